What follows belongs to an exercise in optimizing a design on an open flow for small area; a production flow would make more cautious choices. At most, simulation tests tie the RTL to the original design; equivalence was not proved. Runs are listed by start time; runs that overlapped did not see each other's results, and the first one shown may already differ from the original design. The series may have gaps, and a smaller design here may also do less where the tests do not look. Only the layout flow was run in run 3; the RTL was not checked for function there. The flow treats the clock pin as an ideal source, which a real chip does not have. No activity file was given, so power comes from the tool's default toggle rates.

==> flow/design.v <==
module ALU (
    input wire                 reset,
    input wire signed [7:0]    a,
    input wire signed [7:0]    b,
    input wire [5:0]           alu_fun, 
    output reg signed [7:0]    alu_out,
    output wire [3:0]           flags
);
    reg zero, neg, cout, overflow;
    assign flags = { overflow, cout, neg, zero };
    always @(*) begin
        alu_out   = b;
        zero      = 'd0;
        neg       = 'd0;
        cout      = 'd0;
        overflow  = 'd0;
        if (~reset) begin
            alu_out   = 'd0;
            zero      = 'd0;
            neg       = 'd0;
            cout      = 'd0;
            overflow  = 'd0;
        end else begin
            case (alu_fun)
                'd2: begin  
                    { cout, alu_out } = a + b;
                    zero              = ~|alu_out;
                    neg               = alu_out[7];
                    overflow          = (a[7] == b[7]) && (alu_out[7] != a[7]);
                end
                'd3: begin  
                    { cout, alu_out } = a - b;
                    zero              = ~|alu_out;
                    neg               = alu_out[7];
                    overflow          = (a[7] != b[7]) && (alu_out[7] != a[7]);
                end
                'd5: begin  
                    alu_out           = a | b;
                    zero              = ~|alu_out;
                    neg               = alu_out[7];
                end
                'd6: begin  
                    alu_out           = { b[6:0], cout };
                    cout              = b[7];
                end
                'd7: begin  
                    alu_out           = { cout, b[7:1] };
                    cout              = b[0];
                end
                'd8: begin  
                    cout              = 'd1;
                end
                'd9: begin  
                    cout              = 'd0;
                end
                'd14: begin  
                    alu_out           = ~b;
                    zero              = ~|alu_out;
                    neg               = alu_out[7];
                end
                'd15: begin  
                    alu_out           = ~b + 1;
                    zero              = ~|alu_out;
                    neg               = alu_out[7];
                end
                'd16: begin  
                    alu_out           = b + 1;
                    zero              = ~|alu_out;
                    neg               = alu_out[7];
                end
                'd17: begin  
                    alu_out           = b - 1;
                    zero              = ~|alu_out;
                    neg               = alu_out[7];
                end
                default: begin
                    alu_out           = b;
                end
            endcase
        end
    end
endmodule
module CCR
(
    input wire CLK,
    input wire RST,
    input wire [ 3 :0 ] IN,
    input wire F_Save,
    input wire F_Restore,
output wire [ 3 : 0 ] OUT
);
reg [ 3 : 0 ] Current_Flags;
reg [ 3 : 0 ] Stacked_flags;
always@( posedge CLK or negedge RST )
    begin
        if( !RST )
            begin
                Current_Flags <= 4'b0;
                Stacked_flags <= 4'b0;
            end
        else
            begin
                if ( F_Save )
                    begin
                        Stacked_flags <= Current_Flags;  
                    end
                Current_Flags <= IN;  
            end
    end
assign OUT = F_Restore ? Stacked_flags : Current_Flags;  
endmodule 
module CU (
    input clk,
    input rst,  
    input wire [7:0] opcode,       
    input wire [3:0] flags,               
    input wire INTR_in,                 
	output reg [1:0] old_rb,  
	output reg [1:0] MUX_RDATA_Sel,
	output reg [1:0] MUX_DMEM_WD_Sel,
	output reg [1:0] MUX_DMEM_A_Sel,
	output reg MUX_OUT_Sel,
	output reg [1:0] PC_Sel,
	output reg [1:0] ADDR_Sel,
	output reg branch_taken_E,
	output reg is_2byte_D,
	output reg F_Save,
	output reg F_Restore,
	output reg SP_Sel,
	output reg RD2_Sel,
	output reg OUT_PORT_sel,
	output reg wr_en_dmem,  
	output reg rd_en,
	output reg wr_en_regf,  
	output reg is_ret,
	output reg [5:0] alu_control
);
	localparam  IDLE = 2'b00, SECOND_BYTE = 2'b01;
	reg [1:0] current_state, next_state;
	reg [7:0] storage;
	reg [3:0] instr_opcode ;
	reg [1:0] instr_ra  ;
	reg [1:0] instr_rb ;
	reg [1:0] instr_brx ;
	always @ (posedge clk or negedge rst)
		begin
			if(~rst)
			begin
				current_state <= IDLE ;
			end
			else
			begin
				current_state <= next_state ;
			end
		end
	always @ (posedge clk or negedge rst)
		begin
			if(~rst)
				storage <= 8'b00000000;
			else if ((current_state == IDLE) && ~INTR_in && (opcode[7:4] == 4'd12))
				storage <= opcode;
		end
	always @ (*)
		begin
			old_rb = 2'b00;
			MUX_RDATA_Sel = 2'b00;
			MUX_DMEM_WD_Sel = 2'b00;
			MUX_DMEM_A_Sel = 2'b00;
			MUX_OUT_Sel = 1'b0;
			PC_Sel = 2'b00;
			ADDR_Sel = 2'b00;
			branch_taken_E = 1'b0;
			is_2byte_D = 1'b0;
			F_Save = 1'b0;
			F_Restore = 1'b0;
			SP_Sel = 1'b0;
			RD2_Sel = 1'b0;
			OUT_PORT_sel = 1'b0;
			wr_en_dmem = 1'b0;
			rd_en = 1'b0;
			wr_en_regf = 1'b0;
			is_ret = 1'b0;
			alu_control = 6'b000000;
			next_state = IDLE;
			instr_opcode = opcode[7:4];
			instr_ra = opcode[3:2];
			instr_rb = opcode[1:0];
			instr_brx = opcode[3:2];
			case (current_state)
				IDLE   :  begin
								if (~rst)
									begin
										old_rb = 2'b00;
										MUX_RDATA_Sel =  2'b00; 
										MUX_DMEM_WD_Sel =  2'b00; 
										MUX_DMEM_A_Sel =  2'b00; 
										MUX_OUT_Sel = 0; 
										PC_Sel = 2'b01;  
										ADDR_Sel = 2'b00;
										wr_en_dmem = 0; 
										rd_en  = 0;
										wr_en_regf  = 0; 
										is_ret  = 0; 
										alu_control = 6'b000000;  
										branch_taken_E = 0;
										F_Save = 0;
										F_Restore = 0;
										SP_Sel = 0;
										RD2_Sel = 0;
										OUT_PORT_sel=1'b0;
									end
								else if (INTR_in)
									begin
										old_rb = 2'b00;
										MUX_RDATA_Sel =  2'b00;  
										MUX_DMEM_WD_Sel =  2'b11;  
										MUX_DMEM_A_Sel =  2'b01;   
										PC_Sel = 2'b10;  
										ADDR_Sel = 2'b10;  
										wr_en_dmem = 1; 
										rd_en  = 0;
										wr_en_regf  = 1; 
										is_ret  = 0; 
										alu_control = 6'b100000;  
										branch_taken_E = 0;
										F_Save = 1;
										SP_Sel = 0;  
									end
								else if (instr_opcode == 'd12)
									begin
									next_state = SECOND_BYTE; 
									is_2byte_D = 1'b1 ;  
										MUX_RDATA_Sel =  2'b00; 
										MUX_DMEM_WD_Sel =  2'b00; 
										MUX_DMEM_A_Sel =  2'b00; 
										MUX_OUT_Sel = 0; 
										PC_Sel = 2'b00;
										ADDR_Sel = 2'b00;
										wr_en_dmem = 0; 
										rd_en  = 0;
										wr_en_regf  = 0; 
										is_ret  = 0; 
										alu_control = 6'b000000; 
										branch_taken_E = 0;
										F_Save = 0;
										F_Restore = 0;
										SP_Sel = 0;
										RD2_Sel = 0;
										OUT_PORT_sel=1'b0;
									end
								else 
									begin
											case (instr_opcode)
												4'b0000: begin
													alu_control = 6'b000000;  
						                            PC_Sel = 2'b00;  
						                        end
												4'b0001: begin
													alu_control = 6'b000001;  
						                            ADDR_Sel = 2'b00;  
						                            MUX_RDATA_Sel = 2'b01;  
						                            wr_en_regf = 1'b1;
						                            PC_Sel = 2'b00;  
						                        end
												4'b0010: begin
						                            alu_control = 6'b000010;     
						                            MUX_OUT_Sel = 1'b1;          
						                            ADDR_Sel = 2'b00;            
						                            MUX_RDATA_Sel = 2'b10;  	 
						                            wr_en_regf = 1'b1;
						                            PC_Sel = 2'b00;	             
						                        end
												4'b0011: begin
						                            alu_control = 6'b000011;  
						                            MUX_OUT_Sel = 1'b1;		  
						                            ADDR_Sel = 2'b00;         
						                            MUX_RDATA_Sel = 2'b10;    
						                            wr_en_regf = 1'b1;
						                            PC_Sel = 2'b00;           
						                        end
												4'b0100: begin
						                            alu_control = 6'b000100;  
						                            MUX_OUT_Sel = 1'b1;       
						                            ADDR_Sel = 2'b00;		  
						                            MUX_RDATA_Sel = 2'b10;    
						                            wr_en_regf = 1'b1;
						                            PC_Sel = 2'b00;           
						                        end
												4'b0101: begin
						                            alu_control = 6'b000101;  
						                            MUX_OUT_Sel = 1'b1;       
						                            ADDR_Sel = 2'b00;		  
						                            MUX_RDATA_Sel = 2'b10;    
						                            wr_en_regf = 1'b1;
						                            PC_Sel = 2'b00;           
						                        end
												4'b0110: begin
						                            case (instr_ra)
						                                2'b00: begin  
						                                    alu_control = 6'b001010;  
						                                    MUX_OUT_Sel = 1'b1;       
						                                    ADDR_Sel = 2'b01;         
						                                    MUX_RDATA_Sel = 2'b10;    
						                                    wr_en_regf = 1'b1;
						                                end
						                                2'b01: begin  
						                                    alu_control = 6'b001011;   
						                                    MUX_OUT_Sel = 1'b1;        
						                                    ADDR_Sel = 2'b01;          
						                                    MUX_RDATA_Sel = 2'b10;     
						                                    wr_en_regf = 1'b1;
						                                end
						                                2'b10: begin  
						                                    alu_control = 6'b001000;   
						                                end
						                                2'b11: begin  
						                                    alu_control = 6'b001001;    
						                                end
						                            endcase
						                            PC_Sel = 2'b00;     
						                        end
												4'b0111: begin
						                            case (instr_ra)
						                                2'b00: begin  
						                                	alu_control = 6'b001010;  
						                                    MUX_DMEM_WD_Sel = 2'b01;  
						                                    MUX_DMEM_A_Sel = 2'b01;   
						                                    wr_en_dmem = 1'b1;
						                                    PC_Sel = 2'b00;
						                                end
						                                2'b01: begin  
						                                	alu_control = 6'b001011;  
						                                	SP_Sel = 1'b1;  
						                                    MUX_DMEM_A_Sel = 2'b10;  
						                                    MUX_OUT_Sel = 1'b0;  
						                                    rd_en = 1'b1;
						                                    wr_en_regf = 1'b1;
						                                    ADDR_Sel = 2'b01;  
						                                    PC_Sel = 2'b00;
						                                end
						                                2'b10: begin  
						                                    alu_control = 6'b001100;  
														    PC_Sel = 2'b00;       
														    OUT_PORT_sel=1'b1;
						                                end
						                                2'b11: begin  
						                                	alu_control = 6'b001101;  
						                                    wr_en_regf = 1'b1;
						                                    MUX_RDATA_Sel=2'b01;   
						                                    ADDR_Sel = 2'b01;      
						                                    PC_Sel = 2'b00;
						                                end
						                            endcase
						                        end
												4'b1000: begin
													case (instr_ra)
														2'b00: begin   
															alu_control = 6'b001110;
															wr_en_regf = 1'b1;
															ADDR_Sel = 2'b01;  
															MUX_OUT_Sel = 1;  
															MUX_RDATA_Sel = 2'b10;  
															wr_en_dmem = 0; 
															rd_en  = 0;
															RD2_Sel = 0;
														end
														2'b01: begin   
															alu_control = 6'b001111;
															wr_en_regf = 1'b1;
															ADDR_Sel = 2'b01;  
															MUX_OUT_Sel = 1;  
															MUX_RDATA_Sel = 2'b10;  
															wr_en_dmem = 0; 
															rd_en  = 0;	
															is_ret  = 0;
															RD2_Sel = 0; 							
														end
														2'b10: begin   
															alu_control = 6'b010000;
															wr_en_regf = 1'b1;
															ADDR_Sel = 2'b01;  
															MUX_OUT_Sel = 1;  
															MUX_RDATA_Sel = 2'b10;  
															wr_en_dmem = 0; 
															rd_en  = 0;		
															is_ret  = 0; 
															RD2_Sel = 0;		
														end
														2'b11: begin   
															alu_control = 6'b010001;
															wr_en_regf = 1'b1;
															ADDR_Sel = 2'b01;  
															MUX_OUT_Sel = 1;  
															MUX_RDATA_Sel = 2'b10;  
															wr_en_dmem = 0; 
															rd_en  = 0;		
															is_ret  = 0; 	
															RD2_Sel = 0;					
														end
													endcase
													PC_Sel = 2'b00;  
												end
												4'b1001: begin
						                            branch_taken_E = 1'b0;
						                            case (instr_brx)
						                                2'b00: begin  
						                                	alu_control = 6'b010010;  
						                                    if (flags[3] == 1'b1) begin    
						                                        alu_control = 6'b010111;  
						                                        MUX_OUT_Sel = 1'b1;  
						                                        PC_Sel = 2'b11;  
						                                        is_ret  = 1'b0; 
						                                        branch_taken_E = 1'b1;
						                                    end else PC_Sel = 2'b00;
						                                end
						                                2'b01: begin  
						                                	alu_control = 6'b010011;  
						                                    if (flags[2] == 1'b1) begin     
						                                        alu_control = 6'b010111;  
						                                        MUX_OUT_Sel = 1'b1;  
						                                        PC_Sel = 2'b11;  
						                                        is_ret  = 1'b0; 
						                                        branch_taken_E = 1'b1;
						                                    end else PC_Sel = 2'b00;
						                                end
						                                2'b10: begin  
						                                	alu_control = 6'b010100;  
						                                    if (flags[1] == 1'b1) begin     
						                                        alu_control = 6'b010111;  
						                                        MUX_OUT_Sel = 1'b1;  
						                                        PC_Sel = 2'b11;  
						                                        is_ret  = 1'b0; 
						                                        branch_taken_E = 1'b1;
						                                    end else PC_Sel = 2'b00;
						                                end
						                                2'b11: begin  
						                                	alu_control = 6'b010101;  
						                                    if (flags[0] == 1'b1) begin     
						                                        alu_control = 6'b010111;  
						                                        MUX_OUT_Sel = 1'b1;  
						                                        PC_Sel = 2'b11;  
						                                        is_ret  = 1'b0; 
						                                        branch_taken_E = 1'b1;
						                                    end else PC_Sel = 2'b00;
						                                end
						                            endcase
						                        end
												4'b1010: begin
						                            alu_control = 6'b010110;  
						                            if (flags[3] != 1'b0) begin
						                                PC_Sel = 2'b11;  
						                                branch_taken_E = 1'b1;
						                            end else begin
						                                PC_Sel = 2'b00;
						                            end
						                            MUX_RDATA_Sel=2'b10;
						                            MUX_OUT_Sel=1'b1;
						                            wr_en_regf = 1'b1;  
						                            ADDR_Sel = 2'b00;  
						                        end
												4'b1011: begin
													case (instr_brx)
														2'b00: begin   
															alu_control = 6'b010111;  
															MUX_OUT_Sel = 1;  
															PC_Sel = 2'b11;  
															is_ret  = 0; 
															branch_taken_E = 1;  
															wr_en_dmem = 0; 
															rd_en  = 0;
															wr_en_regf  = 0; 
															F_Save = 0;
															F_Restore = 0;
															RD2_Sel = 0;
														end
														2'b01: begin   
															alu_control = 6'b011000;  
															MUX_OUT_Sel = 1;   
															PC_Sel = 2'b11;  
															is_ret  = 0; 
															branch_taken_E = 1;  
															MUX_RDATA_Sel =  2'b00; 
															MUX_DMEM_A_Sel =  2'b01;   
															MUX_DMEM_WD_Sel =  2'b10;  
															ADDR_Sel = 2'b10;  
															wr_en_dmem = 1; 
															rd_en  = 0;
															wr_en_regf  = 1;
															SP_Sel = 0;  
															F_Save = 0;
															F_Restore = 0;
															RD2_Sel = 0;
														end
														2'b10: begin   
															MUX_RDATA_Sel =  2'b00;  
															MUX_DMEM_A_Sel =  2'b10;  
															MUX_OUT_Sel = 0;  
															PC_Sel = 2'b11;  
															ADDR_Sel = 2'b10;  
															wr_en_dmem = 0; 
															rd_en  = 1; 
															wr_en_regf  = 1; 
															is_ret  = 1;  
															alu_control = 6'b011001;  
															branch_taken_E = 0;
															F_Save = 0;
															F_Restore = 0;
															SP_Sel = 1;  
															RD2_Sel = 0; 
														end
														2'b11: begin   
															MUX_RDATA_Sel =  2'b00;  
															MUX_DMEM_A_Sel =  2'b10;  
															MUX_OUT_Sel = 0;  
															PC_Sel = 2'b11;  
															ADDR_Sel = 2'b10;  
															wr_en_dmem = 0; 
															rd_en  = 1; 
															wr_en_regf  = 1; 
															is_ret  = 1;  
															alu_control = 6'b011010;  
															branch_taken_E = 0;
															F_Save = 0;
															F_Restore = 1;  
															SP_Sel = 1;  
															RD2_Sel = 0;
														end
													endcase
												end
												4'b1101: begin
													MUX_RDATA_Sel =  2'b10;  
													MUX_DMEM_A_Sel =  2'b00;  
													MUX_OUT_Sel = 0;   
													PC_Sel = 2'b00;  
													ADDR_Sel = 2'b01;  
													wr_en_dmem = 0; 
													rd_en  = 1;
													wr_en_regf  = 1; 
													is_ret  = 0; 
													alu_control = 6'b011110;  
													branch_taken_E = 0;
													RD2_Sel = 0;
												end
												4'b1110: begin
													MUX_DMEM_WD_Sel =  2'b01;  
													MUX_DMEM_A_Sel =  2'b00;  
													PC_Sel = 2'b00;  
													wr_en_dmem = 1; 
													rd_en  = 0;
													wr_en_regf  = 0; 
													is_ret  = 0; 
													alu_control = 6'b011111;  
													branch_taken_E = 0;
													RD2_Sel = 0;
												end
												default: begin
													PC_Sel = 2'b00;
													wr_en_dmem = 0; 
													rd_en  = 0;
													wr_en_regf  = 0; 
													is_ret  = 0; 
													alu_control = 6'b000000;  
													RD2_Sel = 0;
												end
											endcase
									end
				end	
				SECOND_BYTE  :  begin
								instr_opcode = storage[7:4];
								instr_ra = storage[3:2];
								instr_rb = storage[1:0];
								next_state = IDLE;
								old_rb = storage[1:0];
								PC_Sel = 2'b00;  
								if (instr_ra == 2'b00) begin   
									MUX_RDATA_Sel =  2'b11;  
									MUX_OUT_Sel = 1;  
									ADDR_Sel = 2'b11;  
									wr_en_dmem = 0; 
									rd_en  = 0;
									wr_en_regf  = 1; 
									is_ret  = 0; 
									alu_control = 6'b011011;  
									branch_taken_E = 0;
									F_Save = 0;
									F_Restore = 0;
									RD2_Sel = 0;
								end else if (instr_ra == 2'b01) begin   
									MUX_RDATA_Sel =  2'b10;  
									MUX_DMEM_A_Sel =  2'b11;  
									MUX_OUT_Sel = 0;  
									ADDR_Sel = 2'b11;  
									wr_en_dmem = 0; 
									rd_en  = 1;
									wr_en_regf  = 1; 
									is_ret  = 0; 
									alu_control = 6'b011100;  
									branch_taken_E = 0;
									F_Save = 0;
									F_Restore = 0;
									RD2_Sel = 0;
								end else if (instr_ra == 2'b10) begin   
									MUX_DMEM_WD_Sel =  2'b01;  
									MUX_DMEM_A_Sel =  2'b11;  
									wr_en_dmem = 1; 
									rd_en  = 0;
									wr_en_regf  = 0; 
									is_ret  = 0; 
									alu_control = 6'b011101;  
									branch_taken_E = 0;
									F_Save = 0;
									F_Restore = 0;
									RD2_Sel = 1;  
								end
				end
				default : begin
							next_state = IDLE;
				end  
			endcase 
		end
endmodule
module EX_MEM_Reg (
    input wire clk, reset,
    input wire wr_en_regf,     
    input wire wr_en_dmem,     
    input wire rd_en,          
    input wire out_port_sel,   
    input wire is_ret,         
    input wire branch_taken_E, 
    input wire mux_out_sel,     
    input wire [1:0] mux_rdata_sel,   
    input wire [7:0] alu_out,    
    input wire [7:0] RD2,      
    input wire [1:0]  ADDER,      
    input wire [7:0]  IN_PORT,    
    input wire [1:0]  RA,         
    input wire [1:0]  RB,         
    input wire [7:0] instr_in,   
    input wire [7:0] MUX_DMEM_1, 
    input wire [7:0] MUX_DMEM_2, 
    output reg        wr_en_regf_M, wr_en_dmem_M, rd_en_M,
    output reg        out_port_sel_M, is_ret_M, branch_taken_M,
    output reg        mux_out_sel_M, 
    output reg [1:0]  mux_rdata_sel_M,
    output reg [7:0] alu_out_M,
    output reg [7:0] RD2_M,
    output reg [1:0]  rd_M,       
    output reg [7:0]  IN_PORT_M,
    output reg [1:0]  RA_M, RB_M,
    output reg [7:0] instr_M,
    output reg [7:0] mem_addr_M,  
    output reg [7:0] mem_wd_M     
);
    always @(posedge clk or negedge reset) begin
        if (~reset) begin
            wr_en_regf_M     <= 1'b0;
            wr_en_dmem_M     <= 1'b0;
            rd_en_M          <= 1'b0;
            out_port_sel_M   <= 1'b0;
            is_ret_M         <= 1'b0;
            branch_taken_M   <= 1'b0;
            mux_out_sel_M    <= 1'b0;
            mux_rdata_sel_M  <= 2'b0;
            alu_out_M        <= 8'b0;
            RD2_M            <= 8'b0;
            rd_M             <= 2'b0;
            IN_PORT_M        <= 8'b0;
            RA_M             <= 2'b0;
            RB_M             <= 2'b0;
            instr_M          <= 8'b0;
            mem_addr_M       <= 8'b0;
            mem_wd_M         <= 8'b0;
        end 
        else begin
            wr_en_regf_M     <= wr_en_regf;
            wr_en_dmem_M     <= wr_en_dmem;
            rd_en_M          <= rd_en;
            out_port_sel_M   <= out_port_sel;
            is_ret_M         <= is_ret;
            branch_taken_M   <= branch_taken_E;
            mux_out_sel_M    <= mux_out_sel;
            mux_rdata_sel_M  <= mux_rdata_sel;
            alu_out_M        <= alu_out;
            RD2_M            <= RD2;
            rd_M             <= ADDER;
            IN_PORT_M        <= IN_PORT;
            RA_M             <= RA;
            RB_M             <= RB;
            instr_M          <= instr_in;
            mem_addr_M       <= MUX_DMEM_1;
            mem_wd_M         <= MUX_DMEM_2;
        end
    end
endmodule
module Hazard_Unit (
    input wire [1:0] rs_E,       
    input wire [1:0] rt_E,       
    input wire [1:0] rd_M,       
    input wire reg_write_M,     
    input wire [1:0] rd_W,       
    input wire reg_write_W,      
    input wire [1:0] rs_D,       
    input wire [1:0] rt_D,       
    input wire is_2byte_D,
    input wire [1:0] rd_E,       
    input wire mem_read_E,       
    input wire branch_taken_E,    
    input wire is_ret_D,     
    input wire is_ret_E,      
    input wire is_ret_M,       
    output reg [1:0] forward_a_E, 
    output reg [1:0] forward_b_E,
    output reg stall_F,       
    output reg stall_D,       
    output reg flush_E,       
    output reg flush_D        
);
    always @(*) begin
        forward_a_E = 2'b00;  
        if (reg_write_M && (rd_M == rs_E)) begin
            forward_a_E = 2'b10;  
        end else if (reg_write_W && (rd_W == rs_E)) begin
            forward_a_E = 2'b01;  
        end
        forward_b_E = 2'b00;  
        if (reg_write_M && (rd_M == rt_E)) begin
            forward_b_E = 2'b10;
        end else if (reg_write_W && (rd_W == rt_E)) begin
            forward_b_E = 2'b01;
        end
        stall_F = 1'b1;      
        stall_D = 1'b1;      
        flush_E = 1'b0;      
        flush_D = 1'b0;      
        if (is_ret_D || is_ret_E || is_ret_M) begin
            stall_F = 1'b0;     
            flush_D = 1'b1;        
        end
        else if (branch_taken_E) begin
            flush_E = 1'b1;      
            flush_D = 1'b1;      
        end
        else if (is_2byte_D) begin 
        flush_E = 1'b1; 
         end
        else if (mem_read_E && ((rd_E == rs_D) || (rd_E == rt_D))) begin
            stall_F = 1'b0;      
            stall_D = 1'b0;      
            flush_E = 1'b1;      
        end
    end
endmodule
module ID_EX_Reg (
    input wire clk, reset,
    input wire flush_E,           
    input wire [5:0] alu_control, 
    input wire wr_en_regf,     
    input wire wr_en_dmem,     
    input wire rd_en,          
    input wire rd2_sel,    
    input wire mux_out_sel,      
    input wire [1:0] mux_dmem_a_sel,  
    input wire [1:0] mux_dmem_wd_sel,  
    input wire [1:0] mux_rdata_sel,   
    input wire f_save,         
    input wire f_restore,      
    input wire is_ret,         
    input wire branch_taken_E,  
    input wire out_port_sel, 
    input wire [7:0] RD1, 
    input wire [7:0] RD2, 
    input wire [7:0] imm,       
    input wire [7:0] pc_reg,    
    input wire [7:0] pc_plus_1, 
    input wire [1:0]  RA,        
    input wire [1:0]  RB,        
    input wire [1:0]  ADDER,        
    input wire [1:0]  old_rb,
    input wire [7:0] instr_in,  
    input wire [7:0]  sp,       
    input wire [7:0]  sp_plus_1_or_2,
    input wire [7:0]  IN_PORT,
    output reg [5:0]  alu_control_E,
    output reg        wr_en_regf_E, wr_en_dmem_E, rd_en_E,
    output reg        rd2_sel_E,mux_out_sel_E,
    output reg [1:0]  mux_dmem_a_sel_E,mux_dmem_wd_sel_E, mux_rdata_sel_E,
    output reg        f_save_E, f_restore_E, is_ret_E,
    output reg        branch_taken_E_out, out_port_sel_E,
    output reg [7:0] RD1_E, RD2_E, imm_E,
    output reg [7:0] pc_reg_E, pc_plus_1_E,
    output reg [1:0]  RA_E, RB_E, ADDER_E,
    output reg [1:0]  old_rb_E,
    output reg [7:0] instr_out,
    output reg [7:0] sp_E, sp_plus_1_or_2_E,
    output reg [7:0]  IN_PORT_E
);
    always @(posedge clk or negedge reset) begin
        if (~reset) begin
            alu_control_E      <= 6'b0;
            wr_en_regf_E       <= 1'b0;
            wr_en_dmem_E       <= 1'b0;
            rd_en_E            <= 1'b0;
            rd2_sel_E          <= 1'b0;
            mux_out_sel_E      <= 1'b0;
            mux_dmem_a_sel_E   <= 2'b0;
            mux_dmem_wd_sel_E  <= 2'b0;
            mux_rdata_sel_E    <= 2'b0;
            f_save_E           <= 1'b0;
            f_restore_E        <= 1'b0;
            is_ret_E           <= 1'b0;
            branch_taken_E_out <= 1'b0;
            out_port_sel_E     <= 1'b0;
            RD1_E              <= 8'b0;
            RD2_E              <= 8'b0;
            imm_E              <= 8'b0;
            pc_reg_E           <= 8'b0;
            pc_plus_1_E        <= 8'b0;
            RA_E               <= 2'b0;
            RB_E               <= 2'b0;
            ADDER_E            <= 2'b0;
            old_rb_E           <= 2'b0;
            instr_out       <= 8'b0;
            sp_E               <= 8'b0;
            sp_plus_1_or_2_E   <= 8'b0;
            IN_PORT_E          <= 8'b0;
        end
        else if (flush_E) begin
            alu_control_E      <= 6'b0;
            wr_en_regf_E       <= 1'b0;
            wr_en_dmem_E       <= 1'b0;
            rd_en_E            <= 1'b0;
            rd2_sel_E          <= 1'b0;
            mux_out_sel_E      <= 1'b0;
            mux_dmem_a_sel_E   <= 2'b0;
            mux_dmem_wd_sel_E  <= 2'b0;
            mux_rdata_sel_E    <= 2'b0;
            f_save_E           <= 1'b0;
            f_restore_E        <= 1'b0;
            is_ret_E           <= 1'b0;
            branch_taken_E_out <= 1'b0;
            out_port_sel_E     <= 1'b0;
            RD1_E              <= 8'b0;
            RD2_E              <= 8'b0;
            imm_E              <= 8'b0;
            pc_reg_E           <= 8'b0;
            pc_plus_1_E        <= 8'b0;
            RA_E               <= 2'b0;
            RB_E               <= 2'b0;
            ADDER_E            <= 2'b0;
            old_rb_E           <= 2'b0;
            instr_out       <= 8'b0;
            sp_E               <= 8'b0;
            sp_plus_1_or_2_E   <= 8'b0;
            IN_PORT_E          <= 8'b0;
        end 
        else begin
            alu_control_E      <= alu_control;
            wr_en_regf_E       <= wr_en_regf;
            wr_en_dmem_E       <= wr_en_dmem;
            rd_en_E            <= rd_en;
            rd2_sel_E          <= rd2_sel;
            mux_out_sel_E      <= mux_out_sel;
            mux_dmem_a_sel_E   <= mux_dmem_a_sel;
            mux_dmem_wd_sel_E  <= mux_dmem_wd_sel;
            mux_rdata_sel_E    <= mux_rdata_sel;
            f_save_E           <= f_save;
            f_restore_E        <= f_restore;
            is_ret_E           <= is_ret;
            branch_taken_E_out <= branch_taken_E;
            out_port_sel_E     <= out_port_sel;
            RD1_E              <= RD1;
            RD2_E              <= RD2;
            imm_E              <= imm;
            pc_reg_E           <= pc_reg;
            pc_plus_1_E        <= pc_plus_1;
            RA_E               <= RA;
            RB_E               <= RB;
            ADDER_E            <= ADDER;
            old_rb_E           <= old_rb;
            instr_out        <= instr_in;
            sp_E               <= sp;
            sp_plus_1_or_2_E   <= sp_plus_1_or_2;
            IN_PORT_E          <= IN_PORT;
        end
    end
endmodule
module IF_ID_Reg (
    input wire clk,
    input wire reset,
    input wire stall_D,    
    input wire flush_D,    
    input wire [7:0] instr_in,       
    input wire [7:0] pc_reg_in,      
    input wire [7:0] pc_plus_1_in,   
    output reg [7:0] instr_out,
    output reg [7:0] pc_reg_out,
    output reg [7:0] pc_plus_1_out
);
    always @(posedge clk or negedge reset) begin
        if (~reset) begin
            instr_out      <= 8'h00;
            pc_reg_out     <= 8'h00;
            pc_plus_1_out  <= 8'h00;
        end 
        else if (flush_D) begin
            instr_out      <= 8'h00; 
            pc_reg_out     <= 8'h00;
            pc_plus_1_out  <= 8'h00;
        end 
        else if (stall_D) begin
            instr_out      <= instr_in;
            pc_reg_out     <= pc_reg_in;
            pc_plus_1_out  <= pc_plus_1_in;
        end
    end
endmodule
module MEM_WB_Reg (
    input wire clk, reset,
    input wire wr_en_regf_M,     
    input wire mux_out_sel_M,    
    input wire [1:0] mux_rdata_sel_M,  
    input wire out_port_sel_M,   
    input wire branch_taken_E,   
    input wire rd_en_M,          
    input wire [1:0] ADDER,      
    input wire [7:0] read_data_M,  
    input wire [7:0] alu_out_M,    
    input wire [7:0]  IN_PORT_M,    
    input wire [7:0] instr_M,      
    input wire [7:0] RD2_M,        
    output reg        wr_en_regf_W, mux_out_sel_W,
    output reg [1:0]  mux_rdata_sel_W,
    output reg        out_port_sel_W, branch_taken_W, rd_en_W,
    output reg [1:0]  ADDER_W,
    output reg [7:0] read_data_W, alu_out_W, instr_W, RD2_W,
    output reg [7:0]  IN_PORT_W
);
    always @(posedge clk or negedge reset) begin
        if (~reset) begin
            wr_en_regf_W    <= 1'b0;
            mux_out_sel_W   <= 1'b0;
            mux_rdata_sel_W <= 2'b0;
            out_port_sel_W  <= 1'b0;
            branch_taken_W  <= 1'b0;
            rd_en_W         <= 1'b0;
            ADDER_W         <= 2'b0;
            read_data_W     <= 8'b0;
            alu_out_W       <= 8'b0;
            IN_PORT_W       <= 8'b0;
            instr_W         <= 8'b0;
            RD2_W           <= 8'b0;
        end 
        else begin
            wr_en_regf_W    <= wr_en_regf_M;
            mux_out_sel_W   <= mux_out_sel_M;
            mux_rdata_sel_W <= mux_rdata_sel_M;
            out_port_sel_W  <= out_port_sel_M;
            branch_taken_W  <= branch_taken_E;
            rd_en_W         <= rd_en_M;
            ADDER_W         <= ADDER;
            read_data_W     <= read_data_M;
            alu_out_W       <= alu_out_M;
            IN_PORT_W       <= IN_PORT_M;
            instr_W         <= instr_M;
            RD2_W           <= RD2_M;
        end
    end
endmodule
module Register_file( 
    input clk,
    input rst,
    input [1:0] RA,        
    input [1:0] RB,        
    input [1:0] ADDER,        
    input [7:0] RDATA,
    input wr_en,
    output [7:0] RD1,
    output [7:0] RD2,
    output [7:0] SP
    );
    reg [7:0] R [0:3];
    always @(posedge clk or negedge rst) begin
        if (~rst) begin
            R[0] <= 8'd0;
            R[1] <= 8'd0;
            R[2] <= 8'd0;
            R[3] <= 8'd255;     
        end else if (wr_en) begin
            R[ADDER] <= RDATA;
        end
    end
    assign RD1 = R[RA];
    assign RD2 = R[RB];
    assign SP = R[3];
endmodule
module Register_en
(
 input wire CLK,
 input wire RST,
 input wire [ 7 : 0 ] in,
 input wire en,
output reg [ 7 : 0 ] out
);
always@( posedge CLK or negedge RST )
    begin
        if( !RST )
            begin
                out <= 0;
            end
        else if ( en )
            begin
                out <= in;
            end
    end
endmodule
module adder (
    input wire [7:0] a,       
    input wire [7:0] b,       
    output wire [7:0] sum    
);
    assign sum = a + b;
endmodule
module mux_2x1 (
    input wire [ 7 : 0 ] i0,     
    input wire [ 7 : 0 ] i1,     
    input wire s,      
    output wire [ 7 : 0 ] out     
);
    assign out = s ? i1 : i0;
endmodule
module mux_4x1 (
    input wire [ 7 : 0 ] i0,     
    input wire [ 7 : 0 ] i1,     
    input wire [ 7 : 0 ] i2,     
    input wire [ 7 : 0 ] i3,     
    input wire s0,     
    input wire s1,     
    output reg [ 7 : 0 ] out     
);
    always @(*) begin
        case ({s1, s0})
            2'b00: out = i0;  
            2'b01: out = i1;  
            2'b10: out = i2;  
            2'b11: out = i3;  
            default: out = 1'b0;
        endcase
    end
endmodule
module mux_4x1_2bits (
    input wire [ 1 : 0 ] i0,     
    input wire [ 1 : 0 ] i1,     
    input wire [ 1 : 0 ] i2,     
    input wire [ 1 : 0 ] i3,     
    input wire s0,     
    input wire s1,     
    output reg [ 1 : 0 ] out     
);
    always @(*) begin
        case ({s1, s0})
            2'b00: out = i0;  
            2'b01: out = i1;  
            2'b10: out = i2;  
            2'b11: out = i3;  
            default: out = 1'b0;
        endcase
    end
endmodule
module pc ( 
    input clk,
	input enable , 
    input [7:0] pc_in,
    output reg [7:0] pc_out
);
	always @(posedge clk ) 
		begin
            if(enable)
				pc_out <= pc_in;
        end
endmodule
module CPU 
(
    input wire CLK,
    input wire RST,
    input wire [ 7 : 0 ] INPUT,
    input wire INTR_in,
    output wire [ 7 : 0 ] imem_addr,
    input wire [ 7 : 0 ] imem_data,
    input wire [ 7 : 0 ] imem_m0,
    input wire [ 7 : 0 ] imem_m1,
    output wire [ 7 : 0 ] dmem_addr,
    output wire [ 7 : 0 ] dmem_wdata,
    output wire dmem_we,
    output wire dmem_re,
    input wire [ 7 : 0 ] dmem_rdata,
    output wire [ 7 : 0 ] OUTPUT
);
wire [ 7 : 0 ] PC_P_one_internal;  
wire [ 7 : 0 ] M0_internal ;  
wire [ 7 : 0 ] M1_internal;  
wire [ 7 : 0 ] MUX_OUT_OUTPUT_internal;  
wire [ 1 : 0 ] PC_Sel_internal;  
wire [ 7 : 0 ] pc_in_internal;  
wire stall_F_internal;  
wire [ 7 : 0 ] pc_out_internal;  
wire [ 7 : 0 ] RD_IM_internal;  
wire [ 7 : 0 ] pc_out_internal_FD_Stage_output;  
wire [ 7 : 0 ] PC_P_one_internal_FD_Stage_output;  
wire stall_D_internal;  
wire flush_D_internal;  
wire [ 7 : 0 ] RD_IM_internal_FD_Stage_output;
wire [ 3 : 0 ] CCR_OUT_internal;  
wire [ 1 : 0 ] old_rb_internal;  
wire [ 1 : 0 ] MUX_RDATA_Sel_internal;  
wire [ 1 : 0 ] MUX_DMEM_WD_Sel_internal;  
wire [ 1 : 0 ] MUX_DMEM_A_Sel_internal;  
wire MUX_OUT_Sel_internal;  
wire [ 1 : 0 ] ADDR_Sel_internal;  
wire branch_taken_E_internal;  
wire is_2byte_D_internal;  
wire F_Save_internal;  
wire F_Restore_internal;  
wire SP_Sel_internal;  
wire RD2_Sel_internal;  
wire OUT_PORT_sel_internal;  
wire wr_en_dmem_internal;  
wire rd_en_internal;  
wire wr_en_regf_internal;  
wire is_ret_internal;  
wire [ 5 : 0 ] alu_control_internal;  
wire [ 1 : 0 ] ADDER_internal_Regf_Addr_MUX;  
wire [ 7 : 0 ] SP_INC_DEC_internal;  
wire [ 7 : 0 ] RD_IM_internal_MWB_Stage_output;  
wire [ 7 : 0 ] RDATA_internal;  
wire [ 1 : 0 ] MUX_RDATA_Sel_internal_MWB_Stage_output;  
wire [ 7 : 0 ] MUX_SP_OUTPUT_internal;  
wire [ 7 : 0 ] SP_internal;  
wire [ 1 : 0 ] ADDER_internal_MWB_Stage_output;  
wire wr_en_regf_internal_WMB_Stage_output;  
wire [ 7 : 0 ] RD1_internal;  
wire [ 7 : 0 ] RD2_internal;  
wire flush_E_internal;  
wire [ 5 : 0 ] alu_control_internal_DEX_Stage_output;  
wire wr_en_regf_internal_DEX_Stage_output;
wire wr_en_dmem_internal_DEX_Stage_output;
wire rd_en_internal_DEX_Stage_output;
wire RD2_Sel_internal_DEX_Stage_output;
wire [ 7 : 0 ] INPUT_DEX_Stage_output;
wire MUX_OUT_Sel_internal_DEX_Stage_output;
wire [ 1 : 0 ] MUX_DMEM_A_Sel_internal_DEX_Stage_output;
wire [ 1 : 0 ] MUX_DMEM_WD_Sel_internal_DEX_Stage_output;
wire [ 1 : 0 ] MUX_RDATA_Sel_internal_DEX_Stage_output;
wire F_Save_internal_DEX_Stage_output;
wire F_Restore_internal_DEX_Stage_output;
wire branch_taken_E_internal_DEX_Stage_output;
wire OUT_PORT_sel_internal_DEX_Stage_output;
wire [ 7 : 0 ] RD1_internal_DEX_Stage_output;
wire [ 7 : 0 ] RD2_internal_DEX_Stage_output;
wire [ 7 : 0 ] IMM_internal_DEX_Stage_output;
wire [ 7 : 0 ] pc_out_internal_DEX_Stage_output;
wire [ 7 : 0 ] PC_P_one_internal_DEX_Stage_output;
wire [ 1 : 0 ] RA_internal_DEX_Stage_output;
wire [ 1 : 0 ] RB_internal_DEX_Stage_output;
wire [ 1 : 0 ] ADDER_internal_Regf_Addr_MUX_DEX_Stage_output;
wire [ 1 : 0 ] old_rb_internal_DEX_Stage_output;
wire [ 7 : 0 ] INSTR_internal_DEX_Stage_output;
wire [ 7 : 0 ] SP_internal_DEX_Stage_output;
wire [ 7 : 0 ] SP_INC_DEC_internal_DEX_Stage_output;
wire [ 7 : 0 ] MUX_RD2_output;
wire [ 7 : 0 ] ALU_OUT_internal;
wire [ 7 : 0 ] MUX1_ALU_output;
wire [ 7 : 0 ] MUX2_ALU_output;
wire [ 3 : 0 ] Flag_internal; 
wire [ 7 : 0 ] MUX_DMEM_A_out;
wire [ 7 : 0 ] MUX_DMEM_WD_out;
wire wr_en_regf_internal_EXM_Stage_output;
wire rd_en_internal_EXM_Stage_output;
wire OUT_PORT_sel_internal_EXM_Stage_output;
wire is_ret_internal_EXM_Stage_output;
wire branch_taken_E_internal_EXM_Stage_output;
wire MUX_OUT_Sel_internal_EXM_Stage_output;
wire [ 1 : 0 ] MUX_RDATA_Sel_internal_EXM_Stage_output;
wire [ 7 : 0 ] ALU_OUT_internal_EXM_Stage_output;
wire [ 7 : 0 ] RD2_internal_EXM_Stage_output;
wire [ 7 : 0 ] INPUT_EXM_Stage_output;
wire [ 1 : 0 ] RA_internal_EXM_Stage_output;
wire [ 1 : 0 ] RB_internal_EXM_Stage_output;
wire [ 7 : 0 ] INSTR_internal_EXM_Stage_output;
wire [ 7 : 0 ] MUX_DMEM_A_out_EXM_Stage_output;
wire [ 7 : 0 ] MUX_DMEM_WD_out_EXM_Stage_output;
wire [ 1 : 0 ] ADDER_internal_Regf_Addr_MUX_EXM_Stage_output;
wire [ 7 : 0 ] RD_DM_internal;
wire MUX_OUT_Sel_internal_MWB_Stage_output;
wire OUT_PORT_sel_internal_MWB_Stage_output;
wire rd_en_internal_MWB_Stage_output;
wire [ 1 : 0 ] ADDER_internal_Regf_Addr_MUX_MWB_Stage_output;
wire [ 7 : 0 ] RD_DM_internal_MWB_Stage_output;
wire [ 7 : 0 ] ALU_OUT_internal_MWB_Stage_output;
wire [ 7 : 0 ] INSTR_internal_MWB_Stage_output;
wire [ 7 : 0 ] RD2_internal_MWB_Stage_output;
wire [ 7 : 0 ] INPUT_MWB_Stage_output;
assign ADDER_internal_MWB_Stage_output = ADDER_internal_Regf_Addr_MUX_MWB_Stage_output;
assign RD_IM_internal_MWB_Stage_output = INSTR_internal_MWB_Stage_output;
wire [ 1 : 0 ] forward_a_E_internal;
wire [ 1 : 0 ] forward_b_E_internal;
mux_4x1 MUX_PC 
(
.i0( PC_P_one_internal ),    
.i1( M0_internal ),   
.i2( M1_internal ),   
.i3( MUX_OUT_OUTPUT_internal ),    
.s0( PC_Sel_internal[0] ),
.s1( PC_Sel_internal[1] ),
.out( pc_in_internal )
);
pc PC
(
.clk( CLK ),
.enable( stall_F_internal ), 
.pc_in( pc_in_internal ),
.pc_out( pc_out_internal )
);
adder PC_adder
(
.a( pc_out_internal ),
.b( 8'b00000001 ),     
.sum( PC_P_one_internal ) 
);
assign imem_addr = pc_out_internal;
assign RD_IM_internal = imem_data;
assign M0_internal = imem_m0;
assign M1_internal = imem_m1;
IF_ID_Reg Fetch_Decode_Register
(
.clk( CLK ),
.reset( RST ),
.stall_D( stall_D_internal ),   
.flush_D( flush_D_internal ),  
.instr_in( RD_IM_internal ),     
.pc_reg_in( pc_out_internal ),     
.pc_plus_1_in( PC_P_one_internal ), 
.instr_out( RD_IM_internal_FD_Stage_output ),
.pc_reg_out( pc_out_internal_FD_Stage_output ),
.pc_plus_1_out( PC_P_one_internal_FD_Stage_output )
);
CU Control_unit 
(
.clk( CLK ),
.rst( RST ), 
.opcode( RD_IM_internal_FD_Stage_output ),      
.flags( CCR_OUT_internal ),             
.INTR_in( INTR_in ), 
.old_rb( old_rb_internal ),
.MUX_RDATA_Sel( MUX_RDATA_Sel_internal ),
.MUX_DMEM_WD_Sel( MUX_DMEM_WD_Sel_internal ),
.MUX_DMEM_A_Sel( MUX_DMEM_A_Sel_internal ),
.MUX_OUT_Sel( MUX_OUT_Sel_internal ),
.PC_Sel( PC_Sel_internal ),
.ADDR_Sel( ADDR_Sel_internal ),
.branch_taken_E( branch_taken_E_internal ),
.is_2byte_D( is_2byte_D_internal ),
.F_Save( F_Save_internal ),
.F_Restore( F_Restore_internal ),
.SP_Sel( SP_Sel_internal ),
.RD2_Sel(RD2_Sel_internal),
.OUT_PORT_sel( OUT_PORT_sel_internal ),
.wr_en_dmem( wr_en_dmem_internal ),
.rd_en( rd_en_internal ),
.wr_en_regf( wr_en_regf_internal ),
.is_ret( is_ret_internal ),
.alu_control( alu_control_internal )
);
mux_4x1_2bits Regf_Addr_MUX
(
.i0( RD_IM_internal_FD_Stage_output [ 1 : 0 ] ),    
.i1( RD_IM_internal_FD_Stage_output [ 2 : 1 ] ),   
.i2( 2'd3 ),   
.i3( old_rb_internal ),    
.s0( ADDR_Sel_internal[ 0 ] ),
.s1( ADDR_Sel_internal[ 1 ] ),
.out( ADDER_internal_Regf_Addr_MUX )
);
mux_4x1 MUX_RDATA
(
.i0( SP_INC_DEC_internal ),    
.i1( INPUT ),   
.i2( MUX_OUT_OUTPUT_internal ),   
.i3( RD_IM_internal_MWB_Stage_output ),    
.s0( MUX_RDATA_Sel_internal_MWB_Stage_output [ 0 ] ),
.s1( MUX_RDATA_Sel_internal_MWB_Stage_output[ 1 ] ),
.out( RDATA_internal )
);
 mux_2x1 MUS_SP
 (
.i0( 8'hff ),    
.i1( 8'h01 ),   
.s( SP_Sel_internal ),    
.out( MUX_SP_OUTPUT_internal )    
);
adder SP_ADD_SUB 
(
.a( SP_internal ),
.b( MUX_SP_OUTPUT_internal ),     
.sum( SP_INC_DEC_internal ) 
);
Register_file Reg_file 
(
.clk( CLK ),
.rst( RST ),
.RA( RD_IM_internal_FD_Stage_output [ 3 : 2 ] ),      
.RB( RD_IM_internal_FD_Stage_output [ 1 : 0 ] ),      
.ADDER( ADDER_internal_MWB_Stage_output ),      
.RDATA( RDATA_internal ),
.wr_en( wr_en_regf_internal_WMB_Stage_output ),
.RD1( RD1_internal ),
.RD2( RD2_internal ),
.SP( SP_internal )
);
ID_EX_Reg Decode_Execute_Register 
(
.clk( CLK ),
.reset( RST ),
.flush_E( flush_E_internal ),          
.alu_control( alu_control_internal ), 
.wr_en_regf( wr_en_regf_internal ),     
.wr_en_dmem( wr_en_dmem_internal ),     
.rd_en( rd_en_internal ),          
.rd2_sel( RD2_Sel_internal ),        
.mux_out_sel( MUX_OUT_Sel_internal ),    
.mux_dmem_a_sel( MUX_DMEM_A_Sel_internal ), 
.mux_dmem_wd_sel( MUX_DMEM_WD_Sel_internal ),
.mux_rdata_sel( MUX_RDATA_Sel_internal ),  
.f_save( F_Save_internal ),         
.f_restore( F_Restore_internal ),      
.is_ret( is_ret_internal ),         
.branch_taken_E( branch_taken_E_internal ),  
.out_port_sel( OUT_PORT_sel_internal ), 
.RD1( RD1_internal ), 
.RD2( RD2_internal ), 
.imm( RD_IM_internal_FD_Stage_output ),       
.pc_reg( pc_out_internal_FD_Stage_output ),    
.pc_plus_1( PC_P_one_internal_FD_Stage_output ), 
.RA( RD_IM_internal_FD_Stage_output [ 3 : 2 ] ),        
.RB( RD_IM_internal_FD_Stage_output [ 1 : 0 ] ),        
.ADDER( ADDER_internal_Regf_Addr_MUX ),        
.old_rb( old_rb_internal ),
.instr_in( RD_IM_internal_FD_Stage_output ),  
.sp( SP_internal ),       
.sp_plus_1_or_2( SP_INC_DEC_internal ),
.IN_PORT( INPUT ),
.alu_control_E( alu_control_internal_DEX_Stage_output ),
.wr_en_regf_E( wr_en_regf_internal_DEX_Stage_output ),
.wr_en_dmem_E( wr_en_dmem_internal_DEX_Stage_output ), 
.rd_en_E( rd_en_internal_DEX_Stage_output ),
.rd2_sel_E( RD2_Sel_internal_DEX_Stage_output ),
.mux_out_sel_E( MUX_OUT_Sel_internal_DEX_Stage_output ),
.mux_dmem_a_sel_E( MUX_DMEM_A_Sel_internal_DEX_Stage_output ),
.mux_dmem_wd_sel_E( MUX_DMEM_WD_Sel_internal_DEX_Stage_output ),
.mux_rdata_sel_E( MUX_RDATA_Sel_internal_DEX_Stage_output ),
.f_save_E( F_Save_internal_DEX_Stage_output ),
.f_restore_E( F_Restore_internal_DEX_Stage_output ), 
.is_ret_E( is_ret_internal_DEX_Stage_output ),
.branch_taken_E_out( branch_taken_E_internal_DEX_Stage_output ), 
.out_port_sel_E( OUT_PORT_sel_internal_DEX_Stage_output ),
.RD1_E( RD1_internal_DEX_Stage_output ), 
.RD2_E( RD2_internal_DEX_Stage_output ), 
.imm_E( IMM_internal_DEX_Stage_output ),
.pc_reg_E( pc_out_internal_DEX_Stage_output ),
.pc_plus_1_E( PC_P_one_internal_DEX_Stage_output ),
.RA_E( RA_internal_DEX_Stage_output ), 
.RB_E( RB_internal_DEX_Stage_output ), 
.ADDER_E( ADDER_internal_Regf_Addr_MUX_DEX_Stage_output ),
.old_rb_E( old_rb_internal_DEX_Stage_output ),
.instr_out( INSTR_internal_DEX_Stage_output ),
.sp_E( SP_internal_DEX_Stage_output ), 
.sp_plus_1_or_2_E( SP_INC_DEC_internal_DEX_Stage_output ),
.IN_PORT_E( INPUT_DEX_Stage_output )
);
mux_2x1 MUX_RD2
(
.i0( RD2_internal_DEX_Stage_output ),    
.i1( { 6'b0 , old_rb_internal_DEX_Stage_output } ),   
.s( RD2_Sel_internal_DEX_Stage_output ),    
.out( MUX_RD2_output )    
);
mux_4x1 MUX1_ALU 
(
.i0( RD1_internal_DEX_Stage_output ),    
.i1( MUX_OUT_OUTPUT_internal ),   
.i2( ALU_OUT_internal_EXM_Stage_output ),   
.i3( 8'b0 ),    
.s0( forward_a_E_internal [ 0 ] ),
.s1( forward_a_E_internal [ 1 ] ),
.out( MUX1_ALU_output )
);
mux_4x1 MUX2_ALU
(
.i0( MUX_RD2_output ),    
.i1(  MUX_OUT_OUTPUT_internal  ),   
.i2( ALU_OUT_internal_EXM_Stage_output  ),   
.i3( 8'b0 ),    
.s0( forward_b_E_internal [ 0 ] ),
.s1( forward_b_E_internal [ 1 ] ),
.out( MUX2_ALU_output )
);
ALU ALU1
(
.reset( RST ),
.a( MUX1_ALU_output ),
.b( MUX2_ALU_output ),
.alu_fun( alu_control_internal_DEX_Stage_output ), 
.alu_out( ALU_OUT_internal ),
.flags( Flag_internal )
);
CCR CCR1
(
.CLK( CLK ),
.RST( RST ),
.IN( Flag_internal ),
.F_Save( F_Save_internal_DEX_Stage_output ),
.F_Restore( F_Restore_internal_DEX_Stage_output ),
.OUT( CCR_OUT_internal )
);
mux_4x1 MUX_DMEM_A
(
.i0( ALU_OUT_internal ),    
.i1( SP_internal_DEX_Stage_output ),   
.i2( SP_INC_DEC_internal_DEX_Stage_output ),   
.i3( IMM_internal_DEX_Stage_output ),    
.s0( MUX_DMEM_A_Sel_internal_DEX_Stage_output [ 0 ] ),
.s1( MUX_DMEM_A_Sel_internal_DEX_Stage_output [ 1 ] ),
.out( MUX_DMEM_A_out )
);
mux_4x1 MUX_DMEM_WD
(
.i0( IMM_internal_DEX_Stage_output ),    
.i1( RD2_internal_DEX_Stage_output ),   
.i2( PC_P_one_internal_DEX_Stage_output ),   
.i3( pc_out_internal_DEX_Stage_output ),    
.s0( MUX_DMEM_WD_Sel_internal_DEX_Stage_output[ 0 ] ),
.s1( MUX_DMEM_WD_Sel_internal_DEX_Stage_output[ 1 ] ),
.out( MUX_DMEM_WD_out )
);
EX_MEM_Reg EXecute_Memory_Register
 (
.clk( CLK ), 
.reset( RST ),
.wr_en_regf( wr_en_regf_internal_DEX_Stage_output ),     
.wr_en_dmem( wr_en_dmem_internal_DEX_Stage_output ),     
.rd_en( rd_en_internal_DEX_Stage_output ),          
.out_port_sel( OUT_PORT_sel_internal_DEX_Stage_output ),   
.is_ret( is_ret_internal_DEX_Stage_output ),         
.branch_taken_E( branch_taken_E_internal_DEX_Stage_output ), 
.mux_out_sel( MUX_OUT_Sel_internal_DEX_Stage_output ),   
.mux_rdata_sel( MUX_RDATA_Sel_internal_DEX_Stage_output ),  
.alu_out( ALU_OUT_internal ),    
.RD2( RD2_internal_DEX_Stage_output ),      
.ADDER( ADDER_internal_Regf_Addr_MUX_DEX_Stage_output ),      
.IN_PORT( INPUT_DEX_Stage_output ),    
.RA( RA_internal_DEX_Stage_output ),         
.RB( RB_internal_DEX_Stage_output ),         
.instr_in( INSTR_internal_DEX_Stage_output ),   
.MUX_DMEM_1(MUX_DMEM_A_out ),
.MUX_DMEM_2(MUX_DMEM_WD_out ), 
.wr_en_regf_M( wr_en_regf_internal_EXM_Stage_output ), 
.wr_en_dmem_M( wr_en_dmem_internal_EXM_Stage_output ) , 
.rd_en_M( rd_en_internal_EXM_Stage_output ),
.out_port_sel_M( OUT_PORT_sel_internal_EXM_Stage_output ), 
.is_ret_M( is_ret_internal_EXM_Stage_output ), 
.branch_taken_M( branch_taken_E_internal_EXM_Stage_output ),
.mux_out_sel_M( MUX_OUT_Sel_internal_EXM_Stage_output ), 
.mux_rdata_sel_M( MUX_RDATA_Sel_internal_EXM_Stage_output ),
.alu_out_M( ALU_OUT_internal_EXM_Stage_output ),
.RD2_M( RD2_internal_EXM_Stage_output ),
.rd_M( ADDER_internal_Regf_Addr_MUX_EXM_Stage_output ),       
.IN_PORT_M( INPUT_EXM_Stage_output ),
.RA_M( RA_internal_EXM_Stage_output ), 
.RB_M( RB_internal_EXM_Stage_output ),
.instr_M( INSTR_internal_EXM_Stage_output ),
.mem_addr_M( MUX_DMEM_A_out_EXM_Stage_output ), 
.mem_wd_M( MUX_DMEM_WD_out_EXM_Stage_output )    
);
assign dmem_addr = MUX_DMEM_A_out_EXM_Stage_output;
assign dmem_wdata = MUX_DMEM_WD_out_EXM_Stage_output;
assign dmem_we = wr_en_dmem_internal_EXM_Stage_output;
assign dmem_re = rd_en_internal_EXM_Stage_output;
assign RD_DM_internal = dmem_rdata;
 MEM_WB_Reg Memory_WriteBack_Register
 (
.clk( CLK ), 
.reset( RST ),
.wr_en_regf_M( wr_en_regf_internal_EXM_Stage_output ),    
.mux_out_sel_M( MUX_OUT_Sel_internal_EXM_Stage_output ),   
.mux_rdata_sel_M( MUX_RDATA_Sel_internal_EXM_Stage_output ), 
.out_port_sel_M( OUT_PORT_sel_internal_EXM_Stage_output ),  
.branch_taken_E( branch_taken_E_internal_EXM_Stage_output ),  
.rd_en_M( rd_en_internal_EXM_Stage_output ),         
.ADDER( ADDER_internal_Regf_Addr_MUX_EXM_Stage_output ),    
.read_data_M( RD_DM_internal ), 
.alu_out_M( ALU_OUT_internal_EXM_Stage_output ),   
.IN_PORT_M( INPUT_EXM_Stage_output ),   
.instr_M( INSTR_internal_EXM_Stage_output ),     
.RD2_M( RD2_internal_EXM_Stage_output ),      
.wr_en_regf_W( wr_en_regf_internal_WMB_Stage_output ), 
.mux_out_sel_W( MUX_OUT_Sel_internal_MWB_Stage_output ),
.mux_rdata_sel_W(MUX_RDATA_Sel_internal_MWB_Stage_output),
.out_port_sel_W(OUT_PORT_sel_internal_MWB_Stage_output),
.branch_taken_W(branch_taken_E_internal_MWB_Stage_output), 
.rd_en_W( rd_en_internal_MWB_Stage_output ),
.ADDER_W( ADDER_internal_Regf_Addr_MUX_MWB_Stage_output ),
.read_data_W( RD_DM_internal_MWB_Stage_output ), 
.alu_out_W( ALU_OUT_internal_MWB_Stage_output ), 
.instr_W( INSTR_internal_MWB_Stage_output ), 
.RD2_W( RD2_internal_MWB_Stage_output ),
.IN_PORT_W( INPUT_MWB_Stage_output )
);
Register_en output_Registered
(
.CLK( CLK ),
.RST( RST ),
.in( RD2_internal_MWB_Stage_output ),
.en( OUT_PORT_sel_internal_MWB_Stage_output ),
.out( OUTPUT )
);
mux_2x1 MUX_RD_IM
 (
.i0( RD_DM_internal_MWB_Stage_output ),    
.i1( ALU_OUT_internal_MWB_Stage_output ),   
.s( MUX_OUT_Sel_internal_MWB_Stage_output ),    
.out( MUX_OUT_OUTPUT_internal )    
);
Hazard_Unit HU
(
.rs_E( RA_internal_DEX_Stage_output ),       
.rt_E( RB_internal_DEX_Stage_output ),       
.rd_M(ADDER_internal_Regf_Addr_MUX_EXM_Stage_output),       
.reg_write_M( wr_en_regf_internal_EXM_Stage_output ),     
.rd_W( ADDER_internal_Regf_Addr_MUX_MWB_Stage_output ),       
.reg_write_W( wr_en_regf_internal_WMB_Stage_output ),      
.rs_D( RD_IM_internal_FD_Stage_output[ 3 : 2 ] ),       
.rt_D( RD_IM_internal_FD_Stage_output[ 1 : 0 ] ),       
.is_2byte_D( is_2byte_D_internal ),
.rd_E( ADDER_internal_Regf_Addr_MUX_DEX_Stage_output ),       
.mem_read_E( rd_en_internal_MWB_Stage_output ),       
.branch_taken_E( branch_taken_E_internal_MWB_Stage_output ),   
.is_ret_D( is_ret_internal ),     
.is_ret_E( is_ret_internal_DEX_Stage_output ),      
.is_ret_M( is_ret_internal_EXM_Stage_output ),       
.forward_a_E( forward_a_E_internal ), 
.forward_b_E( forward_b_E_internal ),
.stall_F( stall_F_internal ),     
.stall_D( stall_D_internal ),      
.flush_E( flush_E_internal ),      
.flush_D( flush_D_internal )    
);
endmodule 
==> flow/run.sh <==
#!/bin/bash
# synth_recipe.tcl (not shown) runs the flow's synth.tcl, then flattens the netlist and writes it again
# the make line also repeats each setting of config.mk as NAME=value (left out here)
make -C /OpenROAD-flow-scripts/flow DESIGN_CONFIG=/design/flow/config.mk WORK_HOME=/design/flow/orfs CLKGATE_MAP_FILE= SYNTH_SCRIPT=/design/flow/synth_recipe.tcl finish
==> flow/config.mk <==
export PLATFORM = sky130hd
export DESIGN_NAME = CPU
export DESIGN_NICKNAME = CPU
export VERILOG_FILES = /design/flow/design.v
export SDC_FILE = /design/flow/constraint.sdc
export NUM_CORES = 4
export LEC_CHECK = 0
export CAP_MARGIN = 20
export CORE_MARGIN = 2
export CORE_UTILIZATION = 40
export SLEW_MARGIN = 20
==> flow/constraint.sdc <==
create_clock -name core_clock -period 8.0 [get_ports {CLK}]
set_input_delay 1.6000 -clock core_clock [delete_from_list [all_inputs] [get_ports {CLK}]]
set_output_delay 1.6000 -clock core_clock [all_outputs]
set_load 0.01 [all_outputs]
==> results.yml, run 1 <==
setup_path:
  r2r_slack_ns: 3.14
  cpMaxStageDelayCell: "or3_1"
  reg2regPathDepth: 14
  required_ns: 8.47
  crit_top_cell: "a21oi_1"
  reg2reg_to: "EXecute_Memory_Register.mem_addr_M[7]"
  critPathMaxFanout: 74
  cpPeakStageDelay_ns: 0.55
  crit_arrival_ns: 5.80
  cp_top_family: "compound AO/OA/AOI/OAI gates"
  crit_start: "RST"
  path_cells: "buf_8 -> inv_1 -> or3_1 -> nor2_1 -> nand2_1 -> ha_1 -> a21o_1 -> a21oi_1 -> o21bai_1 -> a21oi_1 -> o21bai_1 -> a21oi_1 -> xnor2_1 -> mux4_2 -> o21ai_0"
  cp.depth: 15
  cp.buffers_inverters: 2
  crit_end: "Reg_file.R[3][7]"
  path_class: "in -> reg"
  worstSetupEndpointType: "register"
  r2r-start: "Memory_WriteBack_Register.wr_en_regf_W"
  start_kind: "primary input"
routing:
  wl_per_cell_um: 21.77
  drtPass1Iterations: 7
  drt_wl_total_mm: 37.35
  drcViolationCount: 0
  routed_via_density: 5.693
  vias: 9769
  ant_nets: 0
  drtIter0Drc: 1055
sta:
  fmax_mhz: 187.5
  finalHoldViolations: 0
  finalCriticalPeriod_ns: 5.333
  fin_skew_ns: 0.01404
  slew_violations: 0
  finalSetupTns_ns: 0
  max_slew_margin_pct: 32.50
  tightest_slew_ns: 1.012
  rsz0062_at_grt: "false"
  period_share_pct: 66.67
  setup_viol: 0
power:
  p_total_w: 0.005208
  peakVddDrop_uv: 210.1
  p_switching_w: 0.001908
  p_leak_nw: 6.376
  p_seq_share_pct: 37.3
  clkPwrFrac_pct: 25.6
  power_density_nw_per_um2: 338.2
  intPower_w: 0.003300
  comb_power_share_pct: 37.1
  swShare_pct: 36.64
run:
  cap_violations: 0
hold_path:
  hold_class: "reg -> reg"
floorplanning:
  start_util_pct: 40.76
  die_w_um: 186.5
  dieArea_um2: 34800
  die_height_um: 186.5
  ios: 77
  core-area_um2: 32700
  fp-row-count: 66
global_routing:
  grt_pass1_vias: 9648
  grt_max_degree: 78
  grt_pass1_wl_mm: 58.73
  antenna_found_initial: 3
  grt-ovfl-total: 0
  grt_util_all_layers_pct: 21.52
clocking:
  cts_buffers: 29
  clock-sinks: 258
  clk_latency_ns: 0.56
  cts_max_level: 1
  clockBufferDepth: 3
  tritoncts: "yes"
  cts_resized: 0
  post_cts_buffers: 0
  clock-root-buffer: "clkbuf_16"
  clkTransAtPathRegs_ns: 0.06
  cts_hold_buffers: 0
logic_synthesis:
  yosysWarnings: 17
  synth_fp_nets: 1298
  synth_cells: 1208
  async_flop_share_pct: 96.90
  synth_edf_count: 8
  synth-seq-cells: 258
  synth_cell_type_count: 86
  ys.flop_type: "dfrtp_1"
  yosysSeqAreaShare_pct: 48.81
  syn_area_per_cell_um2: 11.03
  syn-cell-area_um2: 13330
final_layout:
  fin_nets: 1340
  largest_reg_flops: 32
  layout-drive-gt1-share_pct: 15.79
  syn2layout_area_growth_pct: 15.54
  largest-register: "Reg_file.R"
place:
  hpwl_mm: 27.07
  port_buffers: 76
  place_congestion: 0.9104
run_status:
  status: "no timing/DRC/antenna violations"
==> how the worst min path moves through the flow <==
stage	from	endpoint	slack [ns]	cells past startpoint
final	EXecute_Memory_Register.mux_rdata_sel_M[0]	Memory_WriteBack_Register.mux_rdata_sel_W[0]	0.35	0
after global routing	EXecute_Memory_Register.mux_rdata_sel_M[0]	Memory_WriteBack_Register.mux_rdata_sel_W[0]	0.35	0
after CTS	EXecute_Memory_Register.RD2_M[1]	Memory_WriteBack_Register.RD2_W[1]	0.35	0
after detailed placement	EXecute_Memory_Register.RD2_M[1]	Memory_WriteBack_Register.RD2_W[1]	0.33	0
after global placement	Decode_Execute_Register.branch_taken_E_out	EXecute_Memory_Register.branch_taken_M	0.33	0
after floorplan	Decode_Execute_Register.branch_taken_E_out	EXecute_Memory_Register.branch_taken_M	0.33	0
==> area by class of cell <==
type	count	area, µm²
Multi-Input combinational cell	829	6342
Clock buffer	31	743.2
Sequential cell	258	6506
Clock inverter	23	230.2
Inverter	45	173.9
Fill cell	3069	17300
Timing Repair Buffer	87	848.3
Antenna cell	1	2.502
Tap cell	442	553.0
==> routing by layer <==
layer,GRT usage [%],part of all wire (%),wire (µm)
met1,32.14,47,17450
met2,33.04,45,16810
met3,2.990,5.8,2172
met4,5.495,2.5,928
met5,0,0,0
==> layout by cell type (no fill, tap or decap), drive strengths merged, types with 7 or more instances in the layout <==
| cell type | count |
|---|---|
| dfrtp | 242 |
| buf | 12 |
| a22oi | 14 |
| mux4 | 30 |
| inv | 48 |
| nor3 | 30 |
| nor4 | 16 |
| o21ai | 59 |
| nand4 | 15 |
| mux2i | 16 |
| nor2 | 83 |
| nor2b | 55 |
| nand2b | 10 |
| o311ai | 7 |
| a31oi | 13 |
| a22o | 19 |
| edfxtp | 8 |
| clkinv | 14 |
| xor2 | 17 |
| clkbuf | 31 |
| xnor2 | 35 |
| nand2 | 86 |
| nand3 | 24 |
| ha | 44 |
| dfstp | 8 |
| a222oi | 8 |
| clkdlybuf4s50 | 75 |
| a21oi | 71 |
| mux2 | 60 |
| or3 | 11 |
==> stage by stage <==
step | util (%) | instance area [µm²] | hold slack (ns) | instances | worst slack, ns
floorplan | - | 13330 | 0.3312 | 1208 | 3.589
CTS | 47.08 | 15390 | 0.3484 | 1715 | 2.731
global placement | 44.10 | 14420 | 0.3322 | 1661 | 2.299
detailed placement | 44.10 | 14420 | 0.3347 | 1661 | 2.135
global route | 47.08 | 15400 | 0.3463 | 1715 | 2.262
finish | 47.09 | 15400 | 0.3451 | 1716 | 2.667
==> cell usage after synthesis, drive strengths merged, types with 10 or more instances <==
| cell | number | share of area (%) |
|---|---|---|
| mux2 | 60 | 5.1 |
| nand4 | 15 | 0.70 |
| nor3 | 30 | 1.2 |
| a22o | 19 | 1.2 |
| nand3 | 24 | 0.98 |
| nor2b | 55 | 2.6 |
| clkbuf | 59 | 1.7 |
| nand2b | 10 | 0.47 |
| inv | 45 | 1.3 |
| a22oi | 14 | 0.79 |
| xor2 | 17 | 1.5 |
| buf | 17 | 0.73 |
| mux4 | 30 | 5.1 |
| ha | 44 | 4.1 |
| a21oi | 71 | 2.7 |
| nand2 | 86 | 2.4 |
| dfrtp | 242 | 45 |
| a31oi | 13 | 0.93 |
| mux2i | 16 | 1.2 |
| nor4 | 16 | 0.94 |
| or3 | 11 | 0.52 |
| o21ai | 59 | 2.2 |
| nor2 | 83 | 2.3 |
| xnor2 | 35 | 2.5 |
==> cell families after synthesis <==
logic type      count (synthesis)  synth area share [%]
xor+xnor                       52                 3.980
fa+ha+maj                      47                 4.581
buf+inv                       121                 3.708
compound gates                265                 13.84
flops                         258                 48.81
simple gates                  359                 13.74
mux                           106                 11.34
==> power by group through the flow <==
stage	sequential (W)	combinational [W]	clock, W
floorplan	0.00183	0.00141	0
global placement	0.00196	0.00190	0
detailed placement	0.00197	0.00190	0
CTS	0.00194	0.00192	0.00136
global route	0.00198	0.00212	0.00142
finish	0.00194	0.00193	0.00133
==> worst register-to-register path, delay by kind of cell, from the launching register on <==
family	cells	cell delay, ns
DFF	1	0.62
AOI/OAI and AO/OA	6	1.37
adders and majority gates	1	0.45
buffers and inverters	1	0.22
muxes	2	0.91
and+or+nand+nor	4	1.16
==> run 2, diff against run 1 <==
==> flow/design.v (replaced) <==
module CPU
(
    input wire CLK,
    input wire RST,
    input wire [ 7 : 0 ] INPUT,
    input wire INTR_in,
    output wire [ 7 : 0 ] imem_addr,
    input wire [ 7 : 0 ] imem_data,
    input wire [ 7 : 0 ] imem_m0,
    input wire [ 7 : 0 ] imem_m1,
    output wire [ 7 : 0 ] dmem_addr,
    output wire [ 7 : 0 ] dmem_wdata,
    output wire dmem_we,
    output wire dmem_re,
    input wire [ 7 : 0 ] dmem_rdata,
    output wire [ 7 : 0 ] OUTPUT
);
localparam OP_PASS = 4'd0, OP_ADD = 4'd1, OP_SUB = 4'd2, OP_OR  = 4'd3,
           OP_NOT  = 4'd4, OP_NEG = 4'd5, OP_INC = 4'd6, OP_DEC = 4'd7,
           OP_SETC = 4'd8;
localparam AS_INSTR = 2'd0, AS_SP = 2'd1, AS_SP1 = 2'd2;
reg [7:0] pc;                  
reg [7:0] ir_d, pc_d;          
reg       sb;                  
reg [7:0] r0, r1, r2, r3;      
reg [7:0] ea, eb, ec;          
reg [1:0] ra_e, rb_e;
reg       wr_e, we_e, re_e, mo_e, ret_e, br_e, out_e;
reg [3:0] op_e;
reg [1:0] rd_e;
reg [1:0] rs_e;                
reg       apre_e;              
reg       wsel_e;              
reg [7:0] alu_m, addr_m, wd_m;
reg       wr_m, we_m, re_m, mo_m, ret_m, br_m, out_m;
reg [1:0] rs_m, rd_m;
reg [7:0] mo_w, aux_w;
reg       wr_w, out_w, br_w, re_w;
reg [1:0] rs_w, rd_w;
reg [3:0] flg;                 
reg [7:0] outr;
wire [3:0] opc = ir_d[7:4];
wire [1:0] fa  = ir_d[3:2];
wire [1:0] fb  = ir_d[1:0];
reg       d_wr, d_we, d_re, d_mo, d_ret, d_br, d_out, d_apre, d_wsel, d_call;
reg       d_2b, d_intr, d_jmp, d_spinc;
reg [1:0] d_rs, d_rd, d_as;
reg [3:0] d_op;
always @(*) begin
    d_wr = 1'b0; d_we = 1'b0; d_re = 1'b0; d_mo = 1'b0; d_ret = 1'b0;
    d_br = 1'b0; d_out = 1'b0; d_apre = 1'b0; d_wsel = 1'b0; d_call = 1'b0;
    d_2b = 1'b0; d_intr = 1'b0; d_jmp = 1'b0; d_spinc = 1'b0;
    d_rs = 2'b00; d_rd = fb; d_as = AS_INSTR; d_op = OP_PASS;
    if (!sb) begin
        if (INTR_in) begin
            d_intr = 1'b1; d_wr = 1'b1; d_we = 1'b1; d_wsel = 1'b1;
            d_apre = 1'b1; d_as = AS_SP; d_rd = 2'd3;
        end else begin
            case (opc)
                4'd1: begin d_rs = 2'b01; d_wr = 1'b1; end
                4'd2: begin d_op = OP_ADD; d_mo = 1'b1; d_rs = 2'b10; d_wr = 1'b1; end
                4'd3: begin d_op = OP_SUB; d_mo = 1'b1; d_rs = 2'b10; d_wr = 1'b1; end
                4'd4: begin d_mo = 1'b1; d_rs = 2'b10; d_wr = 1'b1; end
                4'd5: begin d_op = OP_OR; d_mo = 1'b1; d_rs = 2'b10; d_wr = 1'b1; end
                4'd6: begin
                    case (fa)
                        2'd0, 2'd1: begin d_mo = 1'b1; d_rd = ir_d[2:1]; d_rs = 2'b10; d_wr = 1'b1; end
                        2'd2: d_op = OP_SETC;
                        default: ;
                    endcase
                end
                4'd7: begin
                    case (fa)
                        2'd0: begin d_apre = 1'b1; d_as = AS_SP; d_we = 1'b1; end
                        2'd1: begin d_spinc = 1'b1; d_apre = 1'b1; d_as = AS_SP1; d_re = 1'b1;
                                    d_wr = 1'b1; d_rd = ir_d[2:1]; end
                        2'd2: d_out = 1'b1;
                        default: begin d_wr = 1'b1; d_rs = 2'b01; d_rd = ir_d[2:1]; end
                    endcase
                end
                4'd8: begin
                    case (fa)
                        2'd0: d_op = OP_NOT;
                        2'd1: d_op = OP_NEG;
                        2'd2: d_op = OP_INC;
                        default: d_op = OP_DEC;
                    endcase
                    d_wr = 1'b1; d_rd = ir_d[2:1]; d_mo = 1'b1; d_rs = 2'b10;
                end
                4'd9: begin
                    if (flg[~fa]) begin d_mo = 1'b1; d_jmp = 1'b1; d_br = 1'b1; end
                end
                4'd10: begin
                    d_rs = 2'b10; d_mo = 1'b1; d_wr = 1'b1;
                    if (flg[3]) begin d_jmp = 1'b1; d_br = 1'b1; end
                end
                4'd11: begin
                    case (fa)
                        2'd0: begin d_mo = 1'b1; d_jmp = 1'b1; d_br = 1'b1; end
                        2'd1: begin d_mo = 1'b1; d_jmp = 1'b1; d_br = 1'b1; d_apre = 1'b1;
                                    d_as = AS_SP; d_wsel = 1'b1; d_call = 1'b1; d_rd = 2'd3;
                                    d_we = 1'b1; d_wr = 1'b1; end
                        default: begin d_apre = 1'b1; d_as = AS_SP1; d_rd = 2'd3; d_re = 1'b1;
                                    d_wr = 1'b1; d_ret = 1'b1; d_spinc = 1'b1; end
                    endcase
                end
                4'd12: d_2b = 1'b1;
                4'd13: begin d_rs = 2'b10; d_rd = ir_d[2:1]; d_re = 1'b1; d_wr = 1'b1; end
                4'd14: d_we = 1'b1;
                default: ;
            endcase
        end
    end else begin
        case (ec[3:2])
            2'd0: begin d_rs = 2'b11; d_mo = 1'b1; d_rd = ec[1:0]; d_wr = 1'b1; end
            2'd1: begin d_rs = 2'b10; d_apre = 1'b1; d_rd = ec[1:0]; d_re = 1'b1; d_wr = 1'b1; end
            2'd2: begin d_apre = 1'b1; d_we = 1'b1; end
            default: ;
        endcase
    end
end
wire ret_h   = d_ret | ret_e | ret_m;
wire lu      = re_w & ((rd_e == fa) | (rd_e == fb));
wire lu_stall = ~br_w & ~d_2b & lu;
wire pc_hold = ret_h | lu_stall;
wire flush_d = ret_h | br_w;
wire hold_d  = ~ret_h & lu_stall;
wire flush_e = ~ret_h & (br_w | d_2b | lu);
reg [7:0] rd1, rd2;
always @(*) begin
    case (fa) 2'd0: rd1 = r0; 2'd1: rd1 = r1; 2'd2: rd1 = r2; default: rd1 = r3; endcase
    case (fb) 2'd0: rd2 = r0; 2'd1: rd2 = r1; 2'd2: rd2 = r2; default: rd2 = r3; endcase
end
wire [7:0] spid = d_spinc ? r3 + 8'd1 : r3 - 8'd1;
wire [7:0] pc_inc = pc + 8'd1;
always @(posedge CLK) begin
    if (!RST)
        pc <= imem_m0;
    else if (!pc_hold)
        pc <= d_intr ? imem_m1 : d_jmp ? mo_w : pc_inc;
end
assign imem_addr = pc;
always @(posedge CLK or negedge RST) begin
    if (!RST) begin
        ir_d <= 8'h00; pc_d <= 8'h00; sb <= 1'b0;
    end else begin
        sb <= d_2b;
        if (flush_d) begin
            ir_d <= 8'h00; pc_d <= 8'h00;
        end else if (!hold_d) begin
            ir_d <= imem_data; pc_d <= pc;
        end
    end
end
always @(posedge CLK or negedge RST) begin
    if (!RST) begin
        wr_e <= 1'b0; we_e <= 1'b0; re_e <= 1'b0; mo_e <= 1'b0; ret_e <= 1'b0;
        br_e <= 1'b0; out_e <= 1'b0; op_e <= OP_PASS; rd_e <= 2'd0;
    end else if (flush_e) begin
        wr_e <= 1'b0; we_e <= 1'b0; re_e <= 1'b0; mo_e <= 1'b0; ret_e <= 1'b0;
        br_e <= 1'b0; out_e <= 1'b0; op_e <= OP_PASS; rd_e <= 2'd0;
    end else begin
        wr_e <= d_wr; we_e <= d_we; re_e <= d_re; mo_e <= d_mo; ret_e <= d_ret;
        br_e <= d_br; out_e <= d_out; op_e <= d_op; rd_e <= d_rd;
    end
end
always @(posedge CLK) begin
    ea <= d_wsel ? pc_d + {7'd0, d_call} : rd1;
    eb <= rd2;
    ec <= (d_as == AS_SP) ? r3 : (d_as == AS_SP1) ? spid : ir_d;
    ra_e <= fa; rb_e <= fb;
    rs_e <= d_rs; apre_e <= d_apre; wsel_e <= d_wsel;
end
wire fa_m = wr_m & (rd_m == ra_e);
wire fa_w = wr_w & (rd_w == ra_e);
wire fb_m = wr_m & (rd_m == rb_e);
wire fb_w = wr_w & (rd_w == rb_e);
wire [7:0] A = fa_m ? alu_m : fa_w ? mo_w : ea;
wire [7:0] B = fb_m ? alu_m : fb_w ? mo_w : eb;
reg        use_a, inv_b, cin, dec, is_or, zn, cv, setc;
always @(*) begin
    use_a = 1'b0; inv_b = 1'b0; cin = 1'b0; dec = 1'b0; is_or = 1'b0;
    zn = 1'b1; cv = 1'b0; setc = 1'b0;
    case (op_e)
        OP_ADD:  begin use_a = 1'b1; cv = 1'b1; end
        OP_SUB:  begin use_a = 1'b1; inv_b = 1'b1; cin = 1'b1; cv = 1'b1; end
        OP_OR:   is_or = 1'b1;
        OP_NOT:  inv_b = 1'b1;
        OP_NEG:  begin inv_b = 1'b1; cin = 1'b1; end
        OP_INC:  cin = 1'b1;
        OP_DEC:  dec = 1'b1;
        OP_SETC: begin zn = 1'b0; setc = 1'b1; end
        default: zn = 1'b0;
    endcase
end
wire [7:0] P = use_a ? A : {8{dec}};
wire [7:0] Q = inv_b ? ~B : B;
wire [8:0] S = {P[7], P} + {Q[7], Q} + {8'd0, cin};
wire [7:0] alu = is_or ? (A | B) : S[7:0];
wire       f_z = zn & ~|alu;
wire       f_n = zn & alu[7];
wire       f_v = cv & (P[7] == Q[7]) & (S[7] != P[7]);
wire       f_c = (cv & S[8]) | setc;
wire [7:0] addr_e = apre_e ? ec : alu;
wire [7:0] wd_e   = wsel_e ? ea : (rs_e == 2'b11) ? ec : eb;
always @(posedge CLK) flg <= {f_v, f_c, f_n, f_z};
always @(posedge CLK or negedge RST) begin
    if (!RST) begin
        wr_m <= 1'b0; we_m <= 1'b0; re_m <= 1'b0; mo_m <= 1'b0; ret_m <= 1'b0;
        br_m <= 1'b0; out_m <= 1'b0;
    end else begin
        wr_m <= wr_e; we_m <= we_e; re_m <= re_e; mo_m <= mo_e; ret_m <= ret_e;
        br_m <= br_e; out_m <= out_e;
    end
end
always @(posedge CLK) begin
    alu_m <= alu; addr_m <= addr_e; wd_m <= wd_e; rs_m <= rs_e; rd_m <= rd_e;
end
assign dmem_addr  = addr_m;
assign dmem_wdata = wd_m;
assign dmem_we    = we_m;
assign dmem_re    = re_m;
always @(posedge CLK or negedge RST) begin
    if (!RST) begin
        wr_w <= 1'b0; out_w <= 1'b0; br_w <= 1'b0; re_w <= 1'b0;
    end else begin
        wr_w <= wr_m; out_w <= out_m; br_w <= br_m; re_w <= re_m;
    end
end
always @(posedge CLK) begin
    mo_w <= mo_m ? alu_m : dmem_rdata;
    aux_w <= wd_m; rs_w <= rs_m; rd_w <= rd_m;
end
reg [7:0] wdata;
always @(*) begin
    case (rs_w)
        2'b00: wdata = spid;
        2'b01: wdata = INPUT;
        2'b10: wdata = mo_w;
        default: wdata = aux_w;
    endcase
end
always @(posedge CLK or negedge RST) begin
    if (!RST) begin
        r0 <= 8'd0; r1 <= 8'd0; r2 <= 8'd0; r3 <= 8'd255;
    end else if (wr_w) begin
        case (rd_w)
            2'd0: r0 <= wdata;
            2'd1: r1 <= wdata;
            2'd2: r2 <= wdata;
            default: r3 <= wdata;
        endcase
    end
end
always @(posedge CLK or negedge RST) begin
    if (!RST) outr <= 8'd0;
    else if (out_w) outr <= aux_w;
end
assign OUTPUT = outr;
endmodule
==> run 2 against run 1 <==
  * Routed wire length fell by 33%
  * Combinational power decreased by 28%
  * Setup slack improved by 0.49 ns
  * Power decreased by 30%
  * Sequential share of layout area shrank 3.3 points
  * First-iteration DRC count fell by 44%
  * Register-to-register slack improved by 0.29 ns
  * Still clean on timing, DRC and antenna
  * Final area decreased by 34%
  * Clock-buffer cell count decreased by 14
  * Synthesized cell count shrank 27%
  * Sequential power is 25% lower
==> results.yml, run 2 <==
run_status:
  status: "no timing/DRC/antenna violations"
final_layout:
  fill_cells: 1967
  fin_nets: 1000
  layout_commonest_cell: "nand2_1"
  layout-drive-gt1-share_pct: 10.79
  syn2layout_area_growth_pct: 17.27
  mostFrequentLayoutCells: "nand2_1, dfxtp_1, o21ai_0, clkdlybuf4s50_1, dfrtp_1"
  final_cells: 1220
  num_antenna_cells: 0
sta:
  hold_slack_ns: 0.3291
  finalCriticalPeriod_ns: 4.845
  period_share_pct: 60.56
  setup_viol: 0
  max_slew_margin_pct: 31.39
  finalHoldViolations: 0
  slew_violations: 0
  fmax_mhz: 206.4
  tightest_slew_ns: 1.025
  fin_skew_ns: 0.01412
  rsz0062_at_grt: "false"
  finalSetupTns_ns: 0
logic_synthesis:
  synth_top_area_share_pct: 21.10
  synthTopCellsByArea: "dfrtp_1, dfxtp_1, mux4_2, nand2_1, o21ai_0"
  synth_edf_count: 8
  ys.flop_type: "dfxtp_1"
  synth_cell_type_count: 70
  synth_most_common_cell: "nand2_1"
  ys_top_cells_by_count: "nand2_1, dfxtp_1, o21ai_0"
  async_flop_share_pct: 46.82
  synth-seq-cells: 173
  syn-cell-area_um2: 8657
  syn_area_per_cell_um2: 9.804
  yosysWarnings: 1
  yosysTopAreaCell: "dfrtp_1"
  yosysSeqAreaShare_pct: 45.73
  synth_cells: 883
  synth_fp_nets: 951
global_routing:
  grt_pass1_vias: 6464
  grt_pass1_wl_mm: 38.16
  grt-ovfl-total: 0
  grt_max_degree: 76
  grt_util_all_layers_pct: 22.55
  antenna_found_initial: 1
power:
  clkPwrFrac_pct: 21.8
  swShare_pct: 38.48
  p_seq_share_pct: 40.0
  peakVddDrop_uv: 176.3
  p_switching_w: 0.001404
  p_leak_nw: 4.282
  intPower_w: 0.002244
  p_total_w: 0.003647
  comb_power_share_pct: 38.1
  power_density_nw_per_um2: 359.3
setup_path:
  r2r-start: "rd_w[0]"
  start_kind: "primary input"
  critPathMaxFanout: 13
  worstSetupEndpointType: "register"
  required_ns: 8.34
  cpMaxStageDelayCell: "o41ai_1"
  path_class: "in -> reg"
  reg2regPathDepth: 15
  r2r_slack_ns: 3.43
  reg2reg_to: "flg[0]"
  path_cells: "clkdlybuf4s50_1 -> nor2_1 -> nand2b_1 -> ha_1 -> a21o_1 -> a21oi_1 -> o21ai_0 -> o41ai_1 -> xnor2_1 -> or3_1 -> a31oi_1"
  cpPeakStageDelay_ns: 0.54
  crit_arrival_ns: 5.19
clocking:
  clock-sinks: 173
  clockBufferDepth: 2
  post_cts_buffers: 0
  cts_resized: 0
  clk_latency_ns: 0.43
  cts_buffers: 17
  clock-root-buffer: "clkbuf_16"
  cts_hold_buffers: 0
  tritoncts: "yes"
  cts_max_level: 4
  clkTransAtPathRegs_ns: 0.06
run:
  cap_violations: 0
place:
  hpwl_mm: 18.53
  port_buffers: 76
  dpl.cell_count: 1188
  place_congestion: 0.9053
hold_path:
  min_to: "rs_w[0]"
  whs_path_depth: 0
  min-delay-start: "rs_m[0]"
  hold_class: "reg -> reg"
routing:
  routed_via_density: 5.575
  vias: 6801
  drt_wl_total_mm: 25.01
  ant_nets: 0
  drcViolationCount: 0
  drtIter0Drc: 593
  drtPass1Iterations: 5
  wl_per_cell_um: 20.50
floorplanning:
  fp-row-count: 53
  ios: 77
  die_height_um: 151.1
  dieArea_um2: 22840
  die_w_um: 151.1
  start_util_pct: 40.92
  core-area_um2: 21150
-- run 2: changes by cell type in the layout (fill, tap and decap cells not counted), sizes merged, moves of 22 or more --
cell,previous run,this run
a21oi,71,36
dfrtp,242,73
dfxtp,0,84
ha,44,22
mux2,60,27
nand2,86,119
nor2,83,54
nor2b,55,21
o21ai,59,81
-- run 2: metal layers --
layer,GRT usage [%],routed length [µm],vias up
li1,-,-,3252
met1,32.99,11740,3303
met2,34.07,11310,224
met3,4.548,1583,22
met4,6.168,375,0
met5,0,0,-
-- run 2: how the worst max path moves through the flow --
stage | start | to | slack, ns | depth (start not counted)
finish | INTR_in | r2[7] | 3.16 | 11
global route | INTR_in | r3[7] | 2.74 | 11
CTS | INTR_in | r2[7] | 3.19 | 11
detailed placement | INTR_in | r2[7] | 2.76 | 11
global placement | INTR_in | r1[7] | 2.88 | 11
floorplan | INTR_in | r3[7] | 3.91 | 11
-- run 2: cell families after synthesis --
logic type	count (synthesis)	share of synthesized area, %
simple gates	284	15.49
compound gates	207	15.19
flops	173	45.73
buf+inv	78	3.642
mux	73	11.72
xor+xnor	43	4.350
fa+ha+maj	25	3.873
-- run 2: worst max-delay path, delay by kind of cell --
family / cells / cell delay (ns)
AOI/OAI and AO/OA: 5 / 1.29
xor gates and xnor gates: 1 / 0.13
adders and majority gates: 1 / 0.41
buffers and inverters: 1 / 0.47
and+or+nand+nor: 3 / 1.28
-- run 2: power by group through the flow --
stage	registers (W)	clock network (W)	logic (W)
4_1_cts	0.00146	0.000810	0.00138
3_5_place_dp	0.00147	0	0.00137
5_1_grt	0.00149	0.000850	0.00154
6_report	0.00146	0.000796	0.00139
3_3_place_gp	0.00146	0	0.00136
2_1_floorplan	0.00135	0	0.000960
-- run 2: cell type report --
cell class,instances,area (µm²),area share [%]
flip-flops and latches,173,3959,38.99
clock buffers,17,425.4,4.190
clock inverters,15,136.4,1.343
repair buffers,83,810.8,7.986
multi-input cells,632,4383,43.17
inverters,25,93.84,0.9243
well taps,275,344.1,3.389
-- run 2: metrics by stage --
stage / setup slack [ns] / cell area, µm² / util, %
floorplan: 3.910 / 8657 / -
global placement: 2.876 / 9590 / 45.34
detailed placement: 2.759 / 9590 / 45.34
CTS: 3.195 / 10150 / 47.99
global route: 2.742 / 10150 / 47.99
finish: 3.155 / 10150 / 47.99
==> run 3, diff against run 2 <==
--- a/flow/design.v
+++ b/flow/design.v
@@ -24,31 +24,29 @@
 reg       sb;                  
 reg [7:0] r0, r1, r2, r3;      
 reg [7:0] ea, eb, ec;          
-reg [1:0] ra_e, rb_e;
-reg       wr_e, we_e, re_e, mo_e, ret_e, br_e, out_e;
+reg       wr_e, we_e, re_e, mo_e, br_e;
 reg [3:0] op_e;
 reg [1:0] rd_e;
 reg [1:0] rs_e;                
 reg       apre_e;              
-reg       wsel_e;              
 reg [7:0] alu_m, addr_m, wd_m;
-reg       wr_m, we_m, re_m, mo_m, ret_m, br_m, out_m;
+reg       wr_m, we_m, re_m, mo_m, br_m;
 reg [1:0] rs_m, rd_m;
 reg [7:0] mo_w, aux_w;
-reg       wr_w, out_w, br_w, re_w;
+reg       wr_w, br_w, re_w;
 reg [1:0] rs_w, rd_w;
 reg [3:0] flg;                 
 reg [7:0] outr;
 wire [3:0] opc = ir_d[7:4];
 wire [1:0] fa  = ir_d[3:2];
 wire [1:0] fb  = ir_d[1:0];
-reg       d_wr, d_we, d_re, d_mo, d_ret, d_br, d_out, d_apre, d_wsel, d_call;
+reg       d_wr, d_we, d_re, d_mo, d_ret, d_br, d_apre, d_wsel, d_call, d_st;
 reg       d_2b, d_intr, d_jmp, d_spinc;
 reg [1:0] d_rs, d_rd, d_as;
 reg [3:0] d_op;
 always @(*) begin
     d_wr = 1'b0; d_we = 1'b0; d_re = 1'b0; d_mo = 1'b0; d_ret = 1'b0;
-    d_br = 1'b0; d_out = 1'b0; d_apre = 1'b0; d_wsel = 1'b0; d_call = 1'b0;
+    d_br = 1'b0; d_apre = 1'b0; d_wsel = 1'b0; d_call = 1'b0; d_st = 1'b0;
     d_2b = 1'b0; d_intr = 1'b0; d_jmp = 1'b0; d_spinc = 1'b0;
     d_rs = 2'b00; d_rd = fb; d_as = AS_INSTR; d_op = OP_PASS;
     if (!sb) begin
@@ -71,10 +69,10 @@
                 end
                 4'd7: begin
                     case (fa)
-                        2'd0: begin d_apre = 1'b1; d_as = AS_SP; d_we = 1'b1; end
+                        2'd0: begin d_apre = 1'b1; d_as = AS_SP; d_we = 1'b1; d_st = 1'b1; end
                         2'd1: begin d_spinc = 1'b1; d_apre = 1'b1; d_as = AS_SP1; d_re = 1'b1;
                                     d_wr = 1'b1; d_rd = ir_d[2:1]; end
-                        2'd2: d_out = 1'b1;
+                        2'd2: begin d_re = 1'b1; d_st = 1'b1; end
                         default: begin d_wr = 1'b1; d_rs = 2'b01; d_rd = ir_d[2:1]; end
                     endcase
                 end
@@ -101,12 +99,12 @@
                                     d_as = AS_SP; d_wsel = 1'b1; d_call = 1'b1; d_rd = 2'd3;
                                     d_we = 1'b1; d_wr = 1'b1; end
                         default: begin d_apre = 1'b1; d_as = AS_SP1; d_rd = 2'd3; d_re = 1'b1;
-                                    d_wr = 1'b1; d_ret = 1'b1; d_spinc = 1'b1; end
+                                    d_we = 1'b1; d_wr = 1'b1; d_ret = 1'b1; d_spinc = 1'b1; end
                     endcase
                 end
                 4'd12: d_2b = 1'b1;
                 4'd13: begin d_rs = 2'b10; d_rd = ir_d[2:1]; d_re = 1'b1; d_wr = 1'b1; end
-                4'd14: d_we = 1'b1;
+                4'd14: begin d_we = 1'b1; d_st = 1'b1; end
                 default: ;
             endcase
         end
@@ -114,21 +112,22 @@
         case (ec[3:2])
             2'd0: begin d_rs = 2'b11; d_mo = 1'b1; d_rd = ec[1:0]; d_wr = 1'b1; end
             2'd1: begin d_rs = 2'b10; d_apre = 1'b1; d_rd = ec[1:0]; d_re = 1'b1; d_wr = 1'b1; end
-            2'd2: begin d_apre = 1'b1; d_we = 1'b1; end
+            2'd2: begin d_apre = 1'b1; d_we = 1'b1; d_st = 1'b1; end
             default: ;
         endcase
     end
 end
-wire ret_h   = d_ret | ret_e | ret_m;
-wire lu      = re_w & ((rd_e == fa) | (rd_e == fb));
+wire ret_h   = d_ret | (we_e & re_e) | (we_m & re_m);
+wire lu      = re_w & wr_w & ((rd_e == fa) | (rd_e == fb));
 wire lu_stall = ~br_w & ~d_2b & lu;
 wire pc_hold = ret_h | lu_stall;
 wire flush_d = ret_h | br_w;
 wire hold_d  = ~ret_h & lu_stall;
 wire flush_e = ~ret_h & (br_w | d_2b | lu);
+wire [1:0] xa = d_st ? fb : fa;
 reg [7:0] rd1, rd2;
 always @(*) begin
-    case (fa) 2'd0: rd1 = r0; 2'd1: rd1 = r1; 2'd2: rd1 = r2; default: rd1 = r3; endcase
+    case (xa) 2'd0: rd1 = r0; 2'd1: rd1 = r1; 2'd2: rd1 = r2; default: rd1 = r3; endcase
     case (fb) 2'd0: rd2 = r0; 2'd1: rd2 = r1; 2'd2: rd2 = r2; default: rd2 = r3; endcase
 end
 wire [7:0] spid = d_spinc ? r3 + 8'd1 : r3 - 8'd1;
@@ -154,29 +153,32 @@
 end
 always @(posedge CLK or negedge RST) begin
     if (!RST) begin
-        wr_e <= 1'b0; we_e <= 1'b0; re_e <= 1'b0; mo_e <= 1'b0; ret_e <= 1'b0;
-        br_e <= 1'b0; out_e <= 1'b0; op_e <= OP_PASS; rd_e <= 2'd0;
+        wr_e <= 1'b0; we_e <= 1'b0; re_e <= 1'b0; mo_e <= 1'b0;
+        br_e <= 1'b0; op_e <= OP_PASS; rd_e <= 2'd0;
     end else if (flush_e) begin
-        wr_e <= 1'b0; we_e <= 1'b0; re_e <= 1'b0; mo_e <= 1'b0; ret_e <= 1'b0;
-        br_e <= 1'b0; out_e <= 1'b0; op_e <= OP_PASS; rd_e <= 2'd0;
-    end else begin
-        wr_e <= d_wr; we_e <= d_we; re_e <= d_re; mo_e <= d_mo; ret_e <= d_ret;
-        br_e <= d_br; out_e <= d_out; op_e <= d_op; rd_e <= d_rd;
-    end
-end
-always @(posedge CLK) begin
-    ea <= d_wsel ? pc_d + {7'd0, d_call} : rd1;
-    eb <= rd2;
+        wr_e <= 1'b0; we_e <= 1'b0; re_e <= 1'b0; mo_e <= 1'b0;
+        br_e <= 1'b0; op_e <= OP_PASS; rd_e <= 2'd0;
+    end else begin
+        wr_e <= d_wr; we_e <= d_we; re_e <= d_re; mo_e <= d_mo;
+        br_e <= d_br; op_e <= d_op; rd_e <= d_rd;
+    end
+end
+wire [7:0] alu;
+wire [7:0] mo_nx = mo_m ? alu_m : dmem_rdata;    
+wire fa_m = ~d_st & wr_e & (rd_e == fa);
+wire fa_w = ~d_st & wr_m & (rd_m == fa);
+wire fb_m = wr_e & (rd_e == fb);
+wire fb_w = wr_m & (rd_m == fb);
+wire [7:0] fwd_a = fa_m ? alu : fa_w ? mo_nx : rd1;
+wire [7:0] fwd_b = fb_m ? alu : fb_w ? mo_nx : rd2;
+always @(posedge CLK) begin
+    ea <= d_wsel ? pc_d + {7'd0, d_call} : fwd_a;
+    eb <= fwd_b;
     ec <= (d_as == AS_SP) ? r3 : (d_as == AS_SP1) ? spid : ir_d;
-    ra_e <= fa; rb_e <= fb;
-    rs_e <= d_rs; apre_e <= d_apre; wsel_e <= d_wsel;
-end
-wire fa_m = wr_m & (rd_m == ra_e);
-wire fa_w = wr_w & (rd_w == ra_e);
-wire fb_m = wr_m & (rd_m == rb_e);
-wire fb_w = wr_w & (rd_w == rb_e);
-wire [7:0] A = fa_m ? alu_m : fa_w ? mo_w : ea;
-wire [7:0] B = fb_m ? alu_m : fb_w ? mo_w : eb;
+    rs_e <= d_rs; apre_e <= d_apre;
+end
+wire [7:0] A = ea;
+wire [7:0] B = eb;
 reg        use_a, inv_b, cin, dec, is_or, zn, cv, setc;
 always @(*) begin
     use_a = 1'b0; inv_b = 1'b0; cin = 1'b0; dec = 1'b0; is_or = 1'b0;
@@ -196,21 +198,19 @@
 wire [7:0] P = use_a ? A : {8{dec}};
 wire [7:0] Q = inv_b ? ~B : B;
 wire [8:0] S = {P[7], P} + {Q[7], Q} + {8'd0, cin};
-wire [7:0] alu = is_or ? (A | B) : S[7:0];
+assign alu = is_or ? (A | B) : S[7:0];
 wire       f_z = zn & ~|alu;
 wire       f_n = zn & alu[7];
 wire       f_v = cv & (P[7] == Q[7]) & (S[7] != P[7]);
 wire       f_c = (cv & S[8]) | setc;
 wire [7:0] addr_e = apre_e ? ec : alu;
-wire [7:0] wd_e   = wsel_e ? ea : (rs_e == 2'b11) ? ec : eb;
+wire [7:0] wd_e   = (rs_e == 2'b11) ? ec : ea;
 always @(posedge CLK) flg <= {f_v, f_c, f_n, f_z};
 always @(posedge CLK or negedge RST) begin
     if (!RST) begin
-        wr_m <= 1'b0; we_m <= 1'b0; re_m <= 1'b0; mo_m <= 1'b0; ret_m <= 1'b0;
-        br_m <= 1'b0; out_m <= 1'b0;
-    end else begin
-        wr_m <= wr_e; we_m <= we_e; re_m <= re_e; mo_m <= mo_e; ret_m <= ret_e;
-        br_m <= br_e; out_m <= out_e;
+        wr_m <= 1'b0; we_m <= 1'b0; re_m <= 1'b0; mo_m <= 1'b0; br_m <= 1'b0;
+    end else begin
+        wr_m <= wr_e; we_m <= we_e; re_m <= re_e; mo_m <= mo_e; br_m <= br_e;
     end
 end
 always @(posedge CLK) begin
@@ -218,17 +218,17 @@
 end
 assign dmem_addr  = addr_m;
 assign dmem_wdata = wd_m;
-assign dmem_we    = we_m;
-assign dmem_re    = re_m;
-always @(posedge CLK or negedge RST) begin
-    if (!RST) begin
-        wr_w <= 1'b0; out_w <= 1'b0; br_w <= 1'b0; re_w <= 1'b0;
-    end else begin
-        wr_w <= wr_m; out_w <= out_m; br_w <= br_m; re_w <= re_m;
-    end
-end
-always @(posedge CLK) begin
-    mo_w <= mo_m ? alu_m : dmem_rdata;
+assign dmem_we    = we_m & ~re_m;
+assign dmem_re    = re_m & wr_m;
+always @(posedge CLK or negedge RST) begin
+    if (!RST) begin
+        wr_w <= 1'b0; br_w <= 1'b0; re_w <= 1'b0;
+    end else begin
+        wr_w <= wr_m; br_w <= br_m; re_w <= re_m;
+    end
+end
+always @(posedge CLK) begin
+    mo_w <= mo_nx;
     aux_w <= wd_m; rs_w <= rs_m; rd_w <= rd_m;
 end
 reg [7:0] wdata;
@@ -254,7 +254,7 @@
 end
 always @(posedge CLK or negedge RST) begin
     if (!RST) outr <= 8'd0;
-    else if (out_w) outr <= aux_w;
+    else if (re_w & ~wr_w) outr <= aux_w;
 end
 assign OUTPUT = outr;
 endmodule
==> flow/flow/run.sh (new file) <==
#!/bin/bash
# Own layout flow. Same as the standard flow (standard.sh) except:
#  - synthesis: the standard synthesis script, with only the ABC mapping
#    script replaced by an area-oriented one (flow/area.abc). Registers are
#    mapped before ABC, so they keep the standard names and cell types.
#  - port buffers use sky130_fd_sc_hd__buf_1 (every port still gets one);
#  - clock-tree synthesis uses clkbuf_8 buffers and no dummy loads.
# Each tool's full output stays in orfs/logs/; make's output goes to make.log.
set -euo pipefail
W=$(pwd)
# synthesis script: synth_recipe.tcl with ORFS's synth.tcl swapped for a copy
# whose only change is the ABC script
sed "s|log_cmd abc {\*}\$abc_args|log_cmd abc -script $W/flow/area.abc {*}[lrange \$abc_args 2 end]|" \
  "$FLOW_HOME/scripts/synth.tcl" > "$W/synth_area.tcl"
grep -q "flow/area.abc" "$W/synth_area.tcl"
sed "s|source \$::env(SCRIPTS_DIR)/synth.tcl|source $W/synth_area.tcl|" synth_recipe.tcl > "$W/own_synth.tcl"
grep -q "synth_area.tcl" "$W/own_synth.tcl"
bash standard.sh \
  "SYNTH_SCRIPT=$W/own_synth.tcl" \
  'BUFFER_PORTS_ARGS=-buffer_cell sky130_fd_sc_hd__buf_1' \
  'CTS_ARGS=-sink_clustering_enable -repair_clock_nets -dont_use_dummy_load -buf_list sky130_fd_sc_hd__clkbuf_8' \
  finish > make.log 2>&1
==> flow/flow/area.abc (new file) <==
&get -n
&st
&dch
&nf -R 1000 -p -C 32 -F 8
&put
topo
dnsize -c
==> flow/standard.sh (new file) <==
#!/bin/bash
# synth_recipe.tcl (not shown) runs the flow's synth.tcl, then flattens the netlist and writes it again
# the make line also repeats each setting of config.mk as NAME=value (left out here)
make -C /OpenROAD-flow-scripts/flow DESIGN_CONFIG=/design/flow/config.mk WORK_HOME=/design/flow/orfs CLKGATE_MAP_FILE= SYNTH_SCRIPT=/design/flow/synth_recipe.tcl "${@:-finish}"
removed: flow/run.sh
==> run 3 against run 2 <==
  * Largest cell class unchanged
  * Combinational power barely moved
  * Highest routed layer unchanged
  * Critical endpoint unchanged
  * Cell count fell by 8.3%
  * Sequential share of layout area increased by 4.6 points
  * Clock skew grew 0.0067 ns
  * Synthesized cell count shrank 11%
==> results.yml, run 3 <==
run_status:
  status: "no timing/DRC/antenna violations"
sta:
  setup_slack_ns: 3.195
  finalHoldViolations: 0
  tightest_slew_ns: 0.9846
  fin_skew_ns: 0.02081
  finalCriticalPeriod_ns: 4.805
  fmax_mhz: 208.1
  finalSetupTns_ns: 0
  setup_viol: 0
  period_share_pct: 60.06
  max_slew_margin_pct: 34.06
  slew_violations: 0
  rsz0062_at_grt: "false"
  hold_slack_ns: 0.3325
hold_path:
  min-delay-start: "rs_m[1]"
  hold_class: "reg -> reg"
  whs_path_depth: 0
  min_to: "rs_w[1]"
setup_path:
  r2r-start: "ir_d[2]"
  path_class: "reg -> reg"
  r2r_slack_ns: 3.20
  crit_arrival_ns: 5.10
  worstSetupEndpointType: "register"
  required_ns: 8.30
  start_kind: "register"
  critPathMaxFanout: 11
  reg2regPathDepth: 17
  reg2reg_to: "r2[7]"
final_layout:
  fin_nets: 963
  syn2layout_area_growth_pct: 11.75
  fill_cells: 1832
  seqCellArea_um2: 3734
  layout_commonest_cell: "nand2_1"
  layout-drive-gt1-share_pct: 4.407
  multiInputGateArea_um2: 3849
  mostFrequentLayoutCells: "nand2_1, o21ai_0, dfxtp_1, buf_1, a21oi_1"
  num_antenna_cells: 0
  fin_util_pct: 45.59
clocking:
  cts_max_level: 4
  tritoncts: "yes"
  cts_resized: 0
  cts_hold_buffers: 0
  clk_latency_ns: 0.46
  clkTransAtPathRegs_ns: 0.08
  cts_buffers: 17
  clockBufferDepth: 2
  clock-root-buffer: "clkbuf_8"
  post_cts_buffers: 0
  clock-sinks: 163
logic_synthesis:
  synth_cell_type_count: 48
  yosysSeqAreaShare_pct: 48.77
  synthTopCellsByArea: "dfrtp_1, dfxtp_1, o21ai_0, ha_1, nand2_1"
  ys.flop_type: "dfxtp_1"
  synth_cells: 782
  syn_area_per_cell_um2: 9.790
  synth_edf_count: 8
  synth_top_area_share_pct: 22.23
  yosysWarnings: 1
  syn-cell-area_um2: 7656
  synth_most_common_cell: "nand2_1"
  synth-seq-cells: 163
  async_flop_share_pct: 46.63
  yosysTopAreaCell: "dfrtp_1"
  synth_fp_nets: 858
  ys_top_cells_by_count: "nand2_1, o21ai_0, dfxtp_1"
floorplanning:
  core-area_um2: 18770
  fp-row-count: 50
  ios: 77
  dieArea_um2: 20260
  die_height_um: 142.4
  die_w_um: 142.4
  start_util_pct: 40.79
global_routing:
  grt_pass1_wl_mm: 34.64
  grt-ovfl-total: 0
  antenna_found_initial: 0
  grt_pass1_vias: 6056
  grt_util_all_layers_pct: 22.67
  grt_max_degree: 60
place:
  place_ws_ns: 2.823
  port_buffers: 76
  hpwl_mm: 16.85
  place_congestion: 0.9367
routing:
  drtPass1Iterations: 7
  drt_wl_total_mm: 22.22
  ant_nets: 0
  routed_via_density: 5.633
  wl_per_cell_um: 19.86
  vias: 6303
  drtIter0Drc: 630
  drcViolationCount: 0
power:
  p_leak_nw: 3.538
  power_density_nw_per_um2: 385.5
  peakVddDrop_uv: 145.5
run:
  cap_violations: 0
[run 3: cell count changes after synthesis, sizes merged, moves of 18 or more]
| cell | previous run | this run |
|---|---|---|
| a21oi | 36 | 74 |
| a31oi | 25 | 4 |
| clkbuf | 40 | 0 |
| clkinv | 2 | 22 |
| inv | 23 | 0 |
| mux2i | 26 | 8 |
| mux4 | 20 | 1 |
| nand2 | 119 | 100 |
[run 3: per-layer routing]
metal  track usage [%]  routed length (µm)
met1             33.26               10600
met2             33.94                9773
met4             6.670                 392
met3             4.441                1453
met5                 0                   0
[run 3: cell families (layout without fill, tap and decap cells)]
logic type                 Yosys count  count (layout)  synth area share, %
AOI/OAI and AO/OA                  265             265                21.70
buffers and inverters               22             125                1.079
and+or+nand+nor                    222             222                12.70
DFF                                163             163                48.77
muxes                               38              38                5.605
xor gates and xnor gates            39              39                4.461
adders and majority gates           33              33                5.687
[run 3: how the worst max path moves through the flow]
stage | slack [ns] | cells after the start | endpoint | startpoint
floorplan | 2.87 | 7 | ea[3] | INTR_in
global placement | 2.91 | 16 | r1[7] | INTR_in
detailed placement | 2.82 | 16 | r2[7] | INTR_in
CTS | 3.29 | 16 | r2[7] | INTR_in
global route | 2.91 | 17 | r2[7] | ir_d[3]
finish | 3.20 | 17 | r2[7] | ir_d[2]
[run 3: per-stage QoR]
stage	std cells	cell area [µm²]	total power, W
2_1_floorplan	782	7656	0.002333
3_3_place_gp	1101	8312	0.002826
3_5_place_dp	1102	8322	0.002851
6_report	1119	8556	0.003298
4_1_cts	1119	8556	0.003308
5_1_grt	1119	8556	0.003556
[run 3: report_power, final]
| group | leakage, nW | switching (W) | internal [W] |
|---|---|---|---|
| clock | 0.122 | 0.000266 | 0.000188 |
| combinational | 1.75 | 0.000841 | 0.000539 |
| sequential | 1.67 | 0.000297 | 0.00117 |
| total | 3.54 | 0.00140 | 0.00189 |
[run 3: area by class of cell]
| cell class | instances | share of cell area, % |
|---|---|---|
| Multi-Input combinational cell | 597 | 44.98 |
| Timing Repair Buffer | 86 | 4.256 |
| Sequential cell | 163 | 43.64 |
| Clock buffer | 17 | 2.735 |
| Tap cell | 234 | 3.422 |
| Inverter | 22 | 0.9652 |
[run 3: critical path, cell delays in order (launching register included)]
cell and delay [ns]:
dfrtp_1 0.75, clkinv_1 0.43, ha_1 0.34, nor2_1 0.39, nand2_1 0.15, nor2_1 0.20, a31oi_1 0.22, ha_1 0.50
a21oi_1 0.15, nand2_1 0.09, a21o_1 0.19, a21o_1 0.20, a21o_1 0.18, a21oi_1 0.17, xnor2_1 0.16, o21ai_0 0.11
a21oi_1 0.27, o21ai_0 0.13
==> run 4, diff against run 3 <==
--- a/flow/design.v
+++ b/flow/design.v
@@ -19,6 +19,20 @@
            OP_NOT  = 4'd4, OP_NEG = 4'd5, OP_INC = 4'd6, OP_DEC = 4'd7,
            OP_SETC = 4'd8;
 localparam AS_INSTR = 2'd0, AS_SP = 2'd1, AS_SP1 = 2'd2;
+function [8:0] add8;
+    input [7:0] a, b;
+    input       c;
+    integer     i;
+    reg         k;
+    begin
+        k = c;
+        for (i = 0; i < 8; i = i + 1) begin
+            add8[i] = a[i] ^ b[i] ^ k;
+            k = (a[i] & b[i]) | (k & (a[i] ^ b[i]));
+        end
+        add8[8] = k;
+    end
+endfunction
 reg [7:0] pc;                  
 reg [7:0] ir_d, pc_d;          
 reg       sb;                  
@@ -130,8 +144,10 @@
     case (xa) 2'd0: rd1 = r0; 2'd1: rd1 = r1; 2'd2: rd1 = r2; default: rd1 = r3; endcase
     case (fb) 2'd0: rd2 = r0; 2'd1: rd2 = r1; 2'd2: rd2 = r2; default: rd2 = r3; endcase
 end
-wire [7:0] spid = d_spinc ? r3 + 8'd1 : r3 - 8'd1;
-wire [7:0] pc_inc = pc + 8'd1;
+wire [8:0] spid_c = add8(r3, {{7{~d_spinc}}, 1'b1}, 1'b0);
+wire [7:0] spid = spid_c[7:0];
+wire [8:0] pc_inc_c = add8(pc, 8'd0, 1'b1);
+wire [7:0] pc_inc = pc_inc_c[7:0];
 always @(posedge CLK) begin
     if (!RST)
         pc <= imem_m0;
@@ -171,8 +187,9 @@
 wire fb_w = wr_m & (rd_m == fb);
 wire [7:0] fwd_a = fa_m ? alu : fa_w ? mo_nx : rd1;
 wire [7:0] fwd_b = fb_m ? alu : fb_w ? mo_nx : rd2;
-always @(posedge CLK) begin
-    ea <= d_wsel ? pc_d + {7'd0, d_call} : fwd_a;
+wire [8:0] pcw_c = add8(pc_d, 8'd0, d_call);
+always @(posedge CLK) begin
+    ea <= d_wsel ? pcw_c[7:0] : fwd_a;
     eb <= fwd_b;
     ec <= (d_as == AS_SP) ? r3 : (d_as == AS_SP1) ? spid : ir_d;
     rs_e <= d_rs; apre_e <= d_apre;
@@ -197,7 +214,8 @@
 end
 wire [7:0] P = use_a ? A : {8{dec}};
 wire [7:0] Q = inv_b ? ~B : B;
-wire [8:0] S = {P[7], P} + {Q[7], Q} + {8'd0, cin};
+wire [8:0] Sc = add8(P, Q, cin);
+wire [8:0] S = {P[7] ^ Q[7] ^ Sc[8], Sc[7:0]};
 assign alu = is_or ? (A | B) : S[7:0];
 wire       f_z = zn & ~|alu;
 wire       f_n = zn & alu[7];
==> run 4 against run 3 <==
  * Via count shrank 1.6%
  * Setup slack lost 0.94 ns
  * Combinational power shrank 11%
  * Non-clock buffer count shrank 5
  * Clock skew grew 0.0028 ns
  * Critical endpoint unchanged
  * Highest routed layer unchanged
==> results.yml, run 4 <==
floorplanning:
  fp-row-count: 50
  start_util_pct: 40.36
  core-area_um2: 18580
  ios: 77
  dieArea_um2: 19860
  die_height_um: 140.9
  die_w_um: 140.9
final_layout:
  multiInputGateArea_um2: 3666
  seqCellArea_um2: 3734
  num_antenna_cells: 0
  fin_nets: 918
  layout_commonest_cell: "nand2_1"
  fin_util_pct: 44.98
  layout-drive-gt1-share_pct: 4.082
  fill_cells: 1814
  final_cells: 1067
  syn2layout_area_growth_pct: 11.44
  final_cell_area_um2: 8358
  mostFrequentLayoutCells: "nand2_1, dfxtp_1, buf_1, dfrtp_1, o21ai_0"
setup_path:
  cp.buffers_inverters: 5
  cpPeakStageDelay_ns: 0.46
  path_cells: "buf_1 -> nor2_1 -> nand3_1 -> nand2_1 -> clkinv_1 -> fa_1 -> fa_1 -> fa_1 -> clkinv_1 -> fa_1 -> clkinv_1 -> fa_1 -> clkinv_1 -> fa_1 -> xnor2_1 -> xnor2_1 -> a221oi_1 -> o21ai_0"
  required_ns: 8.31
  critPathMaxFanout: 8
  start_kind: "primary input"
  path_class: "in -> reg"
  crit_top_cell: "fa_1"
  cp_top_family: "adder cells"
  worstSetupEndpointType: "register"
  cpMaxStageDelayCell: "a221oi_1"
  crit_arrival_ns: 6.06
logic_synthesis:
  synth_cell_type_count: 49
  yosysTopAreaCell: "dfrtp_1"
  yosys.area_share.xor_xnor_pct: 2.219
  synth-seq-cells: 163
  synthTopCellsByArea: "dfrtp_1, dfxtp_1, nand2_1, ha_1, o21ai_0"
  synth_top_area_share_pct: 22.69
  syn_area_per_cell_um2: 10.20
  syn-cell-area_um2: 7500
  yosys.area_share.adder_pct: 8.075
  synth_most_common_cell: "nand2_1"
  ys_top_cells_by_count: "nand2_1, dfxtp_1, dfrtp_1"
  synth_edf_count: 8
  yosysSeqAreaShare_pct: 49.78
  synth_cells: 735
  ys.flop_type: "dfxtp_1"
  synth_fp_nets: 818
  synthMuxAreaShare_pct: 5.656
  yosysWarnings: 1
  synth_top_family_by_area: "compound AO/OA/AOI/OAI gates"
  yosys.area_share.simple_pct: 13.86
  synth_compound_area_share_pct: 19.00
  async_flop_share_pct: 46.63
clocking:
  clk_latency_ns: 0.46
  cts_resized: 0
  clkTransAtPathRegs_ns: 0.08
  clock-root-buffer: "clkbuf_8"
  clockBufferDepth: 2
  cts_max_level: 4
  cts_buffers: 17
  post_cts_buffers: 0
  clock-sinks: 163
  tritoncts: "yes"
  cts_hold_buffers: 0
routing:
  drt_wl_total_mm: 21.41
  wl_per_cell_um: 20.06
  drtIter0Drc: 613
  ant_nets: 0
  vias: 6200
  drtPass1Iterations: 9
  drcViolationCount: 0
  routed_via_density: 5.811
place:
  port_buffers: 76
  dpl.cell_count: 1050
  placed_area_um2: 8119
  hpwl_mm: 16.16
  place_congestion: 0.9487
global_routing:
  antenna_found_initial: 0
  grt_pass1_wl_mm: 33.17
  grt_util_all_layers_pct: 22.03
  grt_pass1_vias: 5830
  grt-ovfl-total: 0
  grt_max_degree: 54
sta:
  slew_violations: 0
  finalSetupTns_ns: 0
  fmax_mhz: 174.1
  fin_skew_ns: 0.02365
  setup_viol: 0
  hold_slack_ns: 0.3313
  rsz0062_at_grt: "false"
  finalHoldViolations: 0
  max_slew_margin_pct: 31.16
  finalCriticalPeriod_ns: 5.743
  period_share_pct: 71.78
  tightest_slew_ns: 1.033
power:
  swShare_pct: 41.59
  p_switching_w: 0.001298
  intPower_w: 0.001823
  power_density_nw_per_um2: 373.5
  peakVddDrop_uv: 136.5
  p_seq_share_pct: 46.6
  comb_power_share_pct: 39.3
  clkPwrFrac_pct: 14.2
  p_leak_nw: 3.345
hold_path:
  hold_class: "reg -> reg"
run:
  cap_violations: 0
run_status:
  status: "no timing/DRC/antenna violations"
run 4: final cells by class:
class                   count  share of cell area [%]
flip-flops and latches    163                   44.67
multi-input cells         544                   43.86
repair buffers             81                   3.907
well taps                 234                   3.503
clock buffers              17                   2.799
inverters                  28                   1.257
run 4: power groups by stage:
stage / Combinational, W / Sequential [W] / Clock [W]
after floorplan: 0.000823 / 0.00139 / 0
after global placement: 0.00121 / 0.00146 / 0
after detailed placement: 0.00122 / 0.00146 / 0
after CTS: 0.00122 / 0.00145 / 0.000457
after global routing: 0.00136 / 0.00149 / 0.000488
final: 0.00123 / 0.00145 / 0.000443
run 4: per-stage QoR:
stage | total power, W | setup WS [ns]
after global routing | 0.003342 | 1.914
final | 0.003121 | 2.257
after global placement | 0.002672 | 1.973
after CTS | 0.003129 | 2.342
after detailed placement | 0.002681 | 1.869
after floorplan | 0.002209 | 2.654
run 4: path summary, 6_finish.rpt:
path,startpoint,endpoint,slack (ns),cells after the start
max,INTR_in,r2[7],2.26,18
min,rs_m[1],rs_w[1],0.33,0
max reg2reg,ir_d[2],r2[7],2.46,19
min reg2reg,rs_m[1],rs_w[1],0.33,0
max in group asynchronous,RST,outr[7],5.71,2
min in group asynchronous,RST,ir_d[3],1.14,1
run 4: layer usage:
layer | GRT usage [%] | part of all wire (%)
met1 | 30.61 | 45
met3 | 4.620 | 5.9
met5 | 0 | 0
met2 | 34.79 | 47
met4 | 6.737 | 1.7
run 4: cell families after synthesis:
group,after synthesis
compound gates,211
xor+xnor,19
fa+ha+maj,40
buf+inv,28
flops,163
mux,38
simple gates,236
==> run 5, diff against run 4 <==
==> flow/design.v (replaced) <==
module CPU
(
    input wire CLK,
    input wire RST,
    input wire [ 7 : 0 ] INPUT,
    input wire INTR_in,
    output wire [ 7 : 0 ] imem_addr,
    input wire [ 7 : 0 ] imem_data,
    input wire [ 7 : 0 ] imem_m0,
    input wire [ 7 : 0 ] imem_m1,
    output wire [ 7 : 0 ] dmem_addr,
    output wire [ 7 : 0 ] dmem_wdata,
    output wire dmem_we,
    output wire dmem_re,
    input wire [ 7 : 0 ] dmem_rdata,
    output wire [ 7 : 0 ] OUTPUT
);
localparam K_NOP  = 5'd0,  K_ADD  = 5'd1,  K_SUB  = 5'd2,  K_OR   = 5'd3,
           K_NOT  = 5'd4,  K_NEG  = 5'd5,  K_INC  = 5'd6,  K_DEC  = 5'd7,
           K_SETC = 5'd8,  K_PASSW = 5'd9, K_MOVIN = 5'd10, K_JMP = 5'd11,
           K_LOOPT = 5'd12, K_LDM = 5'd13,
           K_STA  = 5'd16, K_STI  = 5'd17, K_POP  = 5'd18, K_RET  = 5'd19,
           K_OUT  = 5'd20, K_CALL = 5'd21, K_INT  = 5'd22, K_LDI  = 5'd23,
           K_LDD  = 5'd24;
localparam AS_INSTR = 2'd0, AS_SP = 2'd1, AS_SP1 = 2'd2;
function [8:0] add8;
    input [7:0] a, b;
    input       c;
    integer     i;
    reg         k;
    begin
        k = c;
        for (i = 0; i < 8; i = i + 1) begin
            add8[i] = a[i] ^ b[i] ^ k;
            k = (a[i] & b[i]) | (k & (a[i] ^ b[i]));
        end
        add8[8] = k;
    end
endfunction
reg [7:0] pc;                  
reg [7:0] ir_d, pc_d;          
reg       sb;                  
reg [7:0] r0, r1, r2, r3;      
reg [7:0] ea, eb, ec;          
reg [4:0] k_e;                 
reg [1:0] rd_e;
reg [7:0] alu_m, addr_m, wd_m;
reg       wr_m, we_m, re_m, mo_m, br_m;
reg [1:0] rs_m, rd_m;
reg [7:0] mo_w, aux_w;
reg       wr_w, br_w, re_w;
reg [1:0] rs_w, rd_w;
reg [3:0] flg;                 
reg [7:0] outr;
wire [3:0] opc = ir_d[7:4];
wire [1:0] fa  = ir_d[3:2];
wire [1:0] fb  = ir_d[1:0];
reg       d_ret, d_wsel, d_call, d_st;
reg       d_2b, d_intr, d_jmp, d_spinc;
reg [1:0] d_rd, d_as;
reg [4:0] d_k;
always @(*) begin
    d_ret = 1'b0; d_wsel = 1'b0; d_call = 1'b0; d_st = 1'b0;
    d_2b = 1'b0; d_intr = 1'b0; d_jmp = 1'b0; d_spinc = 1'b0;
    d_rd = fb; d_as = AS_INSTR; d_k = K_NOP;
    if (!sb) begin
        if (INTR_in) begin
            d_intr = 1'b1; d_k = K_INT; d_wsel = 1'b1; d_as = AS_SP; d_rd = 2'd3;
        end else begin
            case (opc)
                4'd1: d_k = K_MOVIN;
                4'd2: d_k = K_ADD;
                4'd3: d_k = K_SUB;
                4'd4: d_k = K_PASSW;
                4'd5: d_k = K_OR;
                4'd6: begin
                    case (fa)
                        2'd0, 2'd1: begin d_k = K_PASSW; d_rd = ir_d[2:1]; end
                        2'd2: d_k = K_SETC;
                        default: ;
                    endcase
                end
                4'd7: begin
                    case (fa)
                        2'd0: begin d_k = K_STA; d_as = AS_SP; d_st = 1'b1; end
                        2'd1: begin d_k = K_POP; d_spinc = 1'b1; d_as = AS_SP1; d_rd = ir_d[2:1]; end
                        2'd2: begin d_k = K_OUT; d_st = 1'b1; end
                        default: begin d_k = K_MOVIN; d_rd = ir_d[2:1]; end
                    endcase
                end
                4'd8: begin
                    case (fa)
                        2'd0: d_k = K_NOT;
                        2'd1: d_k = K_NEG;
                        2'd2: d_k = K_INC;
                        default: d_k = K_DEC;
                    endcase
                    d_rd = ir_d[2:1];
                end
                4'd9: begin
                    if (flg[~fa]) begin d_k = K_JMP; d_jmp = 1'b1; end
                end
                4'd10: begin
                    d_k = K_PASSW;
                    if (flg[3]) begin d_k = K_LOOPT; d_jmp = 1'b1; end
                end
                4'd11: begin
                    case (fa)
                        2'd0: begin d_k = K_JMP; d_jmp = 1'b1; end
                        2'd1: begin d_k = K_CALL; d_jmp = 1'b1; d_as = AS_SP; d_wsel = 1'b1;
                                    d_call = 1'b1; d_rd = 2'd3; end
                        default: begin d_k = K_RET; d_as = AS_SP1; d_rd = 2'd3; d_ret = 1'b1;
                                    d_spinc = 1'b1; end
                    endcase
                end
                4'd12: d_2b = 1'b1;
                4'd13: begin d_k = K_LDI; d_rd = ir_d[2:1]; end
                4'd14: begin d_k = K_STI; d_st = 1'b1; end
                default: ;
            endcase
        end
    end else begin
        case (ec[3:2])
            2'd0: begin d_k = K_LDM; d_rd = ec[1:0]; end
            2'd1: begin d_k = K_LDD; d_rd = ec[1:0]; end
            2'd2: begin d_k = K_STA; d_st = 1'b1; end
            default: ;
        endcase
    end
end
reg        wr_e, we_e, re_e, mo_e, br_e, apre_e;
reg  [1:0] rs_e;
reg        use_a, inv_b, cin, dec, is_or, zn, cv, setc;
always @(*) begin
    wr_e = 1'b0; we_e = 1'b0; re_e = 1'b0; mo_e = 1'b0; br_e = 1'b0; apre_e = 1'b0;
    rs_e = 2'b10;
    use_a = 1'b0; inv_b = 1'b0; cin = 1'b0; dec = 1'b0; is_or = 1'b0;
    zn = 1'b0; cv = 1'b0; setc = 1'b0;
    case (k_e)
        K_ADD:   begin wr_e = 1'b1; mo_e = 1'b1; use_a = 1'b1; zn = 1'b1; cv = 1'b1; end
        K_SUB:   begin wr_e = 1'b1; mo_e = 1'b1; use_a = 1'b1; inv_b = 1'b1; cin = 1'b1; zn = 1'b1; cv = 1'b1; end
        K_OR:    begin wr_e = 1'b1; mo_e = 1'b1; is_or = 1'b1; zn = 1'b1; end
        K_NOT:   begin wr_e = 1'b1; mo_e = 1'b1; inv_b = 1'b1; zn = 1'b1; end
        K_NEG:   begin wr_e = 1'b1; mo_e = 1'b1; inv_b = 1'b1; cin = 1'b1; zn = 1'b1; end
        K_INC:   begin wr_e = 1'b1; mo_e = 1'b1; cin = 1'b1; zn = 1'b1; end
        K_DEC:   begin wr_e = 1'b1; mo_e = 1'b1; dec = 1'b1; zn = 1'b1; end
        K_SETC:  setc = 1'b1;
        K_PASSW: begin wr_e = 1'b1; mo_e = 1'b1; end
        K_MOVIN: begin wr_e = 1'b1; rs_e = 2'b01; end
        K_JMP:   begin mo_e = 1'b1; br_e = 1'b1; end
        K_LOOPT: begin wr_e = 1'b1; mo_e = 1'b1; br_e = 1'b1; end
        K_LDM:   begin wr_e = 1'b1; mo_e = 1'b1; rs_e = 2'b11; end
        K_STA:   begin we_e = 1'b1; apre_e = 1'b1; end
        K_STI:   we_e = 1'b1;
        K_POP:   begin re_e = 1'b1; wr_e = 1'b1; apre_e = 1'b1; rs_e = 2'b00; end
        K_RET:   begin re_e = 1'b1; we_e = 1'b1; wr_e = 1'b1; apre_e = 1'b1; rs_e = 2'b00; end
        K_OUT:   re_e = 1'b1;
        K_CALL:  begin mo_e = 1'b1; br_e = 1'b1; apre_e = 1'b1; we_e = 1'b1; wr_e = 1'b1; rs_e = 2'b00; end
        K_INT:   begin wr_e = 1'b1; we_e = 1'b1; apre_e = 1'b1; rs_e = 2'b00; end
        K_LDI:   begin re_e = 1'b1; wr_e = 1'b1; end
        K_LDD:   begin re_e = 1'b1; wr_e = 1'b1; apre_e = 1'b1; end
        default: ;
    endcase
end
wire ret_h   = d_ret | (we_e & re_e) | (we_m & re_m);
wire lu      = re_w & wr_w & ((rd_e == fa) | (rd_e == fb));
wire lu_stall = ~br_w & ~d_2b & lu;
wire pc_hold = ret_h | lu_stall;
wire flush_d = ret_h | br_w;
wire hold_d  = ~ret_h & lu_stall;
wire flush_e = ~ret_h & (br_w | d_2b | lu);
wire [1:0] xa = d_st ? fb : fa;
reg [7:0] rd1, rd2;
always @(*) begin
    case (xa) 2'd0: rd1 = r0; 2'd1: rd1 = r1; 2'd2: rd1 = r2; default: rd1 = r3; endcase
    case (fb) 2'd0: rd2 = r0; 2'd1: rd2 = r1; 2'd2: rd2 = r2; default: rd2 = r3; endcase
end
wire [8:0] spid_c = add8(r3, {{7{~d_spinc}}, 1'b1}, 1'b0);
wire [7:0] spid = spid_c[7:0];
wire [8:0] pc_inc_c = add8(pc, 8'd0, 1'b1);
wire [7:0] pc_inc = pc_inc_c[7:0];
always @(posedge CLK) begin
    if (!RST)
        pc <= imem_m0;
    else if (!pc_hold)
        pc <= d_intr ? imem_m1 : d_jmp ? mo_w : pc_inc;
end
assign imem_addr = pc;
always @(posedge CLK or negedge RST) begin
    if (!RST) begin
        ir_d <= 8'h00; pc_d <= 8'h00; sb <= 1'b0;
    end else begin
        sb <= d_2b;
        if (flush_d) begin
            ir_d <= 8'h00; pc_d <= 8'h00;
        end else if (!hold_d) begin
            ir_d <= imem_data; pc_d <= pc;
        end
    end
end
always @(posedge CLK or negedge RST) begin
    if (!RST) begin
        k_e <= K_NOP; rd_e <= 2'd0;
    end else if (flush_e) begin
        k_e <= K_NOP; rd_e <= 2'd0;
    end else begin
        k_e <= d_k; rd_e <= d_rd;
    end
end
wire [7:0] alu;
wire [7:0] mo_nx = mo_m ? alu_m : dmem_rdata;    
wire fa_m = ~d_st & wr_e & (rd_e == fa);
wire fa_w = ~d_st & wr_m & (rd_m == fa);
wire fb_m = wr_e & (rd_e == fb);
wire fb_w = wr_m & (rd_m == fb);
wire [7:0] fwd_a = fa_m ? alu : fa_w ? mo_nx : rd1;
wire [7:0] fwd_b = fb_m ? alu : fb_w ? mo_nx : rd2;
wire [8:0] pcw_c = add8(pc_d, 8'd0, d_call);
always @(posedge CLK) begin
    ea <= d_wsel ? pcw_c[7:0] : fwd_a;
    eb <= fwd_b;
    ec <= (d_as == AS_SP) ? r3 : (d_as == AS_SP1) ? spid : ir_d;
end
wire [7:0] A = ea;
wire [7:0] B = eb;
wire [7:0] P = use_a ? A : {8{dec}};
wire [7:0] Q = inv_b ? ~B : B;
wire [8:0] Sc = add8(P, Q, cin);
wire [8:0] S = {P[7] ^ Q[7] ^ Sc[8], Sc[7:0]};
assign alu = is_or ? (A | B) : S[7:0];
wire       f_z = zn & ~|alu;
wire       f_n = zn & alu[7];
wire       f_v = cv & (P[7] == Q[7]) & (S[7] != P[7]);
wire       f_c = (cv & S[8]) | setc;
wire [7:0] addr_e = apre_e ? ec : alu;
wire [7:0] wd_e   = (rs_e == 2'b11) ? ec : ea;
always @(posedge CLK) flg <= {f_v, f_c, f_n, f_z};
always @(posedge CLK or negedge RST) begin
    if (!RST) begin
        wr_m <= 1'b0; we_m <= 1'b0; re_m <= 1'b0; mo_m <= 1'b0; br_m <= 1'b0;
    end else begin
        wr_m <= wr_e; we_m <= we_e; re_m <= re_e; mo_m <= mo_e; br_m <= br_e;
    end
end
always @(posedge CLK) begin
    alu_m <= alu; addr_m <= addr_e; wd_m <= wd_e; rs_m <= rs_e; rd_m <= rd_e;
end
assign dmem_addr  = addr_m;
assign dmem_wdata = wd_m;
assign dmem_we    = we_m & ~re_m;
assign dmem_re    = re_m & wr_m;
always @(posedge CLK or negedge RST) begin
    if (!RST) begin
        wr_w <= 1'b0; br_w <= 1'b0; re_w <= 1'b0;
    end else begin
        wr_w <= wr_m; br_w <= br_m; re_w <= re_m;
    end
end
always @(posedge CLK) begin
    mo_w <= mo_nx;
    aux_w <= wd_m; rs_w <= rs_m; rd_w <= rd_m;
end
reg [7:0] wdata;
always @(*) begin
    case (rs_w)
        2'b00: wdata = spid;
        2'b01: wdata = INPUT;
        2'b10: wdata = mo_w;
        default: wdata = aux_w;
    endcase
end
always @(posedge CLK or negedge RST) begin
    if (!RST) begin
        r0 <= 8'd0; r1 <= 8'd0; r2 <= 8'd0; r3 <= 8'd255;
    end else if (wr_w) begin
        case (rd_w)
            2'd0: r0 <= wdata;
            2'd1: r1 <= wdata;
            2'd2: r2 <= wdata;
            default: r3 <= wdata;
        endcase
    end
end
always @(posedge CLK or negedge RST) begin
    if (!RST) outr <= 8'd0;
    else if (re_w & ~wr_w) outr <= aux_w;
end
assign OUTPUT = outr;
endmodule
==> run 5 against run 4 <==
  * Still clean on timing, DRC and antenna
  * Sequential share of layout area is 1.2 points lower
  * Clock-buffer cell count stayed put
  * Hold slack better by 0.024 ns
  * Flip-flop and latch count decreased by 7
  * Critical path type unchanged
  * Highest routed layer unchanged
==> results.yml, run 5 <==
hold_path:
  hold_class: "reg -> reg"
  min_to: "aux_w[4]"
  whs_path_depth: 0
  min-delay-start: "wd_m[4]"
clocking:
  cts_buffers: 17
  cts_max_level: 4
  clkTransAtPathRegs_ns: 0.09
  clk_latency_ns: 0.46
  clockBufferDepth: 2
  tritoncts: "yes"
  clock-root-buffer: "clkbuf_8"
  post_cts_buffers: 0
  clock-sinks: 156
  cts_resized: 0
  cts_hold_buffers: 0
place:
  place_congestion: 0.9445
  hpwl_mm: 16.73
  port_buffers: 76
  placed_area_um2: 7986
logic_synthesis:
  synth_cell_type_count: 55
  synthTopCellsByArea: "dfrtp_1, dfxtp_1, nand2_1, a21oi_1, mux2_1"
  yosysSeqAreaShare_pct: 48.44
  syn-cell-area_um2: 7377
  synth-seq-cells: 156
  synth_top_area_share_pct: 21.71
  synth_fp_nets: 813
  synth_cells: 732
  synth_edf_count: 8
  yosysWarnings: 1
  ys.flop_type: "dfxtp_1"
  syn_area_per_cell_um2: 10.08
  ys_top_cells_by_count: "nand2_1, dfxtp_1, dfrtp_1, nor2_1, a21oi_1"
  synth_most_common_cell: "nand2_1"
  async_flop_share_pct: 46.15
  yosysTopAreaCell: "dfrtp_1"
sta:
  slew_violations: 0
  fin_skew_ns: 0.03861
  hold_slack_ns: 0.3552
  finalSetupTns_ns: 0
  setup_viol: 0
  tightest_slew_ns: 0.9087
  max_slew_margin_pct: 39.20
  rsz0062_at_grt: "false"
  fmax_mhz: 162.2
  finalCriticalPeriod_ns: 6.166
  finalHoldViolations: 0
  period_share_pct: 77.08
routing:
  wl_per_cell_um: 21.24
  drtIter0Drc: 542
  drcViolationCount: 0
  drtPass1Iterations: 6
  vias: 6212
  ant_nets: 0
  drt_wl_total_mm: 22.48
  routed_via_density: 5.871
floorplanning:
  dieArea_um2: 19550
  fp-row-count: 49
  start_util_pct: 40.93
  core-area_um2: 18020
  die_w_um: 139.8
  ios: 77
  die_height_um: 139.8
setup_path:
  required_ns: 8.30
  worstSetupEndpointType: "register"
  start_kind: "primary input"
  cpPeakStageDelay_ns: 0.49
  cp.buffers_inverters: 4
  path_cells: "buf_1 -> nor2_1 -> nand3_1 -> nand2_1 -> clkinv_1 -> fa_1 -> fa_1 -> fa_1 -> clkinv_1 -> fa_1 -> clkinv_1 -> fa_1 -> fa_1 -> a222oi_1 -> a21boi_0 -> o21ai_0"
  r2r_slack_ns: 2.23
  cp_top_family: "adder cells"
  r2r-start: "ir_d[2]"
  critPathMaxFanout: 11
  path_class: "in -> reg"
  crit_arrival_ns: 6.46
  cpMaxStageDelayCell: "fa_1"
  crit_top_cell: "fa_1"
  reg2regPathDepth: 16
  reg2reg_to: "r1[6]"
final_layout:
  layout-drive-gt1-share_pct: 3.860
  fin_util_pct: 45.62
  layout_commonest_cell: "nand2_1"
  num_antenna_cells: 0
  mostFrequentLayoutCells: "nand2_1, dfxtp_1, buf_1, dfrtp_1"
  final_cell_area_um2: 8223
  syn2layout_area_growth_pct: 11.47
  fin_nets: 912
global_routing:
  grt-ovfl-total: 0
  grt_pass1_wl_mm: 34.73
  grt_util_all_layers_pct: 23.38
  grt_max_degree: 50
  antenna_found_initial: 0
  grt_pass1_vias: 5946
run_status:
  status: "no timing/DRC/antenna violations"
run:
  cap_violations: 0
## run 5: changes by cell type in the layout (fill, tap and decap cells not counted), sizes merged, moves of 5 or more
| cell | before | now |
|---|---|---|
| a311oi | 3 | 8 |
| nand3 | 19 | 11 |
| a22oi | 3 | 8 |
| nor2b | 14 | 9 |
| a21oi | 48 | 63 |
| clkinv | 28 | 23 |
| nor2 | 57 | 64 |
| a31oi | 9 | 4 |
| nand2 | 103 | 94 |
| o211ai | 14 | 6 |
## run 5: final cells by class
cell class	count	area [µm²]
inverter	23	86.33
sequential	156	3573
multi-input combinational	553	3724
timing repair buffer	80	319.1
tap	229	286.5
fill	1785	9802
clock buffer	17	234.0
## run 5: worst reg2reg max path: cells and delay by family (launching register included)
kind,cells,cell delay [ns]
compound gates,3,0.87
fa+ha+maj,6,2.38
buf+inv,4,0.76
flops,1,0.77
simple gates,3,0.86
## run 5: per-layer routing
metal	routed length, µm	track usage, %	vias up	share of wire, %
met2	10390	37.02	237	46
met3	1581	4.405	22	7.0
met5	0	0	-	0
met1	10210	33.33	3049	45
met4	293	5.526	0	1.3
li1	-	-	2904	-
## run 5: how the worst max path moves through the flow
| stage | from | end | cells past startpoint |
|---|---|---|---|
| after floorplan | INTR_in | r0[6] | 15 |
| after global placement | INTR_in | r2[6] | 16 |
| after detailed placement | INTR_in | r1[6] | 16 |
| after CTS | INTR_in | r1[6] | 16 |
| after global routing | INTR_in | r2[6] | 16 |
| final | INTR_in | r1[6] | 16 |
## run 5: through the flow
stage	setup WS [ns]	std cells
3_3_place_gp	1.604	1041
5_1_grt	1.478	1058
2_1_floorplan	2.150	732
4_1_cts	1.909	1058
3_5_place_dp	1.435	1041
6_report	1.834	1058
## run 5: kinds of logic (layout without fill, tap and decap cells)
logic type,Yosys count,after routing,share of synthesized area [%]
mux,39,39,5.767
xor+xnor,21,21,2.493
fa+ha+maj,38,38,7.870
buf+inv,23,120,1.170
compound gates,225,225,20.49
simple gates,230,230,13.77
flops,156,156,48.44
Power of run 5 is not shown: the default activity estimate is doubtful for this run.
==> run 6, diff against run 5 <==
==> flow/flow/run.sh (replaced) <==
#!/bin/bash
# Own layout flow. Same as the standard flow (standard.sh) except:
#  - synthesis: the standard synthesis script (synth_recipe.tcl and ORFS's
#    synth.tcl) with only the ABC mapping script replaced. Several
#    area-oriented ABC scripts (flow/m*.abc) are tried and the one giving the
#    smallest cell area is used for the layout. Registers are mapped before
#    ABC, so they keep the standard names and cell types.
#  - port buffers use sky130_fd_sc_hd__buf_1 (every port still gets one);
#  - clock-tree synthesis uses clkbuf_8 buffers and no dummy loads.
# Each tool's full output stays in orfs/logs/ (and cand_*/logs/ for the
# trial syntheses); make's output goes to make*.log.
set -euo pipefail
W=$(pwd)
mk_synth() {  # $1: abc script -> $W/own_synth_<name>.tcl
  local n; n=$(basename "$1" .abc)
  sed "s|log_cmd abc {\*}\$abc_args|log_cmd abc -script $1 {*}[lrange \$abc_args 2 end]|" \
    "$FLOW_HOME/scripts/synth.tcl" > "$W/synth_$n.tcl"
  grep -q "$1" "$W/synth_$n.tcl"
  sed "s|source \$::env(SCRIPTS_DIR)/synth.tcl|source $W/synth_$n.tcl|" synth_recipe.tcl > "$W/own_synth_$n.tcl"
  grep -q "synth_$n.tcl" "$W/own_synth_$n.tcl"
}
best=""; best_area=""
for s in "$W"/flow/m*.abc; do
  n=$(basename "$s" .abc)
  mk_synth "$s"
  if make -C "$FLOW_HOME" DESIGN_CONFIG="$W/config.mk" WORK_HOME="$W/cand_$n" CLKGATE_MAP_FILE= \
       SYNTH_SCRIPT="$W/own_synth_$n.tcl" synth > "$W/make_cand_$n.log" 2>&1; then
    a=$(grep "Chip area for module" "$W/cand_$n/reports/$FLOW_PLATFORM/CPU/base/synth_stat.txt" | awk '{print $NF}')
    echo "$n $a" >> "$W/synth_candidates.txt"
    if [[ -z "$best" ]] || awk -v a="$a" -v b="$best_area" 'BEGIN{exit !(a < b)}'; then
      best=$n; best_area=$a
    fi
  fi
done
echo "chosen ${best:-standard} $best_area" >> "$W/synth_candidates.txt"
rm -rf "$W"/cand_*/objects "$W"/cand_*/results
synth_arg="SYNTH_SCRIPT=$W/synth_recipe.tcl"
if [[ -n "$best" ]]; then synth_arg="SYNTH_SCRIPT=$W/own_synth_$best.tcl"; fi
bash standard.sh \
  "$synth_arg" \
  'BUFFER_PORTS_ARGS=-buffer_cell sky130_fd_sc_hd__buf_1' \
  'CTS_ARGS=-sink_clustering_enable -repair_clock_nets -dont_use_dummy_load -buf_list sky130_fd_sc_hd__clkbuf_8' \
  finish > make.log 2>&1
==> flow/flow/m1.abc (new file) <==
&get -n
&st
&dch
&nf -R 1000 -p -C 32 -F 8
&put
topo
dnsize -c
==> flow/flow/m2.abc (new file) <==
&get -n
&st
&dch
&nf -R 1000 -p -C 32 -F 8
&put
strash
&get -n
&st
&dch
&nf -R 1000 -p -C 32 -F 8
&put
topo
dnsize -c
==> flow/flow/m3.abc (new file) <==
&get -n
&st
&dch
&nf -R 1000 -p -C 32 -F 8
&put
strash
&get -n
&st
&dch
&nf -R 1000 -p -C 32 -F 8
&put
strash
&get -n
&st
&dch
&nf -R 1000 -p -C 32 -F 8
&put
topo
dnsize -c
==> flow/flow/m4.abc (new file) <==
strash
ifraig
dc2
&get -n
&st
&dch
&nf -R 1000 -p -C 32 -F 8
&put
strash
&get -n
&st
&dch
&nf -R 1000 -p -C 32 -F 8
&put
topo
dnsize -c
removed: flow/flow/area.abc
==> run 6 against run 5 <==
  * Synthesized cell count is 0.82% lower
  * Clock skew shrank 0.013 ns
  * Hold slack got worse by 0.054 ns
  * Critical path depth did not move
  * Clock-buffer cell count did not move
  * Die area decreased by 1.1%
  * Maximum frequency is 1.5% higher
  * Register-to-register slack got worse by 0.03 ns
  * Critical endpoint unchanged
==> results.yml, run 6 <==
global_routing:
  use_met3_pct: 6.526
  grt-ovfl-total: 0
  antenna_found_initial: 2
  use_met2_pct: 35.00
  grt_max_degree: 59
  grt-busiest-layer: "met2"
  grt_pass1_vias: 5791
  grt_util_all_layers_pct: 22.93
  use_met1_pct: 32.45
  grt_pass1_wl_mm: 33.97
floorplanning:
  die_w_um: 139.1
  start_util_pct: 40.75
  fp-row-count: 49
  core-area_um2: 17900
  die_height_um: 139.1
  ios: 77
  dieArea_um2: 19340
logic_synthesis:
  synth_cells: 726
  syn_area_per_cell_um2: 10.05
  yosysTopAreaCell: "dfrtp_1"
  syn-cell-area_um2: 7296
  ys.flop_type: "dfxtp_1"
  synthTopCellsByArea: "dfrtp_1, dfxtp_1, a21oi_1, o21ai_0, ha_1"
  async_flop_share_pct: 46.15
  synth-seq-cells: 156
  yosysSeqAreaShare_pct: 48.98
  synth_fp_nets: 807
  synth_edf_count: 8
  synth_top_area_share_pct: 21.95
  synth_most_common_cell: "dfxtp_1"
  synth_cell_type_count: 48
  ys_top_cells_by_count: "dfxtp_1, nor2_1, a21oi_1"
  yosysWarnings: 1
final_layout:
  syn2layout_area_growth_pct: 11.97
  layout-drive-gt1-share_pct: 4.358
  mostFrequentLayoutCells: "dfxtp_1, buf_1, nor2_1, a21oi_1, nand2_1"
  layout_commonest_cell: "dfxtp_1"
  fill_cells: 1795
  seqCellArea_um2: 3573
  final_cells: 1056
  multiInputGateArea_um2: 3656
  fin_nets: 909
clocking:
  tritoncts: "yes"
  clock-root-buffer: "clkbuf_8"
  cts_hold_buffers: 0
  cts_max_level: 4
  cts_buffers: 17
  clk_latency_ns: 0.45
  cts_resized: 0
  clkTransAtPathRegs_ns: 0.09
  clockBufferDepth: 2
  clock-sinks: 156
  post_cts_buffers: 0
sta:
  rsz0062_at_grt: "false"
  slew_violations: 0
  max_slew_margin_pct: 26.08
  setup_viol: 0
  finalSetupTns_ns: 0
  fmax_mhz: 164.5
  fin_skew_ns: 0.02542
  finalCriticalPeriod_ns: 6.077
  period_share_pct: 75.97
  tightest_slew_ns: 1.105
  finalHoldViolations: 0
routing:
  wl_per_cell_um: 20.75
  drtIter0Drc: 701
  drcViolationCount: 0
  ant_nets: 0
  routed_via_density: 5.734
  vias: 6055
  drt_wl_total_mm: 21.91
  drtPass1Iterations: 6
setup_path:
  crit_arrival_ns: 6.36
  reg2regPathDepth: 20
  path_class: "in -> reg"
  critPathMaxFanout: 11
  worstSetupEndpointType: "register"
  r2r_slack_ns: 2.20
  required_ns: 8.29
  start_kind: "primary input"
place:
  port_buffers: 76
  hpwl_mm: 16.52
  place_congestion: 0.9225
  dpl.cell_count: 1038
hold_path:
  hold_class: "reg -> reg"
  whs_path_depth: 0
run:
  cap_violations: 0
run_status:
  status: "no timing/DRC/antenna violations"
-- run 6: cell count changes in the layout (fill, tap and decap cells not counted), sizes merged, moves of 5 or more --
| cell | before | now |
|---|---|---|
| a22o | 2 | 16 |
| nor3 | 19 | 13 |
| nand3 | 11 | 18 |
| nor2 | 64 | 75 |
| o211ai | 6 | 1 |
| a311oi | 8 | 3 |
| a32o | 16 | 0 |
| a21oi | 63 | 74 |
| nand2 | 94 | 73 |
| o21ai | 59 | 70 |
-- run 6: cells by family (layout without fill, tap and decap cells) --
| group | after synthesis | count (layout) | synth area share, % |
|---|---|---|---|
| AO/OA/AOI/OAI | 228 | 228 | 19.79 |
| XOR/XNOR | 20 | 20 | 2.401 |
| adder cells (fa/ha/maj) | 38 | 38 | 7.958 |
| buffers and inverters | 20 | 120 | 1.029 |
| flip-flops | 156 | 156 | 48.98 |
| multiplexers | 41 | 41 | 6.225 |
| other | 0 | 1 | 0 |
| AND/OR/NAND/NOR | 223 | 223 | 13.62 |
-- run 6: per-stage QoR --
stage	utilization (%)	instance area [µm²]	setup WS, ns	hold WS, ns
after floorplan	-	7296	1.499	0.3096
after global placement	44.30	7930	1.761	0.3163
after detailed placement	44.30	7930	1.514	0.3147
after CTS	45.60	8164	1.993	0.3067
after global routing	45.62	8167	1.652	0.3092
final	45.63	8169	1.923	0.3014
-- run 6: cell type report --
type                    count  area share (%)
clock buffers              17           2.864
flip-flops and latches    156           43.74
diodes                      1         0.03063
repair buffers             83           4.181
well taps                 229           3.507
multi-input cells         550           44.75
inverters                  20          0.9190
-- run 6: path summary, 6_finish.rpt --
check                          end    start
max                          r1[6]  INTR_in
min                        rs_w[0]  rs_m[0]
max reg2reg                  ea[7]   k_e[1]
min reg2reg                rs_w[0]  rs_m[0]
max in group asynchronous   k_e[0]      RST
min in group asynchronous  ir_d[1]      RST
-- run 6: critical path, stage by stage --
cell and delay (ns):
buf_1 0.12, or2_0 0.36, o31ai_1 0.34, buf_4 0.25, clkinv_1 0.24, fa_1 0.48, fa_1 0.43, fa_1 0.40
clkinv_1 0.07, fa_1 0.18, clkinv_1 0.09, fa_1 0.43, fa_1 0.50, a222oi_1 0.29, a21boi_0 0.44, o21ai_0 0.14
-- run 6: routing by layer --
metal / up-vias / share of wire [%]
li1: 2873 / -
met1: 2879 / 44
met2: 278 / 45
met3: 23 / 8.8
met4: 2 / 1.5
met5: - / 0.059
Power of run 6 is not shown: the default activity estimate is doubtful for this run.
==> run 7, diff against run 6 <==
--- a/flow/config.mk
+++ b/flow/config.mk
@@ -7,5 +7,6 @@
 export LEC_CHECK = 0
 export CAP_MARGIN = 20
 export CORE_MARGIN = 2
-export CORE_UTILIZATION = 40
+export CORE_UTILIZATION = 60
+export PLACE_DENSITY = 0.75
 export SLEW_MARGIN = 20
==> run 7 against run 6 <==
  * Hold slack improved by 0.031 ns
  * Largest cell class unchanged
  * Register-to-register slack lost 0.11 ns
  * Final area shrank 1.1%
  * Setup slack better by 0.12 ns
  * Still clean on timing, DRC and antenna
  * Flip-flop and latch count unchanged
  * Cell count is 7.7% lower
  * Maximum frequency up 2.0%
==> results.yml, run 7 <==
run:
  cap_violations: 0
logic_synthesis:
  syn-cell-area_um2: 7296
  syn_area_per_cell_um2: 10.05
  synth-seq-cells: 156
  synth_most_common_cell: "dfxtp_1"
  async_flop_share_pct: 46.15
  ys.flop_type: "dfxtp_1"
  synth_edf_count: 8
  ys_top_cells_by_count: "dfxtp_1, nor2_1, a21oi_1"
  yosysTopAreaCell: "dfrtp_1"
  synth_cell_type_count: 48
  synth_top_area_share_pct: 21.95
  synthTopCellsByArea: "dfrtp_1, dfxtp_1, a21oi_1, o21ai_0, ha_1"
  synth_fp_nets: 807
  yosysSeqAreaShare_pct: 48.98
  yosysWarnings: 1
  synth_cells: 726
clocking:
  cts_resized: 0
  cts_max_level: 4
  tritoncts: "yes"
  clkTransAtPathRegs_ns: 0.08
  cts_buffers: 17
  clock-root-buffer: "clkbuf_8"
  cts_hold_buffers: 0
  clockBufferDepth: 2
  clock-sinks: 156
  clk_latency_ns: 0.46
  post_cts_buffers: 0
setup_path:
  required_ns: 8.31
  start_kind: "primary input"
  r2r_slack_ns: 2.09
  path_class: "in -> reg"
  crit_arrival_ns: 6.26
  critPathMaxFanout: 11
  worstSetupEndpointType: "register"
place:
  port_buffers: 76
  hpwl_mm: 16.24
  place_congestion: 0.9524
sta:
  max_slew_margin_pct: 28.18
  slew_violations: 0
  fin_skew_ns: 0.02690
  rsz0062_at_grt: "false"
  finalSetupTns_ns: 0
  finalHoldViolations: 0
  tightest_slew_ns: 1.073
  setup_viol: 0
  finalCriticalPeriod_ns: 5.958
  fmax_mhz: 167.8
  period_share_pct: 74.48
global_routing:
  grt_pass1_wl_mm: 33.47
  grt_util_all_layers_pct: 34.71
  grt_pass1_vias: 6020
  grt_max_degree: 56
  grt-ovfl-total: 0
  antenna_found_initial: 1
run_status:
  status: "no timing/DRC/antenna violations"
final_layout:
  fin_util_pct: 67.57
  mostFrequentLayoutCells: "dfxtp_1, nor2_1, buf_1, nand2_1, a21oi_1"
  layout-drive-gt1-share_pct: 4.710
  syn2layout_area_growth_pct: 10.79
  num_antenna_cells: 0
  fill_cells: 985
  layout_commonest_cell: "dfxtp_1"
  fin_nets: 911
routing:
  drtPass1Iterations: 8
  drtIter0Drc: 1059
  drcViolationCount: 0
  routed_via_density: 6.509
  ant_nets: 0
  drt_wl_total_mm: 21.76
  vias: 6346
  wl_per_cell_um: 22.32
floorplanning:
  die_w_um: 114.3
  start_util_pct: 60.99
  core-area_um2: 11960
  die_height_um: 114.3
  ios: 77
  dieArea_um2: 13060
  fp-row-count: 40
hold_path:
  hold_class: "reg -> reg"
[run 7: kinds of logic (layout without fill, tap and decap cells)]
family                   Yosys count  after routing  share of synthesized area (%)
buffers and inverters             20            122                          1.029
AND/OR/NAND/NOR                  223            223                          13.62
flip-flops                       156            156                          48.98
multiplexers                      41             41                          6.225
adder cells (fa/ha/maj)           38             38                          7.958
XOR/XNOR                          20             20                          2.401
AO/OA/AOI/OAI                    228            228                          19.79
[run 7: layout make-up]
class | count | area, µm² | area share, %
Multi-Input combinational cell | 550 | 3660 | 45.28
Tap cell | 147 | 183.9 | 2.276
Timing Repair Buffer | 85 | 356.6 | 4.412
Inverter | 20 | 75.07 | 0.9288
Clock buffer | 17 | 234.0 | 2.895
Sequential cell | 156 | 3573 | 44.21
[run 7: layer usage]
metal	up-vias	global-route usage (%)	routed length, µm	part of all wire [%]
li1	2871	-	-	-
met1	2990	46.17	8733	40
met2	413	53.53	9917	46
met3	70	9.529	2199	10
met4	2	15.28	895	4.1
met5	-	0	17	0.078
[run 7: through the flow]
stage / instances / hold WS [ns] / cell area (µm²) / setup WS (ns)
3_3_place_gp: 957 / 0.3127 / 7835 / 1.761
4_1_cts: 974 / 0.3331 / 8069 / 2.085
5_1_grt: 975 / 0.3383 / 8083 / 1.702
6_report: 975 / 0.3320 / 8083 / 2.042
3_5_place_dp: 957 / 0.3138 / 7835 / 1.593
2_1_floorplan: 726 / 0.3096 / 7296 / 1.499
[run 7: worst paths after layout]
| check | cells past startpoint | startpoint | end |
|---|---|---|---|
| min in group asynchronous | 1 | RST | r2[4] |
| max in group asynchronous | 2 | RST | r3[0] |
| max | 16 | INTR_in | r2[6] |
| min reg2reg | 0 | rs_m[1] | rs_w[1] |
| min | 0 | rs_m[1] | rs_w[1] |
| max reg2reg | 20 | k_e[1] | ea[7] |
[run 7: worst max-delay path, stage by stage]
cell,delay [ns]
buf_1,0.13
or2_0,0.36
o31ai_1,0.36
buf_4,0.25
clkinv_1,0.24
fa_1,0.46
fa_1,0.43
fa_1,0.40
clkinv_1,0.07
fa_1,0.17
clkinv_1,0.08
fa_1,0.42
fa_1,0.50
a222oi_1,0.23
a21boi_0,0.42
o21ai_0,0.14
Power of run 7 is not shown: the default activity estimate is doubtful for this run.
==> run 8, diff against run 7 <==
--- a/flow/flow/run.sh
+++ b/flow/flow/run.sh
@@ -6,11 +6,15 @@
 #    smallest cell area is used for the layout. Registers are mapped before
 #    ABC, so they keep the standard names and cell types.
 #  - port buffers use sky130_fd_sc_hd__buf_1 (every port still gets one);
-#  - clock-tree synthesis uses clkbuf_8 buffers and no dummy loads.
-# Each tool's full output stays in orfs/logs/ (and cand_*/logs/ for the
-# trial syntheses); make's output goes to make*.log.
+#  - clock-tree synthesis uses clkbuf_8 buffers and no dummy loads; after it,
+#    flow/clkdown.tcl swaps clock buffers to clkbuf_4 where the clock slew at
+#    the flip-flops stays low.
+# Each tool's full output stays in orfs/logs/ (cand_*/logs/ for the trial
+# syntheses, clkdown.log for the clock-buffer step); make's output goes to
+# make*.log.
 set -euo pipefail
 W=$(pwd)
+R="$W/orfs/results/$FLOW_PLATFORM/CPU/base"
 mk_synth() {  # $1: abc script -> $W/own_synth_<name>.tcl
   local n; n=$(basename "$1" .abc)
   sed "s|log_cmd abc {\*}\$abc_args|log_cmd abc -script $1 {*}[lrange \$abc_args 2 end]|" \
@@ -36,8 +40,11 @@
 rm -rf "$W"/cand_*/objects "$W"/cand_*/results
 synth_arg="SYNTH_SCRIPT=$W/synth_recipe.tcl"
 if [[ -n "$best" ]]; then synth_arg="SYNTH_SCRIPT=$W/own_synth_$best.tcl"; fi
-bash standard.sh \
-  "$synth_arg" \
-  'BUFFER_PORTS_ARGS=-buffer_cell sky130_fd_sc_hd__buf_1' \
-  'CTS_ARGS=-sink_clustering_enable -repair_clock_nets -dont_use_dummy_load -buf_list sky130_fd_sc_hd__clkbuf_8' \
-  finish > make.log 2>&1
+args=("$synth_arg"
+  'BUFFER_PORTS_ARGS=-buffer_cell sky130_fd_sc_hd__buf_1'
+  'CTS_ARGS=-sink_clustering_enable -repair_clock_nets -dont_use_dummy_load -buf_list sky130_fd_sc_hd__clkbuf_8')
+bash standard.sh "${args[@]}" cts > make_cts.log 2>&1
+CTS_ODB="$R/4_cts.odb" CTS_SDC="$R/4_cts.sdc" CLK_SLEW_LIMIT=0.105 \
+  PLATFORM_DIR="$FLOW_HOME/platforms/$FLOW_PLATFORM" LIB_FILE="$FLOW_HOME/platforms/$FLOW_PLATFORM/lib/sky130_fd_sc_hd__tt_025C_1v80.lib" \
+  openroad -no_init -exit "$W/flow/clkdown.tcl" > "$W/clkdown.log" 2>&1 || true
+bash standard.sh "${args[@]}" finish > make.log 2>&1
==> flow/flow/clkdown.tcl (new file) <==
# Post-CTS step: swap clock-tree buffers from clkbuf_8 to clkbuf_4 one at a
# time, keeping a swap only while the worst clock slew at any flip-flop stays
# under CLK_SLEW_LIMIT (ns, placement-based estimate). Reads and rewrites the
# CTS result in place.
read_liberty $::env(LIB_FILE)
read_db $::env(CTS_ODB)
read_sdc $::env(CTS_SDC)
source $::env(PLATFORM_DIR)/setRC.tcl
set_propagated_clock [all_clocks]
set limit $::env(CLK_SLEW_LIMIT)
proc max_ck_slew {} {
  set mx 0
  foreach pin [get_pins -hierarchical */CLK] {
    set t [expr max([get_property $pin slew_max_rise],[get_property $pin slew_max_fall])]
    if {$t > $mx} {set mx $t}
  }
  return $mx
}
estimate_parasitics -placement
puts "before: max clock slew [max_ck_slew]"
set changed 0
foreach inst [[ord::get_db_block] getInsts] {
  if {[[$inst getMaster] getName] == "sky130_fd_sc_hd__clkbuf_8"} {
    set name [$inst getName]
    replace_cell [get_cells $name] sky130_fd_sc_hd__clkbuf_4
    estimate_parasitics -placement
    if {[max_ck_slew] > $limit} {
      replace_cell [get_cells $name] sky130_fd_sc_hd__clkbuf_8
      estimate_parasitics -placement
    } else {
      incr changed
    }
  }
}
puts "downsized $changed clock buffers; after: max clock slew [max_ck_slew]"
check_placement
write_db $::env(CTS_ODB)
==> flow/flow/m5.abc (new file) <==
&get -n
&st
&dch
&nf -R 1000 -p -C 32 -F 8
&put
strash
&get -n
&st
&dch
&nf -R 1000 -p -C 32 -F 8
&put
strash
&get -n
&st
&dch
&nf -R 1000 -p -C 32 -F 8
&put
strash
&get -n
&st
&dch
&nf -R 1000 -p -C 32 -F 8
&put
topo
dnsize -c
--- a/flow/config.mk
+++ b/flow/config.mk
@@ -7,6 +7,5 @@
 export LEC_CHECK = 0
 export CAP_MARGIN = 20
 export CORE_MARGIN = 2
-export CORE_UTILIZATION = 60
-export PLACE_DENSITY = 0.75
+export CORE_UTILIZATION = 40
 export SLEW_MARGIN = 20
==> run 8 against run 7 <==
  * Still clean
  * Maximum frequency grew 3.3%
  * Core utilization is 22 points lower
  * Flip-flop and latch count is the same
  * Sequential share of layout area decreased by 0.18 points
  * Final area grew 0.40%
  * Global-route usage decreased by 11 points
  * Clock-buffer cell count is the same
  * Register-to-register slack gained 0.39 ns
  * Die area is 48% higher
  * Critical path depth unchanged
  * First-iteration DRC count shrank 35%
  * Synthesized cell count shrank 0.41%
  * Critical endpoint is now r0[6]
  * Largest cell class unchanged
  * Highest routed layer is now met4
==> results.yml, run 8 <==
setup_path:
  path_class: "in -> reg"
  start_kind: "primary input"
  required_ns: 8.42
  worstSetupEndpointType: "register"
  critPathMaxFanout: 11
  crit_arrival_ns: 6.19
floorplanning:
  dieArea_um2: 19310
  start_util_pct: 40.70
  die_height_um: 139.0
  core-area_um2: 17900
  ios: 77
  die_w_um: 139.0
  fp-row-count: 49
place:
  place_congestion: 0.9524
  hpwl_mm: 16.51
  port_buffers: 76
logic_synthesis:
  synthTopCellsByArea: "dfrtp_1, dfxtp_1, o21ai_0, mux2_1, nand2_1"
  synth_cells: 723
  synth_top_area_share_pct: 21.98
  yosysWarnings: 1
  syn-cell-area_um2: 7286
  syn_area_per_cell_um2: 10.08
  synth_edf_count: 8
  yosysSeqAreaShare_pct: 49.05
  synth-seq-cells: 156
  ys_top_cells_by_count: "nand2_1, dfxtp_1, o21ai_0"
  ys.flop_type: "dfxtp_1"
  async_flop_share_pct: 46.15
  synth_most_common_cell: "nand2_1"
  synth_fp_nets: 804
  yosysTopAreaCell: "dfrtp_1"
  synth_cell_type_count: 48
sta:
  rsz0062_at_grt: "false"
  max_slew_margin_pct: 35.72
  finalCriticalPeriod_ns: 5.769
  finalSetupTns_ns: 0
  period_share_pct: 72.11
  slew_violations: 0
  fmax_mhz: 173.4
  finalHoldViolations: 0
  fin_skew_ns: 0.03532
  setup_viol: 0
  tightest_slew_ns: 0.9600
global_routing:
  antenna_found_initial: 1
  grt_max_degree: 49
  grt_pass1_wl_mm: 34.52
  grt-ovfl-total: 0
  grt_pass1_vias: 5949
  grt_util_all_layers_pct: 23.22
run_status:
  status: "no timing/DRC/antenna violations"
routing:
  vias: 6136
  routed_via_density: 5.822
  drtIter0Drc: 692
  ant_nets: 0
  drtPass1Iterations: 7
  wl_per_cell_um: 20.65
  drcViolationCount: 0
  drt_wl_total_mm: 21.76
clocking:
  clock-sinks: 156
  cts_hold_buffers: 0
  cts_max_level: 4
  clk_latency_ns: 0.60
  cts_buffers: 17
  tritoncts: "yes"
  clkTransAtPathRegs_ns: 0.08
  cts_resized: 0
  post_cts_buffers: 0
  clockBufferDepth: 2
  clock-root-buffer: "clkbuf_8"
final_layout:
  fill_cells: 1766
  mostFrequentLayoutCells: "nand2_1, dfxtp_1, buf_1, o21ai_0, nor2_1"
  layout-drive-gt1-share_pct: 4.490
  seqCellArea_um2: 3573
  fin_nets: 907
  multiInputGateArea_um2: 3649
  syn2layout_area_growth_pct: 11.39
  layout_commonest_cell: "nand2_1"
hold_path:
  hold_class: "reg -> reg"
run:
  cap_violations: 0
[run 8: changes by cell type in the layout (fill, tap and decap cells not counted), sizes merged, moves of 2 or more]
cell	delta
a21oi	-17
nand2	+10
a31oi	+9
nor2	-7
mux2i	-6
o21ai	+4
mux2	+3
a221oi	-2
nand3b	+2
o21a	-2
[run 8: kinds of logic after synthesis]
family          after synthesis  share of synthesized area [%]
compound gates              225                          19.85
xor+xnor                     20                          2.404
fa+ha+maj                    38                          7.968
buf+inv                      19                         0.9789
flops                       156                          49.05
mux                          38                          5.873
simple gates                227                          13.88
[run 8: worst max-delay path, stage by stage]
cell,delay (ns)
buf_1,0.13
or2_0,0.31
o31ai_1,0.30
buf_4,0.25
clkinv_1,0.24
fa_1,0.47
fa_1,0.43
fa_1,0.40
clkinv_1,0.07
fa_1,0.17
clkinv_1,0.08
fa_1,0.42
fa_1,0.49
a222oi_1,0.32
a21boi_0,0.40
a21oi_1,0.12
[run 8: layout make-up]
cell class	count	area share, %
Multi-Input combinational cell	548	44.96
Timing Repair Buffer	84	4.302
Inverter	19	0.8788
Clock buffer	17	2.266
Tap cell	229	3.531
Antenna cell	1	0.03084
Sequential cell	156	44.03
[run 8: worst paths after layout]
check | cells after the start | slack [ns] | from | to
setup / recovery | 16 | 2.23 | INTR_in | r0[6]
hold / removal | 0 | 0.35 | wd_m[6] | aux_w[6]
setup reg to reg | 18 | 2.48 | k_e[1] | ea[6]
hold reg to reg | 0 | 0.35 | wd_m[6] | aux_w[6]
max in group asynchronous | 2 | 5.97 | RST | k_e[3]
min in group asynchronous | 1 | 1.03 | RST | outr[3]
[run 8: per-stage QoR]
step / instances / hold WS (ns) / worst slack, ns / util [%] / cell area (µm²)
after CTS: 1053 / 0.3464 / 2.129 / 45.58 / 8160
after detailed placement: 1036 / 0.3355 / 1.638 / 44.28 / 7926
after floorplan: 723 / 0.3096 / 1.467 / - / 7286
final: 1054 / 0.3535 / 2.231 / 45.33 / 8115
after global routing: 1054 / 0.3691 / 1.936 / 45.33 / 8115
after global placement: 1035 / 0.3336 / 1.755 / 44.23 / 7919
[run 8: metal layers]
layer | track usage [%] | wire (µm) | vias to the layer above
met2 | 35.44 | 10000 | 278
met3 | 4.213 | 1475 | 40
li1 | - | - | 2865
met4 | 7.709 | 533 | 0
met1 | 33.44 | 9748 | 2953
met5 | 0 | 0 | -
Power of run 8 is not shown: the default activity estimate is doubtful for this run.
==> run 9, diff against run 8 <==
--- a/flow/config.mk
+++ b/flow/config.mk
@@ -8,4 +8,5 @@
 export CAP_MARGIN = 20
 export CORE_MARGIN = 2
 export CORE_UTILIZATION = 40
+export GPL_TIMING_DRIVEN = 0
 export SLEW_MARGIN = 20
==> run 9 against run 8 <==
  * Still clean
  * Core utilization grew 0.30 points
  * Cell count decreased by 0.19%
  * Setup slack got worse by 0.79 ns
  * Hold slack got worse by 0.033 ns
  * Critical path depth down 1
==> results.yml, run 9 <==
logic_synthesis:
  synth_fp_nets: 804
  synth_cells: 723
  ys.flop_type: "dfxtp_1"
  synthTopCellsByArea: "dfrtp_1, dfxtp_1, o21ai_0, mux2_1, nand2_1"
  yosysTopAreaCell: "dfrtp_1"
  syn_area_per_cell_um2: 10.08
  synth-seq-cells: 156
  yosysSeqAreaShare_pct: 49.05
  synth_top_area_share_pct: 21.98
  synth_most_common_cell: "nand2_1"
  syn-cell-area_um2: 7286
  async_flop_share_pct: 46.15
  ys_top_cells_by_count: "nand2_1, dfxtp_1, o21ai_0"
  synth_cell_type_count: 48
  synth_edf_count: 8
  yosysWarnings: 1
setup_path:
  worstSetupEndpointType: "register"
  cp_top_family: "adder cells"
  r2r_slack_ns: 1.61
  cp.buffers_inverters: 4
  crit_top_cell: "fa_1"
  crit_start: "INTR_in"
  path_cells: "buf_1 -> or2_0 -> o31ai_2 -> clkinv_1 -> fa_1 -> fa_1 -> fa_1 -> clkinv_1 -> fa_1 -> clkinv_1 -> fa_1 -> fa_1 -> a222oi_1 -> a21boi_0 -> o21ai_0"
  r2r-start: "ir_d[6]"
  required_ns: 8.45
  start_kind: "primary input"
  path_class: "in -> reg"
  crit_arrival_ns: 7.01
  cpPeakStageDelay_ns: 0.79
  critPathMaxFanout: 11
  cpMaxStageDelayCell: "o31ai_2"
sta:
  fmax_mhz: 152.4
  period_share_pct: 82.01
  setup_viol: 0
  slew_violations: 0
  fin_skew_ns: 0.03265
  finalCriticalPeriod_ns: 6.561
  rsz0062_at_grt: "false"
  tightest_slew_ns: 0.9329
  max_slew_margin_pct: 37.43
  finalHoldViolations: 0
  finalSetupTns_ns: 0
floorplanning:
  dieArea_um2: 19310
  die_height_um: 139.0
  ios: 77
  start_util_pct: 40.70
  core-area_um2: 17900
  fp-row-count: 49
  die_w_um: 139.0
hold_path:
  min-delay-start: "rs_m[0]"
  hold_class: "reg -> reg"
global_routing:
  grt_pass1_wl_mm: 33.63
  grt_pass1_vias: 5870
  antenna_found_initial: 2
  grt_util_all_layers_pct: 22.66
  grt-ovfl-total: 0
  grt_max_degree: 34
clocking:
  clkTransAtPathRegs_ns: 0.08
  tritoncts: "yes"
  cts_max_level: 4
  cts_resized: 0
  clockBufferDepth: 2
  clk_latency_ns: 0.61
  clock-sinks: 156
  post_cts_buffers: 0
  clock-root-buffer: "clkbuf_8"
  cts_hold_buffers: 0
  cts_buffers: 17
place:
  hpwl_mm: 16.25
  place_congestion: 0.8820
  port_buffers: 76
final_layout:
  mostFrequentLayoutCells: "nand2_1, dfxtp_1, buf_1, o21ai_0, nor2_1"
  fill_cells: 1767
  layout-drive-gt1-share_pct: 4.745
  layout_commonest_cell: "nand2_1"
  syn2layout_area_growth_pct: 12.12
  fin_nets: 905
run_status:
  status: "no timing/DRC/antenna violations"
run:
  cap_violations: 0
routing:
  drcViolationCount: 0
  wl_per_cell_um: 20.49
  drtIter0Drc: 616
  met1_length_mm: 9.986
  wl_met2_mm: 9.595
  vias: 6034
  drtPass1Iterations: 8
  ant_nets: 0
  drt_wl_total_mm: 21.55
  highest_layer: "met5"
  routed_via_density: 5.736
  wl_met3_mm: 1.422
run 9: logic make-up after synthesis:
group	after synthesis	share of synthesized area, %
AOI/OAI and AO/OA	225	19.85
xor gates and xnor gates	20	2.404
adders and majority gates	38	7.968
buffers and inverters	19	0.9789
DFF	156	49.05
muxes	38	5.873
and+or+nand+nor	227	13.88
run 9: final timing paths:
| check | to | cells past startpoint |
|---|---|---|
| max reg2reg | r2[6] | 15 |
| min | rs_w[0] | 0 |
| max in group asynchronous | r3[0] | 3 |
| min reg2reg | rs_w[0] | 0 |
| min in group asynchronous | pc_d[3] | 1 |
| max | r2[6] | 15 |
run 9: metrics by stage:
| step | hold WS, ns | area [µm²] | worst slack (ns) | instances | utilization, % |
|---|---|---|---|---|---|
| 2_1_floorplan | 0.3096 | 7286 | 1.467 | 723 | - |
| 3_3_place_gp | 0.3136 | 7858 | 0.3653 | 1028 | 43.89 |
| 3_5_place_dp | 0.3198 | 7960 | 0.9140 | 1033 | 44.46 |
| 4_1_cts | 0.3253 | 8194 | 1.377 | 1050 | 45.77 |
| 5_1_grt | 0.3460 | 8169 | 1.107 | 1052 | 45.63 |
| 6_report | 0.3201 | 8169 | 1.439 | 1052 | 45.63 |
run 9: routing by layer:
| metal | up-vias | GRT usage [%] |
|---|---|---|
| met5 | - | 0 |
| met2 | 250 | 35.00 |
| li1 | 2862 | - |
| met3 | 50 | 4.593 |
| met1 | 2870 | 31.67 |
| met4 | 2 | 8.187 |
run 9: cell type report:
type	count	area, µm²	share of cell area (%)
Multi-Input combinational cell	548	3670	44.92
Sequential cell	156	3573	43.74
Timing Repair Buffer	82	369.1	4.518
Tap cell	229	286.5	3.507
Clock buffer	17	196.4	2.405
Inverter	19	71.32	0.8730
Antenna cell	1	2.502	0.03063
Power of run 9 is not shown: the default activity estimate is doubtful for this run.
==> run 10, diff against run 9 <==
--- a/flow/flow/run.sh
+++ b/flow/flow/run.sh
@@ -7,7 +7,7 @@
 #    ABC, so they keep the standard names and cell types.
 #  - port buffers use sky130_fd_sc_hd__buf_1 (every port still gets one);
 #  - clock-tree synthesis uses clkbuf_8 buffers and no dummy loads; after it,
-#    flow/clkdown.tcl swaps clock buffers to clkbuf_4 where the clock slew at
+#    flow/clkdown.tcl swaps clock buffers to smaller ones where the clock slew at
 #    the flip-flops stays low.
 # Each tool's full output stays in orfs/logs/ (cand_*/logs/ for the trial
 # syntheses, clkdown.log for the clock-buffer step); make's output goes to
@@ -44,7 +44,7 @@
   'BUFFER_PORTS_ARGS=-buffer_cell sky130_fd_sc_hd__buf_1'
   'CTS_ARGS=-sink_clustering_enable -repair_clock_nets -dont_use_dummy_load -buf_list sky130_fd_sc_hd__clkbuf_8')
 bash standard.sh "${args[@]}" cts > make_cts.log 2>&1
-CTS_ODB="$R/4_cts.odb" CTS_SDC="$R/4_cts.sdc" CLK_SLEW_LIMIT=0.105 \
+CTS_ODB="$R/4_cts.odb" CTS_SDC="$R/4_cts.sdc" CLK_SLEW_LIMIT=0.112 \
   PLATFORM_DIR="$FLOW_HOME/platforms/$FLOW_PLATFORM" LIB_FILE="$FLOW_HOME/platforms/$FLOW_PLATFORM/lib/sky130_fd_sc_hd__tt_025C_1v80.lib" \
   openroad -no_init -exit "$W/flow/clkdown.tcl" > "$W/clkdown.log" 2>&1 || true
 bash standard.sh "${args[@]}" finish > make.log 2>&1
==> flow/flow/clkdown.tcl (replaced) <==
# Post-CTS step: swap clock-tree buffers to smaller clkbuf cells one at a
# time, keeping a swap only while the worst clock slew at any flip-flop stays
# under CLK_SLEW_LIMIT (ns, placement-based estimate). Reads and rewrites the
# CTS result in place.
read_liberty $::env(LIB_FILE)
read_db $::env(CTS_ODB)
read_sdc $::env(CTS_SDC)
source $::env(PLATFORM_DIR)/setRC.tcl
set_propagated_clock [all_clocks]
set limit $::env(CLK_SLEW_LIMIT)
proc max_ck_slew {} {
  set mx 0
  foreach pin [get_pins -hierarchical */CLK] {
    set t [expr max([get_property $pin slew_max_rise],[get_property $pin slew_max_fall])]
    if {$t > $mx} {set mx $t}
  }
  return $mx
}
estimate_parasitics -placement
puts "before: max clock slew [max_ck_slew]"
set changed 0
set sizes {sky130_fd_sc_hd__clkbuf_8 sky130_fd_sc_hd__clkbuf_4 sky130_fd_sc_hd__clkbuf_2}
foreach inst [[ord::get_db_block] getInsts] {
  set cur [[$inst getMaster] getName]
  set i [lsearch $sizes $cur]
  if {$i < 0} { continue }
  set name [$inst getName]
  foreach smaller [lrange $sizes [expr $i + 1] end] {
    replace_cell [get_cells $name] $smaller
    estimate_parasitics -placement
    if {[max_ck_slew] > $limit} {
      replace_cell [get_cells $name] $cur
      estimate_parasitics -placement
      break
    }
    set cur $smaller
    incr changed
  }
}
puts "downsized $changed clock buffers; after: max clock slew [max_ck_slew]"
check_placement
write_db $::env(CTS_ODB)
--- a/flow/config.mk
+++ b/flow/config.mk
@@ -8,5 +8,4 @@
 export CAP_MARGIN = 20
 export CORE_MARGIN = 2
 export CORE_UTILIZATION = 40
-export GPL_TIMING_DRIVEN = 0
 export SLEW_MARGIN = 20
==> run 10 against run 9 <==
  * Register-to-register slack better by 0.88 ns
  * Setup slack gained 0.99 ns
  * Final area is 0.72% lower
  * Flip-flop and latch count unchanged
  * Critical path type unchanged
==> results.yml, run 10 <==
final_layout:
  layout_commonest_cell: "nand2_1"
  fin_nets: 907
  fin_util_pct: 45.30
  final_cells: 1054
  final_cell_area_um2: 8110
  fill_cells: 1767
  mostFrequentLayoutCells: "nand2_1, dfxtp_1, buf_1, o21ai_0, nor2_1"
  seqCellArea_um2: 3573
  layout-drive-gt1-share_pct: 4.490
  syn2layout_area_growth_pct: 11.32
  multiInputGateArea_um2: 3649
logic_synthesis:
  synthMuxAreaShare_pct: 5.873
  syn-cell-area_um2: 7286
  synth_most_common_cell: "nand2_1"
  synth_top_area_share_pct: 21.98
  syn_area_per_cell_um2: 10.08
  synthTopCellsByArea: "dfrtp_1, dfxtp_1, o21ai_0, mux2_1, nand2_1"
  synth_edf_count: 8
  ys.flop_type: "dfxtp_1"
  yosysTopAreaCell: "dfrtp_1"
  synth_compound_area_share_pct: 19.85
  yosysSeqAreaShare_pct: 49.05
  synth_fp_nets: 804
  synth_top_family_by_area: "compound AO/OA/AOI/OAI gates"
  yosysWarnings: 1
  yosys.area_share.adder_pct: 7.968
  synth-seq-cells: 156
  yosys.area_share.simple_pct: 13.88
  synth_cells: 723
  synth_cell_type_count: 48
  async_flop_share_pct: 46.15
  yosys.area_share.xor_xnor_pct: 2.404
  ys_top_cells_by_count: "nand2_1, dfxtp_1, o21ai_0"
hold_path:
  hold_class: "reg -> reg"
floorplanning:
  start_util_pct: 40.70
  fp-row-count: 49
  core-area_um2: 17900
  die_w_um: 139.0
  ios: 77
  die_height_um: 139.0
  dieArea_um2: 19310
sta:
  finalSetupTns_ns: 0
  fmax_mhz: 179.6
  setup_viol: 0
  finalCriticalPeriod_ns: 5.567
  rsz0062_at_grt: "false"
  slew_violations: 0
  period_share_pct: 69.59
  max_slew_margin_pct: 35.42
  tightest_slew_ns: 0.9644
  fin_skew_ns: 0.04360
  finalHoldViolations: 0
clocking:
  post_cts_buffers: 0
  clock-sinks: 156
  cts_resized: 0
  tritoncts: "yes"
  clkTransAtPathRegs_ns: 0.09
  cts_hold_buffers: 0
  clk_latency_ns: 0.81
  clockBufferDepth: 2
  cts_buffers: 17
  clock-root-buffer: "clkbuf_8"
  cts_max_level: 4
routing:
  drtPass1Iterations: 7
  routed_via_density: 5.853
  ant_nets: 0
  drcViolationCount: 0
  vias: 6169
  drtIter0Drc: 686
  drt_wl_total_mm: 21.82
  wl_per_cell_um: 20.70
place:
  hpwl_mm: 16.51
  port_buffers: 76
  placed_area_um2: 7926
  place_congestion: 0.9524
  dpl.cell_count: 1036
global_routing:
  antenna_found_initial: 1
  use_met2_pct: 35.44
  use_met3_pct: 4.213
  grt_pass1_wl_mm: 34.52
  grt-busiest-layer: "met2"
  grt-ovfl-total: 0
  grt_pass1_vias: 5949
  grt_max_degree: 49
  use_met1_pct: 33.44
  grt_util_all_layers_pct: 23.22
setup_path:
  crit_arrival_ns: 6.19
  required_ns: 8.63
  path_class: "in -> reg"
  worstSetupEndpointType: "register"
  start_kind: "primary input"
  critPathMaxFanout: 11
run_status:
  status: "no timing/DRC/antenna violations"
run:
  cap_violations: 0
-- run 10: per-stage QoR --
step | setup slack, ns | hold slack [ns]
2_1_floorplan | 1.467 | 0.3096
3_3_place_gp | 1.755 | 0.3336
3_5_place_dp | 1.638 | 0.3355
4_1_cts | 2.129 | 0.3464
5_1_grt | 2.109 | 0.3700
6_report | 2.433 | 0.3544
-- run 10: critical path, cell delays in order --
cell      delay (ns)
buf_1           0.13
or2_0           0.31
o31ai_1         0.30
buf_4           0.24
clkinv_1        0.24
fa_1            0.47
fa_1            0.43
fa_1            0.40
clkinv_1        0.07
fa_1            0.17
clkinv_1        0.08
fa_1            0.42
fa_1            0.49
a222oi_1        0.32
a21boi_0        0.40
a21oi_1         0.12
-- run 10: final timing paths --
path / slack [ns] / endpoint / cells past startpoint / startpoint
worst max-delay path: 2.43 / r0[6] / 16 / INTR_in
worst min-delay path: 0.35 / aux_w[6] / 0 / wd_m[6]
worst max register to register: 2.49 / ea[6] / 18 / k_e[1]
worst min register to register: 0.35 / aux_w[6] / 0 / wd_m[6]
max in group asynchronous: 5.92 / k_e[3] / 2 / RST
min in group asynchronous: 0.95 / outr[3] / 1 / RST
-- run 10: kinds of logic (layout without fill, tap and decap cells) --
family	Yosys count	count (layout)
AO/OA/AOI/OAI	225	225
XOR/XNOR	20	20
adder cells (fa/ha/maj)	38	38
buffers and inverters	19	120
flip-flops	156	156
multiplexers	38	38
other	0	1
AND/OR/NAND/NOR	227	227
-- run 10: routing by layer --
layer  wire [µm]  part of all wire (%)  up-vias
met5           0                     0        -
met4         553                   2.5        0
met3        1570                   7.2       45
met2        9993                    46      294
met1        9702                    44     2962
li1            -                     -     2868
-- run 10: final cells by class --
class                      count  area share (%)
clock buffer                  17           2.237
tap                          229           3.533
inverter                      19          0.8794
multi-input combinational    548           44.99
antenna                        1         0.03085
timing repair buffer          84           4.273
sequential                   156           44.06
Power of run 10 is not shown: the default activity estimate is doubtful for this run.
==> run 11, diff against run 10 <==
--- a/flow/design.v
+++ b/flow/design.v
@@ -50,7 +50,9 @@
 reg [7:0] mo_w, aux_w;
 reg       wr_w, br_w, re_w;
 reg [1:0] rs_w, rd_w;
-reg [3:0] flg;                 
+reg [1:0] flg_vc;              
+reg       zn_m;                
+wire [3:0] flg = {flg_vc, zn_m & alu_m[7], zn_m & ~|alu_m};    
 reg [7:0] outr;
 wire [3:0] opc = ir_d[7:4];
 wire [1:0] fa  = ir_d[3:2];
@@ -200,13 +202,14 @@
 end
 always @(posedge CLK or negedge RST) begin
     if (!RST) begin
-        k_e <= K_NOP; rd_e <= 2'd0;
+        k_e <= K_NOP;
     end else if (flush_e) begin
-        k_e <= K_NOP; rd_e <= 2'd0;
-    end else begin
-        k_e <= d_k; rd_e <= d_rd;
-    end
-end
+        k_e <= K_NOP;
+    end else begin
+        k_e <= d_k;
+    end
+end
+always @(posedge CLK) rd_e <= flush_e ? 2'd0 : d_rd;
 wire [7:0] alu;
 wire [7:0] mo_nx = mo_m ? alu_m : dmem_rdata;    
 wire fa_m = ~d_st & wr_e & (rd_e == fa);
@@ -228,13 +231,11 @@
 wire [8:0] Sc = add8(P, Q, cin);
 wire [8:0] S = {P[7] ^ Q[7] ^ Sc[8], Sc[7:0]};
 assign alu = is_or ? (A | B) : S[7:0];
-wire       f_z = zn & ~|alu;
-wire       f_n = zn & alu[7];
 wire       f_v = cv & (P[7] == Q[7]) & (S[7] != P[7]);
 wire       f_c = (cv & S[8]) | setc;
 wire [7:0] addr_e = apre_e ? ec : alu;
 wire [7:0] wd_e   = (rs_e == 2'b11) ? ec : ea;
-always @(posedge CLK) flg <= {f_v, f_c, f_n, f_z};
+always @(posedge CLK) begin flg_vc <= {f_v, f_c}; zn_m <= zn; end
 always @(posedge CLK or negedge RST) begin
     if (!RST) begin
         wr_m <= 1'b0; we_m <= 1'b0; re_m <= 1'b0; mo_m <= 1'b0; br_m <= 1'b0;
==> run 11 against run 10 <==
  * Still clean on timing, DRC and antenna
  * Register-to-register slack improved by 0.26 ns
  * Clock skew grew 0.023 ns
  * Synthesized cell count grew 3.2%
  * Die area decreased by 0.10%
  * Clock-buffer cell count unchanged
  * Flip-flop and latch count down 1
  * First-iteration DRC count fell by 12%
  * Hold slack worse by 0.00088 ns
  * Critical path type unchanged
  * Critical endpoint is now r1[7]
==> results.yml, run 11 <==
run_status:
  status: "no timing/DRC/antenna violations"
setup_path:
  start_kind: "primary input"
  path_cells: "buf_1 -> nor2_1 -> nand3_1 -> o21a_1 -> clkinv_1 -> fa_1 -> fa_1 -> clkinv_1 -> fa_1 -> clkinv_1 -> fa_1 -> clkinv_1 -> fa_1 -> clkinv_1 -> fa_1 -> xnor2_1 -> xnor2_1 -> o21ai_0 -> a21oi_1 -> o21ai_0"
  worstSetupEndpointType: "register"
  reg2regPathDepth: 18
  reg2reg_to: "ea[7]"
  cp.buffers_inverters: 6
  cp_top_family: "adder cells"
  cpMaxStageDelayCell: "fa_1"
  r2r-start: "k_e[1]"
  path_class: "in -> reg"
  crit_arrival_ns: 5.96
  r2r_slack_ns: 2.75
  required_ns: 8.64
  crit_top_cell: "fa_1"
  cpPeakStageDelay_ns: 0.51
  critPathMaxFanout: 11
hold_path:
  min-delay-start: "wd_m[7]"
  min_to: "aux_w[7]"
  whs_path_depth: 0
  hold_class: "reg -> reg"
logic_synthesis:
  synth_cell_type_count: 44
  yosys.area_share.xor_xnor_pct: 2.407
  async_flop_share_pct: 45.16
  synth_edf_count: 8
  ys.flop_type: "dfxtp_1"
  synth_top_area_share_pct: 21.32
  synth_top_family_by_area: "compound AO/OA/AOI/OAI gates"
  synth_compound_area_share_pct: 19.84
  synth-seq-cells: 155
  yosysSeqAreaShare_pct: 48.68
  syn-cell-area_um2: 7278
  ys_top_cells_by_count: "o21ai_0, nand2_1, dfxtp_1"
  synthMuxAreaShare_pct: 5.570
  synth_cells: 746
  syn_area_per_cell_um2: 9.756
  synth_fp_nets: 827
  yosys.area_share.simple_pct: 13.82
  yosysTopAreaCell: "dfrtp_1"
  synth_most_common_cell: "o21ai_0"
  yosys.area_share.adder_pct: 7.977
  synthTopCellsByArea: "dfrtp_1, dfxtp_1, o21ai_0, nand2_1, ha_1"
  yosysWarnings: 1
sta:
  tightest_slew_ns: 1.034
  fin_skew_ns: 0.06678
  rsz0062_at_grt: "false"
  fmax_mhz: 188.1
  setup_viol: 0
  finalSetupTns_ns: 0
  finalHoldViolations: 0
  max_slew_margin_pct: 30.80
  slew_violations: 0
  period_share_pct: 66.45
  finalCriticalPeriod_ns: 5.316
routing:
  drt_wl_total_mm: 22.83
  drtPass1Iterations: 8
  drcViolationCount: 0
  routed_via_density: 5.754
  wl_per_cell_um: 21.15
  ant_nets: 0
  drtIter0Drc: 604
  vias: 6209
final_layout:
  fin_nets: 931
  fill_cells: 1781
  syn2layout_area_growth_pct: 11.55
  mostFrequentLayoutCells: "o21ai_0, nand2_1, dfxtp_1, buf_1, dfrtp_1"
  layout-drive-gt1-share_pct: 4.481
  layout_commonest_cell: "o21ai_0"
floorplanning:
  dieArea_um2: 19290
  fp-row-count: 49
  core-area_um2: 17900
  start_util_pct: 40.66
  die_w_um: 138.9
  ios: 77
  die_height_um: 138.9
place:
  hpwl_mm: 16.78
  port_buffers: 76
  place_congestion: 0.9017
global_routing:
  grt_pass1_wl_mm: 35.54
  grt_max_degree: 49
  grt_pass1_vias: 6004
  antenna_found_initial: 1
  grt_util_all_layers_pct: 24.13
  grt-ovfl-total: 0
clocking:
  tritoncts: "yes"
  cts_buffers: 17
  clockBufferDepth: 2
  post_cts_buffers: 0
  cts_hold_buffers: 0
  clock-sinks: 155
  cts_resized: 0
  cts_max_level: 4
  clock-root-buffer: "clkbuf_8"
  clkTransAtPathRegs_ns: 0.10
  clk_latency_ns: 0.82
run:
  cap_violations: 0
## run 11: cell types whose count changed after synthesis, moves of 9 or more
cell	delta
a21oi_1	-14
a221oi_1	+10
a31oi_1	-9
clkinv_1	+14
mux2i_1	+9
nand3_1	+14
o21ai_0	+34
## run 11: layout make-up
type	instances	area (µm²)	area share (%)
multi-input cells	558	3627	44.68
flip-flops and latches	155	3543	43.64
repair buffers	85	356.6	4.392
well taps	229	286.5	3.529
clock buffers	17	176.4	2.173
inverters	33	123.9	1.526
diodes	2	5.005	0.06164
## run 11: metal layers
metal  GRT usage (%)  routed length [µm]  share of wire, %
met3           4.351                1527               6.7
met4           7.337                 550               2.4
met2           37.44               10450                46
met1           34.59               10300                45
met5               0                   0                 0
## run 11: how the worst max path moves through the flow
stage | startpoint | to | slack (ns) | depth (start not counted)
2_1_floorplan | INTR_in | r0[7] | 2.56 | 19
3_3_place_gp | INTR_in | r2[7] | 1.93 | 20
3_5_place_dp | INTR_in | r1[7] | 1.88 | 20
4_1_cts | INTR_in | r1[7] | 2.38 | 20
5_1_grt | INTR_in | r1[7] | 2.35 | 20
6_report | INTR_in | r1[7] | 2.68 | 20
## run 11: stage by stage
step / utilization (%) / cell area (µm²) / worst slack (ns) / hold slack, ns / instances
floorplan: - / 7278 / 2.557 / 0.3096 / 746
global placement: 44.28 / 7926 / 1.932 / 0.3326 / 1060
detailed placement: 44.28 / 7926 / 1.882 / 0.3395 / 1060
CTS: 45.58 / 8160 / 2.376 / 0.3522 / 1077
global route: 45.35 / 8119 / 2.353 / 0.3486 / 1079
finish: 45.35 / 8119 / 2.684 / 0.3535 / 1079
## run 11: worst register-to-register path: stages, from the launching register on
cell and delay, ns:
dfrtp_1 0.49, clkinv_1 0.20, ha_1 0.34, nand3_1 0.16
nand2b_1 0.27, o21ai_0 0.19, fa_1 0.45, fa_1 0.39
fa_1 0.39, fa_1 0.39, fa_1 0.38, clkinv_1 0.08
fa_1 0.20, fa_1 0.20, fa_1 0.45, nor2_1 0.13
a21oi_1 0.10, o21ai_0 0.23, o21ai_0 0.11
## run 11: kinds of logic after synthesis
kind of cell	Yosys count
fa+ha+maj	38
buf+inv	33
flops	155
mux	38
compound gates	233
simple gates	229
xor+xnor	20
Power of run 11 is not shown: the default activity estimate is doubtful for this run.
==> run 12, diff against run 11 <==
--- a/flow/design.v
+++ b/flow/design.v
@@ -21,7 +21,7 @@
            K_LOOPT = 5'd12, K_LDM = 5'd13,
            K_STA  = 5'd16, K_STI  = 5'd17, K_POP  = 5'd18, K_RET  = 5'd19,
            K_OUT  = 5'd20, K_CALL = 5'd21, K_INT  = 5'd22, K_LDI  = 5'd23,
-           K_LDD  = 5'd24;
+           K_LDD  = 5'd24, K_SB   = 5'd25;    
 localparam AS_INSTR = 2'd0, AS_SP = 2'd1, AS_SP1 = 2'd2;
 function [8:0] add8;
     input [7:0] a, b;
@@ -39,10 +39,10 @@
 endfunction
 reg [7:0] pc;                  
 reg [7:0] ir_d, pc_d;          
-reg       sb;                  
 reg [7:0] r0, r1, r2, r3;      
 reg [7:0] ea, eb, ec;          
 reg [4:0] k_e;                 
+wire      sb = (k_e == K_SB);  
 reg [1:0] rd_e;
 reg [7:0] alu_m, addr_m, wd_m;
 reg       wr_m, we_m, re_m, mo_m, br_m;
@@ -115,7 +115,7 @@
                                     d_spinc = 1'b1; end
                     endcase
                 end
-                4'd12: d_2b = 1'b1;
+                4'd12: begin d_2b = 1'b1; d_k = K_SB; end
                 4'd13: begin d_k = K_LDI; d_rd = ir_d[2:1]; end
                 4'd14: begin d_k = K_STI; d_st = 1'b1; end
                 default: ;
@@ -190,9 +190,8 @@
 assign imem_addr = pc;
 always @(posedge CLK or negedge RST) begin
     if (!RST) begin
-        ir_d <= 8'h00; pc_d <= 8'h00; sb <= 1'b0;
-    end else begin
-        sb <= d_2b;
+        ir_d <= 8'h00; pc_d <= 8'h00;
+    end else begin
         if (flush_d) begin
             ir_d <= 8'h00; pc_d <= 8'h00;
         end else if (!hold_d) begin
@@ -203,7 +202,7 @@
 always @(posedge CLK or negedge RST) begin
     if (!RST) begin
         k_e <= K_NOP;
-    end else if (flush_e) begin
+    end else if (flush_e & ~d_2b) begin
         k_e <= K_NOP;
     end else begin
         k_e <= d_k;
==> run 12 against run 11 <==
  * Still clean on timing, DRC and antenna
  * Setup slack got worse by 0.077 ns
  * Die area rose by 0.60%
  * Synthesized cell count fell by 4.4%
  * Flip-flop and latch count fell by 1
  * Via count fell by 4.5%
  * Largest cell class unchanged
==> results.yml, run 12 <==
logic_synthesis:
  synth_most_common_cell: "dfxtp_1"
  synth_fp_nets: 794
  async_flop_share_pct: 44.81
  synth-seq-cells: 154
  synth_cells: 713
  synthTopCellsByArea: "dfxtp_1, dfrtp_1, a21oi_1, o21ai_0, mux2_1"
  yosysWarnings: 1
  yosysSeqAreaShare_pct: 48.04
  yosysTopAreaCell: "dfxtp_1"
  synth_top_area_share_pct: 21.05
  syn_area_per_cell_um2: 10.27
  synth_cell_type_count: 49
  ys.flop_type: "dfxtp_1"
  syn-cell-area_um2: 7323
  ys_top_cells_by_count: "dfxtp_1, a21oi_1, nand2_1"
  synth_edf_count: 8
place:
  place_congestion: 0.9724
  hpwl_mm: 16.10
  port_buffers: 76
global_routing:
  grt_max_degree: 47
  grt_util_all_layers_pct: 22.57
  antenna_found_initial: 1
  grt_pass1_vias: 5811
  grt_pass1_wl_mm: 33.69
  grt-ovfl-total: 0
floorplanning:
  dieArea_um2: 19410
  core-area_um2: 17960
  ios: 77
  fp-row-count: 49
  die_height_um: 139.3
  die_w_um: 139.3
  start_util_pct: 40.77
clocking:
  cts_max_level: 4
  tritoncts: "yes"
  cts_hold_buffers: 0
  cts_buffers: 17
  post_cts_buffers: 0
  clkTransAtPathRegs_ns: 0.10
  clockBufferDepth: 2
  clk_latency_ns: 0.79
  clock-root-buffer: "clkbuf_8"
  clock-sinks: 154
  cts_resized: 0
setup_path:
  required_ns: 8.63
  path_cells: "clkinv_1 -> ha_1 -> nand3_1 -> nand2b_1 -> o21ai_0 -> fa_1 -> fa_1 -> fa_1 -> fa_1 -> fa_1 -> clkinv_1 -> fa_1 -> fa_1 -> fa_1 -> nand2b_1 -> o31ai_1 -> clkinv_1 -> a21oi_1 -> a21oi_1"
  worstSetupEndpointType: "register"
  start_kind: "register"
  critPathMaxFanout: 8
  cp_top_family: "adder cells"
  cpMaxStageDelayCell: "dfrtp_1"
  crit_arrival_ns: 6.02
  path_class: "reg -> reg"
  crit_top_cell: "fa_1"
  cpPeakStageDelay_ns: 0.49
  cp.buffers_inverters: 3
sta:
  max_slew_margin_pct: 30.33
  setup_viol: 0
  slew_violations: 0
  rsz0062_at_grt: "false"
  finalSetupTns_ns: 0
  finalHoldViolations: 0
  tightest_slew_ns: 1.041
  period_share_pct: 67.41
  fmax_mhz: 185.4
  fin_skew_ns: 0.04049
  finalCriticalPeriod_ns: 5.393
routing:
  drtIter0Drc: 499
  routed_via_density: 5.689
  ant_nets: 0
  vias: 5928
  wl_per_cell_um: 20.55
  drcViolationCount: 0
  drtPass1Iterations: 7
  drt_wl_total_mm: 21.41
hold_path:
  hold_class: "reg -> reg"
run:
  cap_violations: 0
final_layout:
  syn2layout_area_growth_pct: 11.17
  fin_nets: 895
  layout-drive-gt1-share_pct: 5.419
  layout_commonest_cell: "dfxtp_1"
  fill_cells: 1774
  mostFrequentLayoutCells: "dfxtp_1, buf_1, a21oi_1, nand2_1, o21ai_0"
run_status:
  status: "no timing/DRC/antenna violations"
[run 12: cell count changes in the layout (fill, tap and decap cells not counted), sizes merged, moves of 5 or more]
cell and change:
a21oi +26, a22oi -6, clkinv -5, mux2 +7, mux4 +8, nand2 -23, nand2b +11, nand3 -19
nor3 +6, o21ai -44, o31a +5
[run 12: worst register-to-register path, stage by stage (launching register included)]
cell and delay [ns]:
dfrtp_1 0.49, clkinv_1 0.18, ha_1 0.34, nand3_1 0.16
nand2b_1 0.26, o21ai_0 0.18, fa_1 0.46, fa_1 0.39
fa_1 0.41, fa_1 0.41, fa_1 0.38, clkinv_1 0.06
fa_1 0.19, fa_1 0.20, fa_1 0.44, nand2b_1 0.16
o31ai_1 0.11, clkinv_1 0.18, a21oi_1 0.16, a21oi_1 0.08
[run 12: metal layers]
metal	GRT usage (%)	wire length, µm	vias up
met4	7.762	471	0
li1	-	-	2815
met5	0	0	-
met3	4.061	1267	23
met2	34.67	9671	245
met1	32.21	10000	2845
[run 12: area by class of cell]
cell class,instances,area [µm²],share of cell area [%]
multi-input cells,531,3716,45.64
well taps,229,286.5,3.519
inverters,28,105.1,1.291
flip-flops and latches,154,3518,43.21
diodes,1,2.502,0.03074
clock buffers,17,181.4,2.228
repair buffers,82,331.6,4.073
[run 12: through the flow]
stage	worst slack [ns]	hold WS (ns)	std cells	cell area (µm²)	util, %
final	2.607	0.3421	1042	8142	45.32
after detailed placement	2.142	0.3381	1023	7941	44.21
after global routing	2.214	0.3516	1042	8142	45.32
after floorplan	2.688	0.3096	713	7323	-
after CTS	2.617	0.3526	1040	8175	45.51
after global placement	2.257	0.3337	1023	7941	44.21
[run 12: final timing paths]
kind | cells after the start | startpoint | slack (ns) | to
worst max-delay path | 19 | k_e[1] | 2.61 | ea[7]
worst min-delay path | 0 | wd_m[5] | 0.34 | aux_w[5]
worst max register to register | 19 | k_e[1] | 2.61 | ea[7]
worst min register to register | 0 | wd_m[5] | 0.34 | aux_w[5]
max in group asynchronous | 2 | RST | 5.86 | outr[6]
min in group asynchronous | 1 | RST | 0.97 | r1[5]
[run 12: cell families (layout without fill, tap and decap cells)]
logic type                 Yosys count  in the layout  synth area share [%]
muxes                               51             51                 8.799
buffers and inverters               28            127                 1.435
other                                0              1                     0
adders and majority gates           38             38                 7.928
and+or+nand+nor                    207            207                 12.87
xor gates and xnor gates            19             19                 2.272
DFF                                154            154                 48.04
AOI/OAI and AO/OA                  216            216                 18.66
Power of run 12 is not shown: the default activity estimate is doubtful for this run.
==> run 13, diff against run 12 <==
==> flow/design.v: back to that of run 5 <==
--- a/flow/config.mk
+++ b/flow/config.mk
@@ -5,7 +5,7 @@
 export SDC_FILE = /design/flow/constraint.sdc
 export NUM_CORES = 4
 export LEC_CHECK = 0
-export CAP_MARGIN = 20
+export CAP_MARGIN = 0
 export CORE_MARGIN = 2
 export CORE_UTILIZATION = 40
-export SLEW_MARGIN = 20
+export SLEW_MARGIN = 0
==> run 13 against run 12 <==
  * Still clean
  * Sequential share of layout area is 0.88 points higher
  * Routed wire length is 1.8% higher
  * Clock-buffer cell count stayed put
  * Setup slack worse by 0.21 ns
  * Die area is 0.49% lower
  * Area after synthesis is 0.51% lower
  * Core utilization is 0.054 points lower
  * Hold slack better by 0.0039 ns
  * Register-to-register slack worse by 0.15 ns
  * Global-route usage is 0.37 points higher
==> results.yml, run 13 <==
setup_path:
  cp_top_family: "adder cells"
  r2r_slack_ns: 2.46
  critPathMaxFanout: 11
  worstSetupEndpointType: "register"
  path_class: "in -> reg"
  crit_start: "INTR_in"
  r2r-start: "ir_d[7]"
  crit_arrival_ns: 6.23
  path_cells: "buf_1 -> nor2_1 -> nand3_1 -> o31ai_1 -> buf_4 -> clkinv_1 -> fa_1 -> fa_1 -> fa_1 -> clkinv_1 -> fa_1 -> clkinv_1 -> fa_1 -> fa_1 -> a222oi_1 -> a21boi_0 -> o21ai_0"
  start_kind: "primary input"
  crit_top_cell: "fa_1"
  cpPeakStageDelay_ns: 0.48
  cp.buffers_inverters: 5
  cpMaxStageDelayCell: "fa_1"
  required_ns: 8.63
routing:
  vias: 6099
  drt_wl_total_mm: 21.81
  routed_via_density: 5.792
  wl_per_cell_um: 20.71
  drtIter0Drc: 671
  drcViolationCount: 0
  drtPass1Iterations: 9
  ant_nets: 0
global_routing:
  antenna_found_initial: 1
  grt_max_degree: 49
  grt_pass1_vias: 5940
  grt_pass1_wl_mm: 34.02
  grt_util_all_layers_pct: 22.94
  grt-ovfl-total: 0
sta:
  period_share_pct: 70.02
  finalHoldViolations: 0
  rsz0062_at_grt: "false"
  finalSetupTns_ns: 0
  setup_viol: 0
  max_slew_margin_pct: 25.32
  setup_slack_ns: 2.398
  finalCriticalPeriod_ns: 5.602
  fmax_mhz: 178.5
  tightest_slew_ns: 1.116
  slew_violations: 0
  fin_skew_ns: 0.06339
clocking:
  post_cts_buffers: 0
  cts_buffers: 17
  tritoncts: "yes"
  clock-root-buffer: "clkbuf_8"
  clk_latency_ns: 0.80
  clkTransAtPathRegs_ns: 0.10
  clock-sinks: 156
  clockBufferDepth: 2
  cts_hold_buffers: 0
  cts_resized: 0
  cts_max_level: 4
final_layout:
  layout-drive-gt1-share_pct: 4.253
  seqCellArea_um2: 3573
  mostFrequentLayoutCells: "nand2_1, dfxtp_1, buf_1, o21ai_0, nor2_1"
  final_cell_area_um2: 8104
  layout_commonest_cell: "nand2_1"
  fin_nets: 906
  fill_cells: 1743
  syn2layout_area_growth_pct: 11.23
  multiInputGateArea_um2: 3646
floorplanning:
  die_height_um: 139.0
  dieArea_um2: 19310
  fp-row-count: 49
  die_w_um: 139.0
  core-area_um2: 17900
  start_util_pct: 40.70
  ios: 77
run_status:
  status: "no timing/DRC/antenna violations"
logic_synthesis:
  syn-cell-area_um2: 7286
  yosysSeqAreaShare_pct: 49.05
  synth_fp_nets: 804
  yosysWarnings: 1
  synth_cell_type_count: 48
  synthTopCellsByArea: "dfrtp_1, dfxtp_1, o21ai_0, mux2_1, nand2_1"
  synth_edf_count: 8
  synth_cells: 723
  ys.flop_type: "dfxtp_1"
  synth_top_area_share_pct: 21.98
  yosysTopAreaCell: "dfrtp_1"
  ys_top_cells_by_count: "nand2_1, dfxtp_1, o21ai_0"
  synth_most_common_cell: "nand2_1"
  synth-seq-cells: 156
  syn_area_per_cell_um2: 10.08
  async_flop_share_pct: 46.15
hold_path:
  min-delay-start: "wd_m[2]"
  hold_class: "reg -> reg"
place:
  placed_area_um2: 7919
  hpwl_mm: 16.40
  port_buffers: 76
  place_congestion: 0.9524
  place_ws_ns: 1.670
run:
  cap_violations: 0
-- run 13: area by class of cell --
cell class / instances / area share, %
well taps: 229 / 3.536
inverters: 19 / 0.8800
diodes: 1 / 0.03088
flip-flops and latches: 156 / 44.09
multi-input cells: 548 / 44.99
repair buffers: 83 / 4.184
clock buffers: 17 / 2.285
-- run 13: per-stage QoR --
step / hold slack (ns) / utilization (%) / cells
floorplan: 0.3096 / - / 723
global placement: 0.3336 / 44.23 / 1035
detailed placement: 0.3358 / 44.23 / 1035
CTS: 0.3546 / 45.54 / 1052
global route: 0.3421 / 45.27 / 1053
finish: 0.3460 / 45.27 / 1053
-- run 13: path summary, 6_finish.rpt --
| path | cells after the start | endpoint |
|---|---|---|
| worst max-delay path | 17 | r1[6] |
| worst min-delay path | 0 | aux_w[2] |
| worst max register to register | 16 | r1[6] |
| worst min register to register | 0 | aux_w[2] |
| max in group asynchronous | 2 | ir_d[5] |
| min in group asynchronous | 1 | outr[0] |
-- run 13: logic make-up after synthesis --
| kind of cell | share of synthesized area [%] |
|---|---|
| compound gates | 19.85 |
| xor+xnor | 2.404 |
| fa+ha+maj | 7.968 |
| buf+inv | 0.9789 |
| flops | 49.05 |
| mux | 5.873 |
| simple gates | 13.88 |
-- run 13: routing by layer --
metal  vias up  routed length [µm]  global-route usage, %
met4         0                 540                  7.921
met1      2931                9830                  33.09
li1       2857                   -                      -
met5         -                   0                      0
met3        36                1515                  4.558
met2       275                9917                  34.48
-- run 13: worst reg2reg max path, stage by stage (launching register included) --
cell and delay (ns):
dfrtp_1 0.51, nand2b_1 0.26, nand3b_1 0.37, o31ai_1 0.41, buf_4 0.25, clkinv_1 0.23
fa_1 0.46, fa_1 0.43, fa_1 0.41, clkinv_1 0.07, fa_1 0.17, clkinv_1 0.08
fa_1 0.42, fa_1 0.48, a222oi_1 0.32, a21boi_0 0.41, o21ai_0 0.14
Power of run 13 is not shown: the default activity estimate is doubtful for this run.
==> run 14, diff against run 13 <==
==> flow/config.mk (replaced) <==
export PLATFORM = sky130hd
export DESIGN_NAME = CPU
export DESIGN_NICKNAME = CPU
export VERILOG_FILES = /design/flow/design.v
export SDC_FILE = /design/flow/constraint.sdc
export NUM_CORES = 4
export LEC_CHECK = 0
export CAP_MARGIN = 20
export CORE_MARGIN = 2
export CORE_UTILIZATION = 30
export SLEW_MARGIN = 20
==> run 14 against run 13 <==
  * Synthesized cell count did not move
  * Register-to-register slack got worse by 0.25 ns
  * Maximum frequency fell by 3.3%
  * Via count rose by 0.54%
  * Routed wire length rose by 4.1%
  * Final area rose by 1.5%
  * Flip-flop and latch count did not move
  * Die area rose by 32%
  * Cell count rose by 9.0%
  * Largest cell class unchanged
==> results.yml, run 14 <==
logic_synthesis:
  async_flop_share_pct: 46.15
  syn-cell-area_um2: 7286
  synth_fp_nets: 804
  synth_most_common_cell: "nand2_1"
  yosys.area_share.xor_xnor_pct: 2.404
  synth_top_area_share_pct: 21.98
  yosys.area_share.adder_pct: 7.968
  synth_cells: 723
  ys_top_cells_by_count: "nand2_1, dfxtp_1, o21ai_0"
  synth_compound_area_share_pct: 19.85
  synthTopCellsByArea: "dfrtp_1, dfxtp_1, o21ai_0, mux2_1, nand2_1"
  yosysSeqAreaShare_pct: 49.05
  yosys.area_share.simple_pct: 13.88
  yosysTopAreaCell: "dfrtp_1"
  ys.flop_type: "dfxtp_1"
  synth_edf_count: 8
  yosysWarnings: 1
  synth_top_family_by_area: "compound AO/OA/AOI/OAI gates"
  synth-seq-cells: 156
  synth_cell_type_count: 48
  syn_area_per_cell_um2: 10.08
  synthMuxAreaShare_pct: 5.873
clocking:
  post_cts_buffers: 0
  cts_buffers: 17
  clk_latency_ns: 0.80
  clkTransAtPathRegs_ns: 0.10
  clock-sinks: 156
  cts_hold_buffers: 0
  clockBufferDepth: 2
  tritoncts: "yes"
  cts_max_level: 4
  clock-root-buffer: "clkbuf_8"
  cts_resized: 0
floorplanning:
  dieArea_um2: 25550
  ios: 77
  core-area_um2: 24110
  start_util_pct: 30.22
  die_height_um: 159.8
  fp-row-count: 57
  die_w_um: 159.8
routing:
  ant_nets: 0
  drtPass1Iterations: 8
  drcViolationCount: 0
  vias: 6132
  drtIter0Drc: 867
  drt_wl_total_mm: 22.70
  routed_via_density: 5.341
  wl_per_cell_um: 19.77
sta:
  finalSetupTns_ns: 0
  fin_skew_ns: 0.03910
  max_slew_margin_pct: 38.41
  rsz0062_at_grt: "false"
  setup_viol: 0
  finalCriticalPeriod_ns: 5.794
  finalHoldViolations: 0
  period_share_pct: 72.42
  hold_slack_ns: 0.3419
  fmax_mhz: 172.6
  tightest_slew_ns: 0.9142
  slew_violations: 0
final_layout:
  syn2layout_area_growth_pct: 12.90
  mostFrequentLayoutCells: "nand2_1, dfxtp_1, buf_1, o21ai_0, nor2_1"
  layout_commonest_cell: "nand2_1"
  fin_util_pct: 34.12
  fin_nets: 906
  fill_cells: 2546
  layout-drive-gt1-share_pct: 4.374
setup_path:
  r2r-start: "k_e[1]"
  crit_start: "k_e[1]"
  crit_arrival_ns: 6.45
  crit_end: "ea[6]"
  required_ns: 8.66
  reg2reg_to: "ea[6]"
  path_class: "reg -> reg"
  critPathMaxFanout: 9
  reg2regPathDepth: 18
  start_kind: "register"
  r2r_slack_ns: 2.21
  worstSetupEndpointType: "register"
global_routing:
  grt_util_all_layers_pct: 18.00
  grt_pass1_vias: 5804
  antenna_found_initial: 2
  grt_max_degree: 63
  grt-ovfl-total: 0
  grt_pass1_wl_mm: 34.87
run:
  cap_violations: 0
hold_path:
  hold_class: "reg -> reg"
place:
  place_congestion: 0.9134
  port_buffers: 76
  hpwl_mm: 17.21
run_status:
  status: "no timing/DRC/antenna violations"
-- run 14: cell counts after synthesis --
Identical to the previous run, type by type.
-- run 14: critical path: stages, from the launching register on --
cell,delay (ns)
dfrtp_1,0.51
clkinv_1,0.19
ha_1,0.35
nand2_1,0.08
nor2_1,0.48
a21oi_1,0.19
fa_1,0.46
fa_1,0.38
fa_1,0.38
fa_1,0.37
clkinv_1,0.06
fa_1,0.16
clkinv_1,0.07
fa_1,0.36
clkinv_1,0.07
fa_1,0.37
o21ai_0,0.74
o21ai_0,0.23
o22a_1,0.20
-- run 14: layer usage --
| metal | global-route usage, % | routed length, µm |
|---|---|---|
| met1 | 25.62 | 10380 |
| met2 | 26.76 | 9955 |
| met3 | 4.286 | 1822 |
| met4 | 6.224 | 539 |
| met5 | 0 | 0 |
-- run 14: cell type report --
cell class / instances / area, µm² / area share [%]
multi-input combinational: 548 / 3646 / 44.33
sequential: 156 / 3573 / 43.44
tap: 324 / 405.4 / 4.929
timing repair buffer: 83 / 339.1 / 4.122
clock buffer: 17 / 187.7 / 2.282
inverter: 19 / 71.32 / 0.8671
antenna: 1 / 2.502 / 0.03042
-- run 14: through the flow --
step / area (µm²) / instances / setup WS [ns]
2_1_floorplan: 7286 / 723 / 1.467
3_3_place_gp: 8033 / 1130 / 1.779
3_5_place_dp: 8038 / 1130 / 1.669
4_1_cts: 8272 / 1147 / 2.136
5_1_grt: 8225 / 1148 / 1.901
6_report: 8225 / 1148 / 2.206
-- run 14: worst min-delay path by stage --
stage / start / endpoint / slack, ns / cells past startpoint
3_3_place_gp: rs_m[0] / rs_w[0] / 0.31 / 0
2_1_floorplan: rs_m[0] / rs_w[0] / 0.31 / 0
6_report: wd_m[6] / aux_w[6] / 0.34 / 0
3_5_place_dp: rs_m[0] / rs_w[0] / 0.33 / 0
5_1_grt: rs_m[0] / rs_w[0] / 0.35 / 0
4_1_cts: rs_m[0] / rs_w[0] / 0.34 / 0
-- run 14: logic make-up after synthesis --
| family | after synthesis |
|---|---|
| compound gates | 225 |
| xor+xnor | 20 |
| fa+ha+maj | 38 |
| buf+inv | 19 |
| flops | 156 |
| mux | 38 |
| simple gates | 227 |
Power of run 14 is not shown: the default activity estimate is doubtful for this run.
==> run 15, diff against run 14 <==
--- a/flow/design.v
+++ b/flow/design.v
@@ -50,7 +50,9 @@
 reg [7:0] mo_w, aux_w;
 reg       wr_w, br_w, re_w;
 reg [1:0] rs_w, rd_w;
-reg [3:0] flg;                 
+reg [1:0] flg_vc;              
+reg       zn_m;                
+wire [3:0] flg = {flg_vc, zn_m & alu_m[7], zn_m & ~|alu_m};    
 reg [7:0] outr;
 wire [3:0] opc = ir_d[7:4];
 wire [1:0] fa  = ir_d[3:2];
@@ -200,13 +202,14 @@
 end
 always @(posedge CLK or negedge RST) begin
     if (!RST) begin
-        k_e <= K_NOP; rd_e <= 2'd0;
+        k_e <= K_NOP;
     end else if (flush_e) begin
-        k_e <= K_NOP; rd_e <= 2'd0;
-    end else begin
-        k_e <= d_k; rd_e <= d_rd;
-    end
-end
+        k_e <= K_NOP;
+    end else begin
+        k_e <= d_k;
+    end
+end
+always @(posedge CLK) rd_e <= flush_e ? 2'd0 : d_rd;
 wire [7:0] alu;
 wire [7:0] mo_nx = mo_m ? alu_m : dmem_rdata;    
 wire fa_m = ~d_st & wr_e & (rd_e == fa);
@@ -228,13 +231,11 @@
 wire [8:0] Sc = add8(P, Q, cin);
 wire [8:0] S = {P[7] ^ Q[7] ^ Sc[8], Sc[7:0]};
 assign alu = is_or ? (A | B) : S[7:0];
-wire       f_z = zn & ~|alu;
-wire       f_n = zn & alu[7];
 wire       f_v = cv & (P[7] == Q[7]) & (S[7] != P[7]);
 wire       f_c = (cv & S[8]) | setc;
 wire [7:0] addr_e = apre_e ? ec : alu;
 wire [7:0] wd_e   = (rs_e == 2'b11) ? ec : ea;
-always @(posedge CLK) flg <= {f_v, f_c, f_n, f_z};
+always @(posedge CLK) begin flg_vc <= {f_v, f_c}; zn_m <= zn; end
 always @(posedge CLK or negedge RST) begin
     if (!RST) begin
         wr_m <= 1'b0; we_m <= 1'b0; re_m <= 1'b0; mo_m <= 1'b0; br_m <= 1'b0;
==> flow/config.mk (replaced) <==
export PLATFORM = sky130hd
export DESIGN_NAME = CPU
export DESIGN_NICKNAME = CPU
export VERILOG_FILES = /design/flow/design.v
export SDC_FILE = /design/flow/constraint.sdc
export NUM_CORES = 4
export LEC_CHECK = 0
export CAP_MARGIN = 0
export CORE_MARGIN = 2
export CORE_UTILIZATION = 40
export SLEW_MARGIN = 0
==> run 15 against run 14 <==
  * Core utilization rose by 11 points
  * First-iteration DRC count down 22%
  * Still clean on timing, DRC and antenna
  * Highest routed layer is now met5
  * Area after synthesis down 0.10%
  * Clock skew is 0.028 ns higher
  * Global-route usage increased by 6.1 points
  * Hold slack gained 0.011 ns
==> results.yml, run 15 <==
sta:
  slew_violations: 0
  finalCriticalPeriod_ns: 5.332
  max_slew_margin_pct: 19.80
  tightest_slew_ns: 1.203
  rsz0062_at_grt: "false"
  fmax_mhz: 187.5
  setup_slack_ns: 2.668
  fin_skew_ns: 0.06738
  setup_viol: 0
  period_share_pct: 66.65
  finalSetupTns_ns: 0
  finalHoldViolations: 0
final_layout:
  layout_commonest_cell: "o21ai_0"
  mostFrequentLayoutCells: "o21ai_0, nand2_1, dfxtp_1, buf_1, nor2_1"
  layout-drive-gt1-share_pct: 4.245
  syn2layout_area_growth_pct: 11.36
  fill_cells: 1779
  multiInputGateArea_um2: 3616
  fin_util_pct: 45.28
  seqCellArea_um2: 3543
  fin_nets: 931
logic_synthesis:
  synth_fp_nets: 827
  synth-seq-cells: 155
  syn_area_per_cell_um2: 9.756
  synth_cell_type_count: 44
  synthTopCellsByArea: "dfrtp_1, dfxtp_1, o21ai_0, nand2_1, ha_1"
  ys.flop_type: "dfxtp_1"
  ys_top_cells_by_count: "o21ai_0, nand2_1, dfxtp_1"
  yosysTopAreaCell: "dfrtp_1"
  yosysWarnings: 1
  yosysSeqAreaShare_pct: 48.68
  syn-cell-area_um2: 7278
  synth_top_area_share_pct: 21.32
  synth_cells: 746
  async_flop_share_pct: 45.16
  synth_edf_count: 8
  synth_most_common_cell: "o21ai_0"
global_routing:
  grt_max_degree: 49
  grt-ovfl-total: 0
  grt_util_all_layers_pct: 24.13
  antenna_found_initial: 1
  grt_pass1_vias: 6004
  grt_pass1_wl_mm: 35.54
floorplanning:
  die_w_um: 138.9
  ios: 77
  fp-row-count: 49
  die_height_um: 138.9
  start_util_pct: 40.66
  core-area_um2: 17900
  dieArea_um2: 19290
setup_path:
  start_kind: "primary input"
  critPathMaxFanout: 11
  r2r_slack_ns: 2.74
  crit_arrival_ns: 5.99
  path_class: "in -> reg"
  required_ns: 8.66
  worstSetupEndpointType: "register"
routing:
  wl_per_cell_um: 21.13
  drcViolationCount: 0
  drt_wl_total_mm: 22.80
  drtPass1Iterations: 6
  routed_via_density: 5.753
  ant_nets: 0
  drtIter0Drc: 680
  vias: 6208
clocking:
  clockBufferDepth: 2
  clock-sinks: 155
  cts_buffers: 17
  post_cts_buffers: 0
  cts_hold_buffers: 0
  clock-root-buffer: "clkbuf_8"
  cts_max_level: 4
  clk_latency_ns: 0.83
  cts_resized: 0
  clkTransAtPathRegs_ns: 0.10
  tritoncts: "yes"
place:
  port_buffers: 76
  hpwl_mm: 16.78
  place_congestion: 0.9017
  place_ws_ns: 1.882
run_status:
  status: "no timing/DRC/antenna violations"
run:
  cap_violations: 0
hold_path:
  hold_class: "reg -> reg"
-- run 15: worst max-delay path, cell delays in order --
cell,delay [ns]
buf_1,0.14
nor2_1,0.14
nand3_1,0.17
o21a_1,0.35
clkinv_1,0.39
fa_1,0.51
fa_1,0.40
clkinv_1,0.07
fa_1,0.17
clkinv_1,0.08
fa_1,0.39
clkinv_1,0.07
fa_1,0.17
clkinv_1,0.08
fa_1,0.41
xnor2_1,0.22
xnor2_1,0.14
o21ai_0,0.08
a21oi_1,0.27
o21ai_0,0.14
-- run 15: cell type report --
type	instances	share of cell area [%]
Multi-Input combinational cell	558	44.61
Clock buffer	17	2.177
Sequential cell	155	43.72
Antenna cell	2	0.06175
Timing Repair Buffer	85	4.369
Tap cell	229	3.535
Inverter	33	1.528
-- run 15: worst paths after layout --
kind,endpoint,from,cells past startpoint
min in group asynchronous,wr_w,RST,1
hold reg to reg,aux_w[7],wd_m[7],0
setup reg to reg,ea[7],k_e[1],18
max in group asynchronous,r3[2],RST,2
hold / removal,aux_w[7],wd_m[7],0
setup / recovery,r1[7],INTR_in,20
-- run 15: layer usage --
metal	up-vias	share of wire [%]	global-route usage [%]	wire (µm)
li1	2911	-	-	-
met1	2991	45	34.59	10260
met2	265	46	37.44	10480
met3	39	6.4	4.351	1455
met4	2	2.3	7.337	534
met5	-	0.32	0	72
-- run 15: metrics by stage --
stage	cell area (µm²)	instances	hold WS, ns
6_report	8105	1079	0.3525
5_1_grt	8105	1079	0.3486
2_1_floorplan	7278	746	0.3096
3_3_place_gp	7926	1060	0.3326
4_1_cts	8160	1077	0.3522
3_5_place_dp	7926	1060	0.3395
-- run 15: kinds of logic after synthesis --
group           share of synthesized area, %
buf+inv                                1.702
fa+ha+maj                              7.977
flops                                  48.68
mux                                    5.570
simple gates                           13.82
xor+xnor                               2.407
compound gates                         19.84
Power of run 15 is not shown: the default activity estimate is doubtful for this run.
==> run 16, diff against run 15 <==
--- a/flow/design.v
+++ b/flow/design.v
@@ -21,7 +21,7 @@
            K_LOOPT = 5'd12, K_LDM = 5'd13,
            K_STA  = 5'd16, K_STI  = 5'd17, K_POP  = 5'd18, K_RET  = 5'd19,
            K_OUT  = 5'd20, K_CALL = 5'd21, K_INT  = 5'd22, K_LDI  = 5'd23,
-           K_LDD  = 5'd24;
+           K_LDD  = 5'd24, K_SB   = 5'd25;    
 localparam AS_INSTR = 2'd0, AS_SP = 2'd1, AS_SP1 = 2'd2;
 function [8:0] add8;
     input [7:0] a, b;
@@ -39,10 +39,10 @@
 endfunction
 reg [7:0] pc;                  
 reg [7:0] ir_d, pc_d;          
-reg       sb;                  
 reg [7:0] r0, r1, r2, r3;      
 reg [7:0] ea, eb, ec;          
 reg [4:0] k_e;                 
+wire      sb = (k_e == K_SB);  
 reg [1:0] rd_e;
 reg [7:0] alu_m, addr_m, wd_m;
 reg       wr_m, we_m, re_m, mo_m, br_m;
@@ -115,7 +115,7 @@
                                     d_spinc = 1'b1; end
                     endcase
                 end
-                4'd12: d_2b = 1'b1;
+                4'd12: begin d_2b = 1'b1; d_k = K_SB; end
                 4'd13: begin d_k = K_LDI; d_rd = ir_d[2:1]; end
                 4'd14: begin d_k = K_STI; d_st = 1'b1; end
                 default: ;
@@ -190,9 +190,8 @@
 assign imem_addr = pc;
 always @(posedge CLK or negedge RST) begin
     if (!RST) begin
-        ir_d <= 8'h00; pc_d <= 8'h00; sb <= 1'b0;
-    end else begin
-        sb <= d_2b;
+        ir_d <= 8'h00; pc_d <= 8'h00;
+    end else begin
         if (flush_d) begin
             ir_d <= 8'h00; pc_d <= 8'h00;
         end else if (!hold_d) begin
@@ -203,7 +202,7 @@
 always @(posedge CLK or negedge RST) begin
     if (!RST) begin
         k_e <= K_NOP;
-    end else if (flush_e) begin
+    end else if (flush_e & ~d_2b) begin
         k_e <= K_NOP;
     end else begin
         k_e <= d_k;
==> run 16 against run 15 <==
  * Clock-buffer cell count did not move
  * Critical path depth is 3 lower
  * Critical endpoint is now r2[5]
  * Hold slack got worse by 0.011 ns
  * Critical path type is now reg -> reg
  * Final area grew 0.22%
  * Die area is 0.60% higher
  * Largest cell class unchanged
  * Still clean on timing, DRC and antenna
==> results.yml, run 16 <==
sta:
  finalSetupTns_ns: 0
  setup_viol: 0
  slew_violations: 0
  setup_slack_ns: 2.587
  fin_skew_ns: 0.04072
  finalHoldViolations: 0
  max_slew_margin_pct: 21.54
  rsz0062_at_grt: "false"
  hold_slack_ns: 0.3411
  tightest_slew_ns: 1.173
  fmax_mhz: 184.7
  period_share_pct: 67.66
  finalCriticalPeriod_ns: 5.413
routing:
  wl_per_cell_um: 20.58
  drtIter0Drc: 478
  drtPass1Iterations: 6
  drcViolationCount: 0
  ant_nets: 0
  routed_via_density: 5.692
  vias: 5925
  drt_wl_total_mm: 21.43
logic_synthesis:
  ys_top_cells_by_count: "dfxtp_1, a21oi_1, nand2_1"
  syn_area_per_cell_um2: 10.27
  ys.flop_type: "dfxtp_1"
  synth_most_common_cell: "dfxtp_1"
  synth_cell_type_count: 49
  synth_cells: 713
  synth_fp_nets: 794
  syn-cell-area_um2: 7323
  async_flop_share_pct: 44.81
  yosysSeqAreaShare_pct: 48.04
  synth_top_area_share_pct: 21.05
  yosysWarnings: 1
  synth_edf_count: 8
  yosysTopAreaCell: "dfxtp_1"
  synth-seq-cells: 154
  synthTopCellsByArea: "dfxtp_1, dfrtp_1, a21oi_1, o21ai_0, mux2_1"
global_routing:
  grt_util_all_layers_pct: 22.57
  grt-ovfl-total: 0
  grt-busiest-layer: "met2"
  use_met1_pct: 32.21
  grt_pass1_wl_mm: 33.69
  use_met3_pct: 4.061
  grt_pass1_vias: 5811
  antenna_found_initial: 1
  use_met2_pct: 34.67
  grt_max_degree: 47
run:
  cap_violations: 0
final_layout:
  final_cell_area_um2: 8123
  mostFrequentLayoutCells: "dfxtp_1, buf_1, a21oi_1, nand2_1, nor2_1"
  fin_nets: 894
  syn2layout_area_growth_pct: 10.92
  layout-drive-gt1-share_pct: 4.932
  layout_commonest_cell: "dfxtp_1"
  fill_cells: 1775
setup_path:
  crit_arrival_ns: 6.04
  critPathMaxFanout: 12
  required_ns: 8.62
  worstSetupEndpointType: "register"
  start_kind: "register"
  path_class: "reg -> reg"
clocking:
  clk_latency_ns: 0.80
  cts_buffers: 17
  cts_hold_buffers: 0
  clock-root-buffer: "clkbuf_8"
  clkTransAtPathRegs_ns: 0.10
  post_cts_buffers: 0
  clock-sinks: 154
  cts_resized: 0
  tritoncts: "yes"
  clockBufferDepth: 2
  cts_max_level: 4
floorplanning:
  core-area_um2: 17960
  ios: 77
  die_w_um: 139.3
  start_util_pct: 40.77
  fp-row-count: 49
  dieArea_um2: 19410
  die_height_um: 139.3
place:
  place_ws_ns: 2.142
  place_congestion: 0.9724
  port_buffers: 76
  hpwl_mm: 16.10
  placed_area_um2: 7941
hold_path:
  hold_class: "reg -> reg"
run_status:
  status: "no timing/DRC/antenna violations"
run 16: cell count changes after synthesis, sizes merged, moves of 6 or more:
cell and delta:
nand2b +11, mux2 +7, o21ai -44, a21oi +26, a22oi -6, nand3 -19
mux4 +8, nor3 +6, nand2 -23
run 16: layout make-up:
class | instances | area [µm²] | area share (%)
clock buffers | 17 | 181.4 | 2.234
repair buffers | 81 | 324.1 | 3.990
well taps | 229 | 286.5 | 3.527
flip-flops and latches | 154 | 3518 | 43.31
inverters | 28 | 105.1 | 1.294
diodes | 1 | 2.502 | 0.03081
multi-input cells | 531 | 3705 | 45.61
run 16: routing by layer:
| layer | routed length, µm | up-vias |
|---|---|---|
| li1 | - | 2820 |
| met4 | 486 | 0 |
| met1 | 10060 | 2840 |
| met5 | 0 | - |
| met3 | 1259 | 27 |
| met2 | 9618 | 238 |
run 16: worst max-delay path, cell delays in order, from the launching register on:
cell and delay (ns):
dfrtp_1 0.49, clkinv_1 0.18, ha_1 0.25, nand3_1 0.10, nor2_1 0.16, nor2_1 0.49
nand3_1 0.25, o21a_1 0.35, fa_1 0.47, fa_1 0.41, clkinv_1 0.07, fa_1 0.16
clkinv_1 0.08, fa_1 0.42, fa_1 0.50, a222oi_1 0.32, a21boi_0 0.42, o21ai_0 0.13
run 16: kinds of logic (layout without fill, tap and decap cells):
kind of cell / count (synthesis) / in the layout / share of synthesized area, %
compound gates: 216 / 216 / 18.66
xor+xnor: 19 / 19 / 2.272
fa+ha+maj: 38 / 38 / 7.928
buf+inv: 28 / 126 / 1.435
flops: 154 / 154 / 48.04
mux: 51 / 51 / 8.799
other cells: 0 / 1 / 0
simple gates: 207 / 207 / 12.87
run 16: per-stage QoR:
| step | std cells | utilization (%) |
|---|---|---|
| after floorplan | 713 | - |
| after global placement | 1023 | 44.21 |
| after detailed placement | 1023 | 44.21 |
| after CTS | 1040 | 45.51 |
| after global routing | 1041 | 45.22 |
| final | 1041 | 45.22 |
run 16: worst paths after layout:
kind / depth (start not counted) / endpoint / startpoint / slack, ns
max: 17 / r2[5] / k_e[1] / 2.59
min: 0 / aux_w[5] / wd_m[5] / 0.34
max reg2reg: 17 / r2[5] / k_e[1] / 2.59
min reg2reg: 0 / aux_w[5] / wd_m[5] / 0.34
max in group asynchronous: 2 / outr[6] / RST / 5.88
min in group asynchronous: 1 / r0[5] / RST / 0.96
Power of run 16 is not shown: the default activity estimate is doubtful for this run.
==> run 17, diff against run 16 <==
--- a/flow/design.v
+++ b/flow/design.v
@@ -21,7 +21,7 @@
            K_LOOPT = 5'd12, K_LDM = 5'd13,
            K_STA  = 5'd16, K_STI  = 5'd17, K_POP  = 5'd18, K_RET  = 5'd19,
            K_OUT  = 5'd20, K_CALL = 5'd21, K_INT  = 5'd22, K_LDI  = 5'd23,
-           K_LDD  = 5'd24, K_SB   = 5'd25;    
+           K_LDD  = 5'd24;
 localparam AS_INSTR = 2'd0, AS_SP = 2'd1, AS_SP1 = 2'd2;
 function [8:0] add8;
     input [7:0] a, b;
@@ -39,10 +39,10 @@
 endfunction
 reg [7:0] pc;                  
 reg [7:0] ir_d, pc_d;          
+reg       sb;                  
 reg [7:0] r0, r1, r2, r3;      
 reg [7:0] ea, eb, ec;          
 reg [4:0] k_e;                 
-wire      sb = (k_e == K_SB);  
 reg [1:0] rd_e;
 reg [7:0] alu_m, addr_m, wd_m;
 reg       wr_m, we_m, re_m, mo_m, br_m;
@@ -115,7 +115,7 @@
                                     d_spinc = 1'b1; end
                     endcase
                 end
-                4'd12: begin d_2b = 1'b1; d_k = K_SB; end
+                4'd12: d_2b = 1'b1;
                 4'd13: begin d_k = K_LDI; d_rd = ir_d[2:1]; end
                 4'd14: begin d_k = K_STI; d_st = 1'b1; end
                 default: ;
@@ -190,8 +190,9 @@
 assign imem_addr = pc;
 always @(posedge CLK or negedge RST) begin
     if (!RST) begin
-        ir_d <= 8'h00; pc_d <= 8'h00;
-    end else begin
+        ir_d <= 8'h00; pc_d <= 8'h00; sb <= 1'b0;
+    end else begin
+        sb <= d_2b;
         if (flush_d) begin
             ir_d <= 8'h00; pc_d <= 8'h00;
         end else if (!hold_d) begin
@@ -202,7 +203,7 @@
 always @(posedge CLK or negedge RST) begin
     if (!RST) begin
         k_e <= K_NOP;
-    end else if (flush_e & ~d_2b) begin
+    end else if (flush_e) begin
         k_e <= K_NOP;
     end else begin
         k_e <= d_k;
--- a/flow/config.mk
+++ b/flow/config.mk
@@ -8,4 +8,5 @@
 export CAP_MARGIN = 0
 export CORE_MARGIN = 2
 export CORE_UTILIZATION = 40
+export GPL_ROUTABILITY_DRIVEN = 0
 export SLEW_MARGIN = 0
==> run 17 against run 16 <==
  * Final area down 0.17%
  * Clock-buffer cell count did not move
  * Clock skew up 0.020 ns
  * Via count is 6.3% higher
  * Flip-flop and latch count rose by 1
  * Setup slack worse by 0.076 ns
  * Highest routed layer unchanged
  * Global-route usage grew 1.5 points
  * Register-to-register slack improved by 0.04 ns
  * Hold slack gained 0.013 ns
  * Critical endpoint is now r1[7]
  * Critical path depth increased by 3
  * Cell count up 3.5%
  * Core utilization up 0.078 points
==> results.yml, run 17 <==
sta:
  max_slew_margin_pct: 15.92
  fmax_mhz: 182.2
  slew_violations: 0
  rsz0062_at_grt: "false"
  period_share_pct: 68.61
  tightest_slew_ns: 1.256
  finalHoldViolations: 0
  finalCriticalPeriod_ns: 5.489
  fin_skew_ns: 0.06050
  setup_viol: 0
  finalSetupTns_ns: 0
logic_synthesis:
  synth_edf_count: 8
  synth_top_area_share_pct: 21.32
  synth_cell_type_count: 44
  ys_top_cells_by_count: "o21ai_0, nand2_1, dfxtp_1"
  synth_fp_nets: 827
  async_flop_share_pct: 45.16
  synth_most_common_cell: "o21ai_0"
  ys.flop_type: "dfxtp_1"
  synth-seq-cells: 155
  synth_cells: 746
  yosysTopAreaCell: "dfrtp_1"
  yosysWarnings: 1
  syn_area_per_cell_um2: 9.756
  synthTopCellsByArea: "dfrtp_1, dfxtp_1, o21ai_0, nand2_1, ha_1"
  syn-cell-area_um2: 7278
  yosysSeqAreaShare_pct: 48.68
clocking:
  cts_buffers: 17
  cts_resized: 0
  clock-sinks: 155
  clkTransAtPathRegs_ns: 0.10
  post_cts_buffers: 0
  cts_hold_buffers: 0
  clockBufferDepth: 2
  clock-root-buffer: "clkbuf_8"
  cts_max_level: 4
  tritoncts: "yes"
  clk_latency_ns: 0.81
setup_path:
  critPathMaxFanout: 11
  cpMaxStageDelayCell: "fa_1"
  worstSetupEndpointType: "register"
  reg2regPathDepth: 19
  required_ns: 8.64
  crit_top_cell: "fa_1"
  path_class: "in -> reg"
  r2r-start: "ir_d[3]"
  cp.depth: 20
  start_kind: "primary input"
  cp_top_family: "adder cells"
  crit_arrival_ns: 6.12
  r2r_slack_ns: 2.63
  cpPeakStageDelay_ns: 0.52
  reg2reg_to: "r1[7]"
  cp.buffers_inverters: 6
  path_cells: "buf_1 -> nor2_1 -> nand3_1 -> o21a_1 -> clkinv_1 -> fa_1 -> fa_1 -> clkinv_1 -> fa_1 -> clkinv_1 -> fa_1 -> clkinv_1 -> fa_1 -> clkinv_1 -> fa_1 -> xnor2_1 -> xnor2_1 -> o21ai_0 -> a21oi_1 -> o21ai_0"
final_layout:
  fill_cells: 1821
  syn2layout_area_growth_pct: 11.41
  num_antenna_cells: 0
  final_cell_area_um2: 8109
  layout_commonest_cell: "o21ai_0"
  final_cells: 1077
  mostFrequentLayoutCells: "o21ai_0, nand2_1, dfxtp_1, buf_1, nor2_1"
  fin_nets: 931
  layout-drive-gt1-share_pct: 4.245
floorplanning:
  core-area_um2: 17900
  die_height_um: 138.9
  ios: 77
  start_util_pct: 40.66
  die_w_um: 138.9
  fp-row-count: 49
  dieArea_um2: 19290
routing:
  drtIter0Drc: 670
  drtPass1Iterations: 8
  ant_nets: 0
  wl_per_cell_um: 21.26
  drt_wl_total_mm: 22.89
  drcViolationCount: 0
  routed_via_density: 5.851
  vias: 6301
global_routing:
  grt_pass1_vias: 6145
  grt_util_all_layers_pct: 24.04
  antenna_found_initial: 0
  grt-ovfl-total: 0
  grt_pass1_wl_mm: 35.36
  grt_max_degree: 71
place:
  dpl.cell_count: 1060
  port_buffers: 76
  hpwl_mm: 16.80
  placed_area_um2: 7926
hold_path:
  whs_path_depth: 0
  hold_class: "reg -> reg"
  min_to: "aux_w[5]"
  min-delay-start: "wd_m[5]"
run_status:
  status: "no timing/DRC/antenna violations"
run:
  cap_violations: 0
## run 17: changes by cell type after synthesis, moves of 8 or more
cell,change
nand2b_1,-11
nand3_1,+19
a21oi_1,-26
mux4_2,-8
o21ai_0,+44
nand2_1,+23
## run 17: kinds of logic after synthesis
| group | synth area share (%) |
|---|---|
| mux | 5.570 |
| compound gates | 19.84 |
| fa+ha+maj | 7.977 |
| simple gates | 13.82 |
| flops | 48.68 |
| buf+inv | 1.702 |
| xor+xnor | 2.407 |
## run 17: per-layer routing
| metal | vias to the layer above | share of wire [%] | GRT usage (%) |
|---|---|---|---|
| li1 | 2922 | - | - |
| met1 | 3034 | 44 | 33.84 |
| met3 | 45 | 8.0 | 4.731 |
| met4 | 0 | 2.4 | 8.240 |
| met5 | - | 0 | 0 |
| met2 | 300 | 46 | 37.23 |
## run 17: layout make-up
cell class / count / area [µm²] / area share [%]
clock buffers: 17 / 185.2 / 2.284
repair buffers: 85 / 354.1 / 4.367
multi-input cells: 558 / 3616 / 44.59
well taps: 229 / 286.5 / 3.533
flip-flops and latches: 155 / 3543 / 43.70
inverters: 33 / 123.9 / 1.528
## run 17: worst max-delay path by stage
stage / startpoint / to / slack [ns]
floorplan: INTR_in / r0[7] / 2.56
global placement: INTR_in / r2[7] / 1.95
detailed placement: INTR_in / r1[7] / 1.75
CTS: INTR_in / r1[7] / 2.24
global route: k_e[1] / ea[7] / 2.25
finish: INTR_in / r1[7] / 2.51
## run 17: per-stage QoR
stage | worst slack, ns | utilization (%) | hold WS (ns)
finish | 2.511 | 45.30 | 0.3544
global route | 2.253 | 45.30 | 0.3680
CTS | 2.238 | 45.58 | 0.3514
detailed placement | 1.747 | 44.28 | 0.3357
global placement | 1.952 | 44.28 | 0.3322
floorplan | 2.557 | - | 0.3096
Power of run 17 is not shown: the default activity estimate is doubtful for this run.

## what the ideal ports hide
How much do the figures lean on ideal ports? The routed layouts below were timed once more, with nothing changed but the port constraints.
Step 1 assumes that a clkbuf_16 drives the clock port and a buf_2 every other input.
Step 2 adds t to the input delays and takes it off the output delays; t is the mean of the earliest and latest rising clock arrival at the registers after step 1. Input paths then give back, and output paths get back, about the clock's delay inside the block.
Three values: ideal, step 1, step 2; two values: the first two.
| run | t, ns | setup slack, ns | worst setup path at the end |
|---|---|---|---|
| run 1 | 0.607 | 2.667 / 2.671 / 2.064 | input to register |
| run 2 | 0.474 | 3.155 / 3.173 / 2.699 | input to register |
| run 3 | 0.484 | 3.195 / 3.195 / 2.732 | input to register |
| run 4 | 0.486 | 2.257 / 2.278 / 1.792 | input to register |
| run 5 | 0.480 | 1.834 / 1.846 / 1.367 | input to register |
| run 6 | 0.477 | 1.923 / 1.939 / 1.462 | input to register |
| run 7 | 0.489 | 2.042 / 2.060 / 1.571 | input to register |
| run 8 | 0.620 | 2.231 / 2.247 / 1.627 | input to register |
| run 9 | 0.637 | 1.439 / 1.461 / 0.824 | input to register |
| run 10 | 0.824 | 2.433 / 2.447 / 1.623 | input to register |
| run 11 | 0.825 | 2.684 / 2.688 / 1.863 | input to register |
| run 12 | 0.802 | 2.607 / 2.607 / 2.089 | input to register |
| run 13 | 0.803 | 2.398 / 2.401 / 1.598 | input to register |
| run 14 | 0.818 | 2.206 / 2.206 / 1.590 | input to register |
| run 15 | 0.833 | 2.668 / 2.670 / 1.838 | input to register |
| run 16 | 0.811 | 2.587 / 2.587 / 2.068 | input to register |
| run 17 | 0.810 | 2.511 / 2.522 / 1.712 | input to register |
After both steps every run listed still meets setup and hold. The setup slack of run 15, which loses most, moves by +0.002 ns with the drivers and by -0.830 ns with both steps.
